From an optimization exercise on the open Yosys and OpenROAD flow, aimed at small area, a short achievable clock period and few clock cycles; shortcuts taken in it are not production practice. RTL that was checked went through simulation tests only; none was proved equivalent to the original. Runs are listed by start time; runs that overlapped did not see each other's results, and the first one shown may already differ from the original design. The series may have gaps, and a smaller design here may also do less where the tests do not look. The RTL of runs 2 to 8 was laid out without a check of its function. No activity file was given, so power comes from the tool's default toggle rates.

**design/flow/config.mk**
```make
export PLATFORM = sky130hd
export DESIGN_NAME = alu
export DESIGN_NICKNAME = alu
export VERILOG_FILES = /design/flow/design.v
export SDC_FILE = /design/flow/constraint.sdc
export NUM_CORES = 4
export LEC_CHECK = 0
export CAP_MARGIN = 20
export CORE_MARGIN = 2
export CORE_UTILIZATION = 40
export SLEW_MARGIN = 20
```
**design/flow/constraint.sdc**
```tcl
create_clock -name core_clock -period 10.0 [get_ports {clk}]
set_input_delay 2.0000 -clock core_clock [delete_from_list [all_inputs] [get_ports {clk}]]
set_output_delay 2.0000 -clock core_clock [all_outputs]
set_load 0.01 [all_outputs]
```
**design/flow/design.v**
```verilog
module adder_16(input[15:0] a, b, input cin, output cout, output[15:0] result);
	wire [2:0] cins;
	wire [3:0] g;
	wire [3:0] p;
	wire go;
	wire po;
	wire poc0;
	cla_gen_4 level2(cin, g, p, go, po, cins);
	cl_adder_4 a1(a[3:0], b[3:0], cin, g[0], p[0], result[3:0]);
	cl_adder_4 a2(a[7:4], b[7:4], cins[0], g[1], p[1], result[7:4]);
	cl_adder_4 a3(a[11:8], b[11:8], cins[1], g[2], p[2], result[11:8]);
	cl_adder_4 a4(a[15:12], b[15:12], cins[2], g[3], p[3], result[15:12]);
	and and1(poc0, po, cin);
	or or1(cout, poc0, go);
endmodule
module adder_32(input[31:0] a, b, input cin, output cout, output[31:0] result);
	wire cout1;
	adder_16 adder1(
		.a(a[15:0]),
		.b(b[15:0]),
		.cin(cin),
		.cout(cout1),
		.result(result[15:0])
	);
	adder_16 adder2(
		.a(a[31:16]),
		.b(b[31:16]),
		.cin(cout1),
		.cout(cout),
		.result(result[31:16])
	);
endmodule
module cl_adder_4(input[3:0] a, b, input cin, output g_o, p_o, output[3:0] s);
	wire [3:0] g, p;
	wire [2:0] couts;
	cla_gen_4 gen(
		.cin(cin), 
		.g({g[3], g[2], g[1], g[0]}),
		.p({p[3], p[2], p[1], p[0]}), 
		.g_o(g_o), 
		.p_o(p_o), 
		.cout({couts[2], couts[1], couts[0]})
	);
	fulladder_gm fa1(.a(a[0]), .b(b[0]), .cin(cin), .g(g[0]), .p(p[0]), .sum(s[0]));
	fulladder_gm fa2(.a(a[1]), .b(b[1]), .cin(couts[0]), .g(g[1]), .p(p[1]), .sum(s[1]));
	fulladder_gm fa3(.a(a[2]), .b(b[2]), .cin(couts[1]), .g(g[2]), .p(p[2]), .sum(s[2]));
	fulladder_gm fa4(.a(a[3]), .b(b[3]), .cin(couts[2]), .g(g[3]), .p(p[3]), .sum(s[3]));
endmodule
module cla_gen_4(
	input cin, 
	input [3:0] g,
	input[3:0] p, 
	output g_o, 
	output p_o, 
	output [2:0] cout
);
	wire c0p0;
	wire c0p0p1, g0p1;
	wire c0p0p1p2, g0p1p2, g1p2;
	and and1_1(c0p0, cin, p[0]);
	and and2_1(c0p0p1, c0p0, p[1]);
	and and2_2(g0p1, g[0], p[1]);
	and and3_1(c0p0p1p2, c0p0p1, p[2]);
	and and3_2(g0p1p2, g0p1, p[2]);
	and and3_3(g1p2, g[1], p[2]);
	wire g0p1p2p3, g1p2p3, g2p3;  
	and andg1(g0p1p2p3, g0p1p2, p[3]);
	and andg2(g1p2p3, g1p2, p[3]);
	and andg3(g2p3, g[2], p[3]);
	and_4 and4_1(p_o, p[0], p[1], p[2], p[3]);  
	or_4 or4_1(g_o, g0p1p2p3, g1p2p3, g2p3, g[3]);  
	or or_r1(cout[0], c0p0, g[0]);
	or_3 or_r2(cout[1], c0p0p1, g0p1, g[1]);
	or_4 or_r3(cout[2], c0p0p1p2, g0p1p2, g1p2, g[2]);
endmodule
module fulladder_gm(input a, b, cin, output g, p, sum);
	wire wp, wg;
	xor xor1(p, a, b);
	xor xor2(wp, a, b);
	and and1(g, a, b);
	xor xor3(sum, cin, wp);
endmodule
module and_3(output y, input a, b, c);
	wire w;
	and and1(w, a, b);
	and and2(y, w, c);
endmodule
module and_32_bit(output [31:0] result, input [31:0] a, input [31:0] b);
	and and0 (result[0], a[0], b[0]);
	and and1 (result[1], a[1], b[1]);
	and and2 (result[2], a[2], b[2]);
	and and3 (result[3], a[3], b[3]);
	and and4 (result[4], a[4], b[4]);
	and and5 (result[5], a[5], b[5]);
	and and6 (result[6], a[6], b[6]);
	and and7 (result[7], a[7], b[7]);
	and and8 (result[8], a[8], b[8]);
	and and9 (result[9], a[9], b[9]);
	and and10 (result[10], a[10], b[10]);
	and and11 (result[11], a[11], b[11]);
	and and12 (result[12], a[12], b[12]);
	and and13 (result[13], a[13], b[13]);
	and and14 (result[14], a[14], b[14]);
	and and15 (result[15], a[15], b[15]);
	and and16 (result[16], a[16], b[16]);
	and and17 (result[17], a[17], b[17]);
	and and18 (result[18], a[18], b[18]);
	and and19 (result[19], a[19], b[19]);
	and and20 (result[20], a[20], b[20]);
	and and21 (result[21], a[21], b[21]);
	and and22 (result[22], a[22], b[22]);
	and and23 (result[23], a[23], b[23]);
	and and24 (result[24], a[24], b[24]);
	and and25 (result[25], a[25], b[25]);
	and and26 (result[26], a[26], b[26]);
	and and27 (result[27], a[27], b[27]);
	and and28 (result[28], a[28], b[28]);
	and and29 (result[29], a[29], b[29]);
	and and30 (result[30], a[30], b[30]);
	and and31 (result[31], a[31], b[31]);
endmodule
module and_4(output y, input a, b, c, d);
	wire w1, w2;
	and and1(w1, a, b);
	and and2(w2, c, d);
	and and3(y, w1, w2);
endmodule
module and_4bit(output [3:0] out, input [3:0] a, b);
	and and1(out[0],a[0],b[0]);
	and and2(out[1],a[1],b[1]);
	and and3(out[2],a[2],b[2]);
	and and4(out[3],a[3],b[3]);
endmodule
module lessthan_32(output [31:0]result, input [31:0] a, b);
	wire [31:0] subresult;
	wire cout;
	wire result_1bit;
	subtractor_32 sub1(a, b, cout, subresult);
	wire different;  
	xor(different, a[31], b[31]);  
	mux_2x1 mux1(result_1bit, subresult[31], a[31], different);
	mux2x1_32bit mux2(result, {32'h00000000}, {32'h00000001}, result_1bit);  
endmodule
module mod(input wire clk, input wire reset, output reg [31:0] result, output reg done, input [31:0] a, b);
	parameter STATE0 = 0;
	parameter STATE1 = 1;
	parameter STATE2 = 2;
	reg [1:0] state;
	wire [1:0] next_state_wire;
	reg [31:0] temp;
	wire [31:0] temp_minus_b;
	wire temp_min_b_lt_b;
	mod_cu cu1(state, next_state_wire, reset, temp_min_b_lt_b);
	mod_dp dp1(temp_min_b_lt_b, temp_minus_b, temp, b);
	always @(posedge clk) begin 
		if (reset)
			state <= STATE0;
		else
			state <= next_state_wire;
	end
	always @(posedge clk) begin
		if (reset)
			done <= 1'b0;
		else
			done <= (state == STATE2);
	end
	always @(posedge clk) begin
		if (state == STATE0) 
			temp <= a;	
		else if (state == STATE1)
			temp <= temp_minus_b;
		else if(state == STATE2)
			result <= temp;
	end
endmodule 
module mod_cu (
  input wire [1:0] state,
  output wire [1:0] next_state,
  input wire reset,
  input wire temp_min_b_lt_b
);
  assign next_state[0] = !reset & ((~state[0] & ~state[1]) | (~temp_min_b_lt_b & state[0] & ~state[1]));
  assign next_state[1] = !reset & ((temp_min_b_lt_b & state[0] & ~state[1]) | (state[1] & ~state[0]));
endmodule
module mod_dp (output temp_min_b_lt_b, output[31:0] temp_minus_b, input [31:0] temp, b);
	wire [31:0] temp_min_b_lt_b_32;
	wire cout;
	subtractor_32 sub1(temp, b, cout, temp_minus_b);
	lessthan_32 lt1(temp_min_b_lt_b_32, temp_minus_b, b);
	or or1(temp_min_b_lt_b, {1'b0}, temp_min_b_lt_b_32[0]);
endmodule
module mux2x1_32bit(output [31:0] result, input [31:0] in0, input [31:0] in1, input sel);
	mux2x1_4bit mux1(result[3:0], in0[3:0], in1[3:0], sel);
	mux2x1_4bit mux2(result[7:4], in0[7:4], in1[7:4], sel);
	mux2x1_4bit mux3(result[11:8], in0[11:8], in1[11:8], sel);
	mux2x1_4bit mux4(result[15:12], in0[15:12], in1[15:12], sel);
	mux2x1_4bit mux5(result[19:16], in0[19:16], in1[19:16], sel);
	mux2x1_4bit mux6(result[23:20], in0[23:20], in1[23:20], sel);
	mux2x1_4bit mux7(result[27:24], in0[27:24], in1[27:24], sel);
	mux2x1_4bit mux8(result[31:28], in0[31:28], in1[31:28], sel);
endmodule
module mux2x1_4bit (output [3:0] result, input [3:0] result1, input [3:0] result2, input sel);
	wire [3:0] result_1;
	wire [3:0] result_2;
	wire [3:0] select;
	wire [3:0] select_not;
	or or1 (select[0], sel, sel);
	or or2 (select[1], sel, sel);
	or or3 (select[2], sel, sel);
	or or4 (select[3], sel, sel);
	not not1 (sel_not, sel);
	or or9 (select_not[0], sel_not, sel_not);
	or or10 (select_not[1], sel_not, sel_not);
	or or11 (select_not[2], sel_not, sel_not);
	or or12 (select_not[3], sel_not, sel_not);
	and_4bit and1 (result_1, result1, select_not);
	and_4bit and2 (result_2, result2, select);
	or or5 (result[0], result_1[0], result_2[0]);
	or or6 (result[1], result_1[1], result_2[1]);
	or or7 (result[2], result_1[2], result_2[2]);
	or or8 (result[3], result_1[3], result_2[3]);
endmodule
module mux8x1_32bit(
	output [31:0] result, 
	input [31:0] in0, 
	input [31:0] in1, 
	input [31:0] in2, 
	input [31:0] in3, 
	input [31:0] in4, 
	input [31:0] in5, 
	input [31:0] in6, 
	input [31:0] in7, 
	input [2:0] sel
);
	wire [31:0] w1,w2,w3,w4,w5,w6;
	mux2x1_32bit mux0(w1, in0,in1,sel[0]);
	mux2x1_32bit mux1(w2, in2,in3,sel[0]);
	mux2x1_32bit mux2(w3, in4,in5,sel[0]);
	mux2x1_32bit mux3(w4, in6,in7,sel[0]);
	mux2x1_32bit mux4(w5, w1,w2,sel[1]);
	mux2x1_32bit mux5(w6, w3,w4,sel[1]);
	mux2x1_32bit mux6(result, w5, w6,sel[2]);
endmodule
module mux_2x1(output result, input a, b, sel);
	wire notsel, notsela, selb;
	not not1(notsel, sel);
	and and1(notsela, a, notsel);
	and and2(selb, b, sel);
	or or1(result, notsela, selb);
endmodule
module nor_32_bit(output [31:0] result, input [31:0] a, input [31:0] b);
	nor nor0 (result[0], a[0], b[0]);
	nor nor1 (result[1], a[1], b[1]);
	nor nor2 (result[2], a[2], b[2]);
	nor nor3 (result[3], a[3], b[3]);
	nor nor4 (result[4], a[4], b[4]);
	nor nor5 (result[5], a[5], b[5]);
	nor nor6 (result[6], a[6], b[6]);
	nor nor7 (result[7], a[7], b[7]);
	nor nor8 (result[8], a[8], b[8]);
	nor nor9 (result[9], a[9], b[9]);
	nor nor10 (result[10], a[10], b[10]);
	nor nor11 (result[11], a[11], b[11]);
	nor nor12 (result[12], a[12], b[12]);
	nor nor13 (result[13], a[13], b[13]);
	nor nor14 (result[14], a[14], b[14]);
	nor nor15 (result[15], a[15], b[15]);
	nor nor16 (result[16], a[16], b[16]);
	nor nor17 (result[17], a[17], b[17]);
	nor nor18 (result[18], a[18], b[18]);
	nor nor19 (result[19], a[19], b[19]);
	nor nor20 (result[20], a[20], b[20]);
	nor nor21 (result[21], a[21], b[21]);
	nor nor22 (result[22], a[22], b[22]);
	nor nor23 (result[23], a[23], b[23]);
	nor nor24 (result[24], a[24], b[24]);
	nor nor25 (result[25], a[25], b[25]);
	nor nor26 (result[26], a[26], b[26]);
	nor nor27 (result[27], a[27], b[27]);
	nor nor28 (result[28], a[28], b[28]);
	nor nor29 (result[29], a[29], b[29]);
	nor nor30 (result[30], a[30], b[30]);
	nor nor31 (result[31], a[31], b[31]);
endmodule
module not_32_bit(output[31:0] result, input[31:0] a);
	not not0 (result[0], a[0]);
	not not1 (result[1], a[1]);
	not not2 (result[2], a[2]);
	not not3 (result[3], a[3]);
	not not4 (result[4], a[4]);
	not not5 (result[5], a[5]);
	not not6 (result[6], a[6]);
	not not7 (result[7], a[7]);
	not not8 (result[8], a[8]);
	not not9 (result[9], a[9]);
	not not10 (result[10], a[10]);
	not not11 (result[11], a[11]);
	not not12 (result[12], a[12]);
	not not13 (result[13], a[13]);
	not not14 (result[14], a[14]);
	not not15 (result[15], a[15]);
	not not16 (result[16], a[16]);
	not not17 (result[17], a[17]);
	not not18 (result[18], a[18]);
	not not19 (result[19], a[19]);
	not not20 (result[20], a[20]);
	not not21 (result[21], a[21]);
	not not22 (result[22], a[22]);
	not not23 (result[23], a[23]);
	not not24 (result[24], a[24]);
	not not25 (result[25], a[25]);
	not not26 (result[26], a[26]);
	not not27 (result[27], a[27]);
	not not28 (result[28], a[28]);
	not not29 (result[29], a[29]);
	not not30 (result[30], a[30]);
	not not31 (result[31], a[31]);
endmodule
module or_3(output y, input a, b, c);
	wire w;
	or or1(w, a, b);
	or or2(y, w, c);
endmodule
module or_32_bit(output [31:0] result, input [31:0] a, input [31:0] b);
	or or0 (result[0], a[0], b[0]);
	or or1 (result[1], a[1], b[1]);
	or or2 (result[2], a[2], b[2]);
	or or3 (result[3], a[3], b[3]);
	or or4 (result[4], a[4], b[4]);
	or or5 (result[5], a[5], b[5]);
	or or6 (result[6], a[6], b[6]);
	or or7 (result[7], a[7], b[7]);
	or or8 (result[8], a[8], b[8]);
	or or9 (result[9], a[9], b[9]);
	or or10 (result[10], a[10], b[10]);
	or or11 (result[11], a[11], b[11]);
	or or12 (result[12], a[12], b[12]);
	or or13 (result[13], a[13], b[13]);
	or or14 (result[14], a[14], b[14]);
	or or15 (result[15], a[15], b[15]);
	or or16 (result[16], a[16], b[16]);
	or or17 (result[17], a[17], b[17]);
	or or18 (result[18], a[18], b[18]);
	or or19 (result[19], a[19], b[19]);
	or or20 (result[20], a[20], b[20]);
	or or21 (result[21], a[21], b[21]);
	or or22 (result[22], a[22], b[22]);
	or or23 (result[23], a[23], b[23]);
	or or24 (result[24], a[24], b[24]);
	or or25 (result[25], a[25], b[25]);
	or or26 (result[26], a[26], b[26]);
	or or27 (result[27], a[27], b[27]);
	or or28 (result[28], a[28], b[28]);
	or or29 (result[29], a[29], b[29]);
	or or30 (result[30], a[30], b[30]);
	or or31 (result[31], a[31], b[31]);
endmodule
module or_4(output y, input a, b, c, d);
	wire w1, w2;
	or or1(w1, a, b);
	or or2(w2, c, d);
	or or3(y, w1, w2);
endmodule
module subtractor_32(input[31:0] a, b, output cout, output[31:0] result);
	wire [31:0] b_not;
	not_32_bit not1(b_not, b);
	adder_32 adder(
		.a(a), 
		.b(b_not), 
		.cin({1'b1}),
		.cout(cout),
		.result(result)
	);
endmodule
module xor_32_bit(output [31:0] result, input [31:0] a, input [31:0] b);
	xor xor0 (result[0], a[0], b[0]);
	xor xor1 (result[1], a[1], b[1]);
	xor xor2 (result[2], a[2], b[2]);
	xor xor3 (result[3], a[3], b[3]);
	xor xor4 (result[4], a[4], b[4]);
	xor xor5 (result[5], a[5], b[5]);
	xor xor6 (result[6], a[6], b[6]);
	xor xor7 (result[7], a[7], b[7]);
	xor xor8 (result[8], a[8], b[8]);
	xor xor9 (result[9], a[9], b[9]);
	xor xor10 (result[10], a[10], b[10]);
	xor xor11 (result[11], a[11], b[11]);
	xor xor12 (result[12], a[12], b[12]);
	xor xor13 (result[13], a[13], b[13]);
	xor xor14 (result[14], a[14], b[14]);
	xor xor15 (result[15], a[15], b[15]);
	xor xor16 (result[16], a[16], b[16]);
	xor xor17 (result[17], a[17], b[17]);
	xor xor18 (result[18], a[18], b[18]);
	xor xor19 (result[19], a[19], b[19]);
	xor xor20 (result[20], a[20], b[20]);
	xor xor21 (result[21], a[21], b[21]);
	xor xor22 (result[22], a[22], b[22]);
	xor xor23 (result[23], a[23], b[23]);
	xor xor24 (result[24], a[24], b[24]);
	xor xor25 (result[25], a[25], b[25]);
	xor xor26 (result[26], a[26], b[26]);
	xor xor27 (result[27], a[27], b[27]);
	xor xor28 (result[28], a[28], b[28]);
	xor xor29 (result[29], a[29], b[29]);
	xor xor30 (result[30], a[30], b[30]);
	xor xor31 (result[31], a[31], b[31]);
endmodule
module alu(
	input wire clk,
	input wire reset,
	output [31:0] result, 
	output done,
	input [2:0] sel,
	input [31:0] a,
	input [31:0] b
);
	wire [31:0] result_and, result_or, result_xor, result_nor, result_lt, result_add, result_sub, result_mod;
	wire cout_add, cout_sub;
	and_32_bit	and1(result_and, a, b);
	or_32_bit or1(result_or, a, b);
	xor_32_bit xor1(result_xor, a, b);
	nor_32_bit nor1(result_nor, a, b);
	lessthan_32 lt1(result_lt, a, b);
	adder_32 add1(a, b, {1'b0}, cout_add, result_add);	
	subtractor_32 sub1(a, b, cout_sub, result_sub);
	mod mod1(clk, reset, result_mod, done, a, b);
	mux8x1_32bit mux1(
		.result(result), 
		.in0(result_and), 
		.in1(result_or), 
		.in2(result_xor), 
		.in3(result_nor), 
		.in4(result_lt), 
		.in5(result_add), 
		.in6(result_sub), 
		.in7(result_mod), 
		.sel(sel)
	);
endmodule
```
**design/flow/run.sh**
```bash
#!/bin/bash
# synth_recipe.tcl (not shown) runs the flow's synth.tcl, then flattens the netlist and writes it again
# the make line also repeats each setting of config.mk as NAME=value (left out here)
make -C /OpenROAD-flow-scripts/flow DESIGN_CONFIG=/design/flow/config.mk WORK_HOME=/design/flow/orfs CLKGATE_MAP_FILE= SYNTH_SCRIPT=/design/flow/synth_recipe.tcl finish
```
==> results of run 1 <==
[logic make-up (layout without fill, tap and decap cells)]
kind of cell | Yosys count | in the layout | share of synthesized area, %
mux | 5 | 5 | 0.5969
compound gates | 353 | 353 | 23.97
flops | 67 | 67 | 21.01
fa+ha+maj | 205 | 205 | 29.11
buf+inv | 166 | 230 | 6.779
simple gates | 258 | 258 | 12.50
xor+xnor | 65 | 65 | 6.036
[through the flow]
| step | std cells | power [mW] |
|---|---|---|
| after floorplan | 1119 | 1.534 |
| after global placement | 1485 | 1.916 |
| after detailed placement | 1486 | 1.937 |
| after CTS | 1502 | 2.256 |
| after global routing | 1502 | 2.465 |
| final | 1502 | 2.248 |
[layout by cell type, fill, tap and decap left out, drive strengths merged, types with 21 or more instances in the layout]
cell type and instances:
a21o 25, o21a 21, a211oi 39, ha 181, a21oi 126, nor2 111
o21ai 72, fa 24, xor2 46, nor2b 33, inv 102, clkdlybuf4s50 98
nand2 61, edfxtp 64
[how the worst min path moves through the flow]
| stage | cells past startpoint | slack, ps | end | startpoint |
|---|---|---|---|---|
| global placement | 0 | 440 | mod1.result[30]$_DFFE_PP_ | mod1.temp[30]$_DFFE_PP_ |
| detailed placement | 0 | 440 | mod1.result[13]$_DFFE_PP_ | mod1.temp[13]$_DFFE_PP_ |
| CTS | 0 | 460 | mod1.result[13]$_DFFE_PP_ | mod1.temp[13]$_DFFE_PP_ |
| floorplan | 0 | 430 | mod1.result[10]$_DFFE_PP_ | mod1.temp[10]$_DFFE_PP_ |
| finish | 0 | 460 | mod1.result[13]$_DFFE_PP_ | mod1.temp[13]$_DFFE_PP_ |
| global route | 0 | 470 | mod1.result[13]$_DFFE_PP_ | mod1.temp[13]$_DFFE_PP_ |
[area by class of cell]
type	count	share of cell area, %
well taps	319	3.646
flip-flops and latches	67	18.10
clock inverters	7	0.4915
multi-input cells	886	62.26
clock buffers	9	2.057
repair buffers	112	9.944
inverters	102	3.498
[where the power goes]
group          switching, mW  total (mW)  leakage (nW)  internal [mW]
sequential            0.0631       0.566         0.652          0.503
combinational          0.808        1.37          4.11          0.567
clock                  0.138       0.307         0.128          0.169
[registers in the layout, indices dropped and copies added (netlist names)]
signal	flops
mod1.done	1
mod1.state	2
mod1.result	32
mod1.temp	32
[layer usage]
layer | up-vias | part of all wire, % | GRT usage [%]
met3 | 29 | 4.2 | 2.891
met5 | - | 0 | 0
met2 | 182 | 47 | 36.31
met1 | 3815 | 47 | 28.88
met4 | 0 | 1.7 | 5.541
li1 | 4049 | - | -
[critical path, delay by kind of cell]
| family | cells | cell delay, ps |
|---|---|---|
| compound gates | 8 | 1960 |
| buf+inv | 3 | 1250 |
| fa+ha+maj | 3 | 950 |
| simple gates | 7 | 720 |
==> impl_metrics.ini, run 1 <==
[die]
die-area_sq_um = 24820
design.core.area_sq_um = 23330
io_pins = 102
die_x_um = 157.6
initial_core_util_pct = 40.42
die_y_um = 157.6
rows = 56

[place]
dp_slack_ps = 1171
postPlaceCellArea_sq_um = 10670
dp_hpwl_um = 19520
numPortBuffers = 101
place.gp.congestion = 0.8239

[sta]
tightest_slew_ps = 1043
finalSetupViolCount = 0
worst_slack_ps = 1126
fmax_mhz = 112.7
fin_setup_tns_ps = 0
fin_crit_ps = 8874
drv_slew = 0
slew_headroom_pct = 30.50
clock_skew_ps = 8.508
final_hold_viol_count = 0
holdWs_ps = 459.0
min_period_over_period_pct = 88.74
rsz0062_at_grt = false

[drt]
drcViolationCount = 0
post_drt_wl_per_cell_um = 17.45
totalWireLength_um = 26220
first_pass_iters = 5
antenna_left = 0
vias = 8075
drt_first_iter_violations = 366
vias_per_cell = 5.376

[logic_synthesis]
yosysTopAreaCell = ha_1
synthesis.nets = 1393
synth_top_cell_area_share_pct = 24.01
yosysMostFrequentCell = ha_1
synth_edf_count = 64
async_flop_share_pct = 0
synth_cell_types = 62
synth-seq-area-share_pct = 21.01
synth_seq_cells = 67
synth_top_cells_by_count = ha_1 (181), a21oi_1 (126), nor2_1 (110)
synthFlopType = edfxtp_1
synthCells = 1119
syn_area_per_cell_sq_um = 8.429
yosysWarnings = 2
synth.area.top_cells = ha_1 (24%), edfxtp_1 (20%), a21oi_1 (6.7%)
syn_area_sq_um = 9432

[cells_and_area]
utilization_pct = 46.92
area_delta_synth_final_pct = 16.06
drive_gt1_share_pct = 4.734
ff_latch_area_sq_um = 1982
fin_nets = 1452
n_fill_cell = 2301
diodes = 0
final_area_sq_um = 10950
multi_input_area_sq_um = 6815

[worst_setup_path]
worstSetupEndpointType = primary output
r2r_end = mod1.state[1]$_SDFF_PP0_
critPathKind = input port to primary output
r2r_slack_ps = 4990
critPathMaxFanout = 5
cpPeakStageDelay_ps = 580
ff2ff_path_depth = 22
crit_end = result[31]
crit_slowest_cell = clkdlybuf4s50_1
worst_path_most_repeated_cell = nor2_1
timing.rr.start = mod1.temp[0]$_DFFE_PP_
cp-startpoint = b[0]
crit_required_ps = 8000
crit_chain = clkdlybuf4s50_1 > inv_1 > ha_1 > nand2b_1 > a221oi_2 > o21bai_2 > o2bb2ai_2 > a2111o_1 > a211oi_2 > o41ai_1 > ha_1 > nor2_1 > nor2_1 > nor2_1 > nor2_1 > nor2_1 > fa_1 > o21ai_0 > a21oi_1 > nor2_1 > clkdlybuf4s50_1
arrival_ps = 6870
start_kind = input port

[clock_tree]
cts_buffers = 9
clkTransAtPathRegs_ps = 60
clk_path_buf_depth = 2
cts_max_level = 3
insertion_delay_ps = 360
cts_tree = yes
root_buffer = clkbuf_16
cts_hold_buf = 0
cts_setup_buffers = 0
ctsResizeCount = 0
cts_sinks = 67

[grt]
antenna_found_initial = 0
grt_max_degree = 82
overflow = 0
grt_pass1_wl_um = 41370
grt_pass1_vias = 7812
track_usage_pct = 21.48

[worst_hold_path]
hp-class = flop to flop

[power]
power_leakage_nw = 4.888
vdd_drop_max_mv = 0.1014
power_density_nw_per_um2 = 205.3

[status]
status = no timing/DRC/antenna violations

[job]
drv_cap = 0
Testbench counts, summed over its fixed seeds: cycles 247,246.
==> run 2: changes to the inputs <==
==> design/flow/design.v (replaced) <==
module mod(input wire clk, input wire reset, input [31:0] a, input [31:0] b,
           output [31:0] result, output reg done);
	reg [31:0] r;
	reg [4:0] cnt;
	reg start, busy, big;
	function [4:0] msb(input [31:0] x);
		integer i;
		begin
			msb = 5'd0;
			for (i = 0; i < 32; i = i + 1)
				if (x[i]) msb = i[4:0];
		end
	endfunction
	wire [5:0] s = {1'b0, msb(a)} - {1'b0, msb(b)};
	wire pos = ~s[5] & (s[4:0] != 5'd0);
	wire [31:0] d = b << cnt;
	wire [32:0] t = {1'b0, r} - {1'b0, d};
	wire last = (cnt == 5'd0);
	always @(posedge clk) begin
		if (reset) begin
			start <= 1'b1;
			busy <= 1'b0;
			done <= 1'b0;
		end else if (start) begin
			start <= 1'b0;
			busy <= 1'b1;
		end else if (busy & last) begin
			busy <= 1'b0;
			done <= 1'b1;
		end
	end
	always @(posedge clk) begin
		if (start) begin
			r <= a;
			cnt <= pos ? s[4:0] : 5'd0;
			big <= pos;
		end else if (busy) begin
			if (~t[32] | (last & ~big))
				r <= t[31:0];
			cnt <= cnt - 5'd1;
		end
	end
	assign result = r;
endmodule
module alu(
	input wire clk,
	input wire reset,
	output reg [31:0] result,
	output done,
	input [2:0] sel,
	input [31:0] a,
	input [31:0] b
);
	wire sub = sel[2] & ~sel[0];
	wire [31:0] bx = b ^ {32{sub}};
	wire [31:0] s = a + bx + {31'd0, sub};
	wire lt = (a[31] ^ b[31]) ? a[31] : s[31];
	wire [31:0] result_mod;
	mod mod1(.clk(clk), .reset(reset), .a(a), .b(b),
	         .result(result_mod), .done(done));
	always @(*) begin
		case (sel)
			3'd0: result = a & b;
			3'd1: result = a | b;
			3'd2: result = a ^ b;
			3'd3: result = ~(a | b);
			3'd4: result = {31'd0, lt};
			3'd7: result = result_mod;
			default: result = s;
		endcase
	end
endmodule
--- a/design/flow/config.mk
+++ b/design/flow/config.mk
@@ -10,2 +10,4 @@
 export CORE_UTILIZATION = 40
+export SETUP_SLACK_MARGIN = 3.5
 export SLEW_MARGIN = 20
+export TNS_END_PERCENT = 100
==> impl_metrics.ini, run 2 <==
[status]
status = no timing/DRC/antenna violations

[sta]
clock_skew_ps = 7.728
drv_slew = 0
fin_crit_ps = 6862
finalSetupViolCount = 0
tightest_slew_ps = 937.8
min_period_over_period_pct = 68.62
slew_headroom_pct = 37.48
fin_setup_tns_ps = 0
holdWs_ps = 489.0
final_hold_viol_count = 0
rsz0062_at_grt = true
fmax_mhz = 145.7

[logic_synthesis]
synthFlopType = edfxtp_1
synth_seq_cells = 41
synth_top_cells_by_count = o21ai_0 (137), ha_1 (133), nand2_1 (133)
synth_cell_types = 73
synth.area.top_cells = ha_1 (17%), edfxtp_1 (11%), o21ai_0 (6.8%)
synthesis.nets = 1568
synth_edf_count = 38
yosysWarnings = 2
synth-seq-area-share_pct = 11.92
syn_area_sq_um = 10080
synth_top_cell_area_share_pct = 16.51
synthCells = 1363
yosysMostFrequentCell = o21ai_0
yosysTopAreaCell = ha_1
syn_area_per_cell_sq_um = 7.394
async_flop_share_pct = 0

[power]
vdd_drop_max_mv = 0.1081
p_total_mw = 2.489
power_leakage_nw = 5.376
power_density_nw_per_um2 = 197.3

[drt]
post_drt_wl_per_cell_um = 21.84
drcViolationCount = 0
drt_first_iter_violations = 1259
totalWireLength_um = 39030
vias_per_cell = 6.183
first_pass_iters = 6
antenna_left = 0
vias = 11050

[cells_and_area]
final_common_cell = nand2_1
utilization_pct = 50.54
reg_top3 = mod1.r (32), mod1.cnt (5)
ff_latch_area_sq_um = 1202
largest_register_ffs = 32
fin_nets = 1661
final_cell_mix = nand2_1 (131), ha_1 (120), o21ai_0 (111), a21oi_1 (106), inv_1 (93)
diodes = 0
drive_gt1_share_pct = 16.95
area_delta_synth_final_pct = 25.19
regMostFlops = mod1.r
multi_input_area_sq_um = 8921
layoutNonFillerInstCount = 1787
n_fill_cell = 2415

[job]
drv_cap = 0

[worst_setup_path]
start_kind = input port
worstSetupEndpointType = primary output
r2r_slack_ps = 4470
crit_required_ps = 8000
critPathMaxFanout = 7
arrival_ps = 4860
critPathKind = input port to primary output

[place]
place.gp.congestion = 0.9530
dp_cells = 1724
dp_hpwl_um = 29110
numPortBuffers = 101

[grt]
antenna_found_initial = 0
track_usage_pct = 28.40
overflow = 0
grt_pass1_wl_um = 58670
grt_max_degree = 73
gr-max-usage-layer = met2
use_met3_pct = 1.757
grt_pass1_vias = 10140
gr-usage-met1_pct = 41.67
met2_usage_pct = 44.95

[die]
io_pins = 102
design.core.area_sq_um = 24960
die_x_um = 162.7
initial_core_util_pct = 40.37
rows = 58
die-area_sq_um = 26480
die_y_um = 162.7

[worst_hold_path]
hp-class = flop to flop

[clock_tree]
cts_tree = yes
clkTransAtPathRegs_ps = 60
root_buffer = clkbuf_16
cts_buffers = 5
cts_max_level = 2
insertion_delay_ps = 290
clk_path_buf_depth = 2
cts_sinks = 41
[run 2: changes by cell type in the layout (fill, tap and decap cells not counted), sizes merged, moves of 22 or more]
cell / delta
clkdlybuf4s50: -74
buf: +72
nand2: +72
o21ai: +69
mux2i: +52
ha: -48
xnor2: +41
dlygate4sd2: +33
edfxtp: -26
nand3: +24
nor2b: -22
[run 2: layout make-up]
| type | count | share of cell area (%) |
|---|---|---|
| Inverter | 95 | 2.826 |
| Multi-Input combinational cell | 1146 | 70.71 |
| Clock inverter | 3 | 0.5454 |
| Sequential cell | 41 | 9.530 |
| Clock buffer | 5 | 0.9917 |
| Tap cell | 330 | 3.273 |
| Timing Repair Buffer | 167 | 12.13 |
[run 2: final timing paths]
kind	to	cells after the start	startpoint
worst max-delay path	result[0]	15	sel[0]
worst min-delay path	mod1.done$_SDFFE_PP0P_	2	mod1.done$_SDFFE_PP0P_
worst min register to register	mod1.done$_SDFFE_PP0P_	2	mod1.done$_SDFFE_PP0P_
worst max register to register	mod1.r[4]$_DFFE_PP_	14	mod1.cnt[2]$_DFFE_PP_
[run 2: what timing repair did]
item,in CTS,in global routing
hold buffers,0,0
buffers inserted,37,16
resized for setup,243,71
cloned,2,0
setup endpoints to repair,64,63
pin swaps,58,49
[run 2: metrics by stage]
step	worst slack [ps]	area, sq um
after global routing	2940	12620
after global placement	1764	11340
final	3138	12620
after CTS	3150	12250
after floorplan	3202	10210
after detailed placement	1713	11340
[run 2: where the power goes]
| part | switching [mW] | internal [mW] | total, mW |
|---|---|---|---|
| combinational | 1.06 | 0.799 | 1.86 |
| sequential | 0.107 | 0.304 | 0.410 |
| clock | 0.0766 | 0.144 | 0.221 |
[run 2: kinds of logic after synthesis]
| kind of cell | share of synthesized area [%] |
|---|---|
| AOI/OAI and AO/OA | 28.68 |
| and+or+nand+nor | 18.47 |
| buffers and inverters | 6.741 |
| adders and majority gates | 17.11 |
| xor gates and xnor gates | 7.561 |
| muxes | 9.522 |
| DFF | 11.92 |
[run 2: worst max-delay path, stage by stage]
cell and delay (ps):
buf_16 110, nand2b_4 180, buf_12 170, xnor2_1 130
ha_1 280, or3_4 410, o21ai_2 70, a211o_1 130
nand3_2 80, a221o_1 310, a31o_4 250, a31oi_4 240
nor2_2 60, nor4_2 260, buf_2 170
[run 2: routing by layer]
metal	routed length, um	part of all wire [%]	up-vias
met5	0	0	-
met4	1019	2.6	0
met3	3323	8.5	60
met2	17410	45	505
met1	17280	44	5282
li1	-	-	5202
==> run 3: changes to the inputs <==
==> design/flow/design.v (replaced) <==
module add32bk(input [31:0] a, input [31:0] b, input cin, output [31:0] s, output co);
	wire [31:0] p0 = a ^ b;
	wire [31:0] g0 = a & b;
	wire [31:0] g1, p1;
	assign g1[0] = g0[0] | (p0[0] & cin);
	assign p1[0] = p0[0];
	assign g1[31:1] = g0[31:1];
	assign p1[31:1] = p0[31:1];
	wire [31:0] G [0:5];
	wire [31:0] P [0:5];
	assign G[0] = g1; assign P[0] = p1;
	genvar l, i;
	generate
		for (l = 0; l < 5; l = l + 1) begin : up
			for (i = 0; i < 32; i = i + 1) begin : n
				if ((i % (2 << l)) == ((2 << l) - 1)) begin
					assign G[l+1][i] = G[l][i] | (P[l][i] & G[l][i - (1 << l)]);
					assign P[l+1][i] = P[l][i] & P[l][i - (1 << l)];
				end else begin
					assign G[l+1][i] = G[l][i];
					assign P[l+1][i] = P[l][i];
				end
			end
		end
	endgenerate
	wire [31:0] C [0:4];
	assign C[0] = G[5];
	generate
		for (l = 3; l >= 0; l = l - 1) begin : dn
			for (i = 0; i < 32; i = i + 1) begin : n
				if ((i % (2 << l)) == ((1 << l) - 1) && i >= (2 << l)) begin
					assign C[4-l][i] = C[3-l][i] | (P[l][i] & C[3-l][i - (1 << l)]) ;
				end else begin
					assign C[4-l][i] = C[3-l][i];
				end
			end
		end
	endgenerate
	wire [31:0] c = C[4];
	assign s = p0 ^ {c[30:0], cin};
	assign co = c[31];
endmodule
module mod(input wire clk, input wire reset, input [31:0] a, input [31:0] b,
           output [31:0] result, output reg done);
	reg [31:0] r;
	reg [4:0] cnt;
	reg start, busy;
	wire [4:0] pa, pb;
	msb32 ma(.x(a), .p(pa));
	msb32 mb(.x(b), .p(pb));
	wire [5:0] s = {1'b0, pa} - {1'b0, pb};
	wire pos = ~s[5] & (s[4:0] != 5'd0);
	wire [4:0] sh = start ? (pos ? s[4:0] : 5'd0) : cnt;
	wire [31:0] x = start ? a : r;
	wire [31:0] d = b << sh;
	wire [31:0] t;
	wire nb;
	add32bk sub1(.a(x), .b(~d), .cin(1'b1), .s(t), .co(nb));
	wire last = (sh == 5'd0);
	wire take = nb | (last & start);
	always @(posedge clk) begin
		if (reset) begin
			start <= 1'b1;
			busy <= 1'b0;
			done <= 1'b0;
		end else if (start | busy) begin
			start <= 1'b0;
			busy <= ~last;
			done <= last;
		end
	end
	always @(posedge clk) begin
		if (start | busy) begin
			r <= take ? t : x;
			cnt <= sh - 5'd1;
		end
	end
	assign result = r;
endmodule
module msb32(input [31:0] x, output [4:0] p);
	wire [15:0] v1; wire [15:0] p1;
	wire [7:0] v2; wire [15:0] p2;
	wire [3:0] v3; wire [11:0] p3;
	wire [1:0] v4; wire [7:0] p4;
	genvar i;
	generate
		for (i = 0; i < 16; i = i + 1) begin : l1
			assign v1[i] = x[2*i+1] | x[2*i];
			assign p1[i] = x[2*i+1];
		end
		for (i = 0; i < 8; i = i + 1) begin : l2
			assign v2[i] = v1[2*i+1] | v1[2*i];
			assign p2[2*i+1:2*i] = v1[2*i+1] ? {1'b1, p1[2*i+1]} : {1'b0, p1[2*i]};
		end
		for (i = 0; i < 4; i = i + 1) begin : l3
			assign v3[i] = v2[2*i+1] | v2[2*i];
			assign p3[3*i+2:3*i] = v2[2*i+1] ? {1'b1, p2[4*i+3:4*i+2]} : {1'b0, p2[4*i+1:4*i]};
		end
		for (i = 0; i < 2; i = i + 1) begin : l4
			assign v4[i] = v3[2*i+1] | v3[2*i];
			assign p4[4*i+3:4*i] = v3[2*i+1] ? {1'b1, p3[6*i+5:6*i+3]} : {1'b0, p3[6*i+2:6*i]};
		end
	endgenerate
	assign p = v4[1] ? {1'b1, p4[7:4]} : {1'b0, p4[3:0]};
endmodule
module alu(
	input wire clk,
	input wire reset,
	output reg [31:0] result,
	output done,
	input [2:0] sel,
	input [31:0] a,
	input [31:0] b
);
	wire sub = sel[2] & ~sel[0];
	wire [31:0] bx = b ^ {32{sub}};
	wire [31:0] s;
	wire co;
	add32bk add1(.a(a), .b(bx), .cin(sub), .s(s), .co(co));
	wire lt = (a[31] ^ b[31]) ? a[31] : s[31];
	wire [31:0] result_mod;
	mod mod1(.clk(clk), .reset(reset), .a(a), .b(b),
	         .result(result_mod), .done(done));
	always @(*) begin
		case (sel)
			3'd0: result = a & b;
			3'd1: result = a | b;
			3'd2: result = a ^ b;
			3'd3: result = ~(a | b);
			3'd4: result = {31'd0, lt};
			3'd7: result = result_mod;
			default: result = s;
		endcase
	end
endmodule
==> impl_metrics.ini, run 3 <==
[worst_setup_path]
r2r_slack_ps = 3690
arrival_ps = 8370
critPathMaxFanout = 6
crit_slowest_cell = a221o_1
crit_required_ps = 10050
worstSetupEndpointType = flop
start_kind = input port
cpPeakStageDelay_ps = 390
critPathKind = input port to flop

[logic_synthesis]
synthCells = 1232
yosysMostFrequentCell = ha_1
syn_area_sq_um = 10020
synthesis.nets = 1463
synthFlopType = edfxtp_1
yosysTopAreaCell = ha_1
synth_top_cells_by_count = ha_1 (129), a21oi_1 (113), inv_1 (109)
synth.area.top_cells = ha_1 (16%), edfxtp_1 (11%), mux2i_1 (7.9%)
syn_area_per_cell_sq_um = 8.135
synth_cell_types = 69
synth-seq-area-share_pct = 11.69
synth_top_cell_area_share_pct = 16.10
synth_edf_count = 37
synth_seq_cells = 40
yosysWarnings = 3
async_flop_share_pct = 0

[cells_and_area]
reg_top3 = mod1.r (32), mod1.cnt (5)
area_delta_synth_final_pct = 39.73
fin_nets = 1687
diodes = 0
regMostFlops = mod1.r
largest_register_ffs = 32
drive_gt1_share_pct = 39.33
final_common_cell = buf_4
final_cell_mix = buf_4 (155), ha_1 (119), nor2_1 (84), inv_1 (75), a21oi_1 (73)
layoutNonFillerInstCount = 1781

[sta]
worst_slack_ps = 1681
drv_slew = 0
slew_headroom_pct = 36.38
holdWs_ps = 461.5
final_hold_viol_count = 0
min_period_over_period_pct = 83.19
rsz0062_at_grt = true
finalSetupViolCount = 0
fmax_mhz = 120.2
tightest_slew_ps = 947.9
clock_skew_ps = 7.122
fin_setup_tns_ps = 0
fin_crit_ps = 8319

[drt]
first_pass_iters = 7
totalWireLength_um = 41660
vias = 10780
vias_per_cell = 6.055
post_drt_wl_per_cell_um = 23.39
antenna_left = 0
drt_first_iter_violations = 1179
drcViolationCount = 0

[power]
power_density_nw_per_um2 = 204.7
power_leakage_nw = 6.195
vdd_drop_max_mv = 0.1154
p_total_mw = 2.867

[grt]
grt_pass1_vias = 10610
antenna_found_initial = 0
track_usage_pct = 31.00
overflow = 0
grt_max_degree = 52
grt_pass1_wl_um = 62760

[clock_tree]
cts_tree = yes
cts_buffers = 5
cts_sinks = 40
clkTransAtPathRegs_ps = 70
insertion_delay_ps = 300
clk_path_buf_depth = 2
root_buffer = clkbuf_16
cts_max_level = 2

[die]
rows = 57
io_pins = 102
die_x_um = 162.3
design.core.area_sq_um = 24460
initial_core_util_pct = 40.97
die_y_um = 162.3
die-area_sq_um = 26340

[place]
dp_slack_ps = 333.9
dp_hpwl_um = 30600
dp_cells = 1646
numPortBuffers = 101
place.gp.congestion = 0.9880

[job]
drv_cap = 0

[worst_hold_path]
hp-class = flop to flop

[status]
status = no timing/DRC/antenna violations
run 3: final cells by class:
| class | instances | area, sq um |
|---|---|---|
| Clock buffer | 5 | 125.1 |
| Clock inverter | 3 | 18.77 |
| Fill cell | 2237 | 10460 |
| Inverter | 110 | 476.7 |
| Multi-Input combinational cell | 1016 | 9368 |
| Sequential cell | 40 | 1172 |
| Tap cell | 324 | 405.4 |
| Timing Repair Buffer | 281 | 2420 |
| Timing Repair inverter | 2 | 17.52 |
run 3: final timing paths:
check | endpoint | from | cells past startpoint
worst max-delay path | mod1.r[31]$_DFFE_PP_ | a[29] | 29
worst min-delay path | mod1.done$_SDFFE_PP0P_ | mod1.done$_SDFFE_PP0P_ | 2
worst max register to register | mod1.r[31]$_DFFE_PP_ | mod1.start$_SDFFE_PP1P_ | 23
worst min register to register | mod1.done$_SDFFE_PP0P_ | mod1.done$_SDFFE_PP0P_ | 2
run 3: metrics by stage:
step | instance area (sq um) | utilization [%]
CTS | 13360 | 54.61
detailed placement | 11830 | 48.36
global route | 14000 | 57.25
finish | 14000 | 57.25
floorplan | 10370 | -
global placement | 11830 | 48.36
run 3: power by group:
part           switching (mW)  internal [mW]  total [mW]  leakage, nW
sequential             0.0903          0.326       0.416        0.395
combinational            1.12           1.17        2.28         5.73
clock                  0.0732         0.0922       0.165       0.0736
total                    1.28           1.58        2.87         6.20
run 3: repair_timing:
| item | CTS | global route |
|---|---|---|
| buffers inserted | 96 | 23 |
| endpoints found under the setup margin | 64 | 59 |
| hold buffers | 0 | 0 |
| pin swaps | 98 | 48 |
| resized for setup | 563 | 105 |
| cloned | 7 | 1 |
run 3: cells by family (layout without fill, tap and decap cells):
logic type / count (synthesis) / in the layout / synth area share, %
AOI/OAI and AO/OA: 371 / 371 / 24.41
and+or+nand+nor: 266 / 268 / 11.95
buffers and inverters: 178 / 401 / 7.078
adders and majority gates: 162 / 162 / 22.70
muxes: 138 / 138 / 15.46
xor gates and xnor gates: 77 / 77 / 6.729
DFF: 40 / 40 / 11.69
run 3: layer usage:
| metal | GRT usage, % | vias up | part of all wire (%) |
|---|---|---|---|
| met4 | 10.02 | 0 | 3.4 |
| met5 | 0 | - | 0 |
| li1 | - | 4972 | - |
| met2 | 48.63 | 562 | 44 |
| met3 | 5.975 | 103 | 9.4 |
| met1 | 42.91 | 5147 | 43 |
run 3: worst max-delay path: cells and delay by family:
family	cells	cell delay [ps]
adders and majority gates	4	1150
xor gates and xnor gates	2	380
buffers and inverters	3	510
AOI/OAI and AO/OA	10	2240
muxes	3	760
and+or+nand+nor	7	1330
==> run 4: changes to the inputs <==
--- a/design/flow/design.v
+++ b/design/flow/design.v
@@ -46,3 +46,3 @@
 	reg [4:0] cnt;
-	reg start, busy;
+	reg start, busy, big;
 	wire [4:0] pa, pb;
@@ -52,10 +52,7 @@
 	wire pos = ~s[5] & (s[4:0] != 5'd0);
-	wire [4:0] sh = start ? (pos ? s[4:0] : 5'd0) : cnt;
-	wire [31:0] x = start ? a : r;
-	wire [31:0] d = b << sh;
+	wire [31:0] d = b << cnt;
 	wire [31:0] t;
 	wire nb;
-	add32bk sub1(.a(x), .b(~d), .cin(1'b1), .s(t), .co(nb));
-	wire last = (sh == 5'd0);
-	wire take = nb | (last & start);
+	add32bk sub1(.a(r), .b(~d), .cin(1'b1), .s(t), .co(nb));
+	wire last = (cnt == 5'd0);
 	always @(posedge clk) begin
@@ -65,6 +62,8 @@
 			done <= 1'b0;
-		end else if (start | busy) begin
+		end else if (start) begin
 			start <= 1'b0;
-			busy <= ~last;
-			done <= last;
+			busy <= 1'b1;
+		end else if (busy & last) begin
+			busy <= 1'b0;
+			done <= 1'b1;
 		end
@@ -72,5 +71,10 @@
 	always @(posedge clk) begin
-		if (start | busy) begin
-			r <= take ? t : x;
-			cnt <= sh - 5'd1;
+		if (start) begin
+			r <= a;
+			cnt <= pos ? s[4:0] : 5'd0;
+			big <= pos;
+		end else if (busy) begin
+			if (nb | (last & ~big))
+				r <= t;
+			cnt <= cnt - 5'd1;
 		end
==> impl_metrics.ini, run 4 <==
[worst_setup_path]
critPathKind = input port to primary output
crit_required_ps = 8000
r2r_end = mod1.r[31]$_DFFE_PP_
arrival_ps = 5650
worstSetupEndpointType = primary output
critPathMaxFanout = 7
ff2ff_path_depth = 17
start_kind = input port
r2r_slack_ps = 4920
timing.rr.start = mod1.cnt[2]$_DFFE_PP_

[cells_and_area]
final_common_cell = ha_1
diodes = 0
utilization_pct = 49.60
reg_top3 = mod1.r (32), mod1.cnt (5)
final_cell_mix = ha_1 (127), inv_1 (114), nand2_1 (106), a21oi_1 (90), nor2_1 (86)
drive_gt1_share_pct = 15.51
regMostFlops = mod1.r
layoutNonFillerInstCount = 1570
fin_nets = 1488
area_delta_synth_final_pct = 20.71
final_area_sq_um = 11300
largest_register_ffs = 32

[sta]
min_period_over_period_pct = 76.48
fmax_mhz = 130.8
drv_slew = 0
tightest_slew_ps = 852.2
finalSetupViolCount = 0
fin_setup_tns_ps = 0
fin_crit_ps = 7648
clock_skew_ps = 3.609
final_hold_viol_count = 0
rsz0062_at_grt = true
slew_headroom_pct = 43.19

[logic_synthesis]
synthFlopType = edfxtp_1
synthCells = 1174
synth_cell_types = 68
yosysTopAreaCell = ha_1
synth_top_cells_by_count = ha_1 (130), inv_1 (115), nand2_1 (109)
yosysMostFrequentCell = ha_1
yosysWarnings = 3
async_flop_share_pct = 0
synth.area.top_cells = ha_1 (17%), edfxtp_1 (12%), fa_1 (7.1%)
synth_seq_cells = 41
synth_top_cell_area_share_pct = 17.38
synth-seq-area-share_pct = 12.83
synth_edf_count = 38
syn_area_per_cell_sq_um = 7.973
synthesis.nets = 1406
syn_area_sq_um = 9360

[grt]
track_usage_pct = 28.52
overflow = 0
grt_pass1_vias = 8963
antenna_found_initial = 0
grt_pass1_wl_um = 52970
grt_max_degree = 72

[drt]
drt_first_iter_violations = 867
vias = 9286
first_pass_iters = 5
antenna_left = 0
vias_per_cell = 5.915
totalWireLength_um = 34940
drcViolationCount = 0
post_drt_wl_per_cell_um = 22.25

[clock_tree]
insertion_delay_ps = 290
cts_buffers = 5
cts_sinks = 41
clkTransAtPathRegs_ps = 60
cts_tree = yes
clk_path_buf_depth = 2
cts_hold_buf = 0
cts_max_level = 2
root_buffer = clkbuf_16

[worst_hold_path]
hold_end = mod1.done$_SDFFE_PP0P_
whs_path_depth = 2
hold_start = mod1.done$_SDFFE_PP0P_
hp-class = flop to flop

[place]
dp_hpwl_um = 26070
postPlaceCellArea_sq_um = 10680
dp_cells = 1532
place.gp.congestion = 0.9208
numPortBuffers = 101

[die]
die_x_um = 157.0
io_pins = 102
die-area_sq_um = 24640
design.core.area_sq_um = 22780
initial_core_util_pct = 41.09
rows = 55
die_y_um = 157.0

[power]
power_density_nw_per_um2 = 186.5
p_total_mw = 2.107
vdd_drop_max_mv = 0.1076
power_leakage_nw = 5.036

[status]
status = no timing/DRC/antenna violations

[job]
drv_cap = 0
==> run 4: cell count changes in the layout (fill, tap and decap cells not counted), moves of 23 or more <==
cell and delta:
a21oi_2 -30, o21ai_0 +41, buf_2 -24, buf_6 -25, mux2_4 -26, mux4_2 +23
inv_1 +39, mux2i_1 -24, nand2_1 +44, clkdlybuf4s50_1 +28, buf_4 -121
==> run 4: final cells by class <==
type                            count  area (sq um)
Clock buffer                        7         142.6
Clock inverter                      1         30.03
Fill cell                        2223         11480
Inverter                          119         466.7
Multi-Input combinational cell    945          7809
Sequential cell                    41          1202
Tap cell                          313         391.6
Timing Repair Buffer              143          1247
Timing Repair inverter              1         8.758
==> run 4: timing repair <==
action                                  CTS  global route
gates cloned                              3             0
buffers inserted                         19             8
endpoints found under the setup margin   35            31
pin swaps                                24            15
gates resized for setup                 188            35
==> run 4: cells by family (layout without fill, tap and decap cells) <==
logic type	Yosys count	in the layout	synth area share [%]
muxes	71	71	10.83
and+or+nand+nor	292	294	14.05
AOI/OAI and AO/OA	345	345	23.19
adders and majority gates	163	163	24.44
buffers and inverters	190	271	7.927
xor gates and xnor gates	72	72	6.737
DFF	41	41	12.83
==> run 4: power breakdown <==
group          switching (mW)  internal (mW)  leakage (nW)  total, mW
clock network          0.0730          0.125        0.0841      0.198
logic                   0.842          0.663          4.54       1.50
registers              0.0990          0.305         0.408      0.404
==> run 4: metrics by stage <==
stage	hold slack, ps	setup slack, ps
CTS	488.8	2375
finish	481.0	2352
global placement	463.9	1380
global route	520.7	2206
floorplan	500.2	2766
detailed placement	473.9	1385
==> run 4: routing by layer <==
metal,up-vias,routed length (um),track usage (%)
met5,-,0,0
met4,0,1694,12.23
met3,80,2361,3.937
met2,407,15870,47.06
met1,4445,15010,37.37
li1,4354,-,-
==> run 4: critical path, stage by stage <==
cell and delay, ps:
buf_12 120, inv_16 70, nand2_8 100, xnor2_2 170, ha_1 310, o21ai_0 130, a21oi_1 250, o2111ai_2 180
nand2_2 150, a22o_4 150, a41oi_2 100, a211o_2 340, o21a_1 190, fa_2 350, xor2_1 160, xnor2_1 220
buf_4 150, xnor2_1 70, a221oi_2 230, a21oi_1 60, buf_2 150
==> run 4: how the worst max path moves through the flow <==
stage            from          to  slack (ps)  cells after the start
2_1_floorplan  sel[0]  result[31]        2770                     19
3_3_place_gp     b[1]  result[31]        1380                     19
3_5_place_dp     b[1]  result[31]        1390                     19
4_1_cts         b[21]  result[31]        2380                     18
5_1_grt        sel[0]  result[31]        2210                     21
6_report       sel[0]  result[31]        2350                     21
==> run 5: changes to the inputs <==
--- a/design/flow/design.v
+++ b/design/flow/design.v
@@ -1,19 +1,15 @@
-module add32bk(input [31:0] a, input [31:0] b, input cin, output [31:0] s, output co);
+module add32sk(input [31:0] a, input [31:0] b, input cin, output [31:0] s, output co);
 	wire [31:0] p0 = a ^ b;
 	wire [31:0] g0 = a & b;
-	wire [31:0] g1, p1;
-	assign g1[0] = g0[0] | (p0[0] & cin);
-	assign p1[0] = p0[0];
-	assign g1[31:1] = g0[31:1];
-	assign p1[31:1] = p0[31:1];
 	wire [31:0] G [0:5];
 	wire [31:0] P [0:5];
-	assign G[0] = g1; assign P[0] = p1;
+	assign G[0] = {g0[31:1], g0[0] | (p0[0] & cin)};
+	assign P[0] = p0;
 	genvar l, i;
 	generate
-		for (l = 0; l < 5; l = l + 1) begin : up
+		for (l = 0; l < 5; l = l + 1) begin : lv
 			for (i = 0; i < 32; i = i + 1) begin : n
-				if ((i % (2 << l)) == ((2 << l) - 1)) begin
-					assign G[l+1][i] = G[l][i] | (P[l][i] & G[l][i - (1 << l)]);
-					assign P[l+1][i] = P[l][i] & P[l][i - (1 << l)];
+				if (i & (1 << l)) begin
+					assign G[l+1][i] = G[l][i] | (P[l][i] & G[l][((i >> l) << l) - 1]);
+					assign P[l+1][i] = P[l][i] & P[l][((i >> l) << l) - 1];
 				end else begin
@@ -25,16 +21,3 @@
 	endgenerate
-	wire [31:0] C [0:4];
-	assign C[0] = G[5];
-	generate
-		for (l = 3; l >= 0; l = l - 1) begin : dn
-			for (i = 0; i < 32; i = i + 1) begin : n
-				if ((i % (2 << l)) == ((1 << l) - 1) && i >= (2 << l)) begin
-					assign C[4-l][i] = C[3-l][i] | (P[l][i] & C[3-l][i - (1 << l)]) ;
-				end else begin
-					assign C[4-l][i] = C[3-l][i];
-				end
-			end
-		end
-	endgenerate
-	wire [31:0] c = C[4];
+	wire [31:0] c = G[5];
 	assign s = p0 ^ {c[30:0], cin};
@@ -46,3 +29,3 @@
 	reg [4:0] cnt;
-	reg start, busy, big;
+	reg start, busy;
 	wire [4:0] pa, pb;
@@ -52,7 +35,13 @@
 	wire pos = ~s[5] & (s[4:0] != 5'd0);
-	wire [31:0] d = b << cnt;
-	wire [31:0] t;
-	wire nb;
-	add32bk sub1(.a(r), .b(~d), .cin(1'b1), .s(t), .co(nb));
-	wire last = (cnt == 5'd0);
+	wire [4:0] sh = start ? 5'd0 : cnt;
+	wire [31:0] x = start ? a : r;
+	wire [31:0] d1 = b << sh;
+	wire [31:0] d0 = {1'b0, d1[31:1]};
+	wire [31:0] t1, t0;
+	wire nb1, nb0;
+	add32sk sub1(.a(x), .b(~d1), .cin(1'b1), .s(t1), .co(nb1));
+	add32sk sub0(.a(x), .b(~d0), .cin(1'b1), .s(t0), .co(nb0));
+	wire last = (sh == 5'd0);
+	wire two = ~last & ~nb1;
+	wire fin = start ? ~pos : (last | (two & (sh == 5'd1)));
 	always @(posedge clk) begin
@@ -62,8 +51,6 @@
 			done <= 1'b0;
-		end else if (start) begin
+		end else if (start | busy) begin
 			start <= 1'b0;
-			busy <= 1'b1;
-		end else if (busy & last) begin
-			busy <= 1'b0;
-			done <= 1'b1;
+			busy <= ~fin;
+			done <= fin;
 		end
@@ -72,9 +59,10 @@
 		if (start) begin
-			r <= a;
-			cnt <= pos ? s[4:0] : 5'd0;
-			big <= pos;
+			r <= pos ? a : t1;
+			cnt <= s[4:0];
 		end else if (busy) begin
-			if (nb | (last & ~big))
-				r <= t;
-			cnt <= cnt - 5'd1;
+			if (nb1)
+				r <= t1;
+			else if (two & nb0)
+				r <= t0;
+			cnt <= sh - (two ? 5'd2 : 5'd1);
 		end
@@ -122,3 +110,3 @@
 	wire co;
-	add32bk add1(.a(a), .b(bx), .cin(sub), .s(s), .co(co));
+	add32sk add1(.a(a), .b(bx), .cin(sub), .s(s), .co(co));
 	wire lt = (a[31] ^ b[31]) ? a[31] : s[31];
==> impl_metrics.ini, run 5 <==
[worst_hold_path]
hold_start = mod1.done$_SDFFE_PP0P_
hp-class = flop to flop
hold_end = mod1.done$_SDFFE_PP0P_
whs_path_depth = 2

[logic_synthesis]
yosysTopAreaCell = ha_1
synthesis.nets = 1764
synth_compound_area_share_pct = 28.57
yosysMostFrequentCell = a21oi_1
yosys.area_share.simple_pct = 17.12
syn_area_per_cell_sq_um = 7.497
yosysWarnings = 3
synth_top_cell_area_share_pct = 17.71
synth_xor_area_share_pct = 8.240
synth_cell_types = 84
synth.area.top_cells = ha_1 (18%), edfxtp_1 (9.8%), a21oi_1 (8.0%)
synthFlopType = edfxtp_1
synth_seq_cells = 40
async_flop_share_pct = 0
synth_mux_area_share_pct = 8.966
synth_edf_count = 37
synth_top_cells_by_count = a21oi_1 (181), ha_1 (161), nand2_1 (129)
syn_area_sq_um = 11370
synth-seq-area-share_pct = 10.30
synth-adder-area-share_pct = 20.70
synthCells = 1517
synth_top_family_by_area = compound AO/OA/AOI/OAI gates

[cells_and_area]
fin_nets = 1881
regMostFlops = mod1.r
utilization_pct = 51.14
area_delta_synth_final_pct = 25.26
final_cell_mix = a21oi_1 (147), ha_1 (147), nand2_1 (126), nor2_1 (114), o21ai_0 (98)
final_area_sq_um = 14250
drive_gt1_share_pct = 21.16
largest_register_ffs = 32
n_fill_cell = 2711
reg_top3 = mod1.r (32), mod1.cnt (5)
diodes = 0

[clock_tree]
cts_max_level = 2
cts_tree = yes
clk_path_buf_depth = 2
insertion_delay_ps = 290
root_buffer = clkbuf_16
cts_sinks = 40
cts_buffers = 5
clkTransAtPathRegs_ps = 70

[drt]
vias = 12380
wl_met1_um = 20310
dr_wl_met3_um = 4366
top_layer = met4
antenna_left = 0
drt_first_iter_violations = 1317
totalWireLength_um = 47420
post_drt_wl_per_cell_um = 23.56
vias_per_cell = 6.148
first_pass_iters = 5
drcViolationCount = 0
wl_met2_um = 21310

[grt]
grt_pass1_wl_um = 70550
antenna_found_initial = 0
grt_pass1_vias = 11870
grt_max_degree = 58
track_usage_pct = 30.25
overflow = 0

[sta]
slew_headroom_pct = 31.71
fmax_mhz = 140.8
finalSetupViolCount = 0
min_period_over_period_pct = 71.01
fin_setup_tns_ps = 0
fin_crit_ps = 7101
clock_skew_ps = 4.444
final_hold_viol_count = 0
worst_slack_ps = 2899
tightest_slew_ps = 1024
rsz0062_at_grt = true
drv_slew = 0

[place]
dp_hpwl_um = 35840
dp_slack_ps = 1969
postPlaceCellArea_sq_um = 12720
place.gp.congestion = 0.9621
numPortBuffers = 101

[power]
intPower_mw = 1.761
vdd_drop_max_mv = 0.1048
p_seq_share_pct = 12.2
power_leakage_nw = 6.197
power_density_nw_per_um2 = 253.7
p_switching_mw = 1.853
p_total_mw = 3.614
switching_share_pct = 51.27
power_frac_comb_pct = 81.1
clockPowerShare_pct = 6.8

[worst_setup_path]
r2r_end = mod1.r[6]$_DFFE_PP_
worstSetupEndpointType = primary output
timing.rr.start = mod1.start$_SDFFE_PP1P_
start_kind = input port
critPathKind = input port to primary output
cp_top_family = simple AND/OR/NAND/NOR gates
crit_chain = buf_8 > clkinv_4 > buf_12 > nand2_8 > xnor2_2 > ha_1 > nand4_1 > or3_4 > a21oi_4 > nor4_4 > buf_4 > buf_6 > buf_6 > o311ai_4 > nand2_1 > nor4_1 > or3_1 > buf_2
crit_slowest_cell = or3_4
r2r_slack_ps = 3860
ff2ff_path_depth = 21
cp_num_buf_inv = 7
arrival_ps = 5100
cpPeakStageDelay_ps = 470
worst_path_most_repeated_cell = buf_6
crit_required_ps = 8000
critPathMaxFanout = 8

[die]
die-area_sq_um = 29800
die_x_um = 172.6
io_pins = 102
initial_core_util_pct = 40.83
design.core.area_sq_um = 27860
die_y_um = 172.6
rows = 61

[job]
drv_cap = 0

[status]
status = no timing/DRC/antenna violations
run 5: cell types whose count changed after synthesis, sizes merged, moves of 14 or more:
cell / delta
a21oi: +82
a221oi: -17
a22oi: +15
fa: -16
ha: +31
inv: -21
mux2: +23
mux2i: +22
mux4: -21
nand2: +22
nor2: +33
nor3: +14
xor2: +22
run 5: cells by family after synthesis:
kind of cell | after synthesis
DFF | 40
xor gates and xnor gates | 107
adders and majority gates | 178
muxes | 95
and+or+nand+nor | 412
AOI/OAI and AO/OA | 511
buffers and inverters | 174
run 5: layout make-up:
| cell class | count | area, sq um | share of cell area (%) |
|---|---|---|---|
| clock inverter | 3 | 90.09 | 0.6324 |
| multi-input combinational | 1306 | 10490 | 73.62 |
| inverter | 100 | 385.4 | 2.705 |
| tap | 378 | 473.0 | 3.320 |
| timing repair buffer | 181 | 1513 | 10.62 |
| sequential | 40 | 1172 | 8.229 |
| clock buffer | 5 | 125.1 | 0.8783 |
run 5: timing repair:
action                     in CTS  in global routing
setup endpoints to repair     101                 96
cloned                          3                  1
pin swaps                      58                 40
gates resized for setup       247                130
setup buffers                  38                 26
hold buffers                    0                  0
hold endpoints to repair        0                  0
run 5: how the worst max path moves through the flow:
stage	from	cells after the start	end	slack, ps
after global placement	sel[0]	16	result[30]	1990
after CTS	sel[0]	19	result[30]	2980
after floorplan	sel[2]	14	result[30]	3400
after detailed placement	sel[0]	16	result[30]	1970
after global routing	sel[0]	21	result[31]	2770
final	sel[0]	18	result[0]	2900
run 5: power groups by stage:
| stage | registers, mW | logic [mW] | clock network, mW |
|---|---|---|---|
| 6_report | 0.440 | 2.93 | 0.244 |
| 5_1_grt | 0.446 | 3.20 | 0.249 |
| 4_1_cts | 0.429 | 2.71 | 0.243 |
| 3_5_place_dp | 0.431 | 2.56 | 0 |
| 3_3_place_gp | 0.433 | 2.54 | 0 |
| 2_1_floorplan | 0.359 | 1.94 | 0 |
run 5: per-layer routing:
layer | vias up | GRT usage (%)
li1 | 5775 | -
met3 | 91 | 5.871
met2 | 652 | 48.06
met4 | 0 | 9.865
met5 | - | 0
met1 | 5858 | 41.14
run 5: through the flow:
stage / instances / hold slack, ps
floorplan: 1517 / 512.1
global placement: 1937 / 496.2
detailed placement: 1937 / 496.9
CTS: 1986 / 511.4
global route: 2013 / 554.9
finish: 2013 / 520.5
run 5: worst register-to-register path, cell delays in order (launching register included):
cell      delay, ps
dfxtp_2         320
buf_6           340
inv_1            80
buf_4           250
nand2_4         410
clkinv_2        330
nor2_2          440
nand2_1         190
o21ai_1         420
o21ai_1         200
nand2b_1        270
ha_4            390
and4_1          250
o2111a_1        200
o21ai_1         150
a2111o_1        510
a21oi_2         190
o21a_2          200
o211ai_1         90
buf_4           160
a21oi_4         170
buf_8           240
==> run 6: changes to the inputs <==
--- a/design/flow/config.mk
+++ b/design/flow/config.mk
@@ -9,3 +9,4 @@
 export CORE_MARGIN = 2
-export CORE_UTILIZATION = 40
+export CORE_UTILIZATION = 65
+export PLACE_DENSITY = 0.75
 export SETUP_SLACK_MARGIN = 3.5
==> impl_metrics.ini, run 6 <==
[power]
power_frac_comb_pct = 82.5
power_density_nw_per_um2 = 256.7
p_switching_mw = 1.903
switching_share_pct = 52.57
vdd_drop_max_mv = 0.2511
intPower_mw = 1.717
clockPowerShare_pct = 5.3
p_total_mw = 3.621
p_seq_share_pct = 12.2
power_leakage_nw = 6.225

[cells_and_area]
fin_nets = 1883
largest_register_ffs = 32
regMostFlops = mod1.r
reg_top3 = mod1.r (32), mod1.cnt (5)
final_cell_mix = ha_1 (148), a21oi_1 (146), nand2_1 (126), nor2_1 (114), o21ai_0 (98)
final_common_cell = ha_1
layoutNonFillerInstCount = 1864
drive_gt1_share_pct = 21.20
area_delta_synth_final_pct = 24.04
n_fill_cell = 1094

[worst_setup_path]
crit_chain = buf_12 > clkinv_8 > nand2_8 > buf_8 > xnor2_1 > ha_1 > nand4_1 > nor2_1 > o211ai_1 > buf_4 > a21oi_4 > nor4_4 > buf_6 > o311ai_4 > buf_4 > a21oi_1 > or3_1 > buf_2
critPathMaxFanout = 4
crit_required_ps = 8000
r2r_slack_ps = 3790
critPathKind = input port to primary output
r2r_end = mod1.r[11]$_DFFE_PP_
arrival_ps = 5640
cp_num_buf_inv = 7
crit_slowest_cell = xnor2_1
start_kind = input port
worst_path_most_repeated_cell = buf_4
worstSetupEndpointType = primary output
cpPeakStageDelay_ps = 570
timing.rr.start = mod1.start$_SDFFE_PP1P_
cp_top_family = buffers and inverters
ff2ff_path_depth = 19

[logic_synthesis]
synth_compound_area_share_pct = 28.57
synth.area.top_cells = ha_1 (18%), edfxtp_1 (9.8%), a21oi_1 (8.0%)
synth_seq_cells = 40
synthesis.nets = 1764
syn_area_sq_um = 11370
synth_top_cells_by_count = a21oi_1 (181), ha_1 (161), nand2_1 (129)
synth_mux_area_share_pct = 8.966
yosysMostFrequentCell = a21oi_1
synth_cell_types = 84
synth_edf_count = 37
synth_xor_area_share_pct = 8.240
synth-seq-area-share_pct = 10.30
yosysWarnings = 3
yosysTopAreaCell = ha_1
synthCells = 1517
syn_area_per_cell_sq_um = 7.497
async_flop_share_pct = 0
synthFlopType = edfxtp_1
synth-adder-area-share_pct = 20.70
synth_top_cell_area_share_pct = 17.71
synth_top_family_by_area = compound AO/OA/AOI/OAI gates
yosys.area_share.simple_pct = 17.12

[place]
dp_hpwl_um = 32320
place.gp.congestion = 1.063
dp_cells = 1780
numPortBuffers = 101

[drt]
vias = 13850
drt_first_iter_violations = 2544
totalWireLength_um = 51120
drcViolationCount = 0
vias_per_cell = 7.429
post_drt_wl_per_cell_um = 27.43
first_pass_iters = 11
antenna_left = 0

[sta]
clock_skew_ps = 8.583
final_hold_viol_count = 0
drv_slew = 0
fin_setup_tns_ps = 0
slew_headroom_pct = 36.52
fmax_mhz = 130.9
tightest_slew_ps = 948.7
rsz0062_at_grt = true
fin_crit_ps = 7642
min_period_over_period_pct = 76.42
finalSetupViolCount = 0

[clock_tree]
root_buffer = clkbuf_16
cts_max_level = 2
insertion_delay_ps = 300
cts_tree = yes
cts_hold_buf = 0
cts_sinks = 40
cts_buffers = 5
clkTransAtPathRegs_ps = 70
clk_path_buf_depth = 2

[grt]
grt_pass1_vias = 12140
antenna_found_initial = 3
grt_pass1_wl_um = 67700
track_usage_pct = 47.47
grt_max_degree = 81
overflow = 0

[job]
drv_cap = 0

[die]
die_x_um = 136.3
die_y_um = 136.3
io_pins = 102
rows = 48
design.core.area_sq_um = 17180
die-area_sq_um = 18570
initial_core_util_pct = 66.22

[worst_hold_path]
hp-class = flop to flop
hold_end = mod1.done$_SDFFE_PP0P_
hold_start = mod1.done$_SDFFE_PP0P_
whs_path_depth = 2

[status]
status = no timing/DRC/antenna violations
-- run 6: changes by cell type in the layout (fill, tap and decap cells not counted), sizes merged --
| cell | before | now |
|---|---|---|
| buf | 105 | 107 |
| bufbuf | 1 | 0 |
| bufinv | 3 | 1 |
| clkbuf | 21 | 11 |
| clkdlybuf4s15 | 7 | 14 |
| clkdlybuf4s50 | 19 | 15 |
| clkinv | 2 | 5 |
| clkinvlp | 1 | 0 |
| diode | 0 | 2 |
| dlygate4sd2 | 24 | 29 |
| dlymetal6s2s | 9 | 10 |
| inv | 97 | 98 |
| nand2 | 133 | 134 |
-- run 6: area by class of cell --
class	count	area, sq um	area share (%)
clock buffers	5	125.1	0.8869
repair buffers	181	1580	11.20
repair inverters	1	5.005	0.03548
inverters	100	394.1	2.794
multi-input cells	1307	10500	74.46
clock inverters	3	37.54	0.2661
well taps	225	281.5	1.996
diodes	2	5.005	0.03548
flip-flops and latches	40	1175	8.328
-- run 6: worst max path at each step --
| stage | endpoint | cells after the start | startpoint |
|---|---|---|---|
| 2_1_floorplan | result[30] | 14 | sel[2] |
| 3_3_place_gp | result[30] | 15 | sel[0] |
| 3_5_place_dp | result[23] | 15 | sel[0] |
| 4_1_cts | result[30] | 17 | sel[0] |
| 5_1_grt | result[0] | 18 | sel[0] |
| 6_report | result[0] | 18 | sel[0] |
-- run 6: metrics by stage --
stage | hold WS [ps] | instance area (sq um) | util, % | setup slack (ps)
after floorplan | 512.1 | 11480 | - | 3402
after global placement | 489.4 | 12510 | 72.82 | 1626
after detailed placement | 510.0 | 12510 | 72.82 | 1462
after CTS | 525.8 | 13340 | 77.69 | 3208
after global routing | 590.5 | 14110 | 82.13 | 2507
final | 532.9 | 14110 | 82.13 | 2358
-- run 6: repair_timing --
action                     in CTS  in global routing
pin swaps                      55                 48
gates cloned                    4                  1
gates resized for setup       267                130
buffers inserted               34                 34
setup endpoints to repair     101                 98
-- run 6: cells by family after synthesis --
| logic type | after synthesis |
|---|---|
| flip-flops | 40 |
| XOR/XNOR | 107 |
| AND/OR/NAND/NOR | 412 |
| multiplexers | 95 |
| adder cells (fa/ha/maj) | 178 |
| buffers and inverters | 174 |
| AO/OA/AOI/OAI | 511 |
-- run 6: tightest hold or removal path: cells and delay by family, from the launching register on --
kind	cells	cell delay (ps)
flops	1	310
simple gates	2	170
-- run 6: metal layers --
layer	up-vias	track usage [%]	wire, um
met5	-	0	244
met4	10	21.53	3824
met3	433	12.34	8063
met2	1330	71.66	20750
met1	6261	63.44	18240
li1	5814	-	-
-- run 6: power groups by stage --
| stage | logic (mW) | clock network (mW) | registers (mW) |
|---|---|---|---|
| after floorplan | 1.94 | 0 | 0.359 |
| after global placement | 2.43 | 0 | 0.423 |
| after detailed placement | 2.51 | 0 | 0.425 |
| after CTS | 2.65 | 0.190 | 0.423 |
| after global routing | 3.20 | 0.194 | 0.441 |
| final | 2.99 | 0.192 | 0.441 |
==> run 7: changes to the inputs <==
--- a/design/flow/design.v
+++ b/design/flow/design.v
@@ -35,3 +35,3 @@
 	wire pos = ~s[5] & (s[4:0] != 5'd0);
-	wire [4:0] sh = start ? 5'd0 : cnt;
+	wire [4:0] sh = start ? (pos ? s[4:0] : 5'd0) : cnt;
 	wire [31:0] x = start ? a : r;
@@ -45,3 +45,3 @@
 	wire two = ~last & ~nb1;
-	wire fin = start ? ~pos : (last | (two & (sh == 5'd1)));
+	wire fin = last | (two & (sh == 5'd1));
 	always @(posedge clk) begin
@@ -58,7 +58,4 @@
 	always @(posedge clk) begin
-		if (start) begin
-			r <= pos ? a : t1;
-			cnt <= s[4:0];
-		end else if (busy) begin
-			if (nb1)
+		if (start | busy) begin
+			if (nb1 | (last & start))
 				r <= t1;
--- a/design/flow/config.mk
+++ b/design/flow/config.mk
@@ -9,4 +9,3 @@
 export CORE_MARGIN = 2
-export CORE_UTILIZATION = 65
-export PLACE_DENSITY = 0.75
+export CORE_UTILIZATION = 40
 export SETUP_SLACK_MARGIN = 3.5
==> impl_metrics.ini, run 7 <==
[sta]
finalSetupViolCount = 0
min_period_over_period_pct = 81.49
tightest_slew_ps = 771.6
fmax_mhz = 122.7
rsz0062_at_grt = true
fin_crit_ps = 8149
final_hold_viol_count = 0
drv_slew = 0
slew_headroom_pct = 48.56
clock_skew_ps = 15.06
fin_setup_tns_ps = 0

[logic_synthesis]
synth_top_cells_by_count = ha_1 (161), mux2i_1 (119), a21oi_1 (112)
yosysWarnings = 3
synthFlopType = edfxtp_1
synthesis.nets = 1685
synth_cell_types = 76
synth.area.top_cells = ha_1 (18%), mux2i_1 (10%), edfxtp_1 (9.8%)
synth_seq_cells = 40
syn_area_per_cell_sq_um = 7.900
synth_top_cell_area_share_pct = 17.73
synth-seq-area-share_pct = 10.31
syn_area_sq_um = 11360
synthCells = 1438
yosysMostFrequentCell = ha_1
synth_edf_count = 37
async_flop_share_pct = 0
yosysTopAreaCell = ha_1

[worst_setup_path]
worstSetupEndpointType = flop
arrival_ps = 8190
cp_top_family = compound AO/OA/AOI/OAI gates
critPathMaxFanout = 6
critPathKind = input port to flop
cp_num_buf_inv = 7
start_kind = input port
crit_slowest_cell = fa_2
cpPeakStageDelay_ps = 410
worst_path_most_repeated_cell = o21ai_1
r2r_slack_ps = 4230
crit_required_ps = 10040

[power]
power_density_nw_per_um2 = 328.3
p_seq_share_pct = 9.3
intPower_mw = 2.828
clockPowerShare_pct = 3.1
power_frac_comb_pct = 87.6
vdd_drop_max_mv = 0.2122
switching_share_pct = 47.89
p_total_mw = 5.427
power_leakage_nw = 7.211
p_switching_mw = 2.599

[grt]
antenna_found_initial = 0
grt_max_degree = 78
overflow = 0
grt_pass1_vias = 12320
track_usage_pct = 30.91
grt_pass1_wl_um = 72280

[drt]
vias = 12640
antenna_left = 0
vias_per_cell = 6.109
drt_first_iter_violations = 1249
drcViolationCount = 0
totalWireLength_um = 48420
post_drt_wl_per_cell_um = 23.40
first_pass_iters = 6

[clock_tree]
root_buffer = clkbuf_16
cts_sinks = 40
insertion_delay_ps = 300
cts_hold_buf = 0
cts_tree = yes
cts_buffers = 5
clkTransAtPathRegs_ps = 80
cts_max_level = 2
clk_path_buf_depth = 2

[job]
drv_cap = 0

[cells_and_area]
drive_gt1_share_pct = 37.14
n_fill_cell = 2435
largest_register_ffs = 32
multi_input_area_sq_um = 11230
regMostFlops = mod1.r
diodes = 0
final_common_cell = buf_4
reg_top3 = mod1.r (32), mod1.cnt (5)
area_delta_synth_final_pct = 45.52
ff_latch_area_sq_um = 1172
final_cell_mix = buf_4 (157), ha_1 (140), mux2i_1 (88), inv_1 (84), nand2_1 (84)
fin_nets = 1937

[status]
status = no timing/DRC/antenna violations

[die]
rows = 61
io_pins = 102
initial_core_util_pct = 40.78
die_y_um = 172.5
die_x_um = 172.5
design.core.area_sq_um = 27860
die-area_sq_um = 29760

[place]
dp_hpwl_um = 33470
place.gp.congestion = 0.9500
numPortBuffers = 101

[worst_hold_path]
hp-class = flop to flop
## run 7: cell count changes in the layout (fill, tap and decap cells not counted), sizes merged, moves of 13 or more
| cell | delta |
|---|---|
| a21oi | -68 |
| buf | +169 |
| dlygate4sd2 | -13 |
| mux2i | +61 |
| nand2 | -42 |
| nand2b | -13 |
| nand3 | +16 |
| nor2 | -30 |
| o21ai | -20 |
## run 7: timing repair
action	CTS	global route
gates cloned	16	0
resized for setup	535	135
setup endpoints to repair	102	101
pin swaps	110	93
buffers inserted	127	35
## run 7: per-layer routing
metal,global-route usage [%],vias to the layer above,share of wire (%)
met1,40.86,6102,42
met3,5.261,133,8.1
met4,12.68,0,4.4
met2,49.85,612,45
met5,0,-,0
li1,-,5792,-
## run 7: area by class of cell
class	count	area share (%)
timing repair buffer	326	18.90
sequential	40	7.092
multi-input combinational	1214	67.93
clock buffer	5	0.7569
clock inverter	3	0.1135
tap	378	2.861
inverter	103	2.346
## run 7: cells by family after synthesis
group,Yosys count,synth area share (%)
muxes,163,14.95
buffers and inverters,186,6.631
adders and majority gates,178,20.73
xor gates and xnor gates,114,8.790
DFF,40,10.31
AOI/OAI and AO/OA,422,24.53
and+or+nand+nor,335,14.07
## run 7: power by group through the flow
stage / Clock, mW / Combinational [mW] / Sequential, mW
floorplan: 0 / 2.51 / 0.437
global placement: 0 / 3.25 / 0.496
detailed placement: 0 / 3.27 / 0.497
CTS: 0.171 / 4.34 / 0.493
global route: 0.175 / 5.07 / 0.505
finish: 0.170 / 4.75 / 0.505
## run 7: through the flow
stage	worst slack, ps	util (%)	cells	hold slack, ps	area (sq um)
3_3_place_gp	263.9	48.00	1883	442.0	13370
2_1_floorplan	2079	-	1438	470.0	11920
5_1_grt	1681	59.34	2069	494.9	16530
6_report	1851	59.34	2069	470.9	16530
3_5_place_dp	269.2	48.01	1883	452.3	13370
4_1_cts	2060	56.84	2034	475.3	15830
## run 7: worst min-delay path: cells and delay by family, from the launching register on
kind	cells	cell delay [ps]
simple gates	1	50
flops	1	320
compound gates	1	50
## run 7: path summary, 6_finish.rpt
path | startpoint | to | depth (start not counted)
setup / recovery | a[18] | mod1.cnt[4]$_DFFE_PP_ | 37
hold / removal | mod1.done$_SDFFE_PP0P_ | mod1.done$_SDFFE_PP0P_ | 2
hold reg to reg | mod1.done$_SDFFE_PP0P_ | mod1.done$_SDFFE_PP0P_ | 2
setup reg to reg | mod1.start$_SDFFE_PP1P_ | mod1.cnt[4]$_DFFE_PP_ | 23
==> run 8: changes to the inputs <==
--- a/design/flow/design.v
+++ b/design/flow/design.v
@@ -35,3 +35,3 @@
 	wire pos = ~s[5] & (s[4:0] != 5'd0);
-	wire [4:0] sh = start ? (pos ? s[4:0] : 5'd0) : cnt;
+	wire [4:0] sh = start ? 5'd0 : cnt;
 	wire [31:0] x = start ? a : r;
@@ -45,3 +45,3 @@
 	wire two = ~last & ~nb1;
-	wire fin = last | (two & (sh == 5'd1));
+	wire fin = start ? ~pos : (last | (two & (sh == 5'd1)));
 	always @(posedge clk) begin
@@ -58,4 +58,7 @@
 	always @(posedge clk) begin
-		if (start | busy) begin
-			if (nb1 | (last & start))
+		if (start) begin
+			r <= pos ? a : t1;
+			cnt <= s[4:0];
+		end else if (busy) begin
+			if (nb1)
 				r <= t1;
--- a/design/flow/config.mk
+++ b/design/flow/config.mk
@@ -10,3 +10,3 @@
 export CORE_UTILIZATION = 40
-export SETUP_SLACK_MARGIN = 3.5
+export SETUP_SLACK_MARGIN = 5
 export SLEW_MARGIN = 20
==> impl_metrics.ini, run 8 <==
[place]
dp_hpwl_um = 35290
numPortBuffers = 101
place.gp.congestion = 0.9636
dp_slack_ps = 1612
postPlaceCellArea_sq_um = 13210

[power]
power_leakage_nw = 6.949
power_frac_comb_pct = 86.4
switching_share_pct = 48.63
vdd_drop_max_mv = 0.1548
p_seq_share_pct = 9.4
clockPowerShare_pct = 4.2
power_density_nw_per_um2 = 280.7
p_switching_mw = 2.309
intPower_mw = 2.440

[sta]
fin_setup_tns_ps = 0
holdWs_ps = 628.9
tightest_slew_ps = 945.7
worst_slack_ps = 3030
drv_slew = 0
finalSetupViolCount = 0
clock_skew_ps = 5.001
slew_headroom_pct = 36.67
fmax_mhz = 143.5
min_period_over_period_pct = 69.70
final_hold_viol_count = 0
fin_crit_ps = 6970
rsz0062_at_grt = true

[worst_setup_path]
start_kind = input port
critPathMaxFanout = 6
crit_required_ps = 8000
cp-startpoint = sel[0]
arrival_ps = 4970
timing.rr.start = mod1.start$_SDFFE_PP1P_
critPathKind = input port to primary output
worstSetupEndpointType = primary output

[grt]
grt_max_degree = 81
antenna_found_initial = 0
track_usage_pct = 32.53
grt_pass1_wl_um = 76290
overflow = 0
grt_pass1_vias = 12790

[cells_and_area]
diodes = 0
fin_nets = 1994
drive_gt1_share_pct = 41.19
final_cell_mix = ha_1 (131), buf_4 (131), nand2_1 (112), a21oi_1 (106), nor2_1 (87)
reg_top3 = mod1.r (32), mod1.cnt (5)
final_area_sq_um = 16920
regMostFlops = mod1.r
area_delta_synth_final_pct = 48.72
largest_register_ffs = 32

[logic_synthesis]
synthFlopType = edfxtp_1
yosysTopAreaCell = ha_1
synth_top_cell_area_share_pct = 17.71
synth-seq-area-share_pct = 10.30
synth.area.top_cells = ha_1 (18%), edfxtp_1 (9.8%), a21oi_1 (8.0%)
synth_seq_cells = 40
synthCells = 1517
yosysWarnings = 3
syn_area_sq_um = 11370
yosysMostFrequentCell = a21oi_1
async_flop_share_pct = 0
synth_cell_types = 84
synth_edf_count = 37
synthesis.nets = 1764
synth_top_cells_by_count = a21oi_1 (181), ha_1 (161), nand2_1 (129)
syn_area_per_cell_sq_um = 7.497

[drt]
totalWireLength_um = 51050
first_pass_iters = 5
drcViolationCount = 0
antenna_left = 0
vias_per_cell = 6.267
post_drt_wl_per_cell_um = 24.01
drt_first_iter_violations = 1177
vias = 13320

[clock_tree]
cts_tree = yes
root_buffer = clkbuf_16
clkTransAtPathRegs_ps = 70
cts_sinks = 40
insertion_delay_ps = 300
cts_buffers = 5
cts_max_level = 2
cts_hold_buf = 0
clk_path_buf_depth = 2

[die]
die_y_um = 172.6
die_x_um = 172.6
io_pins = 102
design.core.area_sq_um = 27860
initial_core_util_pct = 40.83
rows = 61
die-area_sq_um = 29800

[worst_hold_path]
hp-class = flop to flop
hold_start = mod1.done$_SDFFE_PP0P_

[job]
drv_cap = 0

[status]
status = no timing/DRC/antenna violations
==> run 8: cell types whose count changed after synthesis, sizes merged, moves of 11 or more <==
cell / before / now
a21oi: 114 / 182
mux2i: 119 / 58
nand2: 92 / 131
nor2: 92 / 122
o21ai: 91 / 111
nand3: 33 / 17
nand2b: 17 / 32
buf: 33 / 22
nor3: 16 / 27
o21bai: 14 / 3
==> run 8: cell families (layout without fill, tap and decap cells) <==
logic type      count (synthesis)  after routing  share of synthesized area [%]
compound gates                511            511                          28.57
simple gates                  412            417                          17.12
xor+xnor                      107            107                          8.240
buf+inv                       174            400                          6.106
mux                            95             95                          8.966
fa+ha+maj                     178            178                          20.70
flops                          40             40                          10.30
==> run 8: repair_timing <==
action	4_1_cts	5_1_grt
setup buffers	128	42
setup endpoints to repair	103	103
endpoints found under the hold margin	0	0
resized for setup	728	154
pin swaps	132	106
gates cloned	9	3
==> run 8: layout make-up <==
cell class	count	area [sq um]
clock buffer	5	125.1
sequential	40	1175
multi-input combinational	1308	11870
tap	378	473.0
inverter	100	439.2
timing repair buffer	292	2795
clock inverter	3	37.54
fill	2382	10940
==> run 8: final timing paths <==
| kind | end | slack, ps | cells after the start |
|---|---|---|---|
| max | result[23] | 3030 | 18 |
| max reg2reg | mod1.cnt[4]$_DFFE_PP_ | 4220 | 27 |
| min reg2reg | mod1.done$_SDFFE_PP0P_ | 630 | 2 |
| min | mod1.done$_SDFFE_PP0P_ | 630 | 2 |
==> run 8: routing by layer <==
| metal | up-vias | part of all wire [%] | global-route usage (%) |
|---|---|---|---|
| li1 | 6033 | - | - |
| met1 | 6503 | 42 | 44.30 |
| met5 | - | 0 | 0 |
| met2 | 656 | 45 | 51.62 |
| met4 | 0 | 4.9 | 12.89 |
| met3 | 132 | 8.5 | 4.903 |
==> run 8: critical path, cell delays in order <==
cell,delay [ps]
buf_16,110
clkinv_8,70
nand2_8,80
buf_6,140
xnor2_2,120
ha_1,310
o211ai_1,270
a21oi_4,60
o211ai_1,220
buf_4,210
buf_6,110
nand3_4,80
a21o_1,200
a21o_1,230
a31oi_1,230
xor2_1,110
a221oi_2,230
buf_2,170
==> run 8: stage by stage <==
step	util, %	power (mW)	cells
floorplan	-	2.490	1517
global placement	47.43	3.125	1936
detailed placement	47.43	3.146	1936
CTS	57.12	4.207	2081
global route	60.72	5.017	2126
finish	60.72	4.749	2126
==> run 8: power by group through the flow <==
stage	Sequential (mW)	Combinational, mW	Clock [mW]
floorplan	0.358	2.13	0
global placement	0.432	2.69	0
detailed placement	0.432	2.71	0
CTS	0.432	3.58	0.198
global route	0.450	4.36	0.201
finish	0.447	4.10	0.199
==> run 9: changes to the inputs <==
--- a/design/flow/design.v
+++ b/design/flow/design.v
@@ -1,4 +1,5 @@
-module add32sk(input [31:0] a, input [31:0] b, input cin, output [31:0] s, output co);
-	wire [31:0] p0 = a ^ b;
-	wire [31:0] g0 = a & b;
+module add32sk(input [31:0] a, input [31:0] b, input cin, output [31:0] s, output co,
+               output [31:0] p0, output [31:0] g0);
+	assign p0 = a ^ b;
+	assign g0 = a & b;
 	wire [31:0] G [0:5];
@@ -34,4 +35,4 @@
 	wire [5:0] s = {1'b0, pa} - {1'b0, pb};
-	wire pos = ~s[5] & (s[4:0] != 5'd0);
-	wire [4:0] sh = start ? 5'd0 : cnt;
+	wire pos = ~s[5] & (s[4:1] != 4'd0);	 
+	wire [4:0] sh = start ? 5'd1 : cnt;
 	wire [31:0] x = start ? a : r;
@@ -45,3 +46,3 @@
 	wire two = ~last & ~nb1;
-	wire fin = start ? ~pos : (last | (two & (sh == 5'd1)));
+	wire fin = start ? (~pos & two) : (last | (two & (sh == 5'd1)));
 	always @(posedge clk) begin
@@ -59,4 +60,9 @@
 		if (start) begin
-			r <= pos ? a : t1;
-			cnt <= s[4:0];
+			if (pos)
+				r <= a;
+			else if (nb1)
+				r <= t1;
+			else
+				r <= t0;
+			cnt <= pos ? s[4:0] : 5'd0;
 		end else if (busy) begin
@@ -108,5 +114,5 @@
 	wire [31:0] bx = b ^ {32{sub}};
-	wire [31:0] s;
+	wire [31:0] s, p, g;
 	wire co;
-	add32sk add1(.a(a), .b(bx), .cin(sub), .s(s), .co(co));
+	add32sk add1(.a(a), .b(bx), .cin(sub), .s(s), .co(co), .p0(p), .g0(g));
 	wire lt = (a[31] ^ b[31]) ? a[31] : s[31];
@@ -117,6 +123,6 @@
 		case (sel)
-			3'd0: result = a & b;
-			3'd1: result = a | b;
-			3'd2: result = a ^ b;
-			3'd3: result = ~(a | b);
+			3'd0: result = g;
+			3'd1: result = g | p;
+			3'd2: result = p;
+			3'd3: result = ~(g | p);
 			3'd4: result = {31'd0, lt};
--- a/design/flow/config.mk
+++ b/design/flow/config.mk
@@ -10,3 +10,3 @@
 export CORE_UTILIZATION = 40
-export SETUP_SLACK_MARGIN = 5
+export SETUP_SLACK_MARGIN = 2.5
 export SLEW_MARGIN = 20
==> impl_metrics.ini, run 9 <==
[clock_tree]
cts_max_level = 2
root_buffer = clkbuf_16
clk_path_buf_depth = 2
cts_sinks = 40
cts_buffers = 5
insertion_delay_ps = 300
cts_tree = yes
clkTransAtPathRegs_ps = 60

[sta]
rsz0062_at_grt = true
fin_setup_tns_ps = 0
final_hold_viol_count = 0
min_period_over_period_pct = 73.58
holdWs_ps = 507.8
fin_crit_ps = 7358
finalSetupViolCount = 0
worst_slack_ps = 2642
fmax_mhz = 135.9
clock_skew_ps = 8.917
slew_headroom_pct = 46.14
tightest_slew_ps = 807.9
drv_slew = 0

[grt]
grt_max_degree = 81
overflow = 0
grt_pass1_wl_um = 64980
track_usage_pct = 29.31
antenna_found_initial = 0
grt_pass1_vias = 10910

[cells_and_area]
reg_top3 = mod1.r (32), mod1.cnt (5)
final_common_cell = nor2_1
final_cell_mix = nor2_1 (137), a21oi_1 (131), ha_1 (129), nand2_1 (115), inv_1 (99)
n_fill_cell = 2710
area_delta_synth_final_pct = 15.17
fin_nets = 1757
utilization_pct = 47.11
regMostFlops = mod1.r
drive_gt1_share_pct = 7.862
largest_register_ffs = 32

[power]
power_leakage_nw = 5.638
power_density_nw_per_um2 = 296.0
vdd_drop_max_mv = 0.1578

[worst_setup_path]
critPathMaxFanout = 6
critPathKind = input port to primary output
crit_slowest_cell = clkdlybuf4s50_1
cpPeakStageDelay_ps = 630
ff2ff_path_depth = 18
cp_num_buf_inv = 3
cp_top_family = compound AO/OA/AOI/OAI gates
r2r_slack_ps = 3070
worst_path_most_repeated_cell = xnor2_1
worstSetupEndpointType = primary output
timing.rr.start = mod1.start$_SDFFE_PP1P_
r2r_end = mod1.cnt[4]$_DFFE_PP_
crit_required_ps = 8000
arrival_ps = 5360
crit_chain = clkdlybuf4s50_1 > xnor2_1 > inv_1 > ha_1 > a21o_2 > a21oi_1 > nand2_1 > a221o_2 > a21oi_2 > xnor2_1 > a221o_1 > dlygate4sd2_1
start_kind = input port

[logic_synthesis]
syn_area_sq_um = 11060
synth-adder-area-share_pct = 18.02
async_flop_share_pct = 0
synth_cell_types = 81
synth_edf_count = 37
yosysTopAreaCell = ha_1
synth_xor_area_share_pct = 7.922
synth.area.top_cells = ha_1 (15%), edfxtp_1 (10%), mux2i_1 (8.3%)
yosys.area_share.simple_pct = 17.07
synth_top_cell_area_share_pct = 14.94
synth-seq-area-share_pct = 10.59
synth_top_cells_by_count = nor2_1 (137), a21oi_1 (133), ha_1 (132)
synthesis.nets = 1699
synth_compound_area_share_pct = 28.42
syn_area_per_cell_sq_um = 7.465
synthCells = 1481
yosysMostFrequentCell = nor2_1
synth_mux_area_share_pct = 11.69
synth_seq_cells = 40
synth_top_family_by_area = compound AO/OA/AOI/OAI gates
yosysWarnings = 3
synthFlopType = edfxtp_1

[die]
die_y_um = 170.3
io_pins = 102
die-area_sq_um = 28990
design.core.area_sq_um = 27030
die_x_um = 170.3
initial_core_util_pct = 40.91
rows = 60

[drt]
post_drt_wl_per_cell_um = 22.73
vias = 11550
antenna_left = 0
first_pass_iters = 6
drt_first_iter_violations = 1150
vias_per_cell = 6.139
drcViolationCount = 0
totalWireLength_um = 42760

[place]
dp_hpwl_um = 34510
place.gp.congestion = 0.9851
numPortBuffers = 101
dp_slack_ps = 1575

[status]
status = no timing/DRC/antenna violations

[worst_hold_path]
whs_path_depth = 2
hold_start = mod1.done$_SDFFE_PP0P_
hp-class = flop to flop
hold_end = mod1.done$_SDFFE_PP0P_

[job]
drv_cap = 0
## run 9: kinds of logic after synthesis
family | count (synthesis)
fa+ha+maj | 149
compound gates | 482
xor+xnor | 100
flops | 40
simple gates | 407
mux | 124
buf+inv | 179
## run 9: final cells by class
cell class,instances,area (sq um),area share [%]
Antenna cell,1,2.502,0.01965
Clock buffer,5,125.1,0.9827
Clock inverter,2,60.06,0.4717
Inverter,103,394.1,3.096
Multi-Input combinational cell,1263,9376,73.64
Sequential cell,40,1172,9.208
Tap cell,341,426.7,3.351
Timing Repair Buffer,126,1175,9.228
## run 9: where the power goes
group | leakage (nW) | switching (mW) | internal (mW) | total [mW]
Clock | 0.0899 | 0.0765 | 0.142 | 0.218
Sequential | 0.393 | 0.110 | 0.362 | 0.472
Combinational | 5.15 | 1.81 | 1.26 | 3.08
Total | 5.64 | 2.00 | 1.77 | 3.77
## run 9: worst max-delay path by stage
stage	startpoint	end	slack (ps)	depth (start not counted)
after floorplan	sel[2]	result[26]	2540	16
after global placement	sel[0]	result[0]	1660	16
after detailed placement	sel[0]	result[0]	1570	16
after CTS	b[25]	result[0]	2410	14
after global routing	sel[0]	result[28]	2460	17
final	b[18]	result[26]	2640	12
## run 9: routing by layer
layer / track usage [%] / part of all wire, % / up-vias
li1: - / - / 5558
met2: 47.23 / 44 / 408
met1: 40.58 / 46 / 5504
met3: 2.930 / 6.4 / 78
met4: 10.59 / 3.9 / 0
met5: 0 / 0 / -
## run 9: worst min-delay path: stages, from the launching register on
cell and delay, ps:
dfxtp_1 320, nor2_1 50, nor3_2 90
## run 9: stage by stage
stage,cell area (sq um),std cells,power [mW]
floorplan,11060,1481,2.690
global placement,12310,1864,3.440
detailed placement,12310,1864,3.474
CTS,12640,1880,3.710
global route,12730,1880,4.097
finish,12730,1881,3.769
## run 9: timing repair
| item | in CTS | in global routing |
|---|---|---|
| gates resized for setup | 42 | 25 |
| gates cloned | 1 | 0 |
| setup buffers | 8 | 0 |
| pin swaps | 9 | 6 |
| endpoints found under the setup margin | 25 | 48 |
| hold buffers | 0 | 0 |
Testbench counts for the RTL of run 9, summed over its fixed seeds: cycles 14,763.
==> run 10: changes to the inputs <==
--- a/design/flow/config.mk
+++ b/design/flow/config.mk
@@ -10,3 +10,3 @@
 export CORE_UTILIZATION = 40
-export SETUP_SLACK_MARGIN = 2.5
+export SETUP_SLACK_MARGIN = 3.5
 export SLEW_MARGIN = 20
==> impl_metrics.ini, run 10 <==
[logic_synthesis]
synth_top_cell_area_share_pct = 14.94
synthFlopType = edfxtp_1
yosysMostFrequentCell = nor2_1
synthCells = 1481
synth_top_cells_by_count = nor2_1 (137), a21oi_1 (133), ha_1 (132)
synth.area.top_cells = ha_1 (15%), edfxtp_1 (10%), mux2i_1 (8.3%)
syn_area_per_cell_sq_um = 7.465
synth_seq_cells = 40
yosysWarnings = 3
synth_cell_types = 81
synthesis.nets = 1699
synth_edf_count = 37
syn_area_sq_um = 11060
yosysTopAreaCell = ha_1
async_flop_share_pct = 0
synth-seq-area-share_pct = 10.59

[place]
postPlaceCellArea_sq_um = 12500
place.gp.congestion = 1.038
dp_hpwl_um = 34110
numPortBuffers = 101
dp_slack_ps = 2041

[cells_and_area]
n_fill_cell = 2620
final_area_sq_um = 13940
final_common_cell = nor2_1
final_cell_mix = nor2_1 (133), ha_1 (115), a21oi_1 (111), nand2_1 (109), inv_1 (89)
reg_top3 = mod1.r (32), mod1.cnt (5)
regMostFlops = mod1.r
largest_register_ffs = 32
diodes = 0
fin_nets = 1804
area_delta_synth_final_pct = 26.06
drive_gt1_share_pct = 21.11

[power]
power_leakage_nw = 6.065
vdd_drop_max_mv = 0.1643
power_density_nw_per_um2 = 288.4
intPower_mw = 1.890
switching_share_pct = 52.99
p_total_mw = 4.020
clockPowerShare_pct = 4.9
power_frac_comb_pct = 83.3
p_seq_share_pct = 11.8
p_switching_mw = 2.130

[die]
die_x_um = 170.3
io_pins = 102
die_y_um = 170.3
die-area_sq_um = 28990
design.core.area_sq_um = 27030
initial_core_util_pct = 40.91
rows = 60

[grt]
grt_pass1_wl_um = 66480
antenna_found_initial = 1
grt_max_degree = 81
grt_pass1_vias = 10880
overflow = 0
track_usage_pct = 29.92

[sta]
min_period_over_period_pct = 72.21
finalSetupViolCount = 0
fin_crit_ps = 7221
worst_slack_ps = 2779
drv_slew = 0
fin_setup_tns_ps = 0
slew_headroom_pct = 18.72
rsz0062_at_grt = true
clock_skew_ps = 7.250
fmax_mhz = 138.5
final_hold_viol_count = 0
tightest_slew_ps = 1217

[clock_tree]
cts_tree = yes
insertion_delay_ps = 300
cts_hold_buf = 0
cts_buffers = 5
cts_max_level = 2
cts_sinks = 40
root_buffer = clkbuf_16
clkTransAtPathRegs_ps = 70
clk_path_buf_depth = 2

[drt]
antenna_left = 0
drcViolationCount = 0
vias = 12100
post_drt_wl_per_cell_um = 23.29
totalWireLength_um = 44900
first_pass_iters = 5
vias_per_cell = 6.276
drt_first_iter_violations = 1167

[worst_setup_path]
arrival_ps = 5220
critPathMaxFanout = 7
worstSetupEndpointType = primary output
crit_required_ps = 8000
r2r_slack_ps = 3890
start_kind = input port
critPathKind = input port to primary output

[worst_hold_path]
hp-class = flop to flop

[job]
drv_cap = 0

[status]
status = no timing/DRC/antenna violations
==> run 10: cell counts after synthesis <==
No cell type changed its count.
==> run 10: path summary, 6_finish.rpt <==
check / start / end / cells after the start
setup / recovery: b[27] / result[31] / 13
hold / removal: mod1.done$_SDFFE_PP0P_ / mod1.done$_SDFFE_PP0P_ / 2
setup reg to reg: mod1.start$_SDFFE_PP1P_ / mod1.cnt[1]$_DFFE_PP_ / 19
hold reg to reg: mod1.done$_SDFFE_PP0P_ / mod1.done$_SDFFE_PP0P_ / 2
==> run 10: timing repair <==
item / CTS / global route
cloned: 4 / 0
pin swaps: 26 / 49
gates resized for setup: 196 / 165
setup endpoints to repair: 103 / 100
buffers inserted: 25 / 32
==> run 10: critical path, cell delays in order <==
cell             delay [ps]
clkdlybuf4s50_1         620
xnor2_1                 590
inv_1                   100
ha_1                    420
nor2b_1                 190
o21ai_2                 180
a21oi_1                  90
nor2_1                  160
o41ai_4                 130
xnor2_2                 160
buf_4                   140
a221o_1                 280
buf_2                   140
==> run 10: cell type report <==
class / instances / area [sq um] / share of cell area (%)
inverter: 103 / 392.9 / 2.819
tap: 341 / 426.7 / 3.061
multi-input combinational: 1264 / 10250 / 73.56
clock buffer: 6 / 128.9 / 0.9247
clock inverter: 2 / 35.03 / 0.2514
timing repair buffer: 172 / 1529 / 10.97
sequential: 40 / 1172 / 8.412
==> run 10: kinds of logic (layout without fill, tap and decap cells) <==
family,after synthesis,in the layout,synth area share (%)
AO/OA/AOI/OAI,482,482,28.42
AND/OR/NAND/NOR,407,409,17.07
buffers and inverters,179,283,6.292
adder cells (fa/ha/maj),149,149,18.02
multiplexers,124,124,11.69
XOR/XNOR,100,100,7.922
flip-flops,40,40,10.59
==> run 10: power by group through the flow <==
stage,Sequential [mW],Clock [mW],Combinational [mW]
final,0.474,0.196,3.35
after CTS,0.466,0.193,3.12
after floorplan,0.392,0,2.32
after detailed placement,0.469,0,3.01
after global placement,0.467,0,2.98
after global routing,0.481,0.198,3.67
==> run 10: layer usage <==
metal	share of wire [%]	track usage, %	wire length [um]
met3	7.4	2.233	3330
met2	45	48.50	20190
met5	0	0	0
met4	3.8	10.26	1714
met1	44	41.89	19670
==> run 10: stage by stage <==
step	hold slack, ps	util, %	cells
finish	503.3	51.57	1928
global route	558.4	51.57	1928
CTS	509.6	49.01	1896
detailed placement	495.3	46.24	1859
global placement	486.3	46.24	1859
floorplan	533.9	-	1481
==> run 11: changes to the inputs <==
--- a/design/flow/design.v
+++ b/design/flow/design.v
@@ -45,2 +45,4 @@
 	wire last = (sh == 5'd0);
+	wire [4:0] sh_m1 = sh - 5'd1;
+	wire [4:0] sh_m2 = sh - 5'd2;
 	wire two = ~last & ~nb1;
@@ -72,3 +74,3 @@
 				r <= t0;
-			cnt <= sh - (two ? 5'd2 : 5'd1);
+			cnt <= two ? sh_m2 : sh_m1;
 		end
==> design/flow/flow/run.sh (new file) <==
#!/bin/bash
# The standard layout, except that the port buffers are buf_4 cells: left to
# itself buffer_ports picks clkdlybuf4s50_1, a slow delay cell, for every port.
set -euo pipefail
bash standard.sh synth > make_synth.log 2>&1
bash standard.sh BUFFER_PORTS_ARGS="-buffer_cell sky130_fd_sc_hd__buf_4" finish > make_finish.log 2>&1
==> design/flow/standard.sh (new file) <==
#!/bin/bash
# synth_recipe.tcl (not shown) runs the flow's synth.tcl, then flattens the netlist and writes it again
# the make line also repeats each setting of config.mk as NAME=value (left out here)
make -C /OpenROAD-flow-scripts/flow DESIGN_CONFIG=/design/flow/config.mk WORK_HOME=/design/flow/orfs CLKGATE_MAP_FILE= SYNTH_SCRIPT=/design/flow/synth_recipe.tcl "${@:-finish}"
--- a/design/flow/config.mk
+++ b/design/flow/config.mk
@@ -10,3 +10,3 @@
 export CORE_UTILIZATION = 40
-export SETUP_SLACK_MARGIN = 3.5
+export SETUP_SLACK_MARGIN = 2.5
 export SLEW_MARGIN = 20
removed: design/flow/run.sh
==> impl_metrics.ini, run 11 <==
[grt]
grt_pass1_vias = 10290
overflow = 0
grt_max_degree = 71
track_usage_pct = 26.75
grt_pass1_wl_um = 59280
antenna_found_initial = 1

[cells_and_area]
regMostFlops = mod1.r
drive_gt1_share_pct = 13.72
largest_register_ffs = 32
final_cell_mix = a21oi_1 (145), nor2_1 (131), ha_1 (130), buf_4 (123), nand2_1 (106)
n_fill_cell = 2717
final_common_cell = a21oi_1
reg_top3 = mod1.r (32), mod1.cnt (5)
layoutNonFillerInstCount = 1850
area_delta_synth_final_pct = 14.14
fin_nets = 1725
diodes = 0

[sta]
fin_setup_tns_ps = 0
final_hold_viol_count = 0
fin_crit_ps = 7474
drv_slew = 0
clock_skew_ps = 10.86
min_period_over_period_pct = 74.74
tightest_slew_ps = 980.9
rsz0062_at_grt = true
fmax_mhz = 133.8
slew_headroom_pct = 34.61
holdWs_ps = 504.1
finalSetupViolCount = 0

[worst_setup_path]
critPathMaxFanout = 6
crit_required_ps = 8000
start_kind = input port
critPathKind = input port to primary output
worstSetupEndpointType = primary output
arrival_ps = 5470
r2r_slack_ps = 3950

[logic_synthesis]
yosysTopAreaCell = ha_1
async_flop_share_pct = 0
yosysWarnings = 3
synthCells = 1445
synthesis.nets = 1662
synth_cell_types = 79
synthFlopType = edfxtp_1
synth_seq_cells = 40
synth_edf_count = 37
synth.area.top_cells = ha_1 (15%), edfxtp_1 (10%), mux2i_1 (8.8%)
synth_top_cell_area_share_pct = 15.28
synth_top_cells_by_count = a21oi_1 (147), ha_1 (132), nor2_1 (132)
synth-seq-area-share_pct = 10.84
yosysMostFrequentCell = a21oi_1
syn_area_sq_um = 10810
syn_area_per_cell_sq_um = 7.478

[die]
die_y_um = 168.4
initial_core_util_pct = 40.43
die_x_um = 168.4
design.core.area_sq_um = 26730
die-area_sq_um = 28340
rows = 60
io_pins = 102

[power]
vdd_drop_max_mv = 0.1690
power_leakage_nw = 5.536
power_density_nw_per_um2 = 282.2

[drt]
totalWireLength_um = 39520
antenna_left = 0
vias = 11110
post_drt_wl_per_cell_um = 21.36
drt_first_iter_violations = 1283
first_pass_iters = 5
drcViolationCount = 0
vias_per_cell = 6.003

[clock_tree]
insertion_delay_ps = 300
root_buffer = clkbuf_16
clkTransAtPathRegs_ps = 60
clk_path_buf_depth = 2
cts_tree = yes
cts_max_level = 2
cts_hold_buf = 0
cts_buffers = 5
cts_sinks = 40

[status]
status = no timing/DRC/antenna violations

[worst_hold_path]
hp-class = flop to flop

[place]
dp_hpwl_um = 31240
place.gp.congestion = 0.9221
numPortBuffers = 101
dp_cells = 1823

[job]
drv_cap = 0
run 11: metrics by stage:
stage               util, %  power, mW  setup slack (ps)  instance area [sq um]
floorplan                 -      2.531              2510                  10810
global placement      44.19      3.186              1928                  11810
detailed placement    44.19      3.229              1926                  11810
CTS                   45.12      3.413              2516                  12060
global route          46.15      3.785              2457                  12330
finish                46.15      3.481              2526                  12330
run 11: kinds of logic after synthesis:
family                     Yosys count  synth area share (%)
AOI/OAI and AO/OA                  465                 27.45
and+or+nand+nor                    382                 16.30
buffers and inverters              175                 6.264
adders and majority gates          149                 18.35
muxes                              126                 12.03
xor gates and xnor gates           108                 8.754
DFF                                 40                 10.84
run 11: final timing paths:
| kind | start | endpoint | cells after the start |
|---|---|---|---|
| min | mod1.done$_SDFFE_PP0P_ | mod1.done$_SDFFE_PP0P_ | 2 |
| max reg2reg | mod1.start$_SDFFE_PP1P_ | mod1.r[29]$_DFFE_PP_ | 18 |
| max | sel[0] | result[0] | 18 |
| min reg2reg | mod1.done$_SDFFE_PP0P_ | mod1.done$_SDFFE_PP0P_ | 2 |
run 11: routing by layer:
layer	vias to the layer above	global-route usage [%]	share of wire, %
met5	-	0	0.046
met3	65	4.443	7.8
li1	5393	-	-
met1	5220	38.11	46
met2	426	41.19	43
met4	2	8.283	2.9
run 11: report_power, final:
part           internal [mW]  switching [mW]  leakage [nW]
registers              0.347          0.0936         0.394
clock network         0.0919          0.0726        0.0645
logic                   1.19            1.69          5.08
total                   1.63            1.85          5.54
run 11: final cells by class:
| class | count | area [sq um] | share of cell area [%] |
|---|---|---|---|
| multi-input cells | 1231 | 9134 | 74.06 |
| flip-flops and latches | 40 | 1172 | 9.506 |
| repair buffers | 131 | 1086 | 8.806 |
| well taps | 341 | 426.7 | 3.459 |
| inverters | 99 | 374.1 | 3.033 |
| clock buffers | 6 | 128.9 | 1.045 |
| clock inverters | 2 | 11.26 | 0.09131 |
run 11: worst max-delay path: stages:
cell and delay, ps:
buf_8 100, inv_4 50, buf_12 110, nand2_8 100
xnor2_4 190, inv_2 70, fa_2 420, nor2b_4 150
o2111ai_2 170, a21o_1 240, o31ai_4 320, a41oi_4 250
o311ai_4 340, a21oi_2 90, xor2_1 180, maj3_2 340
o21ai_2 170, buf_4 150
run 11: what timing repair did:
item	4_1_cts	5_1_grt
setup endpoints to repair	18	10
pin swaps	5	14
gates cloned	1	1
hold endpoints to repair	0	0
setup buffers	2	13
resized for setup	12	17
Testbench counts for the RTL of run 11, summed over its fixed seeds: cycles 14,763.
==> run 12: changes to the inputs <==
--- a/design/flow/config.mk
+++ b/design/flow/config.mk
@@ -10,3 +10,3 @@
 export CORE_UTILIZATION = 40
-export SETUP_SLACK_MARGIN = 2.5
+export SETUP_SLACK_MARGIN = 1.5
 export SLEW_MARGIN = 20
==> impl_metrics.ini, run 12 <==
[place]
dp_cells = 1824
numPortBuffers = 101
place.gp.congestion = 0.9443
postPlaceCellArea_sq_um = 11820
dp_hpwl_um = 31310

[sta]
final_hold_viol_count = 0
rsz0062_at_grt = false
fmax_mhz = 125.7
clock_skew_ps = 6.192
slew_headroom_pct = 31.96
drv_slew = 0
min_period_over_period_pct = 79.58
fin_crit_ps = 7958
tightest_slew_ps = 1021
finalSetupViolCount = 0
fin_setup_tns_ps = 0

[worst_setup_path]
worstSetupEndpointType = primary output
cpPeakStageDelay_ps = 460
start_kind = input port
timing.rr.start = mod1.cnt[1]$_DFFE_PP_
worst_path_most_repeated_cell = buf_4
crit_slowest_cell = fa_1
crit_required_ps = 8000
cp-startpoint = sel[0]
critPathMaxFanout = 24
crit_chain = buf_4 > inv_1 > buf_4 > nand2_2 > xnor2_1 > inv_1 > fa_1 > nor2b_2 > o2111ai_1 > a21o_1 > o31ai_4 > a41oi_4 > o311ai_2 > a21oi_1 > xor2_1 > maj3_2 > o21ai_2 > buf_4
arrival_ps = 5960
critPathKind = input port to primary output

[power]
power_frac_comb_pct = 82.6
p_total_mw = 3.453
power_density_nw_per_um2 = 288.8
vdd_drop_max_mv = 0.1591
p_seq_share_pct = 12.7
intPower_mw = 1.607
clockPowerShare_pct = 4.7
switching_share_pct = 53.45
power_leakage_nw = 5.355
p_switching_mw = 1.845

[die]
io_pins = 102
rows = 60
die-area_sq_um = 28340
design.core.area_sq_um = 26730
initial_core_util_pct = 40.43
die_y_um = 168.4
die_x_um = 168.4

[drt]
vias_per_cell = 6.007
antenna_left = 0
totalWireLength_um = 39060
vias = 11000
drt_first_iter_violations = 1076
post_drt_wl_per_cell_um = 21.32
drcViolationCount = 0
first_pass_iters = 5

[grt]
grt_pass1_vias = 10120
grt_pass1_wl_um = 59110
antenna_found_initial = 0
gr-usage-met1_pct = 38.52
gr-max-usage-layer = met2
met2_usage_pct = 42.28
track_usage_pct = 26.65
overflow = 0
grt_max_degree = 71
use_met3_pct = 2.915

[worst_hold_path]
hp-class = flop to flop
hold_start = mod1.done$_SDFFE_PP0P_

[cells_and_area]
final_area_sq_um = 11960
regMostFlops = mod1.r
area_delta_synth_final_pct = 10.65
n_fill_cell = 2771
drive_gt1_share_pct = 11.80
largest_register_ffs = 32
final_cell_mix = a21oi_1 (147), ha_1 (132), nor2_1 (131), buf_4 (114), nand2_1 (106)
fin_nets = 1707
layoutNonFillerInstCount = 1832
diodes = 0
reg_top3 = mod1.r (32), mod1.cnt (5)
final_common_cell = a21oi_1

[logic_synthesis]
synth_top_cells_by_count = a21oi_1 (147), ha_1 (132), nor2_1 (132)
yosysTopAreaCell = ha_1
synth.area.top_cells = ha_1 (15%), edfxtp_1 (10%), mux2i_1 (8.8%)
synth_cell_types = 79
synth_edf_count = 37
synthCells = 1445
synth_top_cell_area_share_pct = 15.28
synthFlopType = edfxtp_1
syn_area_sq_um = 10810
synthesis.nets = 1662
synth_seq_cells = 40
async_flop_share_pct = 0
yosysWarnings = 3
yosysMostFrequentCell = a21oi_1
synth-seq-area-share_pct = 10.84
syn_area_per_cell_sq_um = 7.478

[status]
status = no timing/DRC/antenna violations

[clock_tree]
clk_path_buf_depth = 2
clkTransAtPathRegs_ps = 60
root_buffer = clkbuf_16
cts_tree = yes
cts_hold_buf = 0
cts_max_level = 2
cts_buffers = 5
ctsResizeCount = 0
cts_setup_buffers = 0
insertion_delay_ps = 290
cts_sinks = 40

[job]
drv_cap = 0
[run 12: through the flow]
step                      setup WS (ps)  utilization [%]  hold slack (ps)
after CTS                          2027            44.73            527.3
after floorplan                    2227                -            510.4
after global placement             2028            44.21            501.6
after detailed placement           2061            44.21            514.2
after global routing               1742            44.74            586.5
final                              2042            44.74            513.2
[run 12: critical path: cells and delay by family]
| kind | cells | cell delay, ps |
|---|---|---|
| AOI/OAI and AO/OA | 7 | 1580 |
| adders and majority gates | 2 | 810 |
| buffers and inverters | 5 | 680 |
| xor gates and xnor gates | 2 | 440 |
| and+or+nand+nor | 2 | 430 |
[run 12: area by class of cell]
cell class | instances | area (sq um) | share of cell area, %
clock inverter | 1 | 5.005 | 0.04186
tap | 341 | 426.7 | 3.568
timing repair buffer | 114 | 855.8 | 7.158
multi-input combinational | 1230 | 8992 | 75.21
sequential | 40 | 1172 | 9.805
inverter | 99 | 371.6 | 3.108
clock buffer | 7 | 132.6 | 1.109
[run 12: cells by family (layout without fill, tap and decap cells)]
group                      after synthesis  count (layout)  synth area share, %
xor gates and xnor gates               108             108                8.754
DFF                                     40              40                10.84
AOI/OAI and AO/OA                      465             465                27.45
adders and majority gates              149             149                18.35
muxes                                  126             126                12.03
and+or+nand+nor                        382             382                16.30
buffers and inverters                  175             221                6.264
[run 12: path summary, 6_finish.rpt]
path | endpoint | slack [ps] | cells past startpoint
worst max-delay path | result[0] | 2040 | 18
worst min-delay path | mod1.done$_SDFFE_PP0P_ | 510 | 2
worst max register to register | mod1.r[12]$_DFFE_PP_ | 3540 | 18
worst min register to register | mod1.done$_SDFFE_PP0P_ | 510 | 2
[run 12: per-layer routing]
layer | vias up | part of all wire (%)
met5 | - | 0
met4 | 0 | 2.2
met3 | 41 | 6.9
met2 | 398 | 44
met1 | 5207 | 47
li1 | 5358 | -
[run 12: power groups by stage]
stage | logic (mW) | registers (mW) | clock network (mW)
after CTS | 2.80 | 0.435 | 0.164
after global placement | 2.76 | 0.437 | 0
final | 2.85 | 0.440 | 0.161
after global routing | 3.15 | 0.448 | 0.169
after floorplan | 2.15 | 0.376 | 0
after detailed placement | 2.79 | 0.438 | 0
==> run 13: changes to the inputs <==
--- a/design/flow/config.mk
+++ b/design/flow/config.mk
@@ -7,2 +7,3 @@
 export LEC_CHECK = 0
+export ABC_AREA = 1
 export CAP_MARGIN = 20
@@ -10,3 +11,3 @@
 export CORE_UTILIZATION = 40
-export SETUP_SLACK_MARGIN = 1.5
+export SETUP_SLACK_MARGIN = 2.5
 export SLEW_MARGIN = 20
==> impl_metrics.ini, run 13 <==
[status]
status = no timing/DRC/antenna violations

[sta]
tightest_slew_ps = 1011
fmax_mhz = 140.5
fin_crit_ps = 7117
clock_skew_ps = 5.606
min_period_over_period_pct = 71.17
finalSetupViolCount = 0
final_hold_viol_count = 0
fin_setup_tns_ps = 0
drv_slew = 0
rsz0062_at_grt = false
slew_headroom_pct = 32.49

[logic_synthesis]
synth_edf_count = 37
syn_area_sq_um = 11890
yosysWarnings = 3
synth-seq-area-share_pct = 9.851
synth_cell_types = 59
syn_area_per_cell_sq_um = 5.842
async_flop_share_pct = 0
yosysTopAreaCell = nand2_1
synthFlopType = edfxtp_1
synth_top_cells_by_count = nand2_1 (605), inv_1 (331), nand3_1 (144)
yosysMostFrequentCell = nand2_1
synth_top_cell_area_share_pct = 19.10
synthCells = 2035
synthesis.nets = 2252
synth.area.top_cells = nand2_1 (19%), ha_1 (14%), inv_1 (10%)
synth_seq_cells = 40

[worst_hold_path]
hp-class = flop to flop

[clock_tree]
cts_sinks = 40
clk_path_buf_depth = 2
clkTransAtPathRegs_ps = 60
cts_tree = yes
root_buffer = clkbuf_16
cts_max_level = 2
insertion_delay_ps = 310
cts_buffers = 5

[cells_and_area]
utilization_pct = 44.51
drive_gt1_share_pct = 9.861
area_delta_synth_final_pct = 10.37
final_cell_mix = nand2_1 (605), inv_1 (330), nand3_1 (143), ha_1 (132), o21ai_0 (116)
reg_top3 = mod1.r (32), mod1.cnt (5)
regMostFlops = mod1.r
largest_register_ffs = 32
final_common_cell = nand2_1
fin_nets = 2306
diodes = 0

[worst_setup_path]
critPathMaxFanout = 11
crit_required_ps = 8000
start_kind = input port
critPathKind = input port to primary output
arrival_ps = 5120
worstSetupEndpointType = primary output

[power]
power_density_nw_per_um2 = 309.5
vdd_drop_max_mv = 0.1347
power_leakage_nw = 7.067

[drt]
antenna_left = 0
first_pass_iters = 8
post_drt_wl_per_cell_um = 19.22
vias = 13860
drt_first_iter_violations = 1581
vias_per_cell = 5.591
totalWireLength_um = 47650
drcViolationCount = 0

[die]
die_x_um = 176.4
die_y_um = 176.4
design.core.area_sq_um = 29480
rows = 63
initial_core_util_pct = 40.33
io_pins = 102
die-area_sq_um = 31120

[grt]
grt_max_degree = 67
grt_pass1_vias = 12200
antenna_found_initial = 0
grt_pass1_wl_um = 70880
track_usage_pct = 29.91
overflow = 0

[place]
dp_hpwl_um = 38300
numPortBuffers = 101
place.gp.congestion = 0.9883

[job]
drv_cap = 0
-- run 13: cell types whose count changed in the layout (fill, tap and decap cells not counted), moves of 15 or more --
cell / delta
xnor2_1: -56
mux2_2: -30
o21ai_0: +25
nand3_1: +123
o22ai_1: +15
a21o_1: -34
inv_1: +231
a21oi_1: -68
nor2_1: -20
nor2b_1: -15
a31oi_1: -17
mux2i_1: -90
o21ai_1: +77
nand2_1: +499
-- run 13: path summary, 6_finish.rpt --
check	from	to	slack (ps)	cells past startpoint
setup / recovery	sel[2]	result[0]	2880	16
hold / removal	mod1.done$_SDFFE_PP0P_	mod1.done$_SDFFE_PP0P_	520	2
setup reg to reg	mod1.start$_SDFFE_PP1P_	mod1.r[2]$_DFFE_PP_	4220	17
hold reg to reg	mod1.done$_SDFFE_PP0P_	mod1.done$_SDFFE_PP0P_	520	2
-- run 13: area by class of cell --
cell class	count	area, sq um
Multi-Input combinational cell	1582	9072
Inverter	344	1303
Fill cell	3193	16360
Clock inverter	2	60.06
Timing Repair Buffer	115	895.9
Sequential cell	40	1172
Clock buffer	5	125.1
Tap cell	390	488.0
Timing Repair inverter	1	5.005
-- run 13: repair_timing --
action,4_1_cts,5_1_grt
pin swaps,1,0
gates cloned,1,1
buffers inserted,1,4
setup endpoints to repair,9,14
resized for setup,1,1
hold buffers,0,0
endpoints found under the hold margin,0,0
-- run 13: stage by stage --
| stage | area, sq um | total power, mW | hold slack, ps | worst slack [ps] | instances |
|---|---|---|---|---|---|
| final | 13120 | 4.062 | 518.6 | 2883 | 2479 |
| after CTS | 13040 | 4.011 | 524.4 | 2555 | 2473 |
| after detailed placement | 12840 | 3.780 | 516.1 | 2222 | 2464 |
| after global routing | 13120 | 4.498 | 547.9 | 2676 | 2479 |
| after global placement | 12840 | 3.722 | 509.8 | 2261 | 2464 |
| after floorplan | 11890 | 2.965 | 535.5 | 3300 | 2035 |
-- run 13: critical path: stages --
cell and delay (ps):
buf_4 140, clkinvlp_4 180, buf_12 170, nor2_4 340, xor2_1 490, ha_1 360, nand2_1 80, nand2_1 90
a21oi_1 150, nand2_1 180, a21oi_1 220, nand3_1 120, nand3_1 150, nand2_1 70, a21oi_1 200, buf_4 160
-- run 13: metal layers --
layer / vias to the layer above / wire length (um) / GRT usage [%]
met1: 6366 / 20420 / 40.80
met5: - / 0 / 0
li1: 6752 / - / -
met3: 105 / 4432 / 5.642
met4: 0 / 2090 / 11.33
met2: 636 / 20700 / 46.72
-- run 13: where the power goes --
group	leakage [nW]	switching, mW	internal [mW]	total [mW]
Sequential	0.389	0.0390	0.346	0.385
Clock	0.0899	0.0732	0.142	0.215
Combinational	6.59	2.31	1.15	3.46
-- run 13: kinds of logic after synthesis --
kind of cell / count (synthesis) / share of synthesized area, %
simple gates: 959 / 34.70
compound gates: 414 / 20.20
buf+inv: 414 / 14.20
fa+ha+maj: 148 / 16.59
xor+xnor: 55 / 4.052
flops: 40 / 9.851
mux: 5 / 0.4210
==> run 14: changes to the inputs <==
--- a/design/flow/config.mk
+++ b/design/flow/config.mk
@@ -7,7 +7,6 @@
 export LEC_CHECK = 0
-export ABC_AREA = 1
 export CAP_MARGIN = 20
 export CORE_MARGIN = 2
-export CORE_UTILIZATION = 40
-export SETUP_SLACK_MARGIN = 2.5
+export CORE_UTILIZATION = 55
+export SETUP_SLACK_MARGIN = 3.0
 export SLEW_MARGIN = 20
==> impl_metrics.ini, run 14 <==
[cells_and_area]
regMostFlops = mod1.r
layoutNonFillerInstCount = 1776
fin_nets = 1727
drive_gt1_share_pct = 15.68
diodes = 0
final_area_sq_um = 12620
final_common_cell = a21oi_1
area_delta_synth_final_pct = 16.83
largest_register_ffs = 32
utilization_pct = 65.07
final_cell_mix = a21oi_1 (140), nor2_1 (130), ha_1 (123), buf_4 (121), nand2_1 (106)
reg_top3 = mod1.r (32), mod1.cnt (5)

[logic_synthesis]
synth_xor_area_share_pct = 8.754
synth_top_family_by_area = compound AO/OA/AOI/OAI gates
synthesis.nets = 1662
yosysWarnings = 3
synth_compound_area_share_pct = 27.45
synth-seq-area-share_pct = 10.84
async_flop_share_pct = 0
yosys.area_share.simple_pct = 16.30
yosysMostFrequentCell = a21oi_1
syn_area_per_cell_sq_um = 7.478
synthCells = 1445
synth_cell_types = 79
synth.area.top_cells = ha_1 (15%), edfxtp_1 (10%), mux2i_1 (8.8%)
synth_top_cells_by_count = a21oi_1 (147), ha_1 (132), nor2_1 (132)
synth_mux_area_share_pct = 12.03
synth_seq_cells = 40
synthFlopType = edfxtp_1
syn_area_sq_um = 10810
synth-adder-area-share_pct = 18.35
synth_edf_count = 37
synth_top_cell_area_share_pct = 15.28
yosysTopAreaCell = ha_1

[die]
die_x_um = 144.2
design.core.area_sq_um = 19400
rows = 51
io_pins = 102
die_y_um = 144.2
initial_core_util_pct = 55.70
die-area_sq_um = 20780

[worst_setup_path]
ff2ff_path_depth = 18
arrival_ps = 5070
timing.rr.start = mod1.start$_SDFFE_PP1P_
crit_required_ps = 8000
start_kind = input port
critPathKind = input port to primary output
worstSetupEndpointType = primary output
r2r_end = mod1.r[2]$_DFFE_PP_
r2r_slack_ps = 3470
critPathMaxFanout = 7

[clock_tree]
clk_path_buf_depth = 2
cts_tree = yes
cts_hold_buf = 0
cts_max_level = 2
insertion_delay_ps = 290
clkTransAtPathRegs_ps = 70
cts_buffers = 5
cts_sinks = 40
root_buffer = clkbuf_16

[drt]
vias_per_cell = 6.403
drcViolationCount = 0
drt_first_iter_violations = 1089
totalWireLength_um = 39250
first_pass_iters = 5
antenna_left = 0
post_drt_wl_per_cell_um = 22.10
vias = 11370

[place]
dp_cells = 1744
postPlaceCellArea_sq_um = 11770
dp_slack_ps = 1948
dp_hpwl_um = 30120
numPortBuffers = 101
place.gp.congestion = 1.009

[sta]
worst_slack_ps = 2929
fin_setup_tns_ps = 0
fmax_mhz = 141.4
clock_skew_ps = 8.944
min_period_over_period_pct = 70.71
drv_slew = 0
final_hold_viol_count = 0
finalSetupViolCount = 0
rsz0062_at_grt = true
tightest_slew_ps = 1066
slew_headroom_pct = 28.74
fin_crit_ps = 7071
holdWs_ps = 506.5

[grt]
track_usage_pct = 37.20
grt_pass1_wl_um = 59400
grt_max_degree = 63
antenna_found_initial = 0
overflow = 0
grt_pass1_vias = 10350

[worst_hold_path]
hp-class = flop to flop
hold_end = mod1.done$_SDFFE_PP0P_
hold_start = mod1.done$_SDFFE_PP0P_
whs_path_depth = 2

[power]
power_frac_comb_pct = 82.0
clockPowerShare_pct = 5.4
power_density_nw_per_um2 = 285.0
switching_share_pct = 53.45
intPower_mw = 1.675
p_seq_share_pct = 12.7
p_total_mw = 3.598
power_leakage_nw = 5.680
vdd_drop_max_mv = 0.2626
p_switching_mw = 1.923

[job]
drv_cap = 0

[status]
status = no timing/DRC/antenna violations
==> run 14: changes by cell type after synthesis, moves of 17 or more <==
cell | previous run | this run
o21ai_0 | 116 | 91
a31oi_1 | 11 | 29
mux2i_1 | 5 | 95
nor2_1 | 113 | 132
mux2_2 | 0 | 30
clkbuf_1 | 27 | 54
o21ai_1 | 86 | 9
a21o_1 | 4 | 38
xnor2_1 | 12 | 68
nand2_1 | 605 | 107
nand3_1 | 144 | 20
nor2b_1 | 0 | 17
a21oi_1 | 80 | 147
inv_1 | 331 | 99
==> run 14: how the worst max path moves through the flow <==
stage / from / to / slack (ps)
CTS: sel[0] / result[0] / 2860
floorplan: sel[0] / result[0] / 3000
detailed placement: sel[0] / result[0] / 1950
finish: sel[0] / result[0] / 2930
global route: sel[0] / result[0] / 2770
global placement: sel[0] / result[0] / 1980
==> run 14: logic make-up after synthesis <==
family                     Yosys count
adders and majority gates          149
and+or+nand+nor                    382
xor gates and xnor gates           108
DFF                                 40
AOI/OAI and AO/OA                  465
buffers and inverters              175
muxes                              126
==> run 14: area by class of cell <==
type	instances	area (sq um)
clock buffers	5	125.1
well taps	265	331.6
repair inverters	1	8.758
fillers	1800	6775
clock inverters	3	42.54
flip-flops and latches	40	1172
inverters	99	387.9
repair buffers	132	1167
multi-input cells	1231	9388
==> run 14: routing by layer <==
metal | wire (um) | GRT usage (%)
met5 | 0 | 0
met4 | 1103 | 10.42
met3 | 3458 | 3.974
met2 | 16970 | 57.27
met1 | 17720 | 55.02
==> run 14: timing repair <==
action	4_1_cts	5_1_grt
resized for setup	27	34
pin swaps	15	21
cloned	6	0
endpoints found under the setup margin	25	14
buffers inserted	11	6
==> run 14: power by group through the flow <==
stage	Sequential [mW]	Clock, mW	Combinational [mW]
detailed placement	0.450	0	2.82
finish	0.456	0.193	2.95
CTS	0.446	0.193	2.87
global route	0.458	0.197	3.25
global placement	0.448	0	2.78
floorplan	0.376	0	2.16
==> run 14: critical path, cell delays in order <==
cell       delay (ps)
buf_16            120
inv_16             70
nand2_8            90
xnor2_4           160
inv_2              60
fa_2              390
nor2b_4           150
o2111ai_2         120
a21o_1            250
o31ai_4           240
a41oi_4           240
o311ai_4          320
a21oi_2            90
xor2_1            160
maj3_2            310
o21ai_2           130
buf_4             140
==> run 15: changes to the inputs <==
--- a/design/flow/config.mk
+++ b/design/flow/config.mk
@@ -9,5 +9,5 @@
 export CORE_MARGIN = 2
-export CORE_UTILIZATION = 55
+export CORE_UTILIZATION = 40
 export SETUP_SLACK_MARGIN = 3.0
 export SLEW_MARGIN = 20
-export TNS_END_PERCENT = 100
+export TNS_END_PERCENT = 20
==> impl_metrics.ini, run 15 <==
[drt]
post_drt_wl_per_cell_um = 22.20
vias = 11320
drt_first_iter_violations = 1299
totalWireLength_um = 40980
antenna_left = 0
first_pass_iters = 5
drcViolationCount = 0
vias_per_cell = 6.131

[cells_and_area]
multi_input_area_sq_um = 9254
n_fill_cell = 2707
diodes = 0
area_delta_synth_final_pct = 15.59
largest_register_ffs = 32
ff_latch_area_sq_um = 1172
final_cell_mix = a21oi_1 (145), nor2_1 (131), ha_1 (126), buf_4 (120), nand2_1 (106)
reg_top3 = mod1.r (32), mod1.cnt (5)
utilization_pct = 46.73
drive_gt1_share_pct = 14.49
fin_nets = 1722
regMostFlops = mod1.r
final_common_cell = a21oi_1

[sta]
final_hold_viol_count = 0
min_period_over_period_pct = 71.07
slew_headroom_pct = 27.86
drv_slew = 0
tightest_slew_ps = 1080
fin_setup_tns_ps = 0
fmax_mhz = 140.7
clock_skew_ps = 6.940
rsz0062_at_grt = true
worst_slack_ps = 2893
finalSetupViolCount = 0
fin_crit_ps = 7107

[worst_setup_path]
cpPeakStageDelay_ps = 440
critPathKind = input port to primary output
critPathMaxFanout = 6
cp_top_family = simple AND/OR/NAND/NOR gates
start_kind = input port
worst_path_most_repeated_cell = buf_4
crit_chain = buf_16 > inv_16 > nand2_8 > buf_4 > xnor2_1 > inv_1 > ha_1 > and4_1 > nand2_1 > or3_1 > o311ai_4 > a21oi_2 > xor2_1 > maj3_2 > o21ai_2 > buf_4
arrival_ps = 5110
cp_num_buf_inv = 5
crit_required_ps = 8000
worstSetupEndpointType = primary output
crit_slowest_cell = or3_1

[grt]
track_usage_pct = 28.22
grt_pass1_wl_um = 62240
grt_max_degree = 63
antenna_found_initial = 0
grt_pass1_vias = 10440
overflow = 0

[place]
numPortBuffers = 101
dp_slack_ps = 1867
place.gp.congestion = 0.9614
dp_hpwl_um = 31270

[logic_synthesis]
synth_top_cells_by_count = a21oi_1 (147), ha_1 (132), nor2_1 (132)
async_flop_share_pct = 0
synth-seq-area-share_pct = 10.84
synthFlopType = edfxtp_1
synthCells = 1445
synth_top_cell_area_share_pct = 15.28
synth_seq_cells = 40
syn_area_sq_um = 10810
syn_area_per_cell_sq_um = 7.478
yosysTopAreaCell = ha_1
yosysMostFrequentCell = a21oi_1
synth.area.top_cells = ha_1 (15%), edfxtp_1 (10%), mux2i_1 (8.8%)
synthesis.nets = 1662
synth_edf_count = 37
synth_cell_types = 79
yosysWarnings = 3

[die]
die-area_sq_um = 28340
die_x_um = 168.4
die_y_um = 168.4
rows = 60
initial_core_util_pct = 40.43
design.core.area_sq_um = 26730
io_pins = 102

[power]
vdd_drop_max_mv = 0.1621
power_density_nw_per_um2 = 280.8
p_total_mw = 3.507
power_leakage_nw = 5.607

[clock_tree]
clkTransAtPathRegs_ps = 60
clk_path_buf_depth = 2
cts_tree = yes
cts_buffers = 5
root_buffer = clkbuf_16
insertion_delay_ps = 300
cts_hold_buf = 0
cts_sinks = 40
cts_max_level = 2

[job]
drv_cap = 0

[status]
status = no timing/DRC/antenna violations

[worst_hold_path]
hp-class = flop to flop
## run 15: cell families after synthesis
kind of cell	after synthesis	synth area share, %
compound gates	465	27.45
xor+xnor	108	8.754
fa+ha+maj	149	18.35
buf+inv	175	6.264
flops	40	10.84
mux	126	12.03
simple gates	382	16.30
## run 15: area by class of cell
cell class	instances	share of cell area, %
clock buffers	6	1.032
clock inverters	1	0.04007
inverters	99	3.106
multi-input cells	1231	74.09
flip-flops and latches	40	9.387
well taps	341	3.416
repair buffers	127	8.856
repair inverters	1	0.07013
## run 15: path summary, 6_finish.rpt
kind                                              start                     end  slack [ps]  cells after the start
worst max-delay path                             sel[0]               result[0]        2890                     16
worst min-delay path             mod1.done$_SDFFE_PP0P_  mod1.done$_SDFFE_PP0P_         510                      2
worst max register to register  mod1.start$_SDFFE_PP1P_     mod1.r[3]$_DFFE_PP_        3980                     20
worst min register to register   mod1.done$_SDFFE_PP0P_  mod1.done$_SDFFE_PP0P_         510                      2
## run 15: report_power, final
group	total (mW)	internal [mW]	switching, mW	leakage (nW)
combinational	2.90	1.20	1.70	5.15
sequential	0.445	0.347	0.0977	0.394
clock	0.165	0.0911	0.0737	0.0667
total	3.51	1.63	1.87	5.61
## run 15: what timing repair did
action | 4_1_cts | 5_1_grt
setup endpoints to repair | 26 | 32
gates resized for setup | 24 | 15
cloned | 6 | 0
setup buffers | 13 | 0
pin swaps | 15 | 6
## run 15: worst reg2reg max path: cells and delay by family (launching register included)
| family | cells | cell delay [ps] |
|---|---|---|
| compound gates | 8 | 2150 |
| fa+ha+maj | 1 | 300 |
| buf+inv | 4 | 1360 |
| flops | 1 | 510 |
| mux | 3 | 870 |
| simple gates | 4 | 560 |
## run 15: metal layers
layer | up-vias | global-route usage, % | routed length (um)
li1 | 5371 | - | -
met1 | 5408 | 39.82 | 18750
met2 | 476 | 45.82 | 18450
met3 | 63 | 2.492 | 2675
met4 | 0 | 8.283 | 1103
met5 | - | 0 | 0
## run 15: metrics by stage
stage	instances	hold WS, ps	cell area [sq um]
global placement	1820	511.2	11850
global route	1846	570.5	12490
CTS	1846	522.3	12390
finish	1846	511.3	12490
floorplan	1445	510.4	10900
detailed placement	1820	509.9	11850
==> run 16: changes to the inputs <==
==> design/flow/flow/run.sh (replaced) <==
#!/bin/bash
# The standard layout, except that the port buffers are buf_2 cells: left to
# itself buffer_ports picks clkdlybuf4s50_1, a slow delay cell, for every port.
set -euo pipefail
bash standard.sh synth > make_synth.log 2>&1
bash standard.sh BUFFER_PORTS_ARGS="-buffer_cell sky130_fd_sc_hd__buf_2" finish > make_finish.log 2>&1
--- a/design/flow/config.mk
+++ b/design/flow/config.mk
@@ -12,2 +12,2 @@
 export SLEW_MARGIN = 20
-export TNS_END_PERCENT = 20
+export TNS_END_PERCENT = 100
==> impl_metrics.ini, run 16 <==
[status]
status = no timing/DRC/antenna violations

[cells_and_area]
final_cell_mix = a21oi_1 (142), nor2_1 (128), ha_1 (122), nand2_1 (106), buf_2 (99)
fin_nets = 1749
final_common_cell = a21oi_1
area_delta_synth_final_pct = 16.07
largest_register_ffs = 32
reg_top3 = mod1.r (32), mod1.cnt (5)
drive_gt1_share_pct = 17.35
regMostFlops = mod1.r
n_fill_cell = 2696
layoutNonFillerInstCount = 1876

[worst_hold_path]
hold_start = mod1.done$_SDFFE_PP0P_
hp-class = flop to flop

[place]
dp_cells = 1823
dp_hpwl_um = 31280
dp_slack_ps = 2331
place.gp.congestion = 0.9382
numPortBuffers = 101

[die]
die_y_um = 168.4
initial_core_util_pct = 40.43
io_pins = 102
die-area_sq_um = 28340
die_x_um = 168.4
rows = 60
design.core.area_sq_um = 26730

[logic_synthesis]
synth-seq-area-share_pct = 10.84
synth_cell_types = 79
synth.area.top_cells = ha_1 (15%), edfxtp_1 (10%), mux2i_1 (8.8%)
synthCells = 1445
synthesis.nets = 1662
yosysTopAreaCell = ha_1
async_flop_share_pct = 0
syn_area_per_cell_sq_um = 7.478
yosysMostFrequentCell = a21oi_1
synthFlopType = edfxtp_1
synth_top_cell_area_share_pct = 15.28
syn_area_sq_um = 10810
synth_edf_count = 37
synth_seq_cells = 40
yosysWarnings = 3
synth_top_cells_by_count = a21oi_1 (147), ha_1 (132), nor2_1 (132)

[worst_setup_path]
critPathKind = input port to primary output
start_kind = input port
timing.rr.start = mod1.start$_SDFFE_PP1P_
critPathMaxFanout = 7
arrival_ps = 5120
crit_required_ps = 8000
cp-startpoint = sel[0]
worstSetupEndpointType = primary output

[power]
switching_share_pct = 53.51
power_density_nw_per_um2 = 279.8
p_total_mw = 3.509
vdd_drop_max_mv = 0.1253
p_switching_mw = 1.878
p_seq_share_pct = 12.7
intPower_mw = 1.631
power_leakage_nw = 5.649
power_frac_comb_pct = 82.6
clockPowerShare_pct = 4.7

[grt]
overflow = 0
grt_pass1_vias = 10570
antenna_found_initial = 2
grt_max_degree = 71
track_usage_pct = 28.03
grt_pass1_wl_um = 61680

[sta]
fin_setup_tns_ps = 0
fmax_mhz = 140.5
holdWs_ps = 502.7
worst_slack_ps = 2882
fin_crit_ps = 7118
tightest_slew_ps = 1085
min_period_over_period_pct = 71.18
final_hold_viol_count = 0
rsz0062_at_grt = true
slew_headroom_pct = 27.52
clock_skew_ps = 9.435
finalSetupViolCount = 0
drv_slew = 0

[drt]
first_pass_iters = 5
totalWireLength_um = 40740
vias_per_cell = 6.022
antenna_left = 0
post_drt_wl_per_cell_um = 21.71
drt_first_iter_violations = 1103
vias = 11300
drcViolationCount = 0

[clock_tree]
clk_path_buf_depth = 2
clkTransAtPathRegs_ps = 60
cts_max_level = 2
cts_hold_buf = 0
cts_buffers = 5
insertion_delay_ps = 300
cts_tree = yes
root_buffer = clkbuf_16
cts_sinks = 40

[job]
drv_cap = 0
-- run 16: cell counts after synthesis --
No cell type changed its count.
-- run 16: worst max-delay path, stage by stage --
cell       delay, ps
buf_12           110
clkinv_8          50
nand2_8          100
xnor2_4          160
inv_2             70
fa_2             360
nor2b_4          140
o2111ai_2        130
a21o_1           230
o31ai_4          250
a41oi_4          210
o311ai_4         370
a21oi_2          100
xor2_1           160
maj3_2           330
o21ai_2          170
buf_2            160
-- run 16: timing repair --
| item | in CTS | in global routing |
|---|---|---|
| endpoints found under the setup margin | 21 | 51 |
| gates cloned | 3 | 0 |
| hold endpoints to repair | 0 | 0 |
| buffers inserted | 28 | 12 |
| pin swaps | 14 | 14 |
| resized for setup | 27 | 47 |
-- run 16: final timing paths --
path                                                to  slack, ps  cells past startpoint
worst max-delay path                         result[0]       2880                     17
worst min-delay path            mod1.done$_SDFFE_PP0P_        500                      2
worst max register to register    mod1.r[12]$_DFFE_PP_       3700                     20
worst min register to register  mod1.done$_SDFFE_PP0P_        500                      2
-- run 16: logic make-up (layout without fill, tap and decap cells) --
group / Yosys count / count (layout) / synth area share (%)
compound gates: 465 / 465 / 27.45
xor+xnor: 108 / 108 / 8.754
fa+ha+maj: 149 / 149 / 18.35
buf+inv: 175 / 261 / 6.264
flops: 40 / 40 / 10.84
mux: 126 / 126 / 12.03
other cells: 0 / 2 / 0
simple gates: 382 / 384 / 16.30
-- run 16: through the flow --
stage	instance area [sq um]	utilization (%)
6_report	12540	46.93
3_3_place_gp	11630	43.52
3_5_place_dp	11630	43.52
2_1_floorplan	10900	-
4_1_cts	12190	45.59
5_1_grt	12540	46.93
-- run 16: layout make-up --
type / instances / area (sq um) / share of cell area (%)
clock buffers: 6 / 128.9 / 1.028
repair buffers: 153 / 975.9 / 7.781
inverters: 99 / 384.1 / 3.063
well taps: 341 / 426.7 / 3.402
diodes: 2 / 5.005 / 0.03990
repair inverters: 1 / 6.256 / 0.04988
clock inverters: 2 / 11.26 / 0.08978
flip-flops and latches: 40 / 1172 / 9.348
multi-input cells: 1232 / 9432 / 75.20
-- run 16: power by group through the flow --
stage	Clock (mW)	Combinational (mW)	Sequential (mW)
final	0.166	2.90	0.445
after global routing	0.174	3.20	0.449
after global placement	0	2.73	0.437
after floorplan	0	2.16	0.376
after detailed placement	0	2.77	0.441
after CTS	0.171	2.82	0.437
-- run 16: layer usage --
| layer | global-route usage [%] | wire length [um] | vias up |
|---|---|---|---|
| li1 | - | - | 5435 |
| met1 | 40.05 | 18640 | 5333 |
| met2 | 44.87 | 18260 | 468 |
| met3 | 2.280 | 2768 | 62 |
| met4 | 8.583 | 1068 | 0 |
| met5 | 0 | 0 | - |
==> run 17: changes to the inputs <==
==> design/flow/flow/run.sh (replaced) <==
#!/bin/bash
# The standard layout, except that the port buffers are buf_4 cells: left to
# itself buffer_ports picks clkdlybuf4s50_1, a slow delay cell, for every port.
set -euo pipefail
bash standard.sh synth > make_synth.log 2>&1
bash standard.sh BUFFER_PORTS_ARGS="-buffer_cell sky130_fd_sc_hd__buf_4" finish > make_finish.log 2>&1
==> impl_metrics.ini, run 17 <==
[drt]
vias_per_cell = 6.085
post_drt_wl_per_cell_um = 22.18
antenna_left = 0
first_pass_iters = 5
vias = 11300
totalWireLength_um = 41190
drt_first_iter_violations = 1378
drcViolationCount = 0

[clock_tree]
cts_buffers = 5
root_buffer = clkbuf_16
insertion_delay_ps = 300
cts_max_level = 2
cts_hold_buf = 0
cts_sinks = 40
clk_path_buf_depth = 2
clkTransAtPathRegs_ps = 60
cts_tree = yes

[logic_synthesis]
synthCells = 1445
synth_top_cells_by_count = a21oi_1 (147), ha_1 (132), nor2_1 (132)
synthFlopType = edfxtp_1
synth_edf_count = 37
yosysMostFrequentCell = a21oi_1
syn_area_sq_um = 10810
synthesis.nets = 1662
synth-seq-area-share_pct = 10.84
yosysWarnings = 3
yosysTopAreaCell = ha_1
async_flop_share_pct = 0
synth.area.top_cells = ha_1 (15%), edfxtp_1 (10%), mux2i_1 (8.8%)
synth_seq_cells = 40
syn_area_per_cell_sq_um = 7.478
synth_cell_types = 79
synth_top_cell_area_share_pct = 15.28

[grt]
track_usage_pct = 28.24
grt_pass1_wl_um = 62280
grt_pass1_vias = 10460
overflow = 0
antenna_found_initial = 0
grt_max_degree = 63

[cells_and_area]
diodes = 0
area_delta_synth_final_pct = 17.07
reg_top3 = mod1.r (32), mod1.cnt (5)
largest_register_ffs = 32
drive_gt1_share_pct = 15.77
layoutNonFillerInstCount = 1857
n_fill_cell = 2686
fin_nets = 1733
ff_latch_area_sq_um = 1172
multi_input_area_sq_um = 9320
final_common_cell = a21oi_1
regMostFlops = mod1.r
final_cell_mix = a21oi_1 (142), nor2_1 (131), buf_4 (128), ha_1 (124), nand2_1 (106)

[sta]
fin_setup_tns_ps = 0
final_hold_viol_count = 0
rsz0062_at_grt = true
min_period_over_period_pct = 71.22
fmax_mhz = 140.4
fin_crit_ps = 7122
worst_slack_ps = 2878
drv_slew = 0
tightest_slew_ps = 1081
finalSetupViolCount = 0
slew_headroom_pct = 27.79
clock_skew_ps = 5.778
holdWs_ps = 510.6

[power]
clockPowerShare_pct = 4.7
vdd_drop_max_mv = 0.1619
intPower_mw = 1.644
p_switching_mw = 1.878
power_density_nw_per_um2 = 278.5
p_total_mw = 3.522
switching_share_pct = 53.33
power_frac_comb_pct = 82.6
power_leakage_nw = 5.673
p_seq_share_pct = 12.7

[worst_hold_path]
hold_start = mod1.done$_SDFFE_PP0P_
hold_end = mod1.done$_SDFFE_PP0P_
whs_path_depth = 2
hp-class = flop to flop

[worst_setup_path]
ff2ff_path_depth = 20
r2r_slack_ps = 4010
worstSetupEndpointType = primary output
critPathMaxFanout = 5
r2r_end = mod1.r[2]$_DFFE_PP_
crit_required_ps = 8000
start_kind = input port
cp-startpoint = sel[0]
critPathKind = input port to primary output
arrival_ps = 5120
timing.rr.start = mod1.start$_SDFFE_PP1P_

[die]
initial_core_util_pct = 40.43
io_pins = 102
die_y_um = 168.4
die_x_um = 168.4
rows = 60
design.core.area_sq_um = 26730
die-area_sq_um = 28340

[place]
dp_cells = 1820
dp_slack_ps = 1867
place.gp.congestion = 0.9614
dp_hpwl_um = 31270
numPortBuffers = 101

[status]
status = no timing/DRC/antenna violations

[job]
drv_cap = 0
[run 17: worst max-delay path by stage]
stage	to	slack (ps)
CTS	result[0]	2850
floorplan	result[0]	3000
detailed placement	result[0]	1870
global route	result[0]	2770
finish	result[0]	2880
global placement	result[0]	1910
[run 17: metal layers]
| layer | global-route usage [%] | wire length (um) | vias up |
|---|---|---|---|
| li1 | - | - | 5397 |
| met1 | 39.81 | 18760 | 5347 |
| met2 | 45.82 | 18440 | 483 |
| met3 | 2.492 | 2760 | 73 |
| met4 | 8.433 | 1232 | 0 |
| met5 | 0 | 0 | - |
[run 17: logic make-up after synthesis]
logic type | Yosys count | share of synthesized area [%]
AND/OR/NAND/NOR | 382 | 16.30
XOR/XNOR | 108 | 8.754
buffers and inverters | 175 | 6.264
adder cells (fa/ha/maj) | 149 | 18.35
flip-flops | 40 | 10.84
AO/OA/AOI/OAI | 465 | 27.45
multiplexers | 126 | 12.03
[run 17: final cells by class]
type / instances / share of cell area (%)
clock buffers: 6 / 1.019
well taps: 341 / 3.373
inverters: 99 / 3.066
multi-input cells: 1231 / 73.68
repair inverters: 1 / 0.06924
flip-flops and latches: 40 / 9.268
repair buffers: 138 / 9.486
clock inverters: 1 / 0.03956
[run 17: timing repair]
item	CTS	global route
resized for setup	25	31
setup endpoints to repair	26	33
pin swaps	17	7
setup buffers	15	9
cloned	6	0
[run 17: per-stage QoR]
stage          utilization [%]  area (sq um)
2_1_floorplan                -         10900
5_1_grt                  47.33         12650
3_3_place_gp             44.34         11850
4_1_cts                  46.46         12420
6_report                 47.33         12650
3_5_place_dp             44.34         11850
[run 17: power groups by stage]
stage | logic [mW] | clock network, mW | registers, mW
floorplan | 2.16 | 0 | 0.376
detailed placement | 2.79 | 0 | 0.442
finish | 2.91 | 0.165 | 0.446
global placement | 2.75 | 0 | 0.440
global route | 3.19 | 0.173 | 0.452
CTS | 2.84 | 0.167 | 0.438
[run 17: critical path: stages]
cell and delay (ps):
buf_16 120, inv_16 70, nand2_8 100, buf_12 160, xnor2_2 150, inv_1 100
ha_4 290, a21o_1 140, a21oi_2 80, a21o_1 220, o31ai_4 250, a41oi_4 200
o311ai_4 300, a21oi_2 100, xor2_1 170, maj3_2 350, o21ai_2 160, buf_4 150
==> run 18: changes to the inputs <==
==> design/flow/flow/run.sh (replaced) <==
#!/bin/bash
# The standard layout, except that the port buffers are buf_2 cells: left to
# itself buffer_ports picks clkdlybuf4s50_1, a slow delay cell, for every port.
set -euo pipefail
bash standard.sh synth > make_synth.log 2>&1
bash standard.sh BUFFER_PORTS_ARGS="-buffer_cell sky130_fd_sc_hd__buf_2" finish > make_finish.log 2>&1
--- a/design/flow/config.mk
+++ b/design/flow/config.mk
@@ -12,2 +12,2 @@
 export SLEW_MARGIN = 20
-export TNS_END_PERCENT = 100
+export TNS_END_PERCENT = 20
==> impl_metrics.ini, run 18 <==
[cells_and_area]
reg_top3 = mod1.r (32), mod1.cnt (5)
utilization_pct = 46.42
area_delta_synth_final_pct = 14.81
final_cell_mix = a21oi_1 (143), nor2_1 (129), ha_1 (125), nand2_1 (106), buf_2 (99)
largest_register_ffs = 32
fin_nets = 1743
layoutNonFillerInstCount = 1870
regMostFlops = mod1.r
final_common_cell = a21oi_1
drive_gt1_share_pct = 16.44

[worst_hold_path]
hold_start = mod1.done$_SDFFE_PP0P_
hp-class = flop to flop

[worst_setup_path]
crit_required_ps = 8000
critPathKind = input port to primary output
critPathMaxFanout = 7
start_kind = input port
arrival_ps = 5060
crit_end = result[0]
cp-startpoint = sel[0]
ff2ff_path_depth = 20
timing.rr.start = mod1.cnt[1]$_DFFE_PP_
cp.depth = 17
worstSetupEndpointType = primary output
crit_slowest_cell = fa_2
crit_chain = buf_12 > clkinv_8 > nand2_8 > xnor2_4 > inv_2 > fa_2 > nor2b_4 > o2111ai_2 > a21o_1 > o31ai_4 > a41oi_4 > o311ai_4 > a21oi_2 > xor2_1 > maj3_2 > o21ai_2 > buf_2
cpPeakStageDelay_ps = 360
cp_top_family = compound AO/OA/AOI/OAI gates
r2r_end = mod1.r[12]$_DFFE_PP_
r2r_slack_ps = 3750
cp_num_buf_inv = 4

[clock_tree]
cts_buffers = 5
cts_tree = yes
cts_max_level = 2
cts_sinks = 40
insertion_delay_ps = 310
cts_hold_buf = 0
root_buffer = clkbuf_16
clkTransAtPathRegs_ps = 60
clk_path_buf_depth = 2

[logic_synthesis]
synth-seq-area-share_pct = 10.84
yosysMostFrequentCell = a21oi_1
synth.area.top_cells = ha_1 (15%), edfxtp_1 (10%), mux2i_1 (8.8%)
yosysWarnings = 3
syn_area_sq_um = 10810
yosysTopAreaCell = ha_1
synth_top_cells_by_count = a21oi_1 (147), ha_1 (132), nor2_1 (132)
synthFlopType = edfxtp_1
async_flop_share_pct = 0
synth_cell_types = 79
syn_area_per_cell_sq_um = 7.478
synth_top_cell_area_share_pct = 15.28
synth_seq_cells = 40
synthCells = 1445
synthesis.nets = 1662
synth_edf_count = 37

[place]
dp_hpwl_um = 31280
numPortBuffers = 101
dp_cells = 1823
place.gp.congestion = 0.9382

[grt]
grt_pass1_vias = 10530
grt_max_degree = 71
track_usage_pct = 27.93
overflow = 0
grt_pass1_wl_um = 61480
antenna_found_initial = 2

[drt]
post_drt_wl_per_cell_um = 21.62
antenna_left = 0
drcViolationCount = 0
drt_first_iter_violations = 1148
first_pass_iters = 6
totalWireLength_um = 40430
vias = 11330
vias_per_cell = 6.058

[sta]
clock_skew_ps = 9.095
fmax_mhz = 141.6
min_period_over_period_pct = 70.61
tightest_slew_ps = 1073
fin_crit_ps = 7061
finalSetupViolCount = 0
drv_slew = 0
fin_setup_tns_ps = 0
rsz0062_at_grt = true
slew_headroom_pct = 28.30
final_hold_viol_count = 0
holdWs_ps = 501.7

[status]
status = no timing/DRC/antenna violations

[power]
power_leakage_nw = 5.606
power_density_nw_per_um2 = 281.5
p_total_mw = 3.493
vdd_drop_max_mv = 0.1248

[die]
design.core.area_sq_um = 26730
die-area_sq_um = 28340
io_pins = 102
rows = 60
die_y_um = 168.4
initial_core_util_pct = 40.43
die_x_um = 168.4

[job]
drv_cap = 0
## run 18: cell counts after synthesis
Identical to the previous run, type by type.
## run 18: layout make-up
cell class	count	area [sq um]
Antenna cell	2	5.005
Clock buffer	6	128.9
Clock inverter	2	11.26
Fill cell	2716	14320
Inverter	99	384.1
Multi-Input combinational cell	1232	9340
Sequential cell	40	1172
Tap cell	341	426.7
Timing Repair Buffer	147	930.9
Timing Repair inverter	1	6.256
## run 18: stage by stage
stage	instance area (sq um)	setup WS, ps
3_3_place_gp	11630	2325
4_1_cts	12130	2817
2_1_floorplan	10900	2999
3_5_place_dp	11630	2331
5_1_grt	12410	2859
6_report	12410	2939
## run 18: worst min-delay path by stage
stage | to | slack [ps] | depth (start not counted)
floorplan | mod1.done$_SDFFE_PP0P_ | 510 | 2
global placement | mod1.done$_SDFFE_PP0P_ | 500 | 2
detailed placement | mod1.done$_SDFFE_PP0P_ | 510 | 2
CTS | mod1.done$_SDFFE_PP0P_ | 520 | 2
global route | mod1.done$_SDFFE_PP0P_ | 550 | 2
finish | mod1.done$_SDFFE_PP0P_ | 500 | 2
## run 18: routing by layer
metal	wire, um	vias to the layer above	global-route usage [%]
met2	18180	456	44.78
met1	18580	5391	39.95
met3	2684	55	2.398
li1	-	5427	-
met5	0	-	0
met4	983	0	8.133
## run 18: logic make-up (layout without fill, tap and decap cells)
kind of cell             Yosys count  count (layout)  share of synthesized area (%)
buffers and inverters            175             255                          6.264
XOR/XNOR                         108             108                          8.754
AND/OR/NAND/NOR                  382             384                          16.30
AO/OA/AOI/OAI                    465             465                          27.45
flip-flops                        40              40                          10.84
adder cells (fa/ha/maj)          149             149                          18.35
other                              0               2                              0
multiplexers                     126             126                          12.03
## run 18: tightest hold or removal path, stage by stage (launching register included)
cell and delay, ps:
dfxtp_1 320, nor2_1 100, nor3_1 40
## run 18: report_power, final
part           leakage [nW]  switching, mW  internal, mW
Clock                0.0645         0.0758        0.0920
Combinational          5.15           1.70          1.18
Sequential            0.394         0.0952         0.347
## run 18: timing repair
item	CTS	global route
endpoints found under the setup margin	21	52
gates cloned	3	0
setup buffers	27	7
gates resized for setup	19	43
pin swaps	14	13
==> run 19: changes to the inputs <==
--- a/design/flow/config.mk
+++ b/design/flow/config.mk
@@ -7,2 +7,3 @@
 export LEC_CHECK = 0
+export ABC_AREA = 1
 export CAP_MARGIN = 20
==> impl_metrics.ini, run 19 <==
[cells_and_area]
fin_nets = 2314
largest_register_ffs = 32
utilization_pct = 44.03
regMostFlops = mod1.r
drive_gt1_share_pct = 10.82
layoutNonFillerInstCount = 2488
diodes = 0
final_common_cell = nand2_1
area_delta_synth_final_pct = 9.177
final_area_sq_um = 12980
final_cell_mix = nand2_1 (603), inv_1 (330), nand3_1 (144), ha_1 (132), o21ai_0 (116)
reg_top3 = mod1.r (32), mod1.cnt (5)

[logic_synthesis]
synth.area.top_cells = nand2_1 (19%), ha_1 (14%), inv_1 (10%)
synth_xor_area_share_pct = 4.052
synth_edf_count = 37
synthCells = 2035
syn_area_per_cell_sq_um = 5.842
synth-seq-area-share_pct = 9.851
synth_cell_types = 59
synth_top_cells_by_count = nand2_1 (605), inv_1 (331), nand3_1 (144)
synth_seq_cells = 40
synth_mux_area_share_pct = 0.4210
yosysWarnings = 3
yosys.area_share.simple_pct = 34.70
async_flop_share_pct = 0
synthFlopType = edfxtp_1
yosysTopAreaCell = nand2_1
synth_top_family_by_area = simple AND/OR/NAND/NOR gates
yosysMostFrequentCell = nand2_1
synth_compound_area_share_pct = 20.20
synth_top_cell_area_share_pct = 19.10
synth-adder-area-share_pct = 16.59
synthesis.nets = 2252
syn_area_sq_um = 11890

[worst_setup_path]
critPathMaxFanout = 5
start_kind = input port
r2r_slack_ps = 4140
arrival_ps = 4850
crit_chain = clkbuf_4 > clkinvlp_4 > nor2_4 > buf_4 > xor2_1 > fa_1 > inv_1 > nand3_1 > nand2_1 > nand2_1 > nand2_2 > nand2_1 > nand2_4 > inv_1 > fa_1 > xnor2_1 > nor2_1 > a31oi_1 > buf_2
critPathKind = input port to primary output
crit_required_ps = 8000
worst_path_most_repeated_cell = nand2_1
crit_slowest_cell = fa_1
cpPeakStageDelay_ps = 420
worstSetupEndpointType = primary output

[clock_tree]
clkTransAtPathRegs_ps = 70
cts_max_level = 2
root_buffer = clkbuf_16
insertion_delay_ps = 300
cts_tree = yes
cts_sinks = 40
cts_hold_buf = 0
cts_buffers = 5
clk_path_buf_depth = 2

[drt]
wl_met1_um = 21910
drt_first_iter_violations = 1406
totalWireLength_um = 49110
dr_wl_met3_um = 3258
vias = 13730
first_pass_iters = 6
drcViolationCount = 0
top_layer = met5
wl_met2_um = 21890
antenna_left = 0
vias_per_cell = 5.520
post_drt_wl_per_cell_um = 19.74

[place]
postPlaceCellArea_sq_um = 12600
dp_hpwl_um = 39910
place.gp.congestion = 0.9654
dp_cells = 2466
numPortBuffers = 101

[die]
initial_core_util_pct = 40.33
design.core.area_sq_um = 29480
io_pins = 102
die_x_um = 176.4
rows = 63
die-area_sq_um = 31120
die_y_um = 176.4

[worst_hold_path]
hp-class = flop to flop

[grt]
grt_pass1_wl_um = 74170
grt_max_degree = 63
overflow = 0
track_usage_pct = 31.18
grt_pass1_vias = 12380
antenna_found_initial = 1

[power]
vdd_drop_max_mv = 0.1513
power_density_nw_per_um2 = 310.3
power_leakage_nw = 7.023

[status]
status = no timing/DRC/antenna violations

[sta]
slew_headroom_pct = 30.47
clock_skew_ps = 9.068
rsz0062_at_grt = false
tightest_slew_ps = 1042
holdWs_ps = 519.7
finalSetupViolCount = 0
fin_crit_ps = 6850
fin_setup_tns_ps = 0
fmax_mhz = 146.0
final_hold_viol_count = 0
drv_slew = 0
min_period_over_period_pct = 68.50

[job]
drv_cap = 0
run 19: cell types whose count changed after synthesis, sizes merged, moves of 21 or more:
cell / change
a21o: -34
inv: +244
clkbuf: -27
nand3: +136
mux2i: -90
buf: +21
nand2: +517
o21ai: +102
a21oi: -62
xnor2: -56
mux2: -31
run 19: metrics by stage:
stage	worst slack, ps	power (mW)
after floorplan	3300	2.965
after global placement	2332	3.714
after detailed placement	2268	3.761
after CTS	3005	3.975
after global routing	3000	4.462
final	3150	4.027
run 19: final cells by class:
class | count | area (sq um)
fillers | 3244 | 16500
multi-input cells | 1581 | 9145
inverters | 344 | 1303
well taps | 390 | 488.0
repair inverters | 1 | 5.005
clock buffers | 5 | 125.1
flip-flops and latches | 40 | 1172
clock inverters | 3 | 46.29
repair buffers | 124 | 695.7
run 19: final timing paths:
check	from	end	cells past startpoint
worst max-delay path	sel[2]	result[17]	19
worst min-delay path	mod1.done$_SDFFE_PP0P_	mod1.done$_SDFFE_PP0P_	2
worst max register to register	mod1.start$_SDFFE_PP1P_	mod1.r[23]$_DFFE_PP_	16
worst min register to register	mod1.done$_SDFFE_PP0P_	mod1.done$_SDFFE_PP0P_	2
run 19: cells by family after synthesis:
logic type / Yosys count
buffers and inverters: 414
DFF: 40
xor gates and xnor gates: 55
muxes: 5
and+or+nand+nor: 959
AOI/OAI and AO/OA: 414
adders and majority gates: 148
run 19: critical path: cells and delay by family:
kind | cells | cell delay, ps
AO/OA/AOI/OAI | 1 | 170
XOR/XNOR | 2 | 280
adder cells (fa/ha/maj) | 2 | 790
buffers and inverters | 6 | 780
AND/OR/NAND/NOR | 8 | 840
run 19: power breakdown:
part	internal, mW	switching, mW
clock	0.119	0.0808
combinational	1.12	2.32
sequential	0.346	0.0418
total	1.59	2.44
run 19: what timing repair did:
| action | in CTS | in global routing |
|---|---|---|
| pin swaps | 1 | 5 |
| endpoints found under the setup margin | 27 | 13 |
| gates cloned | 1 | 0 |
| gates resized for setup | 2 | 19 |
| buffers inserted | 5 | 8 |
run 19: metal layers:
| metal | global-route usage, % | up-vias |
|---|---|---|
| met1 | 43.44 | 6315 |
| met5 | 0 | - |
| met2 | 49.62 | 568 |
| met4 | 11.40 | 2 |
| li1 | - | 6746 |
| met3 | 3.424 | 102 |
==> run 20: changes to the inputs <==
--- a/design/flow/design.v
+++ b/design/flow/design.v
@@ -29,3 +29,3 @@
 	reg [31:0] r;
-	reg [4:0] cnt;
+	reg [3:0] cnt;
 	reg start, busy;
@@ -36,3 +36,3 @@
 	wire pos = ~s[5] & (s[4:1] != 4'd0);	 
-	wire [4:0] sh = start ? 5'd1 : cnt;
+	wire [3:0] sh = start ? 4'd1 : cnt;
 	wire [31:0] x = start ? a : r;
@@ -44,7 +44,8 @@
 	add32sk sub0(.a(x), .b(~d0), .cin(1'b1), .s(t0), .co(nb0));
-	wire last = (sh == 5'd0);
-	wire [4:0] sh_m1 = sh - 5'd1;
-	wire [4:0] sh_m2 = sh - 5'd2;
+	wire last = (sh == 4'd0);
+	wire top = (sh == 4'd15);
+	wire [3:0] sh_m1 = sh - 4'd1;
+	wire [3:0] sh_m2 = sh - 4'd2;
 	wire two = ~last & ~nb1;
-	wire fin = start ? (~pos & two) : (last | (two & (sh == 5'd1)));
+	wire fin = start ? (~pos & two) : (last | (two & (sh == 4'd1)));
 	always @(posedge clk) begin
@@ -68,3 +69,3 @@
 				r <= t0;
-			cnt <= pos ? s[4:0] : 5'd0;
+			cnt <= ~pos ? 4'd0 : s[4] ? 4'd15 : s[3:0];
 		end else if (busy) begin
@@ -74,3 +75,3 @@
 				r <= t0;
-			cnt <= two ? sh_m2 : sh_m1;
+			cnt <= two ? sh_m2 : top ? sh : sh_m1;
 		end
--- a/design/flow/config.mk
+++ b/design/flow/config.mk
@@ -11,3 +11,3 @@
 export CORE_UTILIZATION = 40
-export SETUP_SLACK_MARGIN = 3.0
+export SETUP_SLACK_MARGIN = 2.0
 export SLEW_MARGIN = 20
==> impl_metrics.ini, run 20 <==
[status]
status = no timing/DRC/antenna violations

[clock_tree]
cts_buffers = 5
clkTransAtPathRegs_ps = 60
root_buffer = clkbuf_16
cts_sinks = 39
cts_setup_buffers = 0
clk_path_buf_depth = 2
cts_max_level = 2
cts_hold_buf = 0
insertion_delay_ps = 300
ctsResizeCount = 0
cts_tree = yes

[worst_setup_path]
cp_num_buf_inv = 7
worstSetupEndpointType = primary output
ff2ff_path_depth = 18
crit_required_ps = 8000
crit_chain = buf_2 > inv_1 > nor2_4 > buf_4 > inv_1 > nand2_1 > o21ai_0 > fa_1 > inv_1 > nand3_1 > nand2_1 > nand2_1 > nand2_1 > nand2_1 > nand2_2 > inv_1 > fa_1 > xor2_1 > o21ai_0 > buf_2
r2r_slack_ps = 4320
cp.depth = 20
timing.rr.start = mod1.start$_SDFFE_PP1P_
arrival_ps = 5570
cpPeakStageDelay_ps = 490
worst_path_most_repeated_cell = nand2_1
start_kind = input port
crit_slowest_cell = buf_4
r2r_end = mod1.r[23]$_DFFE_PP_
critPathKind = input port to primary output
critPathMaxFanout = 33
cp_top_family = buffers and inverters

[grt]
track_usage_pct = 27.15
grt_pass1_wl_um = 64910
grt_pass1_vias = 11860
overflow = 0
grt_max_degree = 66
antenna_found_initial = 0

[logic_synthesis]
synthCells = 1944
yosysTopAreaCell = nand2_1
synth_top_cell_area_share_pct = 17.29
synth_top_cells_by_count = nand2_1 (533), inv_1 (345), o21ai_0 (159)
synthFlopType = edfxtp_1
syn_area_sq_um = 11570
synth_seq_cells = 39
async_flop_share_pct = 0
synthesis.nets = 2163
synth_cell_types = 58
yosysWarnings = 3
synth-seq-area-share_pct = 9.863
syn_area_per_cell_sq_um = 5.952
yosysMostFrequentCell = nand2_1
synth.area.top_cells = nand2_1 (17%), ha_1 (14%), inv_1 (11%)
synth_edf_count = 36

[sta]
min_period_over_period_pct = 75.68
fin_setup_tns_ps = 0
final_hold_viol_count = 0
drv_slew = 0
finalSetupViolCount = 0
tightest_slew_ps = 949.4
worst_slack_ps = 2432
fin_crit_ps = 7568
clock_skew_ps = 9.008
fmax_mhz = 132.1
slew_headroom_pct = 36.32
rsz0062_at_grt = false

[power]
vdd_drop_max_mv = 0.1738
p_total_mw = 3.705
power_density_nw_per_um2 = 297.1
power_leakage_nw = 6.732

[die]
die_y_um = 174.1
die_x_um = 174.1
design.core.area_sq_um = 28630
die-area_sq_um = 30300
initial_core_util_pct = 40.42
rows = 62
io_pins = 102

[drt]
antenna_left = 0
post_drt_wl_per_cell_um = 17.53
drt_first_iter_violations = 1305
first_pass_iters = 6
vias_per_cell = 5.486
drcViolationCount = 0
totalWireLength_um = 41760
vias = 13070

[job]
drv_cap = 0

[cells_and_area]
reg_top3 = mod1.r (32), mod1.cnt (4)
final_cell_mix = nand2_1 (533), inv_1 (345), o21ai_0 (158), ha_1 (134), nand3_1 (132)
area_delta_synth_final_pct = 7.797
fin_nets = 2217
final_common_cell = nand2_1
layoutNonFillerInstCount = 2383
regMostFlops = mod1.r
utilization_pct = 43.57
drive_gt1_share_pct = 9.305
diodes = 0
n_fill_cell = 3179
largest_register_ffs = 32

[place]
dp_cells = 2373
numPortBuffers = 101
place.gp.congestion = 0.9371
dp_slack_ps = 2411
dp_hpwl_um = 33800

[worst_hold_path]
hp-class = flop to flop
hold_start = mod1.done$_SDFFE_PP0P_
whs_path_depth = 2
hold_end = mod1.done$_SDFFE_PP0P_
## run 20: cell count changes after synthesis, moves of 7 or more
cell,delta
nand3_2,-9
buf_2,+7
nand3_1,-12
o21ai_1,-71
o21ai_0,+43
xor2_1,+10
mux2i_1,+10
nand2_1,-72
nor2_1,-9
inv_1,+14
## run 20: logic make-up (layout without fill, tap and decap cells)
| logic type | count (synthesis) | after routing | synth area share (%) |
|---|---|---|---|
| fa+ha+maj | 150 | 150 | 17.26 |
| flops | 39 | 39 | 9.863 |
| mux | 15 | 15 | 1.298 |
| compound gates | 399 | 399 | 20.46 |
| xor+xnor | 63 | 63 | 4.769 |
| buf+inv | 422 | 477 | 14.57 |
| simple gates | 856 | 856 | 31.78 |
## run 20: tightest hold or removal path, delay by kind of cell (launching register included)
kind            cells  cell delay [ps]
flops               1              340
compound gates      1               90
simple gates        1              100
## run 20: power by group
| group | internal [mW] | switching (mW) |
|---|---|---|
| clock | 0.0928 | 0.0782 |
| combinational | 1.06 | 2.11 |
| sequential | 0.332 | 0.0328 |
## run 20: area by class of cell
| type | instances | area (sq um) | share of cell area (%) |
|---|---|---|---|
| Clock inverter | 1 | 5.005 | 0.04013 |
| Timing Repair Buffer | 111 | 600.6 | 4.815 |
| Tap cell | 384 | 480.5 | 3.852 |
| Inverter | 358 | 1344 | 10.77 |
| Sequential cell | 39 | 1142 | 9.159 |
| Clock buffer | 7 | 132.6 | 1.063 |
| Multi-Input combinational cell | 1483 | 8767 | 70.29 |
## run 20: routing by layer
| metal | wire length, um | part of all wire (%) | track usage, % |
|---|---|---|---|
| met1 | 19470 | 47 | 39.31 |
| met2 | 17830 | 43 | 42.15 |
| met3 | 3287 | 7.9 | 3.084 |
| met4 | 1177 | 2.8 | 8.158 |
| met5 | 0 | 0 | 0 |
## run 20: how the worst max path moves through the flow
stage                       from             endpoint  slack (ps)
final                     sel[2]           result[17]        2430
after global routing      sel[2]           result[17]        2110
after CTS                 sel[2]           result[17]        2400
after detailed placement  sel[2]           result[17]        2410
after global placement    sel[2]           result[17]        2470
after floorplan             b[4]  mod1.r[0]$_DFFE_PP_        3220
## run 20: stage by stage
stage,instance area (sq um),hold WS (ps)
final,12470,555.9
after global routing,12470,599.4
after CTS,12440,559.9
after detailed placement,12300,542.8
after global placement,12300,521.0
after floorplan,11570,558.3
Testbench counts for the RTL of run 20, summed over its fixed seeds: cycles 14,763.
==> run 21: changes to the inputs <==
--- a/design/flow/config.mk
+++ b/design/flow/config.mk
@@ -7,7 +7,6 @@
 export LEC_CHECK = 0
-export ABC_AREA = 1
 export CAP_MARGIN = 20
 export CORE_MARGIN = 2
-export CORE_UTILIZATION = 40
-export SETUP_SLACK_MARGIN = 2.0
+export CORE_UTILIZATION = 55
+export SETUP_SLACK_MARGIN = 3.0
 export SLEW_MARGIN = 20
==> impl_metrics.ini, run 21 <==
[drt]
totalWireLength_um = 37720
drcViolationCount = 0
vias = 11150
first_pass_iters = 7
antenna_left = 0
vias_per_cell = 6.193
post_drt_wl_per_cell_um = 20.96
drt_first_iter_violations = 955

[cells_and_area]
regMostFlops = mod1.r
largest_register_ffs = 32
n_fill_cell = 1897
area_delta_synth_final_pct = 11.70
diodes = 0
final_common_cell = nor2_1
layoutNonFillerInstCount = 1800
drive_gt1_share_pct = 15.11
reg_top3 = mod1.r (32), mod1.cnt (4)
fin_nets = 1753
final_cell_mix = nor2_1 (135), a21oi_1 (129), ha_1 (126), nand2_1 (124), inv_1 (104)

[die]
initial_core_util_pct = 55.77
die_x_um = 144.3
die_y_um = 144.3
io_pins = 102
die-area_sq_um = 20810
rows = 51
design.core.area_sq_um = 19400

[logic_synthesis]
yosysWarnings = 3
synthFlopType = edfxtp_1
synthCells = 1468
synth.area.top_cells = ha_1 (15%), edfxtp_1 (10%), mux2i_1 (8.3%)
synth-seq-area-share_pct = 10.55
synthesis.nets = 1687
yosysTopAreaCell = ha_1
synth_edf_count = 36
async_flop_share_pct = 0
synth_top_cell_area_share_pct = 15.50
synth_top_cells_by_count = nor2_1 (136), ha_1 (134), a21oi_1 (132)
syn_area_per_cell_sq_um = 7.370
syn_area_sq_um = 10820
synth_cell_types = 71
yosysMostFrequentCell = nor2_1
synth_seq_cells = 39

[sta]
finalSetupViolCount = 0
tightest_slew_ps = 1115
fin_setup_tns_ps = 0
drv_slew = 0
worst_slack_ps = 2777
fin_crit_ps = 7223
min_period_over_period_pct = 72.23
final_hold_viol_count = 0
slew_headroom_pct = 25.49
fmax_mhz = 138.4
clock_skew_ps = 3.976
holdWs_ps = 658.9
rsz0062_at_grt = true

[worst_setup_path]
start_kind = input port
critPathMaxFanout = 8
arrival_ps = 5220
crit_required_ps = 8000
worstSetupEndpointType = primary output
critPathKind = input port to primary output

[place]
dp_slack_ps = 1642
numPortBuffers = 101
place.gp.congestion = 0.9756
dp_hpwl_um = 29510
dp_cells = 1769

[grt]
grt_pass1_vias = 10090
track_usage_pct = 35.89
grt_max_degree = 77
overflow = 0
grt_pass1_wl_um = 57130
antenna_found_initial = 0

[clock_tree]
cts_sinks = 39
root_buffer = clkbuf_16
cts_tree = yes
cts_max_level = 2
clkTransAtPathRegs_ps = 60
insertion_delay_ps = 290
clk_path_buf_depth = 2
cts_buffers = 5

[power]
vdd_drop_max_mv = 0.1951
p_total_mw = 2.780
power_leakage_nw = 5.482
power_density_nw_per_um2 = 230.0

[job]
drv_cap = 0

[status]
status = no timing/DRC/antenna violations

[worst_hold_path]
hp-class = flop to flop
-- run 21: cell count changes in the layout (fill, tap and decap cells not counted), moves of 31 or more --
| cell | delta |
|---|---|
| nor2_1 | +32 |
| mux2i_1 | +75 |
| a21oi_1 | +43 |
| mux2_2 | +34 |
| nand2_1 | -409 |
| nand3_1 | -114 |
| o21ai_0 | -62 |
| a21o_1 | +31 |
| xnor2_1 | +58 |
| inv_1 | -241 |
-- run 21: repair_timing --
item,4_1_cts,5_1_grt
gates cloned,3,1
buffers inserted,17,1
gates resized for setup,30,2
pin swaps,14,0
hold buffers,0,0
setup endpoints to repair,29,47
-- run 21: kinds of logic (layout without fill, tap and decap cells) --
logic type      after synthesis  after routing  share of synthesized area (%)
compound gates              433            433                          24.97
xor+xnor                    105            105                          8.500
fa+ha+maj                   150            150                          18.46
buf+inv                     183            248                          6.684
flops                        39             39                          10.55
mux                         125            125                          11.97
simple gates                433            435                          18.87
-- run 21: final cells by class --
type | instances | area (sq um) | area share, %
multi-input combinational | 1248 | 9248 | 76.52
sequential | 39 | 1142 | 9.452
timing repair buffer | 129 | 795.8 | 6.585
inverter | 109 | 416.7 | 3.448
tap | 265 | 331.6 | 2.744
clock buffer | 6 | 128.9 | 1.066
clock inverter | 2 | 12.51 | 0.1035
timing repair inverter | 2 | 10.01 | 0.08282
-- run 21: metrics by stage --
step                      utilization, %  instance area [sq um]
final                              62.30                  12090
after CTS                          61.99                  12030
after detailed placement           59.47                  11540
after floorplan                        -                  10960
after global routing               62.30                  12090
after global placement             59.47                  11540
-- run 21: worst max-delay path: stages --
cell and delay, ps:
buf_8 100, clkinvlp_4 140, buf_12 130, nand2_8 90, buf_4 160, nor2_1 80, a21oi_1 60, fa_1 390
nand2b_1 190, a21oi_2 170, o21ai_1 100, a21o_1 210, a21oi_2 210, o21ai_2 110, a211o_1 350, a31oi_4 210
mux2_4 340, nor2_4 80, buf_6 100
-- run 21: worst paths after layout --
path,from,endpoint,slack (ps),cells after the start
min,mod1.done$_SDFFE_PP0P_,mod1.done$_SDFFE_PP0P_,660,3
min reg2reg,mod1.done$_SDFFE_PP0P_,mod1.done$_SDFFE_PP0P_,660,3
max,sel[0],result[0],2780,19
max reg2reg,mod1.cnt[2]$_DFFE_PP_,mod1.r[3]$_DFFE_PP_,3700,16
-- run 21: report_power, final --
group	total, mW	switching (mW)	leakage, nW	internal (mW)
Sequential	0.395	0.0793	0.381	0.315
Combinational	2.23	1.30	5.03	0.923
Clock	0.160	0.0681	0.0669	0.0922
Total	2.78	1.45	5.48	1.33
-- run 21: per-layer routing --
| layer | wire length, um | GRT usage [%] | part of all wire (%) |
|---|---|---|---|
| met1 | 17830 | 53.77 | 47 |
| met2 | 16350 | 55.86 | 43 |
| met3 | 2847 | 3.344 | 7.5 |
| met4 | 697 | 7.869 | 1.8 |
| met5 | 0 | 0 | 0 |
==> run 22: changes to the inputs <==
--- a/design/flow/config.mk
+++ b/design/flow/config.mk
@@ -9,3 +9,3 @@
 export CORE_MARGIN = 2
-export CORE_UTILIZATION = 55
+export CORE_UTILIZATION = 40
 export SETUP_SLACK_MARGIN = 3.0
==> impl_metrics.ini, run 22 <==
[status]
status = no timing/DRC/antenna violations

[clock_tree]
cts_hold_buf = 0
clkTransAtPathRegs_ps = 80
clk_path_buf_depth = 2
cts_tree = yes
cts_max_level = 2
cts_buffers = 5
root_buffer = clkbuf_16
cts_sinks = 39
insertion_delay_ps = 300

[place]
dp_hpwl_um = 30740
numPortBuffers = 101
place.gp.congestion = 0.9466
dp_slack_ps = 2193

[cells_and_area]
final_common_cell = nor2_1
drive_gt1_share_pct = 16.04
area_delta_synth_final_pct = 13.38
ff_latch_area_sq_um = 1142
n_fill_cell = 2729
final_cell_mix = nor2_1 (135), a21oi_1 (129), nand2_1 (124), ha_1 (123), inv_1 (100)
fin_nets = 1752
multi_input_area_sq_um = 9336
largest_register_ffs = 32
regMostFlops = mod1.r
reg_top3 = mod1.r (32), mod1.cnt (4)

[sta]
worst_slack_ps = 2860
fmax_mhz = 140.1
final_hold_viol_count = 0
tightest_slew_ps = 1122
rsz0062_at_grt = true
finalSetupViolCount = 0
min_period_over_period_pct = 71.40
fin_crit_ps = 7140
drv_slew = 0
slew_headroom_pct = 25.02
clock_skew_ps = 13.81
fin_setup_tns_ps = 0

[logic_synthesis]
synth_compound_area_share_pct = 24.97
synth-seq-area-share_pct = 10.55
async_flop_share_pct = 0
synth_xor_area_share_pct = 8.500
synthCells = 1468
synth_seq_cells = 39
syn_area_per_cell_sq_um = 7.370
yosysTopAreaCell = ha_1
synth_top_cell_area_share_pct = 15.50
synth_top_cells_by_count = nor2_1 (136), ha_1 (134), a21oi_1 (132)
synth_mux_area_share_pct = 11.97
synth.area.top_cells = ha_1 (15%), edfxtp_1 (10%), mux2i_1 (8.3%)
synth_top_family_by_area = compound AO/OA/AOI/OAI gates
yosysMostFrequentCell = nor2_1
yosysWarnings = 3
synth-adder-area-share_pct = 18.46
synthesis.nets = 1687
synth_edf_count = 36
synth_cell_types = 71
yosys.area_share.simple_pct = 18.87
synthFlopType = edfxtp_1
syn_area_sq_um = 10820

[die]
rows = 60
die-area_sq_um = 28380
design.core.area_sq_um = 26730
die_x_um = 168.5
initial_core_util_pct = 40.48
die_y_um = 168.5
io_pins = 102

[worst_hold_path]
hp-class = flop to flop
whs_path_depth = 3
hold_end = mod1.done$_SDFFE_PP0P_
hold_start = mod1.done$_SDFFE_PP0P_

[drt]
drt_first_iter_violations = 974
vias_per_cell = 5.982
antenna_left = 0
post_drt_wl_per_cell_um = 20.80
totalWireLength_um = 39040
first_pass_iters = 5
vias = 11230
drcViolationCount = 0

[worst_setup_path]
timing.rr.start = mod1.start$_SDFFE_PP1P_
critPathMaxFanout = 7
crit_required_ps = 8000
r2r_end = mod1.r[14]$_DFFE_PP_
start_kind = input port
ff2ff_path_depth = 18
r2r_slack_ps = 3400
critPathKind = input port to primary output
worstSetupEndpointType = primary output
arrival_ps = 5140

[grt]
grt_max_degree = 77
grt_pass1_wl_um = 60110
overflow = 0
grt_pass1_vias = 10640
antenna_found_initial = 2
track_usage_pct = 26.87

[power]
power_leakage_nw = 5.527
power_density_nw_per_um2 = 229.2
vdd_drop_max_mv = 0.09136

[job]
drv_cap = 0
run 22: cell counts after synthesis:
No cell type changed its count.
run 22: critical path, stage by stage:
cell and delay, ps:
buf_6 100, clkinvlp_4 100, nand2_8 100, buf_12 170, xnor2_4 170, inv_2 60, ha_4 270, o211a_1 170
o21ai_2 70, or3_1 330, a21o_1 210, a21oi_2 190, o21ai_2 100, a211o_1 340, a31oi_4 230, mux2_4 340
nor2_4 80, buf_6 100
run 22: metrics by stage:
step / hold WS (ps) / util, % / cell area (sq um) / instances / power, mW
after floorplan: 581.1 / - / 10960 / 1468 / 2.003
after global routing: 730.0 / 45.90 / 12270 / 1877 / 3.053
after detailed placement: 657.2 / 43.60 / 11650 / 1848 / 2.528
after global placement: 649.8 / 43.60 / 11650 / 1848 / 2.494
final: 672.3 / 45.90 / 12270 / 1877 / 2.811
after CTS: 677.0 / 45.50 / 12160 / 1874 / 2.755
run 22: cells by family after synthesis:
kind of cell,Yosys count
xor gates and xnor gates,105
DFF,39
and+or+nand+nor,433
AOI/OAI and AO/OA,433
adders and majority gates,150
buffers and inverters,183
muxes,125
run 22: report_power, final:
| part | switching, mW | total, mW | internal [mW] | leakage (nW) |
|---|---|---|---|---|
| Sequential | 0.0727 | 0.387 | 0.314 | 0.381 |
| Clock | 0.0768 | 0.195 | 0.118 | 0.0838 |
| Combinational | 1.30 | 2.23 | 0.927 | 5.06 |
| Total | 1.45 | 2.81 | 1.36 | 5.53 |
run 22: layout make-up:
class / count / share of cell area [%]
inverters: 109 / 3.366
clock buffers: 5 / 1.020
multi-input cells: 1247 / 76.11
flip-flops and latches: 39 / 9.313
repair buffers: 131 / 6.314
clock inverters: 3 / 0.3570
well taps: 341 / 3.478
diodes: 2 / 0.04080
run 22: how the worst max path moves through the flow:
stage / from / end / slack (ps) / cells past startpoint
after floorplan: sel[0] / result[0] / 3010 / 17
after CTS: sel[0] / result[31] / 2940 / 18
after global placement: sel[0] / result[0] / 2280 / 17
after detailed placement: sel[0] / result[0] / 2190 / 17
final: sel[0] / result[0] / 2860 / 18
after global routing: sel[0] / result[31] / 2740 / 18
run 22: routing by layer:
layer	GRT usage [%]	share of wire [%]
met5	0	0
met4	9.370	3.4
met3	1.730	6.8
met2	43.42	45
met1	37.99	45
run 22: timing repair:
action	CTS	global route
setup buffers	17	1
setup endpoints to repair	23	23
pin swaps	14	6
resized for setup	31	18
gates cloned	1	0
==> run 23: changes to the inputs <==
--- a/design/flow/config.mk
+++ b/design/flow/config.mk
@@ -10,2 +10,3 @@
 export CORE_UTILIZATION = 40
+export PLACE_DENSITY = 0.5
 export SETUP_SLACK_MARGIN = 3.0
==> impl_metrics.ini, run 23 <==
[status]
status = no timing/DRC/antenna violations

[power]
intPower_mw = 1.382
clockPowerShare_pct = 7.6
power_density_nw_per_um2 = 235.2
p_switching_mw = 1.495
power_frac_comb_pct = 78.8
switching_share_pct = 51.96
p_total_mw = 2.877
power_leakage_nw = 5.524
p_seq_share_pct = 13.6
vdd_drop_max_mv = 0.1177

[logic_synthesis]
async_flop_share_pct = 0
syn_area_sq_um = 10820
synth.area.top_cells = ha_1 (15%), edfxtp_1 (10%), mux2i_1 (8.3%)
synth_cell_types = 71
synth_top_cells_by_count = nor2_1 (136), ha_1 (134), a21oi_1 (132)
yosysWarnings = 3
synth_seq_cells = 39
synthesis.nets = 1687
synth_top_cell_area_share_pct = 15.50
yosysTopAreaCell = ha_1
syn_area_per_cell_sq_um = 7.370
synthCells = 1468
synth_edf_count = 36
yosysMostFrequentCell = nor2_1
synthFlopType = edfxtp_1
synth-seq-area-share_pct = 10.55

[worst_setup_path]
cp-startpoint = sel[0]
worstSetupEndpointType = primary output
r2r_end = mod1.cnt[1]$_DFFE_PP_
start_kind = input port
crit_end = result[0]
r2r_slack_ps = 3680
timing.rr.start = mod1.start$_SDFFE_PP1P_
critPathMaxFanout = 7
ff2ff_path_depth = 22
critPathKind = input port to primary output
arrival_ps = 5150
crit_required_ps = 8000

[job]
drv_cap = 0

[sta]
rsz0062_at_grt = true
fmax_mhz = 139.9
drv_slew = 0
min_period_over_period_pct = 71.49
slew_headroom_pct = 27.24
tightest_slew_ps = 1089
clock_skew_ps = 7.011
fin_crit_ps = 7149
finalSetupViolCount = 0
fin_setup_tns_ps = 0
final_hold_viol_count = 0

[cells_and_area]
reg_top3 = mod1.r (32), mod1.cnt (4)
layoutNonFillerInstCount = 1876
final_common_cell = nor2_1
final_cell_mix = nor2_1 (135), a21oi_1 (130), ha_1 (126), nand2_1 (124), inv_1 (103)
drive_gt1_share_pct = 15.19
largest_register_ffs = 32
regMostFlops = mod1.r
n_fill_cell = 2800
fin_nets = 1752
area_delta_synth_final_pct = 13.03

[drt]
vias = 11020
antenna_left = 0
drcViolationCount = 0
vias_per_cell = 5.876
totalWireLength_um = 41020
first_pass_iters = 5
post_drt_wl_per_cell_um = 21.87
drt_first_iter_violations = 885

[clock_tree]
clk_path_buf_depth = 2
cts_max_level = 2
root_buffer = clkbuf_16
cts_buffers = 5
clkTransAtPathRegs_ps = 70
cts_sinks = 39
cts_tree = yes
insertion_delay_ps = 290

[grt]
grt_pass1_vias = 10400
track_usage_pct = 28.20
grt_pass1_wl_um = 62150
overflow = 0
antenna_found_initial = 1
grt_max_degree = 77

[place]
numPortBuffers = 101
dp_hpwl_um = 32670
place.gp.congestion = 0.9180
dp_cells = 1849

[die]
initial_core_util_pct = 40.48
die_x_um = 168.5
die_y_um = 168.5
io_pins = 102
rows = 60
design.core.area_sq_um = 26730
die-area_sq_um = 28380

[worst_hold_path]
whs_path_depth = 3
hp-class = flop to flop
==> run 23: cell counts after synthesis <==
Identical to the previous run, type by type.
==> run 23: per-stage QoR <==
| stage | hold WS [ps] | instance area [sq um] | worst slack (ps) | utilization [%] |
|---|---|---|---|---|
| floorplan | 581.1 | 10960 | 3012 | - |
| global placement | 654.4 | 11660 | 1972 | 43.63 |
| detailed placement | 653.6 | 11660 | 1905 | 43.63 |
| CTS | 664.5 | 12200 | 2822 | 45.65 |
| global route | 689.7 | 12230 | 2682 | 45.76 |
| finish | 665.8 | 12230 | 2851 | 45.76 |
==> run 23: repair_timing <==
action,in CTS,in global routing
setup buffers,13,1
pin swaps,15,1
cloned,3,1
endpoints found under the setup margin,28,68
hold buffers,0,0
resized for setup,35,3
==> run 23: layout make-up <==
cell class                 instances  area (sq um)  share of cell area (%)
clock inverter                     2         60.06                  0.4911
timing repair buffer             129         784.5                   6.415
timing repair inverter             1         5.005                 0.04092
antenna                            1         2.502                 0.02046
inverter                         109         415.4                   3.397
sequential                        39          1142                   9.341
multi-input combinational       1248          9264                   75.75
clock buffer                       6         128.9                   1.054
tap                              341         426.7                   3.489
==> run 23: worst max-delay path, cell delays in order <==
cell and delay (ps):
buf_8 100, inv_4 50, buf_12 120, nand2_8 90, buf_12 160, xnor2_4 140, inv_2 60, ha_4 280
o211a_1 170, o21ai_2 60, or3_1 300, a21o_1 200, a21oi_2 210, o21ai_2 110, a211o_1 350, a31oi_4 220
mux2_4 330, nor2_4 80, buf_6 100
==> run 23: cells by family (layout without fill, tap and decap cells) <==
group	after synthesis	count (layout)	share of synthesized area (%)
mux	125	125	11.97
flops	39	39	10.55
simple gates	433	435	18.87
fa+ha+maj	150	150	18.46
other cells	0	1	0
buf+inv	183	247	6.684
xor+xnor	105	105	8.500
compound gates	433	433	24.97
==> run 23: power groups by stage <==
stage	Clock [mW]	Sequential [mW]	Combinational (mW)
after floorplan	0	0.342	1.66
after global placement	0	0.390	2.19
after detailed placement	0	0.389	2.20
after CTS	0.221	0.385	2.23
after global routing	0.225	0.397	2.51
final	0.218	0.392	2.27
==> run 23: worst min-delay path by stage <==
stage / from / slack, ps / to
2_1_floorplan: mod1.busy$_SDFFE_PP0P_ / 580 / mod1.busy$_SDFFE_PP0P_
3_3_place_gp: mod1.done$_SDFFE_PP0P_ / 650 / mod1.done$_SDFFE_PP0P_
3_5_place_dp: mod1.done$_SDFFE_PP0P_ / 650 / mod1.done$_SDFFE_PP0P_
4_1_cts: mod1.done$_SDFFE_PP0P_ / 660 / mod1.done$_SDFFE_PP0P_
5_1_grt: mod1.done$_SDFFE_PP0P_ / 690 / mod1.done$_SDFFE_PP0P_
6_report: mod1.done$_SDFFE_PP0P_ / 670 / mod1.done$_SDFFE_PP0P_
==> run 23: metal layers <==
metal | track usage, % | wire length, um | vias to the layer above
met2 | 44.34 | 17940 | 311
met5 | 0 | 0 | -
met4 | 6.409 | 731 | 0
met1 | 42.63 | 20370 | 5261
met3 | 1.052 | 1978 | 43
li1 | - | - | 5409
==> run 24: changes to the inputs <==
--- a/design/flow/config.mk
+++ b/design/flow/config.mk
@@ -10,3 +10,3 @@
 export CORE_UTILIZATION = 40
-export PLACE_DENSITY = 0.5
+export PLACE_DENSITY = 0.72
 export SETUP_SLACK_MARGIN = 3.0
==> impl_metrics.ini, run 24 <==
[cells_and_area]
area_delta_synth_final_pct = 12.94
diodes = 0
final_common_cell = nor2_1
regMostFlops = mod1.r
fin_nets = 1752
final_area_sq_um = 12220
multi_input_area_sq_um = 9235
reg_top3 = mod1.r (32), mod1.cnt (4)
final_cell_mix = nor2_1 (135), a21oi_1 (129), ha_1 (126), nand2_1 (124), inv_1 (102)
ff_latch_area_sq_um = 1142
drive_gt1_share_pct = 14.99
n_fill_cell = 2611
largest_register_ffs = 32

[logic_synthesis]
yosysWarnings = 3
synth.area.top_cells = ha_1 (15%), edfxtp_1 (10%), mux2i_1 (8.3%)
syn_area_sq_um = 10820
synth_seq_cells = 39
synth_compound_area_share_pct = 24.97
synth_top_cells_by_count = nor2_1 (136), ha_1 (134), a21oi_1 (132)
synthCells = 1468
synthesis.nets = 1687
synth-seq-area-share_pct = 10.55
yosysMostFrequentCell = nor2_1
yosys.area_share.simple_pct = 18.87
yosysTopAreaCell = ha_1
synthFlopType = edfxtp_1
synth_edf_count = 36
synth_xor_area_share_pct = 8.500
synth_top_family_by_area = compound AO/OA/AOI/OAI gates
synth_cell_types = 71
synth_mux_area_share_pct = 11.97
async_flop_share_pct = 0
synth-adder-area-share_pct = 18.46
syn_area_per_cell_sq_um = 7.370
synth_top_cell_area_share_pct = 15.50

[grt]
grt_pass1_wl_um = 59460
antenna_found_initial = 0
overflow = 0
grt_pass1_vias = 10990
track_usage_pct = 26.26
grt_max_degree = 77

[worst_hold_path]
hold_end = mod1.busy$_SDFFE_PP0P_
hold_start = mod1.busy$_SDFFE_PP0P_
hp-class = flop to flop
whs_path_depth = 3

[drt]
antenna_left = 0
first_pass_iters = 6
vias = 11530
drt_first_iter_violations = 1189
totalWireLength_um = 38340
drcViolationCount = 0
post_drt_wl_per_cell_um = 20.45
vias_per_cell = 6.148

[place]
numPortBuffers = 101
dp_slack_ps = 1975
postPlaceCellArea_sq_um = 11640
dp_hpwl_um = 29720
place.gp.congestion = 0.9420

[die]
rows = 60
die_y_um = 168.5
design.core.area_sq_um = 26730
die_x_um = 168.5
die-area_sq_um = 28380
io_pins = 102
initial_core_util_pct = 40.48

[sta]
min_period_over_period_pct = 72.36
final_hold_viol_count = 0
rsz0062_at_grt = true
clock_skew_ps = 6.837
fin_crit_ps = 7236
fmax_mhz = 138.2
tightest_slew_ps = 1097
drv_slew = 0
fin_setup_tns_ps = 0
worst_slack_ps = 2765
slew_headroom_pct = 26.35
finalSetupViolCount = 0

[clock_tree]
cts_buffers = 5
cts_tree = yes
clk_path_buf_depth = 2
cts_max_level = 2
cts_sinks = 39
insertion_delay_ps = 290
root_buffer = clkbuf_16
clkTransAtPathRegs_ps = 70
cts_hold_buf = 0

[worst_setup_path]
critPathMaxFanout = 6
start_kind = input port
timing.rr.start = mod1.cnt[2]$_DFFE_PP_
r2r_slack_ps = 3500
crit_required_ps = 8000
critPathKind = input port to primary output
ff2ff_path_depth = 18
arrival_ps = 5240
r2r_end = mod1.r[6]$_DFFE_PP_
worstSetupEndpointType = primary output

[power]
power_density_nw_per_um2 = 227.6
vdd_drop_max_mv = 0.1193
power_leakage_nw = 5.529

[job]
drv_cap = 0

[status]
status = no timing/DRC/antenna violations
-- run 24: cell types whose count changed in the layout (fill, tap and decap cells not counted), sizes merged --
cell      before  now
clkinv         1    2
clkinvlp       2    0
buf          128  129
diode          1    0
-- run 24: through the flow --
step,util (%),cells,hold slack [ps],power [mW]
finish,45.72,1875,634.5,2.781
floorplan,-,1468,581.1,2.003
global placement,43.55,1846,616.2,2.420
detailed placement,43.55,1846,625.0,2.472
global route,45.72,1875,684.4,3.019
CTS,45.34,1869,637.5,2.722
-- run 24: critical path: stages --
cell	delay [ps]
buf_8	100
inv_6	50
buf_12	110
nand2_8	100
buf_12	180
xnor2_4	140
inv_2	60
ha_4	250
a21o_1	230
nand3_1	100
a21oi_1	80
a211oi_1	360
a21oi_2	140
buf_4	160
o21a_1	170
o21a_1	190
o21a_1	200
o21a_1	170
o31ai_1	230
buf_2	200
-- run 24: how the worst max path moves through the flow --
stage            from         end  slack (ps)  cells after the start
5_1_grt        sel[0]  result[23]        2660                     20
6_report       sel[0]  result[23]        2760                     20
2_1_floorplan  sel[0]   result[0]        3010                     17
3_5_place_dp   sel[0]   result[0]        1970                     18
3_3_place_gp   sel[0]   result[0]        2080                     18
4_1_cts        sel[0]   result[0]        2870                     19
-- run 24: cell families after synthesis --
family / count (synthesis)
adder cells (fa/ha/maj): 150
multiplexers: 125
AND/OR/NAND/NOR: 433
XOR/XNOR: 105
buffers and inverters: 183
flip-flops: 39
AO/OA/AOI/OAI: 433
-- run 24: report_power, final --
part	leakage, nW	switching, mW	internal [mW]
registers	0.381	0.0700	0.315
logic	5.06	1.25	0.924
clock network	0.0911	0.0756	0.144
-- run 24: cell type report --
class	instances	area share, %
clock buffers	6	1.055
clock inverters	2	0.4915
inverters	109	3.389
multi-input cells	1248	75.58
flip-flops and latches	39	9.349
well taps	341	3.492
repair buffers	130	6.646
-- run 24: timing repair --
action	CTS	global route
setup endpoints to repair	26	19
gates cloned	3	0
pin swaps	13	5
buffers inserted	12	5
gates resized for setup	24	10
-- run 24: routing by layer --
metal / wire (um) / vias up / share of wire, % / global-route usage, %
li1: - / 5417 / - / -
met1: 15820 / 5426 / 41 / 34.29
met2: 17770 / 565 / 46 / 44.73
met3: 3107 / 120 / 8.1 / 2.455
met4: 1644 / 0 / 4.3 / 10.46
met5: 0 / - / 0 / 0

==> separate check: timing with driven ports <==
No port has a modelled driver above. Below, the same layouts with a new extraction and two added sets of constraints.
Step 1 sets driving cells, clkbuf_16 on the clock port and buf_2 on the other inputs (assumed; they add their load-dependent delay and slew).
Step 2 also shifts input and output timing later by t, the mid clock arrival at the registers, as if the neighbouring blocks saw the same clock.
Three values: ideal ports, drivers, drivers and shift; two values: the first two.
run	t, ns	slack for setup (ns)	hold WS [ns]	slew at the worst register clock pin (ns)	cell pins on the clock port's net
run 1	0.397	1.126 / 1.104 / 1.104	0.459 / 0.459 / 0.459	0.07 / 0.07	1
run 2	0.329	3.138 / 3.029 / 3.029	0.489 / 0.489 / 0.489	0.07 / 0.07	1
run 3	0.334	1.681 / 1.701 / 1.367	0.462 / 0.462 / 0.462	0.07 / 0.07	1
run 4	0.328	2.352 / 2.298 / 2.298	0.481 / 0.481 / 0.481	0.06 / 0.06	1
run 5	0.329	2.899 / 2.858 / 2.858	0.520 / 0.520 / 0.520	0.07 / 0.07	1
run 6	0.331	2.358 / 2.298 / 2.298	0.533 / 0.533 / 0.533	0.07 / 0.07	1
run 7	0.338	1.851 / 1.866 / 1.528	0.471 / 0.471 / 0.471	0.08 / 0.08	1
run 8	0.340	3.030 / 2.902 / 2.902	0.629 / 0.629 / 0.629	0.07 / 0.07	1
run 9	0.341	2.642 / 2.618 / 2.588	0.508 / 0.508 / 0.508	0.07 / 0.07	1
run 10	0.344	2.779 / 2.753 / 2.753	0.503 / 0.503 / 0.503	0.07 / 0.07	1
run 11	0.335	2.526 / 2.487 / 2.487	0.504 / 0.504 / 0.504	0.07 / 0.07	1
run 12	0.325	2.042 / 2.016 / 2.016	0.513 / 0.513 / 0.513	0.06 / 0.06	1
run 13	0.347	2.883 / 2.853 / 2.853	0.519 / 0.519 / 0.519	0.06 / 0.06	1
run 14	0.332	2.929 / 2.818 / 2.818	0.507 / 0.507 / 0.507	0.07 / 0.07	1
run 15	0.344	2.893 / 2.774 / 2.774	0.511 / 0.511 / 0.511	0.06 / 0.06	1
run 16	0.342	2.882 / 2.828 / 2.828	0.503 / 0.503 / 0.503	0.07 / 0.07	1
run 17	0.345	2.878 / 2.757 / 2.757	0.511 / 0.511 / 0.511	0.07 / 0.07	1
run 18	0.344	2.939 / 2.889 / 2.889	0.502 / 0.502 / 0.502	0.07 / 0.07	1
run 19	0.347	3.150 / 3.125 / 3.125	0.520 / 0.520 / 0.520	0.07 / 0.07	1
run 20	0.347	2.432 / 2.408 / 2.408	0.556 / 0.556 / 0.556	0.07 / 0.07	1
run 21	0.324	2.777 / 2.737 / 2.737	0.659 / 0.659 / 0.659	0.06 / 0.06	1
run 22	0.333	2.860 / 2.826 / 2.826	0.672 / 0.672 / 0.672	0.08 / 0.08	1
run 23	0.328	2.851 / 2.811 / 2.811	0.666 / 0.666 / 0.666	0.07 / 0.07	1
run 24	0.332	2.765 / 2.721 / 2.721	0.634 / 0.634 / 0.634	0.07 / 0.07	1
After both steps every run listed still meets setup and hold. The setup slack of run 7, which loses most, moves by +0.015 ns with the drivers and by -0.323 ns with both steps.
